This design comes from an exercise in tuning for small area and a short achievable clock period on the open sky130 flow, not from production work.
The RTL was checked by simulation tests, not by an equivalence proof against the original design.
Runs are listed by start time; runs that overlapped did not see each other's results, and the first one shown may already differ from the original design.
Some runs may be left out. An edit can pass the tests and still lose a function that they never use.
The flow treats the clock pin as an ideal source, which a real chip does not have.

[flow/run.sh]
#!/bin/bash
# synth_recipe.tcl (not shown) runs the flow's synth.tcl, then flattens the netlist and writes it again
# the make line also repeats each setting of config.mk as NAME=value (left out here)
make -C /OpenROAD-flow-scripts/flow DESIGN_CONFIG=/design/flow/config.mk WORK_HOME=/design/flow/orfs CLKGATE_MAP_FILE= SYNTH_SCRIPT=/design/flow/synth_recipe.tcl finish
[flow/config.mk]
export PLATFORM = sky130hd
export DESIGN_NAME = alu_top
export DESIGN_NICKNAME = alu_top
export VERILOG_FILES = /design/flow/design.v
export SDC_FILE = /design/flow/constraint.sdc
export NUM_CORES = 4
export LEC_CHECK = 0
export CAP_MARGIN = 20
export CORE_MARGIN = 2
export CORE_UTILIZATION = 45
export SLEW_MARGIN = 20
[flow/constraint.sdc]
create_clock -name core_clock -period 28.0 [get_ports {clk}]
set_input_delay 5.6000 -clock core_clock [delete_from_list [all_inputs] [get_ports {clk}]]
set_output_delay 5.6000 -clock core_clock [all_outputs]
set_load 0.01 [all_outputs]
[flow/design.v]
module alu_top(clk, A, B, opcode, OUT);
input clk;
input [31:0] A, B;
input [4:0] opcode;
output [63:0] OUT;
reg [31:0] a_r, b_r;
reg [4:0] op_r;
reg [63:0] out_r;
wire [63:0] alu_out;
ALU u_alu(.A(a_r), .B(b_r), .opcode(op_r), .OUT(alu_out));
always @(posedge clk) begin
  a_r <= A;
  b_r <= B;
  op_r <= opcode;
  out_r <= alu_out;
end
assign OUT = out_r;
endmodule

module white_dot(gl,gr,al,ar,gout,aout);
input gl,al,gr,ar;
output gout,aout;
assign gout=gl | al&gr ;
assign aout= al&ar ;
endmodule
module black_dot(gl,gr,al,gout);
input gl,al,gr;
output gout;
assign gout=gl | al&gr ;
endmodule
module prefix_adder(x,y,cin,cout,sum);
input [31:0]x,y;
input cin;
output [31:0]sum;
output cout;
wire [31:0]c,g,p,a;
wire [100:0]G;
wire [100:0]A;
assign p= x^y;
assign g= x&y;
assign a= x|y;
black_dot l11(g[0],cin,a[0],G[0]);
white_dot l12(g[2],g[1],a[2],a[1],G[1],A[1]);
white_dot l13(g[4],g[3],a[4],a[3],G[2],A[2]);
white_dot l14(g[6],g[5],a[6],a[5],G[3],A[3]);
white_dot l15(g[8],g[7],a[8],a[7],G[4],A[4]);
white_dot l16(g[10],g[9],a[10],a[9],G[5],A[5]);
white_dot l17(g[12],g[11],a[12],a[11],G[6],A[6]);
white_dot l18(g[14],g[13],a[14],a[13],G[7],A[7]);
white_dot l19(g[16],g[15],a[16],a[15],G[8],A[8]);
white_dot l110(g[18],g[17],a[18],a[17],G[9],A[9]);
white_dot l111(g[20],g[19],a[20],a[19],G[10],A[10]);
white_dot l112(g[22],g[21],a[22],a[21],G[11],A[11]);
white_dot l113(g[24],g[23],a[24],a[23],G[12],A[12]);
white_dot l114(g[26],g[25],a[26],a[25],G[13],A[13]);
white_dot l115(g[28],g[27],a[28],a[27],G[14],A[14]);
white_dot l116(g[30],g[29],a[30],a[29],G[15],A[15]);
black_dot l21(g[1],G[0],a[1],G[16]);
black_dot l22(G[1],G[0],A[1],G[17]);
white_dot l23(g[5],G[2],a[5],A[2],G[18],A[18]);
white_dot l24(G[3],G[2],A[3],A[2],G[19],A[19]);
white_dot l25(g[9],G[4],a[9],A[4],G[20],A[20]);
white_dot l26(G[5],G[4],A[5],A[4],G[21],A[21]);
white_dot l27(g[13],G[6],a[13],A[6],G[22],A[22]);
white_dot l28(G[7],G[6],A[7],A[6],G[23],A[23]);
white_dot l29(g[17],G[8],a[17],A[8],G[24],A[24]);
white_dot l210(G[9],G[8],A[9],A[8],G[25],A[25]);
white_dot l211(g[21],G[10],a[21],A[10],G[26],A[26]);
white_dot l212(G[11],G[10],A[11],A[10],G[27],A[27]);
white_dot l213(g[25],G[12],a[25],A[12],G[28],A[28]);
white_dot l214(G[13],G[12],A[13],A[12],G[29],A[29]);
white_dot l215(g[29],G[14],a[29],A[14],G[30],A[30]);
white_dot l216(G[15],G[14],A[15],A[14],G[31],A[31]);
black_dot l31(g[3],G[17],a[3],G[32]);
black_dot l32(G[2],G[17],A[2],G[33]);
black_dot l33(G[18],G[17],A[18],G[34]);
black_dot l34(G[19],G[17],A[19],G[35]);
white_dot l35(g[11],G[21],a[11],A[21],G[36],A[36]);
white_dot l36(G[6],G[21],A[6],A[21],G[37],A[37]);
white_dot l37(G[22],G[21],A[22],A[21],G[38],A[38]);
white_dot l38(G[23],G[21],A[23],A[21],G[39],A[39]);
white_dot l39(g[19],G[25],a[19],A[25],G[40],A[40]);
white_dot l310(G[10],G[25],A[10],A[25],G[41],A[41]);
white_dot l311(G[26],G[25],A[26],A[25],G[42],A[42]);
white_dot l312(G[27],G[25],A[27],A[25],G[43],A[43]);
white_dot l313(g[27],G[29],a[27],A[29],G[44],A[44]);
white_dot l314(G[14],G[29],A[14],A[29],G[45],A[45]);
white_dot l315(G[30],G[29],A[30],A[29],G[46],A[46]);
white_dot l316(G[31],G[29],A[31],A[29],G[47],A[47]);
black_dot l41(g[7],G[35],a[7],G[48]);  
black_dot l42(G[4],G[35],A[4],G[49]);
black_dot l43(G[20],G[35],A[20],G[50]);
black_dot l44(G[21],G[35],A[21],G[51]);
black_dot l45(G[36],G[35],A[36],G[52]);
black_dot l46(G[37],G[35],A[37],G[53]);
black_dot l47(G[38],G[35],A[38],G[54]);
black_dot l48(G[39],G[35],A[39],G[55]);
white_dot l49(g[23],G[43],a[23],A[43],G[56],A[56]);
white_dot l410(G[12],G[43],A[12],A[43],G[57],A[57]);
white_dot l411(G[28],G[43],A[28],A[43],G[58],A[58]);
white_dot l412(G[29],G[43],A[29],A[43],G[59],A[59]);
white_dot l413(G[44],G[43],A[44],A[43],G[60],A[60]);
white_dot l414(G[45],G[43],A[45],A[43],G[61],A[61]);
white_dot l415(G[46],G[43],A[46],A[43],G[62],A[62]);
white_dot l416(G[47],G[43],A[47],A[43],G[63],A[63]);
black_dot l51(g[15],G[55],a[15],G[64]);
black_dot l52(G[8],G[55],A[8],G[65]);
black_dot l53(G[24],G[55],A[24],G[66]);
black_dot l54(G[25],G[55],A[25],G[67]);
black_dot l55(G[40],G[55],A[40],G[68]);
black_dot l56(G[41],G[55],A[41],G[69]);
black_dot l57(G[42],G[55],A[42],G[70]);
black_dot l58(G[43],G[55],A[43],G[71]);
black_dot l59(G[56],G[55],A[56],G[72]);
black_dot l510(G[57],G[55],A[57],G[73]);
black_dot l511(G[58],G[55],A[58],G[74]);
black_dot l512(G[59],G[55],A[59],G[75]);
black_dot l513(G[60],G[55],A[60],G[76]);
black_dot l514(G[61],G[55],A[61],G[77]);
black_dot l515(G[62],G[55],A[62],G[78]);
black_dot l516(G[63],G[55],A[63],G[79]);
black_dot l61(g[31],G[79],a[31],G[80]);
assign sum[0]= p[0]^cin;
assign sum[1]= p[1]^G[0];
assign sum[2]= p[2]^G[16];
assign sum[3]= p[3]^G[17];
assign sum[4]= p[4]^G[32];
assign sum[5]= p[5]^G[33];
assign sum[6]= p[6]^G[34];
assign sum[7]= p[7]^G[35];
assign sum[8]= p[8]^G[48];
assign sum[9]= p[9]^G[49];
assign sum[10]= p[10]^G[50];
assign sum[11]= p[11]^G[51];
assign sum[12]= p[12]^G[52];
assign sum[13]= p[13]^G[53];
assign sum[14]= p[14]^G[54];
assign sum[15]= p[15]^G[55];
assign sum[16]= p[16]^G[64];
assign sum[17]= p[17]^G[65];
assign sum[18]= p[18]^G[66];
assign sum[19]= p[19]^G[67];
assign sum[20]= p[20]^G[68];
assign sum[21]= p[21]^G[69];
assign sum[22]= p[22]^G[70];
assign sum[23]= p[23]^G[71];
assign sum[24]= p[24]^G[72];
assign sum[25]= p[25]^G[73];
assign sum[26]= p[26]^G[74];
assign sum[27]= p[27]^G[75];
assign sum[28]= p[28]^G[76];
assign sum[29]= p[29]^G[77];
assign sum[30]= p[30]^G[78];
assign sum[31]= p[31]^G[79];
assign cout= G[80];
endmodule 
module csa(a,b,c,sum,carry);
input [62:0]a,b,c;
output [63:0]sum,carry;
assign sum[62:0]=a^b^c;
assign carry[63:1]= a&b | b&c | c&a;
assign carry[0]=0;
assign sum[63]=0;
endmodule                  
module multiplier(a,b,out);
input [31:0]a,b;
output [63:0]out;
wire [62:0]p[0:31];
wire [31:0]x[31:0];
AND a1(a,b[0],x[0]);
AND a2(a,b[1],x[1]);
AND a3(a,b[2],x[2]);
AND a4(a,b[3],x[3]);
AND a5(a,b[4],x[4]);
AND a6(a,b[5],x[5]);
AND a7(a,b[6],x[6]);
AND a8(a,b[7],x[7]);
AND a9(a,b[8],x[8]);
AND a10(a,b[9],x[9]);
AND a11(a,b[10],x[10]);
AND a12(a,b[11],x[11]);
AND a13(a,b[12],x[12]);
AND a14(a,b[13],x[13]);
AND a15(a,b[14],x[14]);
AND a16(a,b[15],x[15]);
AND a17(a,b[16],x[16]);
AND a18(a,b[17],x[17]);
AND a19(a,b[18],x[18]);
AND a20(a,b[19],x[19]);
AND a21(a,b[20],x[20]);
AND a22(a,b[21],x[21]);
AND a23(a,b[22],x[22]);
AND a24(a,b[23],x[23]);
AND a25(a,b[24],x[24]);
AND a26(a,b[25],x[25]);
AND a27(a,b[26],x[26]);
AND a28(a,b[27],x[27]);
AND a29(a,b[28],x[28]);
AND a30(a,b[29],x[29]);
AND a31(a,b[30],x[30]);
AND a32(a,b[31],x[31]);
assign p[0][31:0]=x[0];
assign p[1][32:1]=x[1];
assign p[2][33:2]=x[2];
assign p[3][34:3]=x[3];
assign p[4][35:4]=x[4];
assign p[5][36:5]=x[5];
assign p[6][37:6]=x[6]; 	
assign p[7][38:7]=x[7];
assign p[8][39:8]=x[8];
assign p[9][40:9]=x[9];
assign p[10][41:10]=x[10];
assign p[11][42:11]=x[11];
assign p[12][43:12]=x[12];
assign p[13][44:13]=x[13];
assign p[14][45:14]=x[14]; 	
assign p[15][46:15]=x[15];
assign p[16][47:16]=x[16];
assign p[17][48:17]=x[17];
assign p[18][49:18]=x[18];
assign p[19][50:19]=x[19];
assign p[20][51:20]=x[20];
assign p[21][52:21]=x[21];
assign p[22][53:22]=x[22]; 	
assign p[23][54:23]=x[23];
assign p[24][55:24]=x[24];
assign p[25][56:25]=x[25];
assign p[26][57:26]=x[26];
assign p[27][58:27]=x[27];
assign p[28][59:28]=x[28];
assign p[29][60:29]=x[29];
assign p[30][61:30]=x[30]; 	
assign p[31][62:31]=x[31];
assign p[0][62:32]=0;
assign p[1][62:33]=0;
assign p[2][62:34]=0;
assign p[3][62:35]=0;
assign p[4][62:36]=0;
assign p[5][62:37]=0;
assign p[6][62:38]=0;
assign p[7][62:39]=0;
assign p[8][62:40]=0;
assign p[9][62:41]=0;
assign p[10][62:42]=0;
assign p[11][62:43]=0;
assign p[12][62:44]=0;
assign p[13][62:45]=0;
assign p[14][62:46]=0;
assign p[15][62:47]=0;
assign p[16][62:48]=0;
assign p[17][62:49]=0;
assign p[18][62:50]=0;
assign p[19][62:51]=0;
assign p[20][62:52]=0;
assign p[21][62:53]=0;
assign p[22][62:54]=0;
assign p[23][62:55]=0;
assign p[24][62:56]=0;
assign p[25][62:57]=0;
assign p[26][62:58]=0;
assign p[27][62:59]=0;
assign p[28][62:60]=0;
assign p[29][62:61]=0;
assign p[30][62:62]=0;
assign p[1][0:0]=0;
assign p[2][1:0]=0;
assign p[3][2:0]=0;
assign p[4][3:0]=0;
assign p[5][4:0]=0;
assign p[6][5:0]=0;
assign p[7][6:0]=0;
assign p[8][7:0]=0;
assign p[9][8:0]=0;
assign p[10][9:0]=0;
assign p[11][10:0]=0;
assign p[12][11:0]=0;
assign p[13][12:0]=0;
assign p[14][13:0]=0;
assign p[15][14:0]=0;
assign p[16][15:0]=0;
assign p[17][16:0]=0;
assign p[18][17:0]=0;
assign p[19][18:0]=0;
assign p[20][19:0]=0;
assign p[21][20:0]=0;
assign p[22][21:0]=0;
assign p[23][22:0]=0;
assign p[24][23:0]=0;
assign p[25][24:0]=0;
assign p[26][25:0]=0;
assign p[27][26:0]=0;
assign p[28][27:0]=0;
assign p[29][28:0]=0;
assign p[30][29:0]=0;
assign p[31][30:0]=0;
wire [63:0]p1,p2,p3,p4,p5,p6,p7,p8,p9,p10,p11,p12,p13,p14,p15,p16,p17,p18,p19,p20,p21,p22;
csa l11(p[0],p[1],p[2],p1,p2);
csa l12(p[3],p[4],p[5],p3,p4);
csa l13(p[6],p[7],p[8],p5,p6);
csa l14(p[9],p[10],p[11],p7,p8);
csa l15(p[12],p[13],p[14],p9,p10);
csa l16(p[15],p[16],p[17],p11,p12);
csa l17(p[18],p[19],p[20],p13,p14);
csa l18(p[21],p[22],p[23],p15,p16);
csa l19(p[24],p[25],p[26],p17,p18);
csa l110(p[27],p[28],p[29],p19,p20);
assign p21[63]=0;
assign p22[63]=0;
assign p21[62:0]=p[30];
assign p22[62:0]=p[31];
wire [63:0]q1,q2,q3,q4,q5,q6,q7,q8,q9,q10,q11,q12,q13,q14,q15;
csa  l21(p1[62:0],p2[62:0],p3[62:0],q1,q2);
csa  l22(p4[62:0],p5[62:0],p6[62:0],q3,q4);
csa  l23(p7[62:0],p8[62:0],p9[62:0],q5,q6);
csa  l24(p10[62:0],p11[62:0],p12[62:0],q7,q8);
csa  l25(p13[62:0],p14[62:0],p15[62:0],q9,q10);
csa  l26(p16[62:0],p17[62:0],p18[62:0],q11,q12);
csa  l27(p19[62:0],p20[62:0],p21[62:0],q13,q14);
assign q15=p22;
wire [63:0]r1,r2,r3,r4,r5,r6,r7,r8,r9,r10;
csa  l31(q1[62:0],q2[62:0],q3[62:0],r1,r2);
csa  l32(q4[62:0],q5[62:0],q6[62:0],r3,r4);
csa  l33(q7[62:0],q8[62:0],q9[62:0],r5,r6);
csa  l34(q10[62:0],q11[62:0],q12[62:0],r7,r8);
csa  l35(q13[62:0],q14[62:0],q15[62:0],r9,r10);
wire [63:0]s1,s2,s3,s4,s5,s6,s7;
csa  l41(r1[62:0],r2[62:0],r3[62:0],s1,s2);
csa  l42(r4[62:0],r5[62:0],r6[62:0],s3,s4);
csa  l43(r7[62:0],r8[62:0],r9[62:0],s5,s6);
assign s7=r10;
wire [63:0]t1,t2,t3,t4,t5;
csa  l51(s1[62:0],s2[62:0],s3[62:0],t1,t2);
csa  l52(s4[62:0],s5[62:0],s6[62:0],t3,t4);
assign t5=s7;
wire [63:0]u1,u2,u3,u4;
csa  l61(t1[62:0],t2[62:0],t3[62:0],u1,u2);
assign u3=t4;
assign u4=t5;
wire [63:0]v1,v2,v3;
csa  l71(u1[62:0],u2[62:0],u3[62:0],v1,v2);
assign v3=u4;
wire [63:0]w1,w2;
csa  l81(v1[62:0],v2[62:0],v3[62:0],w1,w2);
wire [63:0]mult;
prefix_adder pre(w1[31:0],w2[31:0],0,cout,mult[31:0]);
prefix_adder pre1(w1[63:32],w2[63:32],cout,Cout,mult[63:32]);
assign out=mult;
endmodule  
module AND(a,b,c);
input [31:0]a;
input b;
output [31:0]c;
assign c[0]=a[0]&b;
assign c[1]=a[1]&b;
assign c[2]=a[2]&b;
assign c[3]=a[3]&b;
assign c[4]=a[4]&b;
assign c[5]=a[5]&b;
assign c[6]=a[6]&b;
assign c[7]=a[7]&b;
assign c[8]=a[8]&b;
assign c[9]=a[9]&b;
assign c[10]=a[10]&b;
assign c[11]=a[11]&b;
assign c[12]=a[12]&b;
assign c[13]=a[13]&b;
assign c[14]=a[14]&b;
assign c[15]=a[15]&b;
assign c[16]=a[16]&b;
assign c[17]=a[17]&b;
assign c[18]=a[18]&b;
assign c[19]=a[19]&b;
assign c[20]=a[20]&b;
assign c[21]=a[21]&b;
assign c[22]=a[22]&b;
assign c[23]=a[23]&b;
assign c[24]=a[24]&b;
assign c[25]=a[25]&b;
assign c[26]=a[26]&b;
assign c[27]=a[27]&b;
assign c[28]=a[28]&b;
assign c[29]=a[29]&b;
assign c[30]=a[30]&b;
assign c[31]=a[31]&b;
endmodule
module acompare_shift(Sa,Sb,SaOut,SbOut,Ma,Mb,Ea,Eb,Ec,MaOut,MbOut);
input Sa,Sb;
output SaOut,SbOut;
input [23:0]Ma,Mb;
output reg [23:0]MaOut,MbOut;
input [7:0]Ea,Eb;
output reg [7:0]Ec;
reg diff;
assign SaOut = Sa;
assign SbOut = Sb;
always@ (*)
begin
	if(Ea==Eb)
	begin
		diff=1'b0;
		 Ec=Ea;
		 MbOut=Mb;
		 MaOut=Ma;
	end
	else if(Ea>Eb)
	begin
		diff=Ea-Eb;
		MbOut=Mb>>diff;
		MaOut=Ma;
		Ec=Ea;
	end
	else
	begin
		 diff=Eb-Ea;
		 MaOut=Ma>>diff;
		 Ec=Eb;
		 MbOut=Mb;
	end
end
endmodule        
module acarry_calculation(a,b,p,cin,c);
input [23:0]a,b;
input cin;
output [23:0]p;
wire [23:0]g;
output [24:0]c;  
assign g=a&b;
assign p=a^b;
assign c[0]=g[0]|(p[0]&cin);
assign c[1]=g[1]|(p[1]&(g[0]|(p[0]&cin)));
assign c[2]=g[2]|(p[2]&(g[1]|(p[1]&(g[0]|(p[0]&cin)))));
assign c[3]=g[3]|(p[3]&(g[2]|(p[2]&(g[1]|(p[1]&(g[0]|(p[0]&cin)))))));
assign c[4]=g[4]|(p[4]&(g[3]|(p[3]&(g[2]|(p[2]&(g[1]|(p[1]&(g[0]|(p[0]&cin)))))))));
assign c[5]=g[5]|(p[5]&(g[4]|(p[4]&(g[3]|(p[3]&(g[2]|(p[2]&(g[1]|(p[1]&(g[0]|(p[0]&cin)))))))))));
assign c[6]=g[6]|(p[6]&(g[5]|(p[5]&(g[4]|(p[4]&(g[3]|(p[3]&(g[2]|(p[2]&(g[1]|(p[1]&(g[0]|(p[0]&cin)))))))))))));
assign c[7]=g[7]|(p[7]&(g[6]|(p[6]&(g[5]|(p[5]&(g[4]|(p[4]&(g[3]|(p[3]&(g[2]|(p[2]&(g[1]|(p[1]&(g[0]|(p[0]&cin)))))))))))))));
assign c[8]=g[8]|(p[8]&(g[7]|(p[7]&(g[6]|(p[6]&(g[5]|(p[5]&(g[4]|(p[4]&(g[3]|(p[3]&(g[2]|(p[2]&(g[1]|(p[1]&(g[0]|(p[0]&cin)))))))))))))))));
assign c[9]=g[9]|(p[9]&(g[8]|(p[8]&(g[7]|(p[7]&(g[6]|(p[6]&(g[5]|(p[5]&(g[4]|(p[4]&(g[3]|(p[3]&(g[2]|(p[2]&(g[1]|(p[1]&(g[0]|(p[0]&cin)))))))))))))))))));
assign c[10]=g[10]|(p[10]&(g[9]|(p[9]&(g[8]|(p[8]&(g[7]|(p[7]&(g[6]|(p[6]&(g[5]|(p[5]&(g[4]|(p[4]&(g[3]|(p[3]&(g[2]|(p[2]&(g[1]|(p[1]&(g[0]|(p[0]&cin)))))))))))))))))))));
assign c[11]=g[11]|(p[11]&(g[10]|(p[10]&(g[9]|(p[9]&(g[8]|(p[8]&(g[7]|(p[7]&(g[6]|(p[6]&(g[5]|(p[5]&(g[4]|(p[4]&(g[3]|(p[3]&(g[2]|(p[2]&(g[1]|(p[1]&(g[0]|(p[0]&cin)))))))))))))))))))))));
assign c[12]=g[12]|(p[12]&(g[11]|(p[11]&(g[10]|(p[10]&(g[9]|(p[9]&(g[8]|(p[8]&(g[7]|(p[7]&(g[6]|(p[6]&(g[5]|(p[5]&(g[4]|(p[4]&(g[3]|(p[3]&(g[2]|(p[2]&(g[1]|(p[1]&(g[0]|(p[0]&cin)))))))))))))))))))))))));
assign c[13]=g[13]|(p[13]&(g[12]|(p[12]&(g[11]|(p[11]&(g[10]|(p[10]&(g[9]|(p[9]&(g[8]|(p[8]&(g[7]|(p[7]&(g[6]|(p[6]&(g[5]|(p[5]&(g[4]|(p[4]&(g[3]|(p[3]&(g[2]|(p[2]&(g[1]|(p[1]&(g[0]|(p[0]&cin)))))))))))))))))))))))))));
assign c[14]=g[14]|(p[14]&(g[13]|(p[13]&(g[12]|(p[12]&(g[11]|(p[11]&(g[10]|(p[10]&(g[9]|(p[9]&(g[8]|(p[8]&(g[7]|(p[7]&(g[6]|(p[6]&(g[5]|(p[5]&(g[4]|(p[4]&(g[3]|(p[3]&(g[2]|(p[2]&(g[1]|(p[1]&(g[0]|(p[0]&cin)))))))))))))))))))))))))))));
assign c[15]=g[15]|(p[15]&(g[14]|(p[14]&(g[13]|(p[13]&(g[12]|(p[12]&(g[11]|(p[11]&(g[10]|(p[10]&(g[9]|(p[9]&(g[8]|(p[8]&(g[7]|(p[7]&(g[6]|(p[6]&(g[5]|(p[5]&(g[4]|(p[4]&(g[3]|(p[3]&(g[2]|(p[2]&(g[1]|(p[1]&(g[0]|(p[0]&cin)))))))))))))))))))))))))))))));
assign c[16]=g[16]|(p[16]&(g[15]|(p[15]&(g[14]|(p[14]&(g[13]|(p[13]&(g[12]|(p[12]&(g[11]|(p[11]&(g[10]|(p[10]&(g[9]|(p[9]&(g[8]|(p[8]&(g[7]|(p[7]&(g[6]|(p[6]&(g[5]|(p[5]&(g[4]|(p[4]&(g[3]|(p[3]&(g[2]|(p[2]&(g[1]|(p[1]&(g[0]|(p[0]&cin)))))))))))))))))))))))))))))))));
assign c[17]=g[17]|(p[17]&(g[16]|(p[16]&(g[15]|(p[15]&(g[14]|(p[14]&(g[13]|(p[13]&(g[12]|(p[12]&(g[11]|(p[11]&(g[10]|(p[10]&(g[9]|(p[9]&(g[8]|(p[8]&(g[7]|(p[7]&(g[6]|(p[6]&(g[5]|(p[5]&(g[4]|(p[4]&(g[3]|(p[3]&(g[2]|(p[2]&(g[1]|(p[1]&(g[0]|(p[0]&cin)))))))))))))))))))))))))))))))))));
assign c[18]=g[18]|(p[18]&(g[17]|(p[17]&(g[16]|(p[16]&(g[15]|(p[15]&(g[14]|(p[14]&(g[13]|(p[13]&(g[12]|(p[12]&(g[11]|(p[11]&(g[10]|(p[10]&(g[9]|(p[9]&(g[8]|(p[8]&(g[7]|(p[7]&(g[6]|(p[6]&(g[5]|(p[5]&(g[4]|(p[4]&(g[3]|(p[3]&(g[2]|(p[2]&(g[1]|(p[1]&(g[0]|(p[0]&cin)))))))))))))))))))))))))))))))))))));
assign c[19]=g[19]|(p[19]&(g[18]|(p[18]&(g[17]|(p[17]&(g[16]|(p[16]&(g[15]|(p[15]&(g[14]|(p[14]&(g[13]|(p[13]&(g[12]|(p[12]&(g[11]|(p[11]&(g[10]|(p[10]&(g[9]|(p[9]&(g[8]|(p[8]&(g[7]|(p[7]&(g[6]|(p[6]&(g[5]|(p[5]&(g[4]|(p[4]&(g[3]|(p[3]&(g[2]|(p[2]&(g[1]|(p[1]&(g[0]|(p[0]&cin)))))))))))))))))))))))))))))))))))))));
assign c[20]=g[20]|(p[20]&(g[19]|(p[19]&(g[18]|(p[18]&(g[17]|(p[17]&(g[16]|(p[16]&(g[15]|(p[15]&(g[14]|(p[14]&(g[13]|(p[13]&(g[12]|(p[12]&(g[11]|(p[11]&(g[10]|(p[10]&(g[9]|(p[9]&(g[8]|(p[8]&(g[7]|(p[7]&(g[6]|(p[6]&(g[5]|(p[5]&(g[4]|(p[4]&(g[3]|(p[3]&(g[2]|(p[2]&(g[1]|(p[1]&(g[0]|(p[0]&cin)))))))))))))))))))))))))))))))))))))))));
assign c[21]=g[21]|(p[21]&(g[20]|(p[20]&(g[19]|(p[19]&(g[18]|(p[18]&(g[17]|(p[17]&(g[16]|(p[16]&(g[15]|(p[15]&(g[14]|(p[14]&(g[13]|(p[13]&(g[12]|(p[12]&(g[11]|(p[11]&(g[10]|(p[10]&(g[9]|(p[9]&(g[8]|(p[8]&(g[7]|(p[7]&(g[6]|(p[6]&(g[5]|(p[5]&(g[4]|(p[4]&(g[3]|(p[3]&(g[2]|(p[2]&(g[1]|(p[1]&(g[0]|(p[0]&cin)))))))))))))))))))))))))))))))))))))))))));
assign c[22]=g[22]|(p[22]&(g[21]|(p[21]&(g[20]|(p[20]&(g[19]|(p[19]&(g[18]|(p[18]&(g[17]|(p[17]&(g[16]|(p[16]&(g[15]|(p[15]&(g[14]|(p[14]&(g[13]|(p[13]&(g[12]|(p[12]&(g[11]|(p[11]&(g[10]|(p[10]&(g[9]|(p[9]&(g[8]|(p[8]&(g[7]|(p[7]&(g[6]|(p[6]&(g[5]|(p[5]&(g[4]|(p[4]&(g[3]|(p[3]&(g[2]|(p[2]&(g[1]|(p[1]&(g[0]|(p[0]&cin)))))))))))))))))))))))))))))))))))))))))))));
assign c[23]=g[23]|(p[23]&(g[22]|(p[22]&(g[21]|(p[21]&(g[20]|(p[20]&(g[19]|(p[19]&(g[18]|(p[18]&(g[17]|(p[17]&(g[16]|(p[16]&(g[15]|(p[15]&(g[14]|(p[14]&(g[13]|(p[13]&(g[12]|(p[12]&(g[11]|(p[11]&(g[10]|(p[10]&(g[9]|(p[9]&(g[8]|(p[8]&(g[7]|(p[7]&(g[6]|(p[6]&(g[5]|(p[5]&(g[4]|(p[4]&(g[3]|(p[3]&(g[2]|(p[2]&(g[1]|(p[1]&(g[0]|(p[0]&cin)))))))))))))))))))))))))))))))))))))))))))))));
assign c[24]=cin;
endmodule   
  module asum_calculation(p,c,sum);
  output [24:0]sum;
  input [23:0]p;
  input [24:0]c;
   assign sum[0]=p[0]^c[24];
  assign sum[1]=p[1]^c[0];
  assign sum[2]=p[2]^c[1];
  assign sum[3]=p[3]^c[2];
  assign sum[4]=p[4]^c[3];
  assign sum[5]=p[5]^c[4];
  assign sum[6]=p[6]^c[5];
  assign sum[7]=p[7]^c[6];
  assign sum[8]=p[8]^c[7];
  assign sum[9]=p[9]^c[8];
  assign sum[10]=p[10]^c[9];
  assign sum[11]=p[11]^c[10];
  assign sum[12]=p[12]^c[11];
  assign sum[13]=p[13]^c[12];
  assign sum[14]=p[14]^c[13];
  assign sum[15]=p[15]^c[14];
  assign sum[16]=p[16]^c[15];
  assign sum[17]=p[17]^c[16];
  assign sum[18]=p[18]^c[17];
  assign sum[19]=p[19]^c[18];
  assign sum[20]=p[20]^c[19];
  assign sum[21]=p[21]^c[20];
  assign sum[22]=p[22]^c[21];
  assign sum[23]=p[23]^c[22];
  assign sum[24]=c[23];
endmodule
module acla(a,b,cin,s1);
  input [23:0]a,b;
  input cin;
  wire [23:0]g,p;
  wire [24:0]c;
  wire [24:0]s;
  output [24:0]s1;
  acarry_calculation acc(a,b,p,cin,c);  
  asum_calculation asc(p,c,s);
  assign s1=s;
endmodule
module aadd(Sa,Sb,Sc,MaOut,MbOut,Mc);
input Sa,Sb;
output reg Sc;
input [23:0]MaOut,MbOut;
reg [23:0]M1,M2;
wire [24:0]M;
output reg [24:0]Mc;
wire sin;
assign sin = Sa^Sb;
always@ (*)
begin
	if(sin)
	begin
		if(MaOut>MbOut)
		begin
		     M1=MaOut;
		     M2=~MbOut+1; 
			 Mc=M;
			 Sc=Sa;
		end
		else
		begin
		     M1=MbOut;
		     M2=~MaOut+1; 
			 Mc=M;
			 Sc=Sb;
		end
	end
	else
	begin
	   M1=MaOut;
	   M2=MbOut;
	   Mc=M;
	   Sc=Sa;
	end
end
acla cl(M1,M2,0,M); 
endmodule
module aresult_normalize(Mc,Sc,Ec,McOut,ScOut,EcOut);
input [24:0]Mc;
input [7:0]Ec;
input Sc;
output reg [24:0]McOut;
output reg [7:0]EcOut;
output reg ScOut;
always@(*)
begin
     McOut= Mc;
     ScOut=Sc;
     EcOut=Ec; 
	if(McOut[24]==1'b1)
	begin
		McOut=McOut>>1'b1;
		EcOut=EcOut+8'b00000001;
	end
	else
	begin
		repeat(24)
		begin
			if(McOut[23]==1'b0)
			begin
				McOut= McOut<<1'b1;
				EcOut=EcOut-8'b00000001;
			end
		end	
	end
end
endmodule
module fpa(a,b,c);
input [31:0]a,b;
output [31:0]c;
reg [31:0]cReg;
wire Sa,Sb,Sc,SaOut,SbOut;
reg SaOutReg,SbOutReg,ScOutReg,ScReg;
reg [7:0]EcReg,EcReg1;
wire [7:0]Ea,Eb,Ec;
wire [23:0]Ma,Mb,MaOut,MbOut;
wire [24:0]Mc;
reg [24:0]McReg;
reg [23:0]MaOutReg,MbOutReg;
wire [24:0]McOut;
wire [7:0]EcOut;
wire ScOut;
wire [31:0]cwire;
reg [24:0]McOutReg;
reg [7:0]EcOutReg;
assign Ma[23]=1'b1;
assign Mb[23]=1'b1;
assign Sa=a[31];
assign Sb=b[31];
assign Ma[22:0]=a[22:0];
assign Mb[22:0]=b[22:0];
assign Ea=a[30:23];
assign Eb=b[30:23];
acompare_shift acs(Sa,Sb,SaOut,SbOut,Ma,Mb,Ea,Eb,Ec,MaOut,MbOut);
aadd aad(SaOutReg,SbOutReg,Sc,MaOutReg,MbOutReg,Mc);
aresult_normalize arn(McReg,ScReg,EcReg1,McOut,ScOut,EcOut);
assign c={ScOutReg,EcOutReg,McOutReg[22:0]};
always @(*)
begin
	EcReg<=Ec;
	MaOutReg<=MaOut;
	MbOutReg<=MbOut;
	SaOutReg<=SaOut;
	SbOutReg<=SbOut;
	ScReg<=Sc;
	McReg<=Mc;
	EcReg1<=EcReg;
	McOutReg<=McOut;
	ScOutReg<=ScOut;
	EcOutReg<=EcOut;
end
endmodule       
module scompare_shift(Sa,Sb,SaOut,SbOut,Ma,Mb,Ea,Eb,Ec,MaOut,MbOut);
input [23:0]Ma,Mb;
output reg [23:0]MaOut,MbOut;
input [7:0]Ea,Eb;
output reg [7:0]Ec;
reg diff;
input Sa,Sb;
output SaOut,SbOut;
assign SaOut = Sa;
assign SbOut = Sb;
always@ (*)
begin
	if(Ea==Eb)
	begin
		diff=1'b0;
		 Ec=Ea;
		 MbOut=Mb;
		 MaOut=Ma;
	end
	else if(Ea>Eb)
	begin
		diff=Ea-Eb;
		MbOut=Mb>>diff;
		MaOut=Ma;
		Ec=Ea;
	end
	else
	begin
		 diff=Eb-Ea;
		 MaOut=Ma>>diff;
		 Ec=Eb;
		 MbOut=Mb;
	end
end
endmodule        
module scarry_calculation(a,b,p,cin,c);
input [23:0]a,b;
input cin;
output [23:0]p;
wire [23:0]g;
output [24:0]c;  
assign g=a&b;
assign p=a^b;
assign c[0]=g[0]|(p[0]&cin);
assign c[1]=g[1]|(p[1]&(g[0]|(p[0]&cin)));
assign c[2]=g[2]|(p[2]&(g[1]|(p[1]&(g[0]|(p[0]&cin)))));
assign c[3]=g[3]|(p[3]&(g[2]|(p[2]&(g[1]|(p[1]&(g[0]|(p[0]&cin)))))));
assign c[4]=g[4]|(p[4]&(g[3]|(p[3]&(g[2]|(p[2]&(g[1]|(p[1]&(g[0]|(p[0]&cin)))))))));
assign c[5]=g[5]|(p[5]&(g[4]|(p[4]&(g[3]|(p[3]&(g[2]|(p[2]&(g[1]|(p[1]&(g[0]|(p[0]&cin)))))))))));
assign c[6]=g[6]|(p[6]&(g[5]|(p[5]&(g[4]|(p[4]&(g[3]|(p[3]&(g[2]|(p[2]&(g[1]|(p[1]&(g[0]|(p[0]&cin)))))))))))));
assign c[7]=g[7]|(p[7]&(g[6]|(p[6]&(g[5]|(p[5]&(g[4]|(p[4]&(g[3]|(p[3]&(g[2]|(p[2]&(g[1]|(p[1]&(g[0]|(p[0]&cin)))))))))))))));
assign c[8]=g[8]|(p[8]&(g[7]|(p[7]&(g[6]|(p[6]&(g[5]|(p[5]&(g[4]|(p[4]&(g[3]|(p[3]&(g[2]|(p[2]&(g[1]|(p[1]&(g[0]|(p[0]&cin)))))))))))))))));
assign c[9]=g[9]|(p[9]&(g[8]|(p[8]&(g[7]|(p[7]&(g[6]|(p[6]&(g[5]|(p[5]&(g[4]|(p[4]&(g[3]|(p[3]&(g[2]|(p[2]&(g[1]|(p[1]&(g[0]|(p[0]&cin)))))))))))))))))));
assign c[10]=g[10]|(p[10]&(g[9]|(p[9]&(g[8]|(p[8]&(g[7]|(p[7]&(g[6]|(p[6]&(g[5]|(p[5]&(g[4]|(p[4]&(g[3]|(p[3]&(g[2]|(p[2]&(g[1]|(p[1]&(g[0]|(p[0]&cin)))))))))))))))))))));
assign c[11]=g[11]|(p[11]&(g[10]|(p[10]&(g[9]|(p[9]&(g[8]|(p[8]&(g[7]|(p[7]&(g[6]|(p[6]&(g[5]|(p[5]&(g[4]|(p[4]&(g[3]|(p[3]&(g[2]|(p[2]&(g[1]|(p[1]&(g[0]|(p[0]&cin)))))))))))))))))))))));
assign c[12]=g[12]|(p[12]&(g[11]|(p[11]&(g[10]|(p[10]&(g[9]|(p[9]&(g[8]|(p[8]&(g[7]|(p[7]&(g[6]|(p[6]&(g[5]|(p[5]&(g[4]|(p[4]&(g[3]|(p[3]&(g[2]|(p[2]&(g[1]|(p[1]&(g[0]|(p[0]&cin)))))))))))))))))))))))));
assign c[13]=g[13]|(p[13]&(g[12]|(p[12]&(g[11]|(p[11]&(g[10]|(p[10]&(g[9]|(p[9]&(g[8]|(p[8]&(g[7]|(p[7]&(g[6]|(p[6]&(g[5]|(p[5]&(g[4]|(p[4]&(g[3]|(p[3]&(g[2]|(p[2]&(g[1]|(p[1]&(g[0]|(p[0]&cin)))))))))))))))))))))))))));
assign c[14]=g[14]|(p[14]&(g[13]|(p[13]&(g[12]|(p[12]&(g[11]|(p[11]&(g[10]|(p[10]&(g[9]|(p[9]&(g[8]|(p[8]&(g[7]|(p[7]&(g[6]|(p[6]&(g[5]|(p[5]&(g[4]|(p[4]&(g[3]|(p[3]&(g[2]|(p[2]&(g[1]|(p[1]&(g[0]|(p[0]&cin)))))))))))))))))))))))))))));
assign c[15]=g[15]|(p[15]&(g[14]|(p[14]&(g[13]|(p[13]&(g[12]|(p[12]&(g[11]|(p[11]&(g[10]|(p[10]&(g[9]|(p[9]&(g[8]|(p[8]&(g[7]|(p[7]&(g[6]|(p[6]&(g[5]|(p[5]&(g[4]|(p[4]&(g[3]|(p[3]&(g[2]|(p[2]&(g[1]|(p[1]&(g[0]|(p[0]&cin)))))))))))))))))))))))))))))));
assign c[16]=g[16]|(p[16]&(g[15]|(p[15]&(g[14]|(p[14]&(g[13]|(p[13]&(g[12]|(p[12]&(g[11]|(p[11]&(g[10]|(p[10]&(g[9]|(p[9]&(g[8]|(p[8]&(g[7]|(p[7]&(g[6]|(p[6]&(g[5]|(p[5]&(g[4]|(p[4]&(g[3]|(p[3]&(g[2]|(p[2]&(g[1]|(p[1]&(g[0]|(p[0]&cin)))))))))))))))))))))))))))))))));
assign c[17]=g[17]|(p[17]&(g[16]|(p[16]&(g[15]|(p[15]&(g[14]|(p[14]&(g[13]|(p[13]&(g[12]|(p[12]&(g[11]|(p[11]&(g[10]|(p[10]&(g[9]|(p[9]&(g[8]|(p[8]&(g[7]|(p[7]&(g[6]|(p[6]&(g[5]|(p[5]&(g[4]|(p[4]&(g[3]|(p[3]&(g[2]|(p[2]&(g[1]|(p[1]&(g[0]|(p[0]&cin)))))))))))))))))))))))))))))))))));
assign c[18]=g[18]|(p[18]&(g[17]|(p[17]&(g[16]|(p[16]&(g[15]|(p[15]&(g[14]|(p[14]&(g[13]|(p[13]&(g[12]|(p[12]&(g[11]|(p[11]&(g[10]|(p[10]&(g[9]|(p[9]&(g[8]|(p[8]&(g[7]|(p[7]&(g[6]|(p[6]&(g[5]|(p[5]&(g[4]|(p[4]&(g[3]|(p[3]&(g[2]|(p[2]&(g[1]|(p[1]&(g[0]|(p[0]&cin)))))))))))))))))))))))))))))))))))));
assign c[19]=g[19]|(p[19]&(g[18]|(p[18]&(g[17]|(p[17]&(g[16]|(p[16]&(g[15]|(p[15]&(g[14]|(p[14]&(g[13]|(p[13]&(g[12]|(p[12]&(g[11]|(p[11]&(g[10]|(p[10]&(g[9]|(p[9]&(g[8]|(p[8]&(g[7]|(p[7]&(g[6]|(p[6]&(g[5]|(p[5]&(g[4]|(p[4]&(g[3]|(p[3]&(g[2]|(p[2]&(g[1]|(p[1]&(g[0]|(p[0]&cin)))))))))))))))))))))))))))))))))))))));
assign c[20]=g[20]|(p[20]&(g[19]|(p[19]&(g[18]|(p[18]&(g[17]|(p[17]&(g[16]|(p[16]&(g[15]|(p[15]&(g[14]|(p[14]&(g[13]|(p[13]&(g[12]|(p[12]&(g[11]|(p[11]&(g[10]|(p[10]&(g[9]|(p[9]&(g[8]|(p[8]&(g[7]|(p[7]&(g[6]|(p[6]&(g[5]|(p[5]&(g[4]|(p[4]&(g[3]|(p[3]&(g[2]|(p[2]&(g[1]|(p[1]&(g[0]|(p[0]&cin)))))))))))))))))))))))))))))))))))))))));
assign c[21]=g[21]|(p[21]&(g[20]|(p[20]&(g[19]|(p[19]&(g[18]|(p[18]&(g[17]|(p[17]&(g[16]|(p[16]&(g[15]|(p[15]&(g[14]|(p[14]&(g[13]|(p[13]&(g[12]|(p[12]&(g[11]|(p[11]&(g[10]|(p[10]&(g[9]|(p[9]&(g[8]|(p[8]&(g[7]|(p[7]&(g[6]|(p[6]&(g[5]|(p[5]&(g[4]|(p[4]&(g[3]|(p[3]&(g[2]|(p[2]&(g[1]|(p[1]&(g[0]|(p[0]&cin)))))))))))))))))))))))))))))))))))))))))));
assign c[22]=g[22]|(p[22]&(g[21]|(p[21]&(g[20]|(p[20]&(g[19]|(p[19]&(g[18]|(p[18]&(g[17]|(p[17]&(g[16]|(p[16]&(g[15]|(p[15]&(g[14]|(p[14]&(g[13]|(p[13]&(g[12]|(p[12]&(g[11]|(p[11]&(g[10]|(p[10]&(g[9]|(p[9]&(g[8]|(p[8]&(g[7]|(p[7]&(g[6]|(p[6]&(g[5]|(p[5]&(g[4]|(p[4]&(g[3]|(p[3]&(g[2]|(p[2]&(g[1]|(p[1]&(g[0]|(p[0]&cin)))))))))))))))))))))))))))))))))))))))))))));
assign c[23]=g[23]|(p[23]&(g[22]|(p[22]&(g[21]|(p[21]&(g[20]|(p[20]&(g[19]|(p[19]&(g[18]|(p[18]&(g[17]|(p[17]&(g[16]|(p[16]&(g[15]|(p[15]&(g[14]|(p[14]&(g[13]|(p[13]&(g[12]|(p[12]&(g[11]|(p[11]&(g[10]|(p[10]&(g[9]|(p[9]&(g[8]|(p[8]&(g[7]|(p[7]&(g[6]|(p[6]&(g[5]|(p[5]&(g[4]|(p[4]&(g[3]|(p[3]&(g[2]|(p[2]&(g[1]|(p[1]&(g[0]|(p[0]&cin)))))))))))))))))))))))))))))))))))))))))))))));
assign c[24]=cin;
endmodule   
module ssum_calculation(p,c,sum);
  output [24:0]sum;
  input [23:0]p;
  input [24:0]c;
  assign sum[0]=p[0]^c[24];
  assign sum[1]=p[1]^c[0];
  assign sum[2]=p[2]^c[1];
  assign sum[3]=p[3]^c[2];
  assign sum[4]=p[4]^c[3];
  assign sum[5]=p[5]^c[4];
  assign sum[6]=p[6]^c[5];
  assign sum[7]=p[7]^c[6];
  assign sum[8]=p[8]^c[7];
  assign sum[9]=p[9]^c[8];
  assign sum[10]=p[10]^c[9];
  assign sum[11]=p[11]^c[10];
  assign sum[12]=p[12]^c[11];
  assign sum[13]=p[13]^c[12];
  assign sum[14]=p[14]^c[13];
  assign sum[15]=p[15]^c[14];
  assign sum[16]=p[16]^c[15];
  assign sum[17]=p[17]^c[16];
  assign sum[18]=p[18]^c[17];
  assign sum[19]=p[19]^c[18];
  assign sum[20]=p[20]^c[19];
  assign sum[21]=p[21]^c[20];
  assign sum[22]=p[22]^c[21];
  assign sum[23]=p[23]^c[22];
  assign sum[24]=c[23];
endmodule
module scla(a,b,cin,s1);
  input [23:0]a,b;
  input cin;
  wire [23:0]g,p;
  wire [24:0]c;
  wire [24:0]s;
  output [24:0]s1;
  scarry_calculation cc(a,b,p,cin,c);  
  ssum_calculation sc(p,c,s);
  assign s1=s;
endmodule
module sadd(Sa,Sb,Sc,MaOut,MbOut,Mc);
input Sa,Sb;
output reg Sc;
input [23:0]MaOut,MbOut;
reg [23:0]M1,M2;
wire [24:0]M;
output reg [24:0]Mc;
wire sin;
assign sin = Sa^Sb;
always@ (*)
begin
	if(sin)
	begin
		M1=MaOut;
	   	M2=MbOut;
	    Mc=M;
	    if(Sa==1'b0 && Sb==1'b1)
	    	Sc=1'b0;
	    else
	    	Sc=1'b1;		
	end
	else
	begin
	    if(MaOut>MbOut)
		begin
		     M1=MaOut;
		     M2=~MbOut+1; 
			 Mc=M;
			 Sc=Sa;
		end
		else
		begin
		     M1=MbOut;
		     M2=~MaOut+1; 
			 Mc=M;
			 Sc=Sb;
		end
	end
end
	scla cl(M1,M2,0,M); 
endmodule
module sresult_normalize(Mc,Sc,Ec,McOut,ScOut,EcOut);
input [24:0]Mc;
input [7:0]Ec;
input Sc;
output reg [24:0]McOut;
output reg [7:0]EcOut;
output reg ScOut;
always@ (*)
begin
     McOut= Mc;
     ScOut=Sc;
     EcOut=Ec; 
	if(McOut[24]==1'b1)
	begin
		McOut=McOut>>1'b1;
		EcOut=EcOut+8'b00000001;
	end
	else
	begin
		repeat(24)
		begin
			if(McOut[23]==1'b0)
			begin
				McOut= McOut<<1'b1;
				EcOut=EcOut-8'b00000001;
			end
		end	
	end
end
endmodule
module fps(a,b,c);
input [31:0]a,b;
output [31:0]c;
reg [31:0]cReg;
wire Sa,Sb,Sc,SaOut,SbOut;
reg SaOutReg,SbOutReg,ScOutReg,ScReg;
reg [7:0]EcReg,EcReg1;
wire [7:0]Ea,Eb,Ec;
wire [23:0]Ma,Mb,MaOut,MbOut;
wire [24:0]Mc;
reg [24:0]McReg;
reg [23:0]MaOutReg,MbOutReg;
wire [24:0]McOut;
wire [7:0]EcOut;
wire ScOut;wire [31:0]fpa_out;
fpa fla(a,b,fpa_out);
wire [31:0]cwire;
reg [24:0]McOutReg;
reg [7:0]EcOutReg;
assign Ma[23]=1'b1;
assign Mb[23]=1'b1;
assign Sa=a[31];
assign Sb=b[31];
assign Ma[22:0]=a[22:0];
assign Mb[22:0]=b[22:0];
assign Ea=a[30:23];
assign Eb=b[30:23];
scompare_shift cs(Sa,Sb,SaOut,SbOut,Ma,Mb,Ea,Eb,Ec,MaOut,MbOut);
sadd ad(SaOutReg,SbOutReg,Sc,MaOutReg,MbOutReg,Mc);
sresult_normalize rn(McReg,ScReg,EcReg1,McOut,ScOut,EcOut);
assign c={ScOutReg,EcOutReg,McOutReg[22:0]};
always @(*)
begin
	EcReg<=Ec;
	MaOutReg<=MaOut;
	MbOutReg<=MbOut;
	SaOutReg<=SaOut;
	SbOutReg<=SbOut;
	ScReg<=Sc;
	McReg<=Mc;
	EcReg1<=EcReg;
	McOutReg<=McOut;
	ScOutReg<=ScOut;
	EcOutReg<=EcOut;
end
endmodule       
module mresult_normalize(Mc,Sc,Ec,ScOut,EcOut,Mc1);
input [48:0]Mc;
input [7:0]Ec;
input Sc;
reg [48:0]McOut;
output reg [24:0]Mc1;
output reg [7:0]EcOut;
output reg ScOut;
always@ (*)
 begin
     McOut= Mc;
     ScOut=Sc;
     EcOut=Ec; 
     Mc1[24:0]=McOut[48:24];
	if(Mc1[24]==1'b1)
	begin
		Mc1=Mc1>>1'b1;
		EcOut=EcOut+8'b00000001;
	end
	else
	begin
		repeat(24)
		begin
			if(Mc1[23]==1'b0)
			begin
				Mc1= Mc1<<1'b1;
				EcOut=EcOut-8'b00000001;
			end
		end	
	end
end
endmodule
module mcarry_calculation(a,b,p,cin,c);
  input [47:0]a,b;
  input cin;
  output [47:0]p;
  wire [47:0]g;
  output [48:0]c;  
assign g=a&b;
assign p=a^b;
assign c[0]=g[0]|(p[0]&cin);
assign c[1]=g[1]|(p[1]&(g[0]|(p[0]&cin)));
assign c[2]=g[2]|(p[2]&(g[1]|(p[1]&(g[0]|(p[0]&cin)))));
assign c[3]=g[3]|(p[3]&(g[2]|(p[2]&(g[1]|(p[1]&(g[0]|(p[0]&cin)))))));
assign c[4]=g[4]|(p[4]&(g[3]|(p[3]&(g[2]|(p[2]&(g[1]|(p[1]&(g[0]|(p[0]&cin)))))))));
assign c[5]=g[5]|(p[5]&(g[4]|(p[4]&(g[3]|(p[3]&(g[2]|(p[2]&(g[1]|(p[1]&(g[0]|(p[0]&cin)))))))))));
assign c[6]=g[6]|(p[6]&(g[5]|(p[5]&(g[4]|(p[4]&(g[3]|(p[3]&(g[2]|(p[2]&(g[1]|(p[1]&(g[0]|(p[0]&cin)))))))))))));
assign c[7]=g[7]|(p[7]&(g[6]|(p[6]&(g[5]|(p[5]&(g[4]|(p[4]&(g[3]|(p[3]&(g[2]|(p[2]&(g[1]|(p[1]&(g[0]|(p[0]&cin)))))))))))))));
assign c[8]=g[8]|(p[8]&(g[7]|(p[7]&(g[6]|(p[6]&(g[5]|(p[5]&(g[4]|(p[4]&(g[3]|(p[3]&(g[2]|(p[2]&(g[1]|(p[1]&(g[0]|(p[0]&cin)))))))))))))))));
assign c[9]=g[9]|(p[9]&(g[8]|(p[8]&(g[7]|(p[7]&(g[6]|(p[6]&(g[5]|(p[5]&(g[4]|(p[4]&(g[3]|(p[3]&(g[2]|(p[2]&(g[1]|(p[1]&(g[0]|(p[0]&cin)))))))))))))))))));
assign c[10]=g[10]|(p[10]&(g[9]|(p[9]&(g[8]|(p[8]&(g[7]|(p[7]&(g[6]|(p[6]&(g[5]|(p[5]&(g[4]|(p[4]&(g[3]|(p[3]&(g[2]|(p[2]&(g[1]|(p[1]&(g[0]|(p[0]&cin)))))))))))))))))))));
assign c[11]=g[11]|(p[11]&(g[10]|(p[10]&(g[9]|(p[9]&(g[8]|(p[8]&(g[7]|(p[7]&(g[6]|(p[6]&(g[5]|(p[5]&(g[4]|(p[4]&(g[3]|(p[3]&(g[2]|(p[2]&(g[1]|(p[1]&(g[0]|(p[0]&cin)))))))))))))))))))))));
assign c[12]=g[12]|(p[12]&(g[11]|(p[11]&(g[10]|(p[10]&(g[9]|(p[9]&(g[8]|(p[8]&(g[7]|(p[7]&(g[6]|(p[6]&(g[5]|(p[5]&(g[4]|(p[4]&(g[3]|(p[3]&(g[2]|(p[2]&(g[1]|(p[1]&(g[0]|(p[0]&cin)))))))))))))))))))))))));
assign c[13]=g[13]|(p[13]&(g[12]|(p[12]&(g[11]|(p[11]&(g[10]|(p[10]&(g[9]|(p[9]&(g[8]|(p[8]&(g[7]|(p[7]&(g[6]|(p[6]&(g[5]|(p[5]&(g[4]|(p[4]&(g[3]|(p[3]&(g[2]|(p[2]&(g[1]|(p[1]&(g[0]|(p[0]&cin)))))))))))))))))))))))))));
assign c[14]=g[14]|(p[14]&(g[13]|(p[13]&(g[12]|(p[12]&(g[11]|(p[11]&(g[10]|(p[10]&(g[9]|(p[9]&(g[8]|(p[8]&(g[7]|(p[7]&(g[6]|(p[6]&(g[5]|(p[5]&(g[4]|(p[4]&(g[3]|(p[3]&(g[2]|(p[2]&(g[1]|(p[1]&(g[0]|(p[0]&cin)))))))))))))))))))))))))))));
assign c[15]=g[15]|(p[15]&(g[14]|(p[14]&(g[13]|(p[13]&(g[12]|(p[12]&(g[11]|(p[11]&(g[10]|(p[10]&(g[9]|(p[9]&(g[8]|(p[8]&(g[7]|(p[7]&(g[6]|(p[6]&(g[5]|(p[5]&(g[4]|(p[4]&(g[3]|(p[3]&(g[2]|(p[2]&(g[1]|(p[1]&(g[0]|(p[0]&cin)))))))))))))))))))))))))))))));
assign c[16]=g[16]|(p[16]&(g[15]|(p[15]&(g[14]|(p[14]&(g[13]|(p[13]&(g[12]|(p[12]&(g[11]|(p[11]&(g[10]|(p[10]&(g[9]|(p[9]&(g[8]|(p[8]&(g[7]|(p[7]&(g[6]|(p[6]&(g[5]|(p[5]&(g[4]|(p[4]&(g[3]|(p[3]&(g[2]|(p[2]&(g[1]|(p[1]&(g[0]|(p[0]&cin)))))))))))))))))))))))))))))))));
assign c[17]=g[17]|(p[17]&(g[16]|(p[16]&(g[15]|(p[15]&(g[14]|(p[14]&(g[13]|(p[13]&(g[12]|(p[12]&(g[11]|(p[11]&(g[10]|(p[10]&(g[9]|(p[9]&(g[8]|(p[8]&(g[7]|(p[7]&(g[6]|(p[6]&(g[5]|(p[5]&(g[4]|(p[4]&(g[3]|(p[3]&(g[2]|(p[2]&(g[1]|(p[1]&(g[0]|(p[0]&cin)))))))))))))))))))))))))))))))))));
assign c[18]=g[18]|(p[18]&(g[17]|(p[17]&(g[16]|(p[16]&(g[15]|(p[15]&(g[14]|(p[14]&(g[13]|(p[13]&(g[12]|(p[12]&(g[11]|(p[11]&(g[10]|(p[10]&(g[9]|(p[9]&(g[8]|(p[8]&(g[7]|(p[7]&(g[6]|(p[6]&(g[5]|(p[5]&(g[4]|(p[4]&(g[3]|(p[3]&(g[2]|(p[2]&(g[1]|(p[1]&(g[0]|(p[0]&cin)))))))))))))))))))))))))))))))))))));
assign c[19]=g[19]|(p[19]&(g[18]|(p[18]&(g[17]|(p[17]&(g[16]|(p[16]&(g[15]|(p[15]&(g[14]|(p[14]&(g[13]|(p[13]&(g[12]|(p[12]&(g[11]|(p[11]&(g[10]|(p[10]&(g[9]|(p[9]&(g[8]|(p[8]&(g[7]|(p[7]&(g[6]|(p[6]&(g[5]|(p[5]&(g[4]|(p[4]&(g[3]|(p[3]&(g[2]|(p[2]&(g[1]|(p[1]&(g[0]|(p[0]&cin)))))))))))))))))))))))))))))))))))))));
assign c[20]=g[20]|(p[20]&(g[19]|(p[19]&(g[18]|(p[18]&(g[17]|(p[17]&(g[16]|(p[16]&(g[15]|(p[15]&(g[14]|(p[14]&(g[13]|(p[13]&(g[12]|(p[12]&(g[11]|(p[11]&(g[10]|(p[10]&(g[9]|(p[9]&(g[8]|(p[8]&(g[7]|(p[7]&(g[6]|(p[6]&(g[5]|(p[5]&(g[4]|(p[4]&(g[3]|(p[3]&(g[2]|(p[2]&(g[1]|(p[1]&(g[0]|(p[0]&cin)))))))))))))))))))))))))))))))))))))))));
assign c[21]=g[21]|(p[21]&(g[20]|(p[20]&(g[19]|(p[19]&(g[18]|(p[18]&(g[17]|(p[17]&(g[16]|(p[16]&(g[15]|(p[15]&(g[14]|(p[14]&(g[13]|(p[13]&(g[12]|(p[12]&(g[11]|(p[11]&(g[10]|(p[10]&(g[9]|(p[9]&(g[8]|(p[8]&(g[7]|(p[7]&(g[6]|(p[6]&(g[5]|(p[5]&(g[4]|(p[4]&(g[3]|(p[3]&(g[2]|(p[2]&(g[1]|(p[1]&(g[0]|(p[0]&cin)))))))))))))))))))))))))))))))))))))))))));
assign c[22]=g[22]|(p[22]&(g[21]|(p[21]&(g[20]|(p[20]&(g[19]|(p[19]&(g[18]|(p[18]&(g[17]|(p[17]&(g[16]|(p[16]&(g[15]|(p[15]&(g[14]|(p[14]&(g[13]|(p[13]&(g[12]|(p[12]&(g[11]|(p[11]&(g[10]|(p[10]&(g[9]|(p[9]&(g[8]|(p[8]&(g[7]|(p[7]&(g[6]|(p[6]&(g[5]|(p[5]&(g[4]|(p[4]&(g[3]|(p[3]&(g[2]|(p[2]&(g[1]|(p[1]&(g[0]|(p[0]&cin)))))))))))))))))))))))))))))))))))))))))))));
assign c[23]=g[23]|(p[23]&(g[22]|(p[22]&(g[21]|(p[21]&(g[20]|(p[20]&(g[19]|(p[19]&(g[18]|(p[18]&(g[17]|(p[17]&(g[16]|(p[16]&(g[15]|(p[15]&(g[14]|(p[14]&(g[13]|(p[13]&(g[12]|(p[12]&(g[11]|(p[11]&(g[10]|(p[10]&(g[9]|(p[9]&(g[8]|(p[8]&(g[7]|(p[7]&(g[6]|(p[6]&(g[5]|(p[5]&(g[4]|(p[4]&(g[3]|(p[3]&(g[2]|(p[2]&(g[1]|(p[1]&(g[0]|(p[0]&cin)))))))))))))))))))))))))))))))))))))))))))))));
assign c[24]=g[24]|(p[24]&(g[23]|(p[23]&(g[22]|(p[22]&(g[21]|(p[21]&(g[20]|(p[20]&(g[19]|(p[19]&(g[18]|(p[18]&(g[17]|(p[17]&(g[16]|(p[16]&(g[15]|(p[15]&(g[14]|(p[14]&(g[13]|(p[13]&(g[12]|(p[12]&(g[11]|(p[11]&(g[10]|(p[10]&(g[9]|(p[9]&(g[8]|(p[8]&(g[7]|(p[7]&(g[6]|(p[6]&(g[5]|(p[5]&(g[4]|(p[4]&(g[3]|(p[3]&(g[2]|(p[2]&(g[1]|(p[1]&(g[0]|(p[0]&cin)))))))))))))))))))))))))))))))))))))))))))))))));
assign c[25]=g[25]|(p[25]&(g[24]|(p[24]&(g[23]|(p[23]&(g[22]|(p[22]&(g[21]|(p[21]&(g[20]|(p[20]&(g[19]|(p[19]&(g[18]|(p[18]&(g[17]|(p[17]&(g[16]|(p[16]&(g[15]|(p[15]&(g[14]|(p[14]&(g[13]|(p[13]&(g[12]|(p[12]&(g[11]|(p[11]&(g[10]|(p[10]&(g[9]|(p[9]&(g[8]|(p[8]&(g[7]|(p[7]&(g[6]|(p[6]&(g[5]|(p[5]&(g[4]|(p[4]&(g[3]|(p[3]&(g[2]|(p[2]&(g[1]|(p[1]&(g[0]|(p[0]&cin)))))))))))))))))))))))))))))))))))))))))))))))))));
assign c[26]=g[26]|(p[26]&(g[25]|(p[25]&(g[24]|(p[24]&(g[23]|(p[23]&(g[22]|(p[22]&(g[21]|(p[21]&(g[20]|(p[20]&(g[19]|(p[19]&(g[18]|(p[18]&(g[17]|(p[17]&(g[16]|(p[16]&(g[15]|(p[15]&(g[14]|(p[14]&(g[13]|(p[13]&(g[12]|(p[12]&(g[11]|(p[11]&(g[10]|(p[10]&(g[9]|(p[9]&(g[8]|(p[8]&(g[7]|(p[7]&(g[6]|(p[6]&(g[5]|(p[5]&(g[4]|(p[4]&(g[3]|(p[3]&(g[2]|(p[2]&(g[1]|(p[1]&(g[0]|(p[0]&cin)))))))))))))))))))))))))))))))))))))))))))))))))))));
assign c[27]=g[27]|(p[27]&(g[26]|(p[26]&(g[25]|(p[25]&(g[24]|(p[24]&(g[23]|(p[23]&(g[22]|(p[22]&(g[21]|(p[21]&(g[20]|(p[20]&(g[19]|(p[19]&(g[18]|(p[18]&(g[17]|(p[17]&(g[16]|(p[16]&(g[15]|(p[15]&(g[14]|(p[14]&(g[13]|(p[13]&(g[12]|(p[12]&(g[11]|(p[11]&(g[10]|(p[10]&(g[9]|(p[9]&(g[8]|(p[8]&(g[7]|(p[7]&(g[6]|(p[6]&(g[5]|(p[5]&(g[4]|(p[4]&(g[3]|(p[3]&(g[2]|(p[2]&(g[1]|(p[1]&(g[0]|(p[0]&cin)))))))))))))))))))))))))))))))))))))))))))))))))))))));
assign c[28]=g[28]|(p[28]&(g[27]|(p[27]&(g[26]|(p[26]&(g[25]|(p[25]&(g[24]|(p[24]&(g[23]|(p[23]&(g[22]|(p[22]&(g[21]|(p[21]&(g[20]|(p[20]&(g[19]|(p[19]&(g[18]|(p[18]&(g[17]|(p[17]&(g[16]|(p[16]&(g[15]|(p[15]&(g[14]|(p[14]&(g[13]|(p[13]&(g[12]|(p[12]&(g[11]|(p[11]&(g[10]|(p[10]&(g[9]|(p[9]&(g[8]|(p[8]&(g[7]|(p[7]&(g[6]|(p[6]&(g[5]|(p[5]&(g[4]|(p[4]&(g[3]|(p[3]&(g[2]|(p[2]&(g[1]|(p[1]&(g[0]|(p[0]&cin)))))))))))))))))))))))))))))))))))))))))))))))))))))))));
assign c[29]=g[29]|(p[29]&(g[28]|(p[28]&(g[27]|(p[27]&(g[26]|(p[26]&(g[25]|(p[25]&(g[24]|(p[24]&(g[23]|(p[23]&(g[22]|(p[22]&(g[21]|(p[21]&(g[20]|(p[20]&(g[19]|(p[19]&(g[18]|(p[18]&(g[17]|(p[17]&(g[16]|(p[16]&(g[15]|(p[15]&(g[14]|(p[14]&(g[13]|(p[13]&(g[12]|(p[12]&(g[11]|(p[11]&(g[10]|(p[10]&(g[9]|(p[9]&(g[8]|(p[8]&(g[7]|(p[7]&(g[6]|(p[6]&(g[5]|(p[5]&(g[4]|(p[4]&(g[3]|(p[3]&(g[2]|(p[2]&(g[1]|(p[1]&(g[0]|(p[0]&cin)))))))))))))))))))))))))))))))))))))))))))))))))))))))))));
assign c[30]=g[30]|(p[30]&(g[29]|(p[29]&(g[28]|(p[28]&(g[27]|(p[27]&(g[26]|(p[26]&(g[25]|(p[25]&(g[24]|(p[24]&(g[23]|(p[23]&(g[22]|(p[22]&(g[21]|(p[21]&(g[20]|(p[20]&(g[19]|(p[19]&(g[18]|(p[18]&(g[17]|(p[17]&(g[16]|(p[16]&(g[15]|(p[15]&(g[14]|(p[14]&(g[13]|(p[13]&(g[12]|(p[12]&(g[11]|(p[11]&(g[10]|(p[10]&(g[9]|(p[9]&(g[8]|(p[8]&(g[7]|(p[7]&(g[6]|(p[6]&(g[5]|(p[5]&(g[4]|(p[4]&(g[3]|(p[3]&(g[2]|(p[2]&(g[1]|(p[1]&(g[0]|(p[0]&cin)))))))))))))))))))))))))))))))))))))))))))))))))))))))))))));
assign c[31]=g[31]|(p[31]&(g[30]|(p[30]&(g[29]|(p[29]&(g[28]|(p[28]&(g[27]|(p[27]&(g[26]|(p[26]&(g[25]|(p[25]&(g[24]|(p[24]&(g[23]|(p[23]&(g[22]|(p[22]&(g[21]|(p[21]&(g[20]|(p[20]&(g[19]|(p[19]&(g[18]|(p[18]&(g[17]|(p[17]&(g[16]|(p[16]&(g[15]|(p[15]&(g[14]|(p[14]&(g[13]|(p[13]&(g[12]|(p[12]&(g[11]|(p[11]&(g[10]|(p[10]&(g[9]|(p[9]&(g[8]|(p[8]&(g[7]|(p[7]&(g[6]|(p[6]&(g[5]|(p[5]&(g[4]|(p[4]&(g[3]|(p[3]&(g[2]|(p[2]&(g[1]|(p[1]&(g[0]|(p[0]&cin)))))))))))))))))))))))))))))))))))))))))))))))))))))))))))))));
assign c[32]=g[32]|(p[32]&(g[31]|(p[31]&(g[30]|(p[30]&(g[29]|(p[29]&(g[28]|(p[28]&(g[27]|(p[27]&(g[26]|(p[26]&(g[25]|(p[25]&(g[24]|(p[24]&(g[23]|(p[23]&(g[22]|(p[22]&(g[21]|(p[21]&(g[20]|(p[20]&(g[19]|(p[19]&(g[18]|(p[18]&(g[17]|(p[17]&(g[16]|(p[16]&(g[15]|(p[15]&(g[14]|(p[14]&(g[13]|(p[13]&(g[12]|(p[12]&(g[11]|(p[11]&(g[10]|(p[10]&(g[9]|(p[9]&(g[8]|(p[8]&(g[7]|(p[7]&(g[6]|(p[6]&(g[5]|(p[5]&(g[4]|(p[4]&(g[3]|(p[3]&(g[2]|(p[2]&(g[1]|(p[1]&(g[0]|(p[0]&cin))))))))))))))))))))))))))))))))))))))))))))))))))))))))))))))))); 
assign c[33]=g[33]|(p[33]&(g[32]|(p[32]&(g[31]|(p[31]&(g[30]|(p[30]&(g[29]|(p[29]&(g[28]|(p[28]&(g[27]|(p[27]&(g[26]|(p[26]&(g[25]|(p[25]&(g[24]|(p[24]&(g[23]|(p[23]&(g[22]|(p[22]&(g[21]|(p[21]&(g[20]|(p[20]&(g[19]|(p[19]&(g[18]|(p[18]&(g[17]|(p[17]&(g[16]|(p[16]&(g[15]|(p[15]&(g[14]|(p[14]&(g[13]|(p[13]&(g[12]|(p[12]&(g[11]|(p[11]&(g[10]|(p[10]&(g[9]|(p[9]&(g[8]|(p[8]&(g[7]|(p[7]&(g[6]|(p[6]&(g[5]|(p[5]&(g[4]|(p[4]&(g[3]|(p[3]&(g[2]|(p[2]&(g[1]|(p[1]&(g[0]|(p[0]&cin)))))))))))))))))))))))))))))))))))))))))))))))))))))))))))))))))));
assign c[34]=g[34]|(p[34]&(g[33]|(p[33]&(g[32]|(p[32]&(g[31]|(p[31]&(g[30]|(p[30]&(g[29]|(p[29]&(g[28]|(p[28]&(g[27]|(p[27]&(g[26]|(p[26]&(g[25]|(p[25]&(g[24]|(p[24]&(g[23]|(p[23]&(g[22]|(p[22]&(g[21]|(p[21]&(g[20]|(p[20]&(g[19]|(p[19]&(g[18]|(p[18]&(g[17]|(p[17]&(g[16]|(p[16]&(g[15]|(p[15]&(g[14]|(p[14]&(g[13]|(p[13]&(g[12]|(p[12]&(g[11]|(p[11]&(g[10]|(p[10]&(g[9]|(p[9]&(g[8]|(p[8]&(g[7]|(p[7]&(g[6]|(p[6]&(g[5]|(p[5]&(g[4]|(p[4]&(g[3]|(p[3]&(g[2]|(p[2]&(g[1]|(p[1]&(g[0]|(p[0]&cin)))))))))))))))))))))))))))))))))))))))))))))))))))))))))))))))))))));
assign c[35]=g[35]|(p[35]&(g[34]|(p[34]&(g[33]|(p[33]&(g[32]|(p[32]&(g[31]|(p[31]&(g[30]|(p[30]&(g[29]|(p[29]&(g[28]|(p[28]&(g[27]|(p[27]&(g[26]|(p[26]&(g[25]|(p[25]&(g[24]|(p[24]&(g[23]|(p[23]&(g[22]|(p[22]&(g[21]|(p[21]&(g[20]|(p[20]&(g[19]|(p[19]&(g[18]|(p[18]&(g[17]|(p[17]&(g[16]|(p[16]&(g[15]|(p[15]&(g[14]|(p[14]&(g[13]|(p[13]&(g[12]|(p[12]&(g[11]|(p[11]&(g[10]|(p[10]&(g[9]|(p[9]&(g[8]|(p[8]&(g[7]|(p[7]&(g[6]|(p[6]&(g[5]|(p[5]&(g[4]|(p[4]&(g[3]|(p[3]&(g[2]|(p[2]&(g[1]|(p[1]&(g[0]|(p[0]&cin)))))))))))))))))))))))))))))))))))))))))))))))))))))))))))))))))))))));
assign c[36]=g[36]|(p[36]&(g[35]|(p[35]&(g[34]|(p[34]&(g[33]|(p[33]&(g[32]|(p[32]&(g[31]|(p[31]&(g[30]|(p[30]&(g[29]|(p[29]&(g[28]|(p[28]&(g[27]|(p[27]&(g[26]|(p[26]&(g[25]|(p[25]&(g[24]|(p[24]&(g[23]|(p[23]&(g[22]|(p[22]&(g[21]|(p[21]&(g[20]|(p[20]&(g[19]|(p[19]&(g[18]|(p[18]&(g[17]|(p[17]&(g[16]|(p[16]&(g[15]|(p[15]&(g[14]|(p[14]&(g[13]|(p[13]&(g[12]|(p[12]&(g[11]|(p[11]&(g[10]|(p[10]&(g[9]|(p[9]&(g[8]|(p[8]&(g[7]|(p[7]&(g[6]|(p[6]&(g[5]|(p[5]&(g[4]|(p[4]&(g[3]|(p[3]&(g[2]|(p[2]&(g[1]|(p[1]&(g[0]|(p[0]&cin)))))))))))))))))))))))))))))))))))))))))))))))))))))))))))))))))))))))));
assign c[37]=g[37]|(p[37]&(g[36]|(p[36]&(g[35]|(p[35]&(g[34]|(p[34]&(g[33]|(p[33]&(g[32]|(p[32]&(g[31]|(p[31]&(g[30]|(p[30]&(g[29]|(p[29]&(g[28]|(p[28]&(g[27]|(p[27]&(g[26]|(p[26]&(g[25]|(p[25]&(g[24]|(p[24]&(g[23]|(p[23]&(g[22]|(p[22]&(g[21]|(p[21]&(g[20]|(p[20]&(g[19]|(p[19]&(g[18]|(p[18]&(g[17]|(p[17]&(g[16]|(p[16]&(g[15]|(p[15]&(g[14]|(p[14]&(g[13]|(p[13]&(g[12]|(p[12]&(g[11]|(p[11]&(g[10]|(p[10]&(g[9]|(p[9]&(g[8]|(p[8]&(g[7]|(p[7]&(g[6]|(p[6]&(g[5]|(p[5]&(g[4]|(p[4]&(g[3]|(p[3]&(g[2]|(p[2]&(g[1]|(p[1]&(g[0]|(p[0]&cin)))))))))))))))))))))))))))))))))))))))))))))))))))))))))))))))))))))))))));
assign c[38]=g[38]|(p[38]&(g[37]|(p[37]&(g[36]|(p[36]&(g[35]|(p[35]&(g[34]|(p[34]&(g[33]|(p[33]&(g[32]|(p[32]&(g[31]|(p[31]&(g[30]|(p[30]&(g[29]|(p[29]&(g[28]|(p[28]&(g[27]|(p[27]&(g[26]|(p[26]&(g[25]|(p[25]&(g[24]|(p[24]&(g[23]|(p[23]&(g[22]|(p[22]&(g[21]|(p[21]&(g[20]|(p[20]&(g[19]|(p[19]&(g[18]|(p[18]&(g[17]|(p[17]&(g[16]|(p[16]&(g[15]|(p[15]&(g[14]|(p[14]&(g[13]|(p[13]&(g[12]|(p[12]&(g[11]|(p[11]&(g[10]|(p[10]&(g[9]|(p[9]&(g[8]|(p[8]&(g[7]|(p[7]&(g[6]|(p[6]&(g[5]|(p[5]&(g[4]|(p[4]&(g[3]|(p[3]&(g[2]|(p[2]&(g[1]|(p[1]&(g[0]|(p[0]&cin)))))))))))))))))))))))))))))))))))))))))))))))))))))))))))))))))))))))))))));
assign c[39]=g[39]|(p[39]&(g[38]|(p[38]&(g[37]|(p[37]&(g[36]|(p[36]&(g[35]|(p[35]&(g[34]|(p[34]&(g[33]|(p[33]&(g[32]|(p[32]&(g[31]|(p[31]&(g[30]|(p[30]&(g[29]|(p[29]&(g[28]|(p[28]&(g[27]|(p[27]&(g[26]|(p[26]&(g[25]|(p[25]&(g[24]|(p[24]&(g[23]|(p[23]&(g[22]|(p[22]&(g[21]|(p[21]&(g[20]|(p[20]&(g[19]|(p[19]&(g[18]|(p[18]&(g[17]|(p[17]&(g[16]|(p[16]&(g[15]|(p[15]&(g[14]|(p[14]&(g[13]|(p[13]&(g[12]|(p[12]&(g[11]|(p[11]&(g[10]|(p[10]&(g[9]|(p[9]&(g[8]|(p[8]&(g[7]|(p[7]&(g[6]|(p[6]&(g[5]|(p[5]&(g[4]|(p[4]&(g[3]|(p[3]&(g[2]|(p[2]&(g[1]|(p[1]&(g[0]|(p[0]&cin)))))))))))))))))))))))))))))))))))))))))))))))))))))))))))))))))))))))))))))));
assign c[40]=g[40]|(p[40]&(g[39]|(p[39]&(g[38]|(p[38]&(g[37]|(p[37]&(g[36]|(p[36]&(g[35]|(p[35]&(g[34]|(p[34]&(g[33]|(p[33]&(g[32]|(p[32]&(g[31]|(p[31]&(g[30]|(p[30]&(g[29]|(p[29]&(g[28]|(p[28]&(g[27]|(p[27]&(g[26]|(p[26]&(g[25]|(p[25]&(g[24]|(p[24]&(g[23]|(p[23]&(g[22]|(p[22]&(g[21]|(p[21]&(g[20]|(p[20]&(g[19]|(p[19]&(g[18]|(p[18]&(g[17]|(p[17]&(g[16]|(p[16]&(g[15]|(p[15]&(g[14]|(p[14]&(g[13]|(p[13]&(g[12]|(p[12]&(g[11]|(p[11]&(g[10]|(p[10]&(g[9]|(p[9]&(g[8]|(p[8]&(g[7]|(p[7]&(g[6]|(p[6]&(g[5]|(p[5]&(g[4]|(p[4]&(g[3]|(p[3]&(g[2]|(p[2]&(g[1]|(p[1]&(g[0]|(p[0]&cin)))))))))))))))))))))))))))))))))))))))))))))))))))))))))))))))))))))))))))))))));
assign c[41]=g[41]|(p[41]&(g[40]|(p[40]&(g[39]|(p[39]&(g[38]|(p[38]&(g[37]|(p[37]&(g[36]|(p[36]&(g[35]|(p[35]&(g[34]|(p[34]&(g[33]|(p[33]&(g[32]|(p[32]&(g[31]|(p[31]&(g[30]|(p[30]&(g[29]|(p[29]&(g[28]|(p[28]&(g[27]|(p[27]&(g[26]|(p[26]&(g[25]|(p[25]&(g[24]|(p[24]&(g[23]|(p[23]&(g[22]|(p[22]&(g[21]|(p[21]&(g[20]|(p[20]&(g[19]|(p[19]&(g[18]|(p[18]&(g[17]|(p[17]&(g[16]|(p[16]&(g[15]|(p[15]&(g[14]|(p[14]&(g[13]|(p[13]&(g[12]|(p[12]&(g[11]|(p[11]&(g[10]|(p[10]&(g[9]|(p[9]&(g[8]|(p[8]&(g[7]|(p[7]&(g[6]|(p[6]&(g[5]|(p[5]&(g[4]|(p[4]&(g[3]|(p[3]&(g[2]|(p[2]&(g[1]|(p[1]&(g[0]|(p[0]&cin)))))))))))))))))))))))))))))))))))))))))))))))))))))))))))))))))))))))))))))))))));
assign c[42]=g[42]|(p[42]&(g[41]|(p[41]&(g[40]|(p[40]&(g[39]|(p[39]&(g[38]|(p[38]&(g[37]|(p[37]&(g[36]|(p[36]&(g[35]|(p[35]&(g[34]|(p[34]&(g[33]|(p[33]&(g[32]|(p[32]&(g[31]|(p[31]&(g[30]|(p[30]&(g[29]|(p[29]&(g[28]|(p[28]&(g[27]|(p[27]&(g[26]|(p[26]&(g[25]|(p[25]&(g[24]|(p[24]&(g[23]|(p[23]&(g[22]|(p[22]&(g[21]|(p[21]&(g[20]|(p[20]&(g[19]|(p[19]&(g[18]|(p[18]&(g[17]|(p[17]&(g[16]|(p[16]&(g[15]|(p[15]&(g[14]|(p[14]&(g[13]|(p[13]&(g[12]|(p[12]&(g[11]|(p[11]&(g[10]|(p[10]&(g[9]|(p[9]&(g[8]|(p[8]&(g[7]|(p[7]&(g[6]|(p[6]&(g[5]|(p[5]&(g[4]|(p[4]&(g[3]|(p[3]&(g[2]|(p[2]&(g[1]|(p[1]&(g[0]|(p[0]&cin)))))))))))))))))))))))))))))))))))))))))))))))))))))))))))))))))))))))))))))))))))));
assign c[43]=g[43]|(p[43]&(g[42]|(p[42]&(g[41]|(p[41]&(g[40]|(p[40]&(g[39]|(p[39]&(g[38]|(p[38]&(g[37]|(p[37]&(g[36]|(p[36]&(g[35]|(p[35]&(g[34]|(p[34]&(g[33]|(p[33]&(g[32]|(p[32]&(g[31]|(p[31]&(g[30]|(p[30]&(g[29]|(p[29]&(g[28]|(p[28]&(g[27]|(p[27]&(g[26]|(p[26]&(g[25]|(p[25]&(g[24]|(p[24]&(g[23]|(p[23]&(g[22]|(p[22]&(g[21]|(p[21]&(g[20]|(p[20]&(g[19]|(p[19]&(g[18]|(p[18]&(g[17]|(p[17]&(g[16]|(p[16]&(g[15]|(p[15]&(g[14]|(p[14]&(g[13]|(p[13]&(g[12]|(p[12]&(g[11]|(p[11]&(g[10]|(p[10]&(g[9]|(p[9]&(g[8]|(p[8]&(g[7]|(p[7]&(g[6]|(p[6]&(g[5]|(p[5]&(g[4]|(p[4]&(g[3]|(p[3]&(g[2]|(p[2]&(g[1]|(p[1]&(g[0]|(p[0]&cin)))))))))))))))))))))))))))))))))))))))))))))))))))))))))))))))))))))))))))))))))))))));
assign c[44]=g[44]|(p[44]&(g[43]|(p[43]&(g[42]|(p[42]&(g[41]|(p[41]&(g[40]|(p[40]&(g[39]|(p[39]&(g[38]|(p[38]&(g[37]|(p[37]&(g[36]|(p[36]&(g[35]|(p[35]&(g[34]|(p[34]&(g[33]|(p[33]&(g[32]|(p[32]&(g[31]|(p[31]&(g[30]|(p[30]&(g[29]|(p[29]&(g[28]|(p[28]&(g[27]|(p[27]&(g[26]|(p[26]&(g[25]|(p[25]&(g[24]|(p[24]&(g[23]|(p[23]&(g[22]|(p[22]&(g[21]|(p[21]&(g[20]|(p[20]&(g[19]|(p[19]&(g[18]|(p[18]&(g[17]|(p[17]&(g[16]|(p[16]&(g[15]|(p[15]&(g[14]|(p[14]&(g[13]|(p[13]&(g[12]|(p[12]&(g[11]|(p[11]&(g[10]|(p[10]&(g[9]|(p[9]&(g[8]|(p[8]&(g[7]|(p[7]&(g[6]|(p[6]&(g[5]|(p[5]&(g[4]|(p[4]&(g[3]|(p[3]&(g[2]|(p[2]&(g[1]|(p[1]&(g[0]|(p[0]&cin)))))))))))))))))))))))))))))))))))))))))))))))))))))))))))))))))))))))))))))))))))))))));
assign c[45]=g[45]|(p[45]&(g[44]|(p[44]&(g[43]|(p[43]&(g[42]|(p[42]&(g[41]|(p[41]&(g[40]|(p[40]&(g[39]|(p[39]&(g[38]|(p[38]&(g[37]|(p[37]&(g[36]|(p[36]&(g[35]|(p[35]&(g[34]|(p[34]&(g[33]|(p[33]&(g[32]|(p[32]&(g[31]|(p[31]&(g[30]|(p[30]&(g[29]|(p[29]&(g[28]|(p[28]&(g[27]|(p[27]&(g[26]|(p[26]&(g[25]|(p[25]&(g[24]|(p[24]&(g[23]|(p[23]&(g[22]|(p[22]&(g[21]|(p[21]&(g[20]|(p[20]&(g[19]|(p[19]&(g[18]|(p[18]&(g[17]|(p[17]&(g[16]|(p[16]&(g[15]|(p[15]&(g[14]|(p[14]&(g[13]|(p[13]&(g[12]|(p[12]&(g[11]|(p[11]&(g[10]|(p[10]&(g[9]|(p[9]&(g[8]|(p[8]&(g[7]|(p[7]&(g[6]|(p[6]&(g[5]|(p[5]&(g[4]|(p[4]&(g[3]|(p[3]&(g[2]|(p[2]&(g[1]|(p[1]&(g[0]|(p[0]&cin)))))))))))))))))))))))))))))))))))))))))))))))))))))))))))))))))))))))))))))))))))))))))));
assign c[46]=g[46]|(p[46]&(g[45]|(p[45]&(g[44]|(p[44]&(g[43]|(p[43]&(g[42]|(p[42]&(g[41]|(p[41]&(g[40]|(p[40]&(g[39]|(p[39]&(g[38]|(p[38]&(g[37]|(p[37]&(g[36]|(p[36]&(g[35]|(p[35]&(g[34]|(p[34]&(g[33]|(p[33]&(g[32]|(p[32]&(g[31]|(p[31]&(g[30]|(p[30]&(g[29]|(p[29]&(g[28]|(p[28]&(g[27]|(p[27]&(g[26]|(p[26]&(g[25]|(p[25]&(g[24]|(p[24]&(g[23]|(p[23]&(g[22]|(p[22]&(g[21]|(p[21]&(g[20]|(p[20]&(g[19]|(p[19]&(g[18]|(p[18]&(g[17]|(p[17]&(g[16]|(p[16]&(g[15]|(p[15]&(g[14]|(p[14]&(g[13]|(p[13]&(g[12]|(p[12]&(g[11]|(p[11]&(g[10]|(p[10]&(g[9]|(p[9]&(g[8]|(p[8]&(g[7]|(p[7]&(g[6]|(p[6]&(g[5]|(p[5]&(g[4]|(p[4]&(g[3]|(p[3]&(g[2]|(p[2]&(g[1]|(p[1]&(g[0]|(p[0]&cin)))))))))))))))))))))))))))))))))))))))))))))))))))))))))))))))))))))))))))))))))))))))))))));
assign c[47]=g[47]|(p[47]&(g[46]|(p[46]&(g[45]|(p[45]&(g[44]|(p[44]&(g[43]|(p[43]&(g[42]|(p[42]&(g[41]|(p[41]&(g[40]|(p[40]&(g[39]|(p[39]&(g[38]|(p[38]&(g[37]|(p[37]&(g[36]|(p[36]&(g[35]|(p[35]&(g[34]|(p[34]&(g[33]|(p[33]&(g[32]|(p[32]&(g[31]|(p[31]&(g[30]|(p[30]&(g[29]|(p[29]&(g[28]|(p[28]&(g[27]|(p[27]&(g[26]|(p[26]&(g[25]|(p[25]&(g[24]|(p[24]&(g[23]|(p[23]&(g[22]|(p[22]&(g[21]|(p[21]&(g[20]|(p[20]&(g[19]|(p[19]&(g[18]|(p[18]&(g[17]|(p[17]&(g[16]|(p[16]&(g[15]|(p[15]&(g[14]|(p[14]&(g[13]|(p[13]&(g[12]|(p[12]&(g[11]|(p[11]&(g[10]|(p[10]&(g[9]|(p[9]&(g[8]|(p[8]&(g[7]|(p[7]&(g[6]|(p[6]&(g[5]|(p[5]&(g[4]|(p[4]&(g[3]|(p[3]&(g[2]|(p[2]&(g[1]|(p[1]&(g[0]|(p[0]&cin)))))))))))))))))))))))))))))))))))))))))))))))))))))))))))))))))))))))))))))))))))))))))))))));
assign c[48]=cin;
endmodule  
module msum_calculation(p,c,sum);
  output [48:0]sum;
  input [47:0]p;
  input [48:0]c;
  assign sum[0]=p[0]^c[48];
  assign sum[1]=p[1]^c[0];
  assign sum[2]=p[2]^c[1];
  assign sum[3]=p[3]^c[2];
  assign sum[4]=p[4]^c[3];
  assign sum[5]=p[5]^c[4];
  assign sum[6]=p[6]^c[5];
  assign sum[7]=p[7]^c[6];
  assign sum[8]=p[8]^c[7];
  assign sum[9]=p[9]^c[8];
  assign sum[10]=p[10]^c[9];
  assign sum[11]=p[11]^c[10];
  assign sum[12]=p[12]^c[11];
  assign sum[13]=p[13]^c[12];
  assign sum[14]=p[14]^c[13];
  assign sum[15]=p[15]^c[14];
  assign sum[16]=p[16]^c[15];
  assign sum[17]=p[17]^c[16];
  assign sum[18]=p[18]^c[17];
  assign sum[19]=p[19]^c[18];
  assign sum[20]=p[20]^c[19];
  assign sum[21]=p[21]^c[20];
  assign sum[22]=p[22]^c[21];
  assign sum[23]=p[23]^c[22];
  assign sum[24]=p[24]^c[23];
  assign sum[25]=p[25]^c[24];
  assign sum[26]=p[26]^c[25];
  assign sum[27]=p[27]^c[26];
  assign sum[28]=p[28]^c[27];
  assign sum[29]=p[29]^c[28];
  assign sum[30]=p[30]^c[29];
  assign sum[31]=p[31]^c[30];
  assign sum[32]=p[32]^c[31];
  assign sum[33]=p[33]^c[32];
  assign sum[34]=p[34]^c[33];
  assign sum[35]=p[35]^c[34];
  assign sum[36]=p[36]^c[35];
  assign sum[37]=p[37]^c[36];
  assign sum[38]=p[38]^c[37];
  assign sum[39]=p[39]^c[38];
  assign sum[40]=p[40]^c[39];
  assign sum[41]=p[41]^c[40];
  assign sum[42]=p[42]^c[41];
  assign sum[43]=p[43]^c[42];
  assign sum[44]=p[44]^c[43];
  assign sum[45]=p[45]^c[44];
  assign sum[46]=p[46]^c[45];
  assign sum[47]=p[47]^c[46];
  assign sum[48]=c[47];
endmodule
module mcla64(a,b,cin,sum);
  input [47:0]a,b;
  input cin;
  output [48:0]sum;
  wire [47:0]p;
  wire [48:0]c;
mcarry_calculation cc(a,b,p,cin,c);  
msum_calculation sc(p,c,sum);  
endmodule
module mfulladder(a,b,cin,s,cout);
input a,b,cin;
output s,cout;
assign s=a^b^cin;
assign cout=(a&b)|(b&cin)|(cin&a);
endmodule
module mcsaveadder(X,Y,Z,U,V);
input [47:0]X;
input [47:0]Y;
input [47:0]Z;
output [47:0]U;
output [47:0]V;
wire m;
assign V[0] = 0;
mfulladder fa0(X[0],Y[0],Z[0],U[0],V[1]);
mfulladder fa1(X[1],Y[1],Z[1],U[1],V[2]);
mfulladder fa2(X[2],Y[2],Z[2],U[2],V[3]);
mfulladder fa3(X[3],Y[3],Z[3],U[3],V[4]);
mfulladder fa4(X[4],Y[4],Z[4],U[4],V[5]);
mfulladder fa5(X[5],Y[5],Z[5],U[5],V[6]);
mfulladder fa6(X[6],Y[6],Z[6],U[6],V[7]);
mfulladder fa7(X[7],Y[7],Z[7],U[7],V[8]);
mfulladder fa8(X[8],Y[8],Z[8],U[8],V[9]);
mfulladder fa9(X[9],Y[9],Z[9],U[9],V[10]);
mfulladder fa10(X[10],Y[10],Z[10],U[10],V[11]);
mfulladder fa11(X[11],Y[11],Z[11],U[11],V[12]);
mfulladder fa12(X[12],Y[12],Z[12],U[12],V[13]);
mfulladder fa13(X[13],Y[13],Z[13],U[13],V[14]);
mfulladder fa14(X[14],Y[14],Z[14],U[14],V[15]);
mfulladder fa15(X[15],Y[15],Z[15],U[15],V[16]);
mfulladder fa16(X[16],Y[16],Z[16],U[16],V[17]);
mfulladder fa17(X[17],Y[17],Z[17],U[17],V[18]);
mfulladder fa18(X[18],Y[18],Z[18],U[18],V[19]);
mfulladder fa19(X[19],Y[19],Z[19],U[19],V[20]);
mfulladder fa20(X[20],Y[20],Z[20],U[20],V[21]);
mfulladder fa21(X[21],Y[21],Z[21],U[21],V[22]);
mfulladder fa22(X[22],Y[22],Z[22],U[22],V[23]);
mfulladder fa23(X[23],Y[23],Z[23],U[23],V[24]);
mfulladder fa24(X[24],Y[24],Z[24],U[24],V[25]);
mfulladder fa25(X[25],Y[25],Z[25],U[25],V[26]);
mfulladder fa26(X[26],Y[26],Z[26],U[26],V[27]);
mfulladder fa27(X[27],Y[27],Z[27],U[27],V[28]);
mfulladder fa28(X[28],Y[28],Z[28],U[28],V[29]);
mfulladder fa29(X[29],Y[29],Z[29],U[29],V[30]);
mfulladder fa30(X[30],Y[30],Z[30],U[30],V[31]);
mfulladder fa31(X[31],Y[31],Z[31],U[31],V[32]);
mfulladder fa32(X[32],Y[32],Z[32],U[32],V[33]);
mfulladder fa33(X[33],Y[33],Z[33],U[33],V[34]);
mfulladder fa34(X[34],Y[34],Z[34],U[34],V[35]);
mfulladder fa35(X[35],Y[35],Z[35],U[35],V[36]);
mfulladder fa36(X[36],Y[36],Z[36],U[36],V[37]);
mfulladder fa37(X[37],Y[37],Z[37],U[37],V[38]);
mfulladder fa38(X[38],Y[38],Z[38],U[38],V[39]);
mfulladder fa39(X[39],Y[39],Z[39],U[39],V[40]);
mfulladder fa40(X[40],Y[40],Z[40],U[40],V[41]);
mfulladder fa41(X[41],Y[41],Z[41],U[41],V[42]);
mfulladder fa42(X[42],Y[42],Z[42],U[42],V[43]);
mfulladder fa43(X[43],Y[43],Z[43],U[43],V[44]);
mfulladder fa44(X[44],Y[44],Z[44],U[44],V[45]);
mfulladder fa45(X[45],Y[45],Z[45],U[45],V[46]);
mfulladder fa46(X[46],Y[46],Z[46],U[46],V[47]);
mfulladder fa47(X[47],Y[47],Z[47],U[47],m);
endmodule
module mpartial_product_add(P0,P1,P2,P3,P4,P5,P6,P7,P8,P9,P10,P11,P12,P13,P14,P15,P16,P17,P18,P19,P20,P21,P22,P23,U0,U1,U2,U3,U4,U5,U6,U7,U8,U9,U10,U11,U12,U13,U14,U15,U16,U17,U18,U19,U20,U29,V0,V1,V2,V3,V4,V5,V6,V7,V8,V9,V10,V11,V12,V13,V14,V15,V16,V17,V18,V19,V20,V29);
input [47:0]P0,P1,P2,P3,P4,P5,P6,P7,P8,P9,P10,P11,P12,P13,P14,P15,P16,P17,P18,P19,P20,P21,P22,P23;
output [47:0]U0,U1,U2,U3,U4,U5,U6,U7,U8,U9,U10,U11,U12,U13,U14,U15,U16,U17,U18,U19,U20,U29;
output [47:0]V0,V1,V2,V3,V4,V5,V6,V7,V8,V9,V10,V11,V12,V13,V14,V15,V16,V17,V18,V19,V20,V29;
mcsaveadder c1(P0,P1,P2,U0,V0);
mcsaveadder c2(P3,P4,P5,U1,V1);
mcsaveadder c3(P6,P7,P8,U2,V2);
mcsaveadder c4(P9,P10,P11,U3,V3);
mcsaveadder c5(P12,P13,P14,U4,V4);
mcsaveadder c6(P15,P16,P17,U5,V5);
mcsaveadder c7(P18,P19,P20,U6,V6);
mcsaveadder c8(P21,P22,P23,U7,V7);
mcsaveadder c9(U0,V0,U1,U8,V8);
mcsaveadder c10(V1,U2,V2,U9,V9);
mcsaveadder c11(U3,V3,U4,U10,V10);
mcsaveadder c12(V4,U5,V5,U11,V11);
mcsaveadder c13(U6,V6,U7,U12,V12);
mcsaveadder c14(U8,V8,U9,U13,V13);
mcsaveadder c15(V9,U10,V10,U14,V14);
mcsaveadder c16(U11,V11,U12,U15,V15);
mcsaveadder c17(U13,V13,U14,U16,V16);
mcsaveadder c18(V14,U15,V15,U17,V17);
mcsaveadder c19(U16,V16,U17,U18,V18);
mcsaveadder c20(V17,V12,V7,U19,V19);
mcsaveadder c21(U18,V18,U19,U20,V20);
mcsaveadder c22(U20,V20,V19,U29,V29);
endmodule
module mpartial_product_gen(A,B,P0,P1,P2,P3,P4,P5,P6,P7,P8,P9,P10,P11,P12,P13,P14,P15,P16,P17,P18,P19,P20,P21,P22,P23);
output [47:0]P0,P1,P2,P3,P4,P5,P6,P7,P8,P9,P10,P11,P12,P13,P14,P15,P16,P17,P18,P19,P20,P21,P22,P23;
input [23:0]A,B;
assign P0=B[0]?A:48'd0;
assign P1=B[1]?A<<1:48'd0;
assign P2=B[2]?A<<2:48'd0;
assign P3=B[3]?A<<3:48'd0;
assign P4=B[4]?A<<4:48'd0;
assign P5=B[5]?A<<5:48'd0;
assign P6=B[6]?A<<6:48'd0;
assign P7=B[7]?A<<7:48'd0;
assign P8=B[8]?A<<8:48'd0;
assign P9=B[9]?A<<9:48'd0;
assign P10=B[10]?A<<10:48'd0;
assign P11=B[11]?A<<11:48'd0;
assign P12=B[12]?A<<12:48'd0;
assign P13=B[13]?A<<13:48'd0;
assign P14=B[14]?A<<14:48'd0;
assign P15=B[15]?A<<15:48'd0;
assign P16=B[16]?A<<16:48'd0;
assign P17=B[17]?A<<17:48'd0;
assign P18=B[18]?A<<18:48'd0;
assign P19=B[19]?A<<19:48'd0;
assign P20=B[20]?A<<20:48'd0;
assign P21=B[21]?A<<21:48'd0;
assign P22=B[22]?A<<22:48'd0;
assign P23=B[23]?A<<23:48'd0;
endmodule
module mwallace_tree_mult32(A,B,product);
input [23:0]A,B;
wire [47:0]U0,U1,U2,U3,U4,U5,U6,U7,U8,U9,U10,U11,U12,U13,U14,U15,U16,U17,U18,U19,U20,U29;
wire [47:0]V0,V1,V2,V3,V4,V5,V6,V7,V8,V9,V10,V11,V12,V13,V14,V15,V16,V17,V18,V19,V20,V29;
wire carry_wire;
wire [48:0]product_wire;
reg [47:0]product_reg;
reg carry_reg;
output [48:0]product;
wire carry;
wire [47:0]P0,P1,P2,P3,P4,P5,P6,P7,P8,P9,P10,P11,P12,P13,P14,P15,P16,P17,P18,P19,P20,P21,P22,P23;
reg [47:0]regU29,regV29;
mpartial_product_gen ppgen(A,B,P0,P1,P2,P3,P4,P5,P6,P7,P8,P9,P10,P11,P12,P13,P14,P15,P16,P17,P18,P19,P20,P21,P22,P23);
mpartial_product_add ppadd(P0,P1,P2,P3,P4,P5,P6,P7,P8,P9,P10,P11,P12,P13,P14,P15,P16,P17,P18,P19,P20,P21,P22,P23,U0,U1,U2,U3,U4,U5,U6,U7,U8,U9,U10,U11,U12,U13,U14,U15,U16,U17,U18,U19,U20,U29,V0,V1,V2,V3,V4,V5,V6,V7,V8,V9,V10,V11,V12,V13,V14,V15,V16,V17,V18,V19,V20,V29);
mcla64 cla(U29,V29,0,product_wire);
assign product=product_wire;
endmodule
module madd(Sa,Sb,Sc,MaOut,MbOut,Mc);
input Sa,Sb;
output reg Sc;   
input [23:0]MaOut,MbOut;
reg [23:0]M1,M2;
wire [48:0]M;
output reg [48:0]Mc;
wire sin;
assign sin = Sa^Sb;
always@ (*)
begin
	if(sin)
	begin
		M1=MaOut;
	   	M2=MbOut;
	    Mc=M;
	    Sc=1'b1;	
	end
	else
	begin
	   	M1=MaOut;
		M2=MbOut; 
		Mc=M;
		Sc=1'b0;
	end
end
mwallace_tree_mult32 wc(M1,M2,M);	
endmodule
module exponent_add(Sa,Sb,SaOut,SbOut,Ma,Mb,Ea,Eb,Ec,MaOut,MbOut);
input Sa,Sb;
output SaOut,SbOut;
input [23:0]Ma,Mb;
output [23:0]MaOut,MbOut;
input [7:0]Ea,Eb;
wire [7:0]EaOut,EbOut;
output [7:0]Ec;
assign EaOut = Ea-8'b11111111;
assign EbOut = Eb-8'b11111111;
assign Ec = EaOut+EbOut+8'b11111111;
assign MaOut = Ma;
assign MbOut = Mb;
assign SaOut = Sa;
assign SbOut = Sb;
endmodule        
module fpm(a,b,c);
input [31:0]a,b;
output [31:0]c;
wire [31:0]cwire;
reg [31:0]cReg;
wire Sa,Sb,Sc;
wire [7:0]Ea,Eb,Ec;
wire [23:0]Ma,Mb,MaOut,MbOut;
wire [48:0]Mc;
wire [24:0]Mc1;
reg [24:0]Mc1Reg;
reg [48:0]McReg;
reg ScReg;
wire [48:0]McOut;
wire [7:0]EcOut;
wire ScOut,SaOut,SbOut;
reg SaOutReg,SbOutReg,ScOutReg;
reg [7:0]EcReg,EcReg1,EcOutReg;
reg [23:0]MaOutReg,MbOutReg;
assign Ma[23]=1'b1;
assign Mb[23]=1'b1;
assign Sa=a[31];
assign Sb=b[31];
assign Ma[22:0]=a[22:0];
assign Mb[22:0]=b[22:0];
assign Ea=a[30:23];
assign Eb=b[30:23];
exponent_add cs(Sa,Sb,SaOut,SbOut,Ma,Mb,Ea,Eb,Ec,MaOut,MbOut);
madd ad(SaOutReg,SbOutReg,Sc,MaOutReg,MbOutReg,Mc);
mresult_normalize rn(McReg,ScReg,EcReg1,ScOut,EcOut,Mc1);
assign c={ScOutReg,EcOutReg,Mc1Reg[22:0]};
always @(*)
  begin
	 SaOutReg<=SaOut;
	 SbOutReg<=SbOut;
	 MaOutReg<=MaOut;
	 MbOutReg<=MbOut;
	 EcReg<=Ec;
	 ScReg<=Sc;
	 McReg<=Mc;
	 EcReg1<=EcReg;
	 ScOutReg<=ScOut;
	 EcOutReg<=EcOut;
	 Mc1Reg<=Mc1;
  end
endmodule       
`timescale 1ns / 1ps
module ALU(A,B,opcode,OUT);
input [31:0] A,B;
input [4:0] opcode;
output [63:0] OUT;          
wire [31:0] A,B;                 
wire [4:0] opcode;
wire [31:0] mem [31:0];
reg [63:0] OUT;                  
wire [63:0]mult;
multiplier mul(A,B,mult);                      
wire [31:0]s_car;
wire c_car;
prefix_adder addc(A,B,1,c_car,s_car);         
wire [31:0]subt;
wire cou;
prefix_adder sub(A,~B,1,cou,subt);            
wire [31:0]s;
wire cout;
prefix_adder add(A,B,0,cout,s);                
wire [31:0]sub_bor;
wire c_bor;
prefix_adder subb(A,~B,0,c_bor,sub_bor);      
wire [31:0]fpa_out;
fpa fla(A,B,fpa_out);
wire [31:0]fps_out;
fps fls(A,B,fps_out);
wire [31:0]fpm_out;
fpm flm(A,B,fpm_out);
        parameter   ADD = 5'b0000;
        parameter   ADD_CARRY = 5'b0001;
        parameter   SUB = 5'b0010;
        parameter   SUB_BORROW = 5'b0011;
        parameter   MUL = 5'b0100;
        parameter   FPA = 5'b0101;
        parameter   FPS = 5'b0110;
        parameter   FPM = 5'b0111;
        parameter   AND = 5'b1000;
        parameter   OR  = 5'b1001;
        parameter   XOR = 5'b1010;
        parameter   NAND = 5'b1011;
        parameter   NOR = 5'b1100;
        parameter   XNOR = 5'b1101;
        parameter   NOT = 5'b1110;
        parameter   NEG = 5'b1111;
        parameter   LOAD = 5'b10000;
        parameter   STORE = 5'b10001;
always @(*)
begin
    case(opcode)
        ADD: OUT <= {cout,s};           
        ADD_CARRY: OUT <= {c_car,s_car};
        SUB: OUT <= {cou,subt};
        SUB_BORROW: OUT <= {c_bor,sub_bor};
        MUL: OUT <= mult;
        FPA: OUT <= fpa_out;
        FPS: OUT <= fps_out;
        FPM: OUT <= fpm_out;
        AND: OUT <= A & B;
        OR:  OUT <= A | B;
        XOR: OUT <= A ^ B;
        XNOR: OUT <= A ~^ B;
        NOR: OUT <= ~(A|B);
        NAND: OUT <= ~(A&B);
        NOT: OUT <= ~A;
        NEG: OUT <= !A;
        default: OUT <= 16'b0000000000000000;
    endcase
end
endmodule
==> run notes, run 1 <==
Status
The run finished with no timing, DRC or antenna violations.

Setup path
The top cell family by delay on the critical path is adder cells. The cell with the biggest individual delay on the critical path is sky130_fd_sc_hd__fa_1. The count of buffer and inverter cells on the critical path is 10. The type of destination of the critical path is a flop. The critical path required time is between 20,000 and 30,000 ps.

The most repeated library cell on the critical path is sky130_fd_sc_hd__fa_1. The kind of launch point of the worst setup path is a flop. The largest single stage delay on the critical path is 540 ps.

At the worst endpoint, the arrival time is around 27,000 ps. The critical setup path kind is reg2reg. The worst-path maximum fanout is 21.

Run
The tool flagged a number of max-cap violations equal to 0.

Yosys
The synthesized area is 74,300 µm². The share of synthesized registers carrying an async set or reset is 0. The Yosys step of the flow raised 26 warnings.

The dominant combinational cell family by area after synthesis is adder cells. The post-synthesis sequential area ratio is 0.0358. Among all flip-flop cells after synthesis, the most frequent one is sky130_fd_sc_hd__dfxtp_1. Counting distinct cell types in the post-synthesis netlist gives around 120. The compound-gate portion of the synthesized area is 0.156. The flip-flop and latch count after synthesis is ~130. In this run the mean area of a mapped cell was 7.82 µm².

After technology mapping, the gate count stands at roughly 9,500. The XOR/XNOR share of the synthesized area is 0.0607. The fraction of the mapped netlist area in adder cells is 0.406.

Measured against the total synthesized area, the mux share comes to 0.0494. The simple-gate area share of the yosys netlist is 0.188. In this run, synthesis inferred 0 flip-flops with an integrated enable.

Drt
In the routed design, unresolved DRC markers number 0. The total wirelength of the detailed-routed design is between 300,000 and 400,000 µm. The detailed-route wire length per cell is 27.2 µm. After the first detailed-routing iteration, the DRC count stood at ~7,400. The post-detailed-route via-to-cell ratio is 6.04. The routed layout has 71,284 vias. The detailed-routing iteration count for the pre-antenna-repair pass is 6. In this run the remaining antenna-violating nets after routing total 0.

Floorplan
In this run the standard cell core region covers 164,000 µm². The overall die width is 410 µm. The number of top-level pins is 134. The effective utilization at floorplan is 0.452. The die footprint is 168,000 µm². In this run the vertical extent of the chip is 410 µm. The floorplan has 149 rows.

STA
Dividing the final minimum period by the clock period gives 0.965. In the final timing run, aggregate negative setup slack is 0 ps. The hold violation total from the final report is 0. Setup violations remaining at the end of the flow were counted as 0. The achievable frequency is 37.0 MHz. The final-report max-slew violation count is 0. The slew at the pin closest to its max-slew limit is around 1300 ps.

Across all setup checks in the final design, the least slack found is 973 ps. Headroom to the max-slew limit came out at 0.159. The worst path needs 27,030 ps of the cycle, external delays included.

The maximum clock skew at final layout is approximately 40 ps.

GRT
The remaining global-route overflow is 0. In the global route stage, overall resource usage came out at 0.381. The initial antenna violation count is 17. Entering global routing, the biggest net connects 76 pins. The via count of the first global-routing pass is 71,850. The global-route wire length before repair is 475,000 µm.

Placement
In this run the cell area measured after placement is 79,800 µm². The placer congestion estimate is 1.00. Detailed placement finished with a half-perimeter wire length of 259,000 µm. The number of port buffers is 133. The pre-CTS setup slack is -510 ps.

Clocking
Counting along the longest clock path gives a buffer depth of 2. The TritonCTS clock tree is done. For this design, the CTS-stage hold fixing added 0 buffers. The H-tree depth is 4.

TritonCTS created 17 clock buffers. The root buffer selected by CTS is sky130_fd_sc_hd__clkbuf_16. The source-to-sink clock delay at the later pin of the worst-skew pair is 610 ps.

CTS saw 133 sinks. The register clock-pin slew on the reported worst setup and hold paths is roughly 90 ps.

Cells and area
The share of final-layout standard cells stronger than drive strength 1 is 0.102. The relative area change from synthesis to final layout is 9.85%. The most frequent standard cell in the layout excluding fill and tap cells is sky130_fd_sc_hd__inv_1. Counting the fill cells in the layout gives 16,233. After routing the design area is 81,600 µm².

The total number of nets in the final design is 11,361. In the layout the commonest cells are sky130_fd_sc_hd__inv_1 (1,477), sky130_fd_sc_hd__nor2_1 (1,279), sky130_fd_sc_hd__fa_1 (1,125), sky130_fd_sc_hd__nand2_1 (879), sky130_fd_sc_hd__ha_1 (504).

Hold path
The type of the tightest min-delay check is reg2reg.
[layout make-up]
type                            count  area (µm²)  share of cell area
Clock buffer                       17         425             0.00521
Tap cell                         2189        2740              0.0336
Multi-Input combinational cell   7344       65100               0.797
Timing Repair Buffer              583        4840              0.0593
Inverter                         1508        5690              0.0697
Sequential cell                   133        2700              0.0330
Antenna cell                       11        27.5            0.000337
Clock inverter                     15         158             0.00193
[stage by stage]
step                      cells  hold slack (ps)  utilization
after floorplan            9501              622            -
after global placement    11702              932        0.486
after detailed placement  11702              974        0.486
after CTS                 11744              974        0.490
after global routing      11793             1020        0.496
final                     11800              982        0.496
[worst register-to-register path, delay by kind of cell (launching register included)]
kind            cells  cell delay [ps]
xor+xnor            5             1180
buf+inv            10             1270
simple gates       16             1880
mux                11             2840
compound gates     18             2680
fa+ha+maj          46            16670
flops               1              400
[cell usage after synthesis, types with 34 or more instances]
master	instances	share of area
sky130_fd_sc_hd__inv_1	1486	0.075
sky130_fd_sc_hd__nor2_1	1289	0.065
sky130_fd_sc_hd__fa_1	1176	0.32
sky130_fd_sc_hd__nand2_1	886	0.045
sky130_fd_sc_hd__ha_1	528	0.089
sky130_fd_sc_hd__clkbuf_1	414	0.021
sky130_fd_sc_hd__a21oi_1	408	0.027
sky130_fd_sc_hd__o21ai_0	356	0.024
sky130_fd_sc_hd__xnor2_1	284	0.033
sky130_fd_sc_hd__nand3_1	179	0.012
sky130_fd_sc_hd__nor3_1	167	0.011
sky130_fd_sc_hd__mux2i_1	153	0.021
sky130_fd_sc_hd__dfxtp_1	133	0.036
sky130_fd_sc_hd__xor2_1	131	0.015
sky130_fd_sc_hd__mux2_2	124	0.019
sky130_fd_sc_hd__o211ai_1	115	0.012
sky130_fd_sc_hd__a211oi_1	101	0.010
sky130_fd_sc_hd__nand4_1	80	0.0067
sky130_fd_sc_hd__a31oi_1	78	0.0066
sky130_fd_sc_hd__buf_1	73	0.0037
sky130_fd_sc_hd__o22ai_1	73	0.0061
sky130_fd_sc_hd__nand2b_1	69	0.0058
sky130_fd_sc_hd__nor2b_1	61	0.0051
sky130_fd_sc_hd__a21o_1	58	0.0059
sky130_fd_sc_hd__and2_1	56	0.0047
sky130_fd_sc_hd__or3_1	50	0.0042
sky130_fd_sc_hd__and3_1	48	0.0040
sky130_fd_sc_hd__nor4_1	48	0.0040
sky130_fd_sc_hd__o21a_1	48	0.0048
sky130_fd_sc_hd__a221oi_1	47	0.0055
sky130_fd_sc_hd__o31ai_1	47	0.0047
sky130_fd_sc_hd__o21bai_1	46	0.0046
sky130_fd_sc_hd__or2_2	37	0.0031
sky130_fd_sc_hd__nor3b_1	36	0.0036
sky130_fd_sc_hd__a22oi_1	34	0.0034
[path summary, 6_finish.rpt]
| check | startpoint | to | slack (ps) | cells past startpoint |
|---|---|---|---|---|
| setup reg to reg | b_r[2] | out_r[30] | 970 | 106 |
| hold reg to reg | b_r[24] | out_r[24] | 980 | 6 |
| setup / recovery | b_r[2] | out_r[30] | 970 | 106 |
| hold / removal | b_r[24] | out_r[24] | 980 | 6 |
[kinds of logic (layout without fill, tap and decap cells)]
kind of cell	Yosys count	in the layout
other cells	0	11
buf+inv	2025	2123
simple gates	3123	3124
mux	310	310
fa+ha+maj	1709	1709
flops	133	133
xor+xnor	456	456
compound gates	1745	1745
[timing repair]
action                     CTS  global route
setup endpoints to repair    5             7
hold endpoints to repair     0             0
gates cloned                 0             2
buffers inserted            10            43
resized for setup           27           163
pin swaps                    9            55
[layer usage]
layer	wire length (µm)	track usage
met1	127000	0.489
met2	143000	0.600
met3	29900	0.0827
met4	20500	0.197
met5	77	0
[registers in the layout (all words and copies together) (netlist names)]
| register | cells |
|---|---|
| op_r | 5 |
| a_r | 32 |
| b_r | 32 |
| out_r | 64 |
Power of run 1 is not shown: default switching activity piles up to over one toggle a cycle in this logic, so the estimate is an artifact.
==> run 2: too many edits to list; what changed since run 1 <==
flow/design.v: 1283 -> 1974 lines; modules unchanged: 1
  fa: new, 6 lines
  ALU: edited, 69 -> 1949 lines, shown in part
  removed: white_dot, black_dot, prefix_adder, csa, multiplier, AND, acompare_shift, acarry_calculation, asum_calculation, acla, aadd, aresult_normalize, fpa, scompare_shift, scarry_calculation, ssum_calculation, scla, sadd, sresult_normalize, fps, mresult_normalize, mcarry_calculation, msum_calculation, mcla64, mfulladder, mcsaveadder, mpartial_product_add, mpartial_product_gen, mwallace_tree_mult32, madd and 2 more
  code outside the modules changed too, not shown
==> module fa as of run 2 <==
module fa(a, b, c, s, co);
input a, b, c;
output s, co;
assign s = a ^ b ^ c;
assign co = (a & b) | (a & c) | (b & c);
endmodule
==> module ALU as of run 2, first 44 of 1949 lines <==
module ALU(A, B, opcode, OUT);
input [31:0] A, B;
input [4:0] opcode;
output [63:0] OUT;
wire is_add = (opcode[4:2] == 3'b000);             
wire is_mul = (opcode == 5'd4);
wire is_fas = (opcode == 5'd5) | (opcode == 5'd6);  
wire is_fpm = (opcode == 5'd7);
wire is_fps = (opcode == 5'd6);
wire sel_p  = (opcode[4:3] == 2'b00) & ~(opcode[2] & (opcode[1] | opcode[0]));  
wire sel_fp = is_fas | is_fpm;
wire ones_hi = (opcode == 5'd11) | (opcode == 5'd12) | (opcode == 5'd13) | (opcode == 5'd14);
wire is_neg = (opcode == 5'd15);
wire sa = A[31], sb = B[31];
wire [7:0] ea = A[30:23], eb = B[30:23];
wire [23:0] ma = {1'b1, A[22:0]}, mb = {1'b1, B[22:0]};
wire a_gt = ea > eb;
wire dsh = ea[0] ^ eb[0];             
wire sh_a = dsh & ~a_gt;
wire sh_b = dsh & a_gt;
wire [23:0] ma_al = sh_a ? {1'b0, ma[23:1]} : ma;
wire [23:0] mb_al = sh_b ? {1'b0, mb[23:1]} : mb;
wire [7:0] ec = a_gt ? ea : eb;
wire [7:0] ec1 = ec + 8'd1;
wire eff_sub = sa ^ sb ^ is_fps;
wire [7:0] em = ea + eb;
wire [7:0] em1 = em + 8'd1;
wire [31:0] x = {A[31:24] & {8{~is_fpm}}, A[23] | is_fpm, A[22:0]};
wire [31:0] y = {B[31:24] & {8{is_mul}}, (B[23] & is_mul) | is_fpm,
                 B[22:1] & {22{is_mul | is_fpm}}, B[0] | is_add};
wire [31:0] z = is_add ? (B ^ {32{opcode[1]}}) :
                is_fas ? {8'b0, mb_al ^ {24{eff_sub}}} : 32'b0;
wire cin = is_add & (opcode[0] ^ opcode[1]);
wire [31:0] pp0 = is_fas ? {8'b0, ma_al} : (x & {32{y[0]}});
wire [31:0] pp1 = x & {32{y[1]}};
wire [31:0] pp2 = x & {32{y[2]}};
wire [31:0] pp3 = x & {32{y[3]}};
wire [31:0] pp4 = x & {32{y[4]}};
wire [31:0] pp5 = x & {32{y[5]}};
wire [31:0] pp6 = x & {32{y[6]}};
wire [31:0] pp7 = x & {32{y[7]}};
wire [31:0] pp8 = x & {32{y[8]}};
wire [31:0] pp9 = x & {32{y[9]}};
wire [31:0] pp10 = x & {32{y[10]}};
--- a/flow/config.mk
+++ b/flow/config.mk
@@ -9,3 +9,5 @@
 export CORE_MARGIN = 2
 export CORE_UTILIZATION = 45
 export SLEW_MARGIN = 20
+export SYNTH_HIERARCHICAL = 1
+export SYNTH_MINIMUM_KEEP_SIZE = 0
==> run 2 against run 1 <==
Against the previous run: sequential share of layout area up 3.3 points; hold slack worse by 110 ps; register-to-register slack better by 15000 ps; cell area down 51%; via count down 56%; area after synthesis down 49%; still clean; non-clock buffer count down 362; clock skew down 6.4 ps; global-route usage down 3.6 points.
==> run notes, run 2 <==
Status
The flow ran to the end and the layout has no timing, DRC or antenna violations.

Drt
The number of DRC markers after the initial detailed-route iteration is 3,919 (-47%). The post-detailed-route DRC marker count is 0 (unchanged). The total wirelength of the detailed-routed design is 148,000 µm (-54%). The post-detailed-route via-to-cell ratio is 6.61 (+9.5%).

The detailed-routing iteration count for the pre-antenna-repair pass is 9 (+3). The detailed-route wire length per cell is 30.8 µm (+13%). The post-route antenna net violation count was 0 (unchanged). The total number of vias was 31,712 (-56%).

Yosys
Sorting the synthesized cells by how often they occur yields sky130_fd_sc_hd__fa_1 (933), sky130_fd_sc_hd__and3_1 (711), sky130_fd_sc_hd__nor2_1 (391). The flip-flop and latch count after synthesis came to 133 (unchanged). The number of flops mapped to enable cells by yosys was 0 (unchanged). In the synthesized netlist the dominant register cell turns out to be sky130_fd_sc_hd__dfxtp_1. The proportion of netlist area held by the largest area contributor was 0.493 (+0.176). The synthesized area came to 37,900 µm² (-49%). The number of cells produced by synthesis is 3,835 (-60%). The total number of yosys warnings is 8 (-69%).

Yosys attributes the largest share of cell area to sky130_fd_sc_hd__fa_1 (49%), sky130_fd_sc_hd__and3_1 (12%), sky130_fd_sc_hd__dfxtp_1 (7.0%), sky130_fd_sc_hd__ha_1 (4.6%), sky130_fd_sc_hd__nor2_1 (3.9%). The unique cell type count in the Yosys netlist was 67 (-42%). The most common cell in the synthesized netlist is sky130_fd_sc_hd__fa_1. The share of synthesized registers carrying an async set or reset is 0 (unchanged).

The most area-hungry cell type in the Yosys netlist is sky130_fd_sc_hd__fa_1. The average footprint of a synthesized cell came to 9.88 µm² (+26%). The post-synthesis sequential area ratio is 0.0703 (+0.0345).

STA
The setup violation total in the final timing report is 0 (unchanged). The worst max-slew margin expressed relative to the limit was 0.226 (+0.0660). The maximum clock skew at final layout is 33.4 ps (-6.39 ps). Setup repair after global routing left no endpoint under its margin. The final-report max-slew violation count is 0 (unchanged). The total negative slack is 0 ps (unchanged). The slew at the pin closest to its max-slew limit is 1160 ps (-101 ps). The share of the cycle needed by the critical path after routing is 0.412 (-0.553). The final setup slack of the worst path is 16,450 ps (+15,480 ps).

The hold violation total from the final report came to 0 (unchanged). The achievable frequency is 86.6 MHz (+130%). The shortest period the worst path allows was 11,550 ps (-15,480 ps).

Cells and area
The share of final-layout standard cells stronger than drive strength 1 is 0.0456 (-0.0568). The relative area change from synthesis to final layout is 6.65%. The library cells used most frequently in the layout, excluding fill and tap cells, are sky130_fd_sc_hd__fa_1 (933), sky130_fd_sc_hd__and3_1 (710), sky130_fd_sc_hd__nor2_1 (389), sky130_fd_sc_hd__nand2_1 (213), sky130_fd_sc_hd__a21oi_1 (149). The number of cells in the finished layout apart from fillers is 4,796 (-59%). The library cell used most frequently in the layout, excluding fill and tap cells, is sky130_fd_sc_hd__fa_1. The area of all placed cells without fillers is 40,400 µm² (-51%).

The largest registers in the layout are out_r (64), a_r (32), b_r (32). The flip-flop count of the largest register after layout is 64 (unchanged). The filler cell count came to 7,791 (-52%).

The total number of nets in the final design is 4,837 (-57%). The combined area of the multi-input logic cells was 33,600 µm² (-48%). The largest register by flop count is out_r.

The register area is 2670 µm² (-1.0%).

Floorplan
The overall die height is 294 µm (-28%). The number of top-level pins is 134 (unchanged). The effective utilization at floorplan was 0.453 (+0.00140). The die footprint is 86,500 µm² (-49%). The core region area is 83,600 µm² (-49%). The overall die width is 294 µm (-28%). The placement row count came to 106 (-29%).

Clocking
The quantity of gates resized following cts came to 0 (-100%). The total clock buffers created by CTS is 17 (unchanged). The number of clock sinks is 133 (unchanged).

The buffer depth of the longest clock path is 2 (unchanged). The count of hold buffers inserted by post-cts repair is 0 (unchanged). The H-tree depth is 4 (unchanged). The TritonCTS clock tree is done. The cell sitting at the root of the clock tree is a sky130_fd_sc_hd__clkbuf_16. The source-to-sink clock delay at the later pin of the worst-skew pair is 530 ps (-80 ps).

The post-CTS setup buffer count came to 0 (-10). The register clock-pin slew on the reported worst setup and hold paths came to 100 ps (about the same).

GRT
The remaining global-route overflow is 0 (unchanged). The pin count of the biggest net entering global routing is 155 (+100%). The via count of the first global-routing pass is 32,843 (-54%). The global-route usage over all layers is 0.345 (-0.0360). The initial antenna violation count is 12 (-5). The global-route wire length before repair is 219,000 µm (-54%).

Placement
The placer congestion estimate is 0.937 (-6.7%). The instance count after placement with tap cells included was 4,757 (-59%). The detailed placer's ending HPWL is 97,000 µm (-63%). The number of port buffers is 133 (unchanged). The pre-CTS setup slack came to 16,260 ps (+16,770 ps). The placed cell area is 39,800 µm² (-50%).

Setup path
The worst setup path is launched from a flop. The critical path required time is 28,310 ps (-150 ps). The critical path in this run is classified as reg2reg. The arrival time reported for the critical path endpoint is 11,860 ps (-15,630 ps). The worst-path maximum fanout was 154 (+630%).

The type of destination of the critical path is a flop.

Hold path
The type of the tightest min-delay check is reg2reg.

Run
The number of maximum-capacitance violations is 0 (unchanged).
## run 2: changes by cell type after synthesis, sizes merged, moves of 243 or more
cell   before  now
nand2     886  213
o21ai     373  121
fa       1176  933
a21oi     409  151
and3       48  711
ha        528  138
nor2     1289  391
inv      1491   40
## run 2: layer usage
metal	vias to the layer above	GRT usage	routed length [µm]
li1	12728	-	-
met1	16331	0.450	54800
met2	2221	0.551	69200
met3	432	0.0754	16400
met4	0	0.155	7170
met5	-	0	0
## run 2: worst max-delay path: stages (launching register included)
cell and delay (ps):
sky130_fd_sc_hd__dfxtp_2 410, sky130_fd_sc_hd__ha_1 320, sky130_fd_sc_hd__and3_1 750, sky130_fd_sc_hd__or2_4 860, sky130_fd_sc_hd__buf_6 770, sky130_fd_sc_hd__buf_4 860
sky130_fd_sc_hd__and3_1 290, sky130_fd_sc_hd__fa_1 460, sky130_fd_sc_hd__fa_1 590, sky130_fd_sc_hd__fa_1 450, sky130_fd_sc_hd__fa_1 410, sky130_fd_sc_hd__fa_1 540
sky130_fd_sc_hd__fa_1 430, sky130_fd_sc_hd__ha_1 190, sky130_fd_sc_hd__ha_1 320, sky130_fd_sc_hd__ha_1 450, sky130_fd_sc_hd__nand2_1 160, sky130_fd_sc_hd__nor2_1 230
sky130_fd_sc_hd__o2111ai_1 260, sky130_fd_sc_hd__a31o_2 330, sky130_fd_sc_hd__a21o_1 200, sky130_fd_sc_hd__nand3_1 90, sky130_fd_sc_hd__buf_4 450, sky130_fd_sc_hd__o2bb2ai_1 180
sky130_fd_sc_hd__a211oi_1 70, sky130_fd_sc_hd__a2111oi_0 840, sky130_fd_sc_hd__o21ai_0 300
## run 2: cell families (layout without fill, tap and decap cells)
family | count (synthesis) | in the layout | share of synthesized area
xor+xnor | 150 | 150 | 0.0352
fa+ha+maj | 1071 | 1071 | 0.539
simple gates | 1494 | 1494 | 0.205
mux | 64 | 64 | 0.0237
flops | 133 | 133 | 0.0703
other cells | 0 | 8 | 0
compound gates | 503 | 503 | 0.0845
buf+inv | 420 | 293 | 0.0425
## run 2: worst paths after layout
kind,end,cells past startpoint,slack (ps),start
hold reg to reg,out_r[30],5,870,a_r[30]
setup reg to reg,out_r[19],26,16450,op_r[1]
hold / removal,out_r[30],5,870,a_r[30]
setup / recovery,out_r[19],26,16450,op_r[1]
## run 2: final cells by class
type | count | share of cell area
clock inverters | 13 | 0.00310
repair buffers | 221 | 0.0495
flip-flops and latches | 133 | 0.0660
well taps | 1080 | 0.0335
clock buffers | 18 | 0.0106
multi-input cells | 3282 | 0.833
diodes | 8 | 0.000496
inverters | 41 | 0.00381
## run 2: modules after synthesis (local to each module, per instance)
| module | copies in the design | cells inside | flip-flops and latches | area [µm²] |
|---|---|---|---|---|
| ALU | 1 | 2771 | 0 | 16600 |
| fa | 931 | 1 | 0 | 20.0 |
| alu_top | 1 | 133 | 133 | 2660 |
## run 2: through the flow
stage / hold WS (ps) / utilization
5_1_grt: 931 / 0.483
3_5_place_dp: 868 / 0.476
3_3_place_gp: 856 / 0.476
4_1_cts: 859 / 0.483
6_report: 872 / 0.483
2_1_floorplan: 511 / -
Power of run 2 is not shown: the default activity estimate is doubtful for this run.
## Run 3: large edit since run 2, in outline
flow/design.v: 1974 -> 1947 lines; modules unchanged: 2
  benc: new, 7 lines
  brow: new, 11 lines
  bcell: new, 5 lines
  fadd: new, 1184 lines, not shown
  ALU: edited, 1949 -> 715 lines, shown in part
==> module benc as of run 3 <==
module benc(b, one, two, neg);
input [2:0] b;
output one, two, neg;
assign one = b[1] ^ b[0];
assign two = (b[2] & ~b[1] & ~b[0]) | (~b[2] & b[1] & b[0]);
assign neg = b[2];
endmodule
==> module brow as of run 3 <==
module brow(x, one, two, neg, p);
input [31:0] x;
input one, two, neg;
output [33:0] p;
wire [33:0] xa = {2'b0, x};
wire [33:0] xb = {1'b0, x, 1'b0};
genvar i;
generate for (i = 0; i < 34; i = i + 1) begin : bits
  bcell uc(.a(xa[i]), .b(xb[i]), .one(one), .two(two), .neg(neg), .p(p[i]));
end endgenerate
endmodule
==> module bcell as of run 3 <==
module bcell(a, b, one, two, neg, p);
input a, b, one, two, neg;
output p;
assign p = ((one & a) | (two & b)) ^ neg;
endmodule
==> module ALU as of run 3, first 44 of 715 lines <==
module ALU(A, B, opcode, OUT);
input [31:0] A, B;
input [4:0] opcode;
output [63:0] OUT;
wire is_add = (opcode[4:2] == 3'b000);             
wire is_mul = (opcode == 5'd4);
wire is_fas = (opcode == 5'd5) | (opcode == 5'd6);  
wire is_fpm = (opcode == 5'd7);
wire is_fps = (opcode == 5'd6);
wire sel_p  = (opcode[4:3] == 2'b00) & ~(opcode[2] & (opcode[1] | opcode[0]));  
wire sel_fp = is_fas | is_fpm;
wire ones_hi = (opcode == 5'd11) | (opcode == 5'd12) | (opcode == 5'd13) | (opcode == 5'd14);
wire is_neg = (opcode == 5'd15);
wire sa = A[31], sb = B[31];
wire [7:0] ea = A[30:23], eb = B[30:23];
wire [23:0] ma = {1'b1, A[22:0]}, mb = {1'b1, B[22:0]};
wire a_gt = ea > eb;
wire dsh = ea[0] ^ eb[0];             
wire sh_a = dsh & ~a_gt;
wire sh_b = dsh & a_gt;
wire [23:0] ma_al = sh_a ? {1'b0, ma[23:1]} : ma;
wire [23:0] mb_al = sh_b ? {1'b0, mb[23:1]} : mb;
wire [7:0] ec = a_gt ? ea : eb;
wire [7:0] ec1 = ec + 8'd1;
wire eff_sub = sa ^ sb ^ is_fps;
wire [7:0] em = ea + eb;
wire [7:0] em1 = em + 8'd1;
wire [31:0] x = {A[31:24] & {8{~is_fpm}}, A[23] | is_fpm, A[22:0]};
wire [31:0] y = {B[31:24] & {8{is_mul}}, (B[23] & is_mul) | is_fpm,
                 B[22:1] & {22{is_mul | is_fpm}}, B[0] | is_add};
wire [31:0] z = is_add ? (B ^ {32{opcode[1]}}) :
                is_fas ? {8'b0, mb_al ^ {24{eff_sub}}} : 32'b0;
wire cin = is_add & (opcode[0] ^ opcode[1]);
wire [31:0] pp0 = is_fas ? {8'b0, ma_al} : (x & {32{y[0]}});
wire [34:0] ye = {2'b0, y, 1'b0};
wire [15:0] one, two, neg;
genvar k;
generate for (k = 0; k < 16; k = k + 1) begin : benc
  benc ue(.b(ye[2*k+2:2*k]), .one(one[k]), .two(two[k]), .neg(neg[k]));
end endgenerate
wire [33:0] bp0;
wire [33:0] bs0;
brow ur0(.x(x), .one(one[0]), .two(two[0]), .neg(neg[0]), .p(bs0));
assign bp0 = is_fas ? {10'b0, ma_al} : bs0;
==> run 3 against run 2 <==
Against the previous run: setup slack got worse by 180 ps; utilization up 2.2 points; register-to-register slack lost 180 ps; clock skew shrank 9.1 ps; critical endpoint is now out_r[29]; largest cell class unchanged; critical path depth up 7; first-iteration DRC count fell by 26%; still clean; clock-buffer cell count stayed put; highest routed layer unchanged.
==> run notes, run 3 <==
Status
The flow ran to the end and the layout has no timing, DRC or antenna violations.

Setup path
The arrival time reported for the critical path endpoint came to 12,060 ps (+200 ps). Among the stages of the critical path, the cell type that occurs most often is sky130_fd_sc_hd__fa_1. The worst setup path is captured at a flop.

The worst-path maximum fanout is 35 (-77%). The critical path required time is 28,340 ps (+30 ps). The kind of launch point of the worst setup path is a flop. The worst setup path is of the reg2reg kind. The largest stage delay on the critical path is 760 ps (-100 ps). The slowest stage of the critical path belongs to the cell sky130_fd_sc_hd__nand2_2.

Cells and area
The number of cells in the finished layout apart from fillers is 4,731 (-1.4%). The largest register by flop count is out_r. From synthesis to final layout, the design area changed by 11.9%. The combined area of the multi-input logic cells is 33,600 µm² (-0.25%). The most frequent standard cell in the layout excluding fill and tap cells is sky130_fd_sc_hd__xnor2_1. The post-route core utilization is 0.505 (+0.0220). The register area is 2700 µm² (+1.0%).

The total number of nets in the final design came to 4,394 (-9.2%). The area of all placed cells without fillers is 40,500 µm² (+0.29%). The filler cell count is 7,546 (-3.1%). The flip-flop count of the largest register after layout is 64 (unchanged).

In the layout the commonest cells are sky130_fd_sc_hd__xnor2_1 (662), sky130_fd_sc_hd__a22oi_2 (544), sky130_fd_sc_hd__fa_1 (514), sky130_fd_sc_hd__nand2_1 (228), sky130_fd_sc_hd__ha_1 (153). The largest registers in the layout are out_r (64), a_r (32), b_r (32). The share of final-layout standard cells stronger than drive strength 1 is 0.227 (+0.182).

Clocking
The quantity of gates resized following cts was 0 (unchanged). The root buffer selected by CTS is sky130_fd_sc_hd__clkbuf_16. The source-to-sink clock delay at the later pin of the worst-skew pair is 490 ps (-40 ps).

The H-tree depth is 4 (unchanged). The total clock buffers created by CTS came to 17 (unchanged). The buffer depth of the longest clock path is 2 (unchanged). The register clock-pin slew on the reported worst setup and hold paths is 80 ps (-20 ps).

The number of clock sinks is 133 (unchanged). The post-CTS setup buffer count is 0 (unchanged). The TritonCTS clock tree is done. The count of hold buffers inserted by post-cts repair is 0 (unchanged).

Yosys
The flip-flop and latch count after synthesis is 133 (unchanged). The post-synthesis sequential area ratio came to 0.0735 (+0.00322). The unique cell type count in the Yosys netlist came to 88 (+31%). The share of synthesized registers carrying an async set or reset is 0 (unchanged). By area the synthesized netlist is led by sky130_fd_sc_hd__fa_1 (28%), sky130_fd_sc_hd__a22oi_2 (19%), sky130_fd_sc_hd__xnor2_1 (16%), sky130_fd_sc_hd__dfxtp_1 (7.4%), sky130_fd_sc_hd__ha_1 (5.3%). The top flip-flop cell by instance count after synthesis is sky130_fd_sc_hd__dfxtp_1. The number of flops mapped to enable cells by yosys came to 0 (unchanged). The total number of yosys warnings is 8 (unchanged). The synthesized area is 36,200 µm² (-4.4%).

The average footprint of a synthesized cell is 10.5 µm² (+6.0%). The proportion of netlist area held by the largest area contributor is 0.284 (-0.209). The number of cells produced by synthesis is 3,461 (-9.8%). Counting instances in the post-synthesis netlist gives the leading cell types as sky130_fd_sc_hd__xnor2_1 (662), sky130_fd_sc_hd__a22oi_2 (544), sky130_fd_sc_hd__fa_1 (514).

The most common cell in the synthesized netlist is sky130_fd_sc_hd__xnor2_1. The most area-hungry cell type in the Yosys netlist is sky130_fd_sc_hd__fa_1.

GRT
The remaining global-route overflow is 0 (unchanged). The pin count of the biggest net entering global routing is 70 (-55%). The via count of the first global-routing pass is 30,779 (-6.3%). The global-route wire length before repair came to 209,000 µm (-4.6%).

The initial antenna violation count is 1 (-11). The global-route usage over all layers is 0.342 (-0.00255).

Placement
The instance count after placement with tap cells included is 4,697 (-1.3%). The number of port buffers is 133 (unchanged). The detailed placer's ending HPWL is 101,000 µm (+4.0%). The placer congestion estimate is 0.948 (+1.1%). The placed cell area is 39,900 µm² (+0.34%).

Drt
The post-detailed-route DRC marker count is 0 (unchanged). The detailed-route wire length per cell is 29.7 µm (-3.6%). The post-route antenna net violation count is 0 (unchanged).

The number of DRC markers after the initial detailed-route iteration is 2,898 (-26%). The detailed-routing iteration count for the pre-antenna-repair pass is 8 (-1). The total number of vias is 30,207 (-4.7%).

The post-detailed-route via-to-cell ratio is 6.38 (-3.4%). The total wirelength of the detailed-routed design is 140,000 µm (-4.9%).

Floorplan
The placement row count came to 104 (-1.9%). The die footprint came to 82,800 µm² (-4.3%). The number of top-level pins is 134 (unchanged). The core region area is 80,200 µm² (-4.1%).

The overall die width is 288 µm (-2.2%). The effective utilization at floorplan is 0.452 (-0.00145). The overall die height is 288 µm (-2.2%).

STA
The maximum clock skew at final layout came to 24.3 ps (-9.11 ps). Setup repair after global routing left no endpoint under its margin. The hold violation total from the final report was 0 (unchanged). The final-report max-slew violation count is 0 (unchanged). The shortest period the worst path allows is 11,720 ps (+176 ps). The slew at the pin closest to its max-slew limit is 1200 ps (+48.6 ps). The setup violation total in the final timing report was 0 (unchanged). The achievable frequency is 85.3 MHz (-1.5%). The share of the cycle needed by the critical path after routing came to 0.419 (+0.00629). The worst max-slew margin expressed relative to the limit is 0.192 (-0.0340). The total negative slack is 0 ps (unchanged).

Hold path
The min-delay analysis places its worst path in the category reg2reg.

Run
The number of maximum-capacitance violations is 0 (unchanged).
-- run 3: changes by cell type in the layout (fill, tap and decap cells not counted), sizes merged, moves of 24 or more --
cell | previous run | this run
and3 | 711 | 45
xnor2 | 104 | 662
a22oi | 4 | 546
fa | 933 | 514
nor2 | 391 | 117
conb | 0 | 83
mux2i | 39 | 74
a222oi | 8 | 32
-- run 3: final cells by class --
cell class                 instances  share of cell area
multi-input combinational       3205               0.828
sequential                       133              0.0665
timing repair buffer             241              0.0529
tap                             1060              0.0327
clock buffer                      18              0.0106
inverter                          58             0.00537
clock inverter                    14             0.00330
antenna                            2            0.000124
-- run 3: worst max-delay path, delay by kind of cell, from the launching register on --
kind                     cells  cell delay [ps]
AO/OA/AOI/OAI                9             1790
adder cells (fa/ha/maj)      9             3880
buffers and inverters        4             2200
AND/OR/NAND/NOR              8             2660
XOR/XNOR                     3              580
flip-flops                   1              320
-- run 3: kinds of logic (layout without fill, tap and decap cells) --
group           Yosys count  count (layout)  synth area share
flops                   133             133            0.0735
other cells              18              85           0.00187
simple gates            582             582            0.0769
xor+xnor                717             717             0.174
fa+ha+maj               668             668             0.337
mux                      99              99            0.0285
buf+inv                 188             331            0.0244
compound gates         1056            1056             0.284
-- run 3: Yosys stat by module, one instance, submodules excluded --
module	area (µm²)	flip-flops and latches
ALU	6650	0
bcell	21.3	0
fa	20.0	0
benc	38.8	0
fadd	4400	0
alu_top	2660	133
brow	3.75	0
-- run 3: worst paths after layout --
path / startpoint / to / slack, ps / depth (start not counted)
worst max-delay path: op_r[1] / out_r[29] / 16280 / 33
worst min-delay path: b_r[20] / out_r[20] / 620 / 2
worst min register to register: b_r[20] / out_r[20] / 620 / 2
worst max register to register: op_r[1] / out_r[29] / 16280 / 33
-- run 3: metal layers --
layer	share of wire	track usage	wire [µm]
met1	0.40	0.434	55700
met2	0.45	0.528	63200
met4	0.079	0.236	11000
met5	0	0	0
met3	0.075	0.0621	10500
-- run 3: stage by stage --
stage	hold slack [ps]	worst slack, ps
finish	615	16280
global route	638	15860
CTS	622	16510
detailed placement	617	16590
global placement	614	16520
floorplan	520	16940
Power of run 3 is not shown: the default activity estimate is doubtful for this run.
==> inputs of run 4 (changes only) <==
--- a/flow/design.v
+++ b/flow/design.v
@@ -34,17 +34,7 @@
 input [31:0] x;
 input one, two, neg;
 output [33:0] p;
-wire [33:0] xa = {2'b0, x};
-wire [33:0] xb = {1'b0, x, 1'b0};
-genvar i;
-generate for (i = 0; i < 34; i = i + 1) begin : bits
-  bcell uc(.a(xa[i]), .b(xb[i]), .one(one), .two(two), .neg(neg), .p(p[i]));
-end endgenerate
-endmodule
-module bcell(a, b, one, two, neg, p);
-input a, b, one, two, neg;
-output p;
-assign p = ((one & a) | (two & b)) ^ neg;
+assign p = (({2'b0, x} & {34{one}}) | ({1'b0, x, 1'b0} & {34{two}})) ^ {34{neg}};
 endmodule
 module fadd(a, b, s, s1);
 input [63:0] a, b;
--- a/flow/config.mk
+++ b/flow/config.mk
@@ -7,7 +7,7 @@
 export LEC_CHECK = 0
 export CAP_MARGIN = 20
 export CORE_MARGIN = 2
-export CORE_UTILIZATION = 45
+export CORE_UTILIZATION = 60
 export SLEW_MARGIN = 20
 export SYNTH_HIERARCHICAL = 1
 export SYNTH_MINIMUM_KEEP_SIZE = 0
==> run 4 against run 3 <==
Against the previous run: first-iteration DRC count is 53% higher; critical path depth grew 2; cell count is 8.4% lower; via count rose by 4.6%; sequential cell count unchanged; clock-buffer cell count unchanged; utilization grew 14 points; hold slack worse by 21 ps; cell area fell by 9.8%; synthesized cell count rose by 3.9%; clock skew grew 2.2 ps; fmax up 0.96%.
==> run notes, run 4 <==
Status
The run finished with no timing, DRC or antenna violations.

Floorplan
The overall die height is 244 µm (-15%). The placement row count is 87 (-16%). The overall die width was 244 µm (-15%). The core region area was 56,600 µm² (-29%).

The die footprint is 59,400 µm² (-28%). The number of top-level pins was 134 (unchanged). The effective utilization at floorplan is 0.609 (+0.157).

Drt
The post-route antenna net violation count was 0 (unchanged). The total number of vias was 31,594 (+4.6%). The detailed-route wire length per cell is 31.2 µm (+5.1%).

The post-detailed-route DRC marker count was 0 (unchanged). The detailed-routing iteration count for the pre-antenna-repair pass is 13 (+5). The total wirelength of the detailed-routed design is 135,000 µm (-3.7%). The post-detailed-route via-to-cell ratio is 7.29 (+14%).

The number of DRC markers after the initial detailed-route iteration is 4,435 (+53%).

GRT
The remaining global-route overflow is 0 (unchanged). The initial antenna violation count is 4 (+3). The pin count of the biggest net entering global routing is 76 (+8.6%). The global-route usage over all layers is 0.450 (+0.108).

The via count of the first global-routing pass was 33,085 (+7.5%). The global-route wire length before repair came to 201,000 µm (-3.8%).

Clocking
The count of hold buffers inserted by post-cts repair is 0 (unchanged). The register clock-pin slew on the reported worst setup and hold paths is 70 ps (about the same). The quantity of gates resized following cts is 0 (unchanged). The buffer depth of the longest clock path came to 2 (unchanged). The number of clock sinks is 133 (unchanged). The tree is rooted in a sky130_fd_sc_hd__clkbuf_16. The post-CTS setup buffer count is 0 (unchanged).

The H-tree depth is 4 (unchanged). The source-to-sink clock delay at the later pin of the worst-skew pair is 470 ps (-20 ps). TritonCTS built the clock tree. The total clock buffers created by CTS is 17 (unchanged).

Cells and area
The largest registers in the layout are out_r (64), a_r (32), b_r (32). The filler cell count was 4,726 (-37%). More flip-flops sit in one register than any other, and that register is out_r. Compared with the post-synthesis result, the final layout area differs by 6.10%. The top cell types in the final layout, fill and taps aside, are sky130_fd_sc_hd__xnor2_1 (653), sky130_fd_sc_hd__fa_1 (514), sky130_fd_sc_hd__a22oi_1 (501), sky130_fd_sc_hd__nand2_1 (254), sky130_fd_sc_hd__ha_1 (153).

The flip-flop count of the largest register after layout was 64 (unchanged). The share of final-layout standard cells stronger than drive strength 1 is 0.0752 (-0.152). The most frequent standard cell in the layout excluding fill and tap cells is sky130_fd_sc_hd__xnor2_1. The total number of nets in the final design is 4,301 (-2.1%).

Setup path
The arrival time reported for the critical path endpoint is 11,940 ps (-120 ps). The endpoint identified for the worst register-to-register timing path is out_r[30]. The setup path with the least slack is of type reg2reg. The setup slack on the worst flop-to-flop path came to 16,390 ps (+110 ps). The largest stage delay on the critical path came to 930 ps (+170 ps). The kind of launch point of the worst setup path is a flop. The critical path required time is 28,330 ps (about the same). The worst-path maximum fanout is 38 (+8.6%). The worst register-to-register path begins at op_r[1]. The number of cell instances on the worst register-to-register path is 35 (+6.1%).

By instance count, the cell type seen most on the critical path is sky130_fd_sc_hd__fa_1. STA classifies the critical path endpoint as a flop. The cell with the biggest individual delay on the critical path is sky130_fd_sc_hd__o22ai_4.

Yosys
The average footprint of a synthesized cell is 9.58 µm² (-8.4%). The unique cell type count in the Yosys netlist is 89 (+1.1%). The fraction of the mapped netlist area in adder cells is 0.355 (+0.0173).

The number of cells produced by synthesis was 3,595 (+3.9%). The multiplexer share of the synthesized area is 0.0293 (+0.000807). For this run, the leading register cell type out of synthesis is sky130_fd_sc_hd__dfxtp_1. The XOR/XNOR share of the synthesized area is 0.179 (+0.00570). By count the netlist is led by sky130_fd_sc_hd__xnor2_1 (653), sky130_fd_sc_hd__fa_1 (514), sky130_fd_sc_hd__a22oi_1 (501). The synthesized design spends more area on one cell type than any other, namely sky130_fd_sc_hd__fa_1. By area, the combinational part of the netlist is dominated by adder cells. The share of synthesized registers carrying an async set or reset was 0 (unchanged).

The total number of yosys warnings was 8 (unchanged). The synthesized area is 34,500 µm² (-4.9%). Sorting the synthesized cells by area gives the leading types as sky130_fd_sc_hd__fa_1 (30%), sky130_fd_sc_hd__xnor2_1 (17%), sky130_fd_sc_hd__a22oi_1 (11%), sky130_fd_sc_hd__dfxtp_1 (7.7%), sky130_fd_sc_hd__ha_1 (5.6%). The compound-gate portion of the synthesized area is 0.211 (-0.0727). The proportion of netlist area held by the largest area contributor came to 0.299 (+0.0145). Among all cell types in the netlist, the one instantiated most often is sky130_fd_sc_hd__xnor2_1. The flip-flop and latch count after synthesis was 133 (unchanged).

The post-synthesis sequential area ratio came to 0.0773 (+0.00376). The simple-gate area share of the yosys netlist is 0.0834 (+0.00648). The number of flops mapped to enable cells by yosys is 0 (unchanged).

Placement
The placer congestion estimate came to 0.987 (+4.2%). The number of port buffers is 133 (unchanged). The detailed placer's ending HPWL came to 91,500 µm (-9.3%).

STA
The final-report max-slew violation count is 0 (unchanged). The slew at the pin closest to its max-slew limit is 1210 ps (+7.97 ps). Setup repair after global routing left no endpoint under its margin. The setup violation total in the final timing report was 0 (unchanged).

The achievable frequency is 86.1 MHz (+0.96%). The hold violation total from the final report was 0 (unchanged). The worst max-slew margin expressed relative to the limit came to 0.192 (+0.000454).

The maximum clock skew at final layout is 26.4 ps (+2.18 ps). The share of the cycle needed by the critical path after routing is 0.415 (-0.00399). The shortest period the worst path allows came to 11,610 ps (-112 ps). The total negative slack is 0 ps (unchanged).

Hold path
The startpoint identified for the worst hold timing path is b_r[13]. The type of the tightest min-delay check is reg2reg. The capture endpoint of the worst hold path is out_r[13].

The number of instances on the worst hold path came to 2 (unchanged).

Run
The number of maximum-capacitance violations came to 0 (unchanged).
## run 4: how the worst max path moves through the flow
stage               startpoint        end  slack, ps  depth (start not counted)
detailed placement     op_r[1]  out_r[30]      16660                         34
floorplan              op_r[1]  out_r[30]      18920                         37
CTS                    op_r[1]  out_r[30]      16620                         34
finish                 op_r[1]  out_r[30]      16390                         35
global placement       op_r[1]  out_r[30]      16880                         35
global route           op_r[1]  out_r[30]      16110                         35
## run 4: final cells by class
cell class                      count  area (µm²)  share of cell area
Multi-Input combinational cell   3116       30000               0.819
Timing Repair Buffer              236        2120              0.0581
Clock inverter                     13         196             0.00537
Tap cell                          756         946              0.0259
Sequential cell                   133        2670              0.0731
Antenna cell                        4        10.0            0.000274
Clock buffer                       18         429              0.0117
Inverter                           59         221             0.00606
## run 4: worst max-delay path: cells and delay by family (launching register included)
| family | cells | cell delay, ps |
|---|---|---|
| compound gates | 10 | 2780 |
| xor+xnor | 4 | 690 |
| fa+ha+maj | 9 | 3650 |
| buf+inv | 4 | 1460 |
| flops | 1 | 310 |
| simple gates | 8 | 2450 |
## run 4: per-module statistics from Yosys, one instance, submodules excluded
module,times used,flip-flops and latches,cells
ALU,1,0,998
alu_top,1,133,133
benc,16,0,5
brow,16,0,77
fa,512,0,1
fadd,1,0,640
## run 4: metrics by stage
step                instance area [µm²]  utilization  worst slack (ps)  hold WS, ps  std cells
CTS                               36500        0.645             16620          595       4330
finish                            36600        0.646             16390          594       4335
global placement                  35900        0.634             16880          574       4299
detailed placement                35900        0.634             16660          578       4299
global route                      36500        0.646             16110          629       4331
floorplan                         34500            -             18920          520       3612
## run 4: metal layers
metal	GRT usage	up-vias	part of all wire
li1	-	12608	-
met1	0.532	15426	0.34
met2	0.710	2705	0.45
met3	0.105	851	0.11
met4	0.351	4	0.092
met5	0	-	0.00020
## run 4: cells by family (layout without fill, tap and decap cells)
logic type                 count (synthesis)  in the layout
AOI/OAI and AO/OA                       1019           1019
xor gates and xnor gates                 706            706
adders and majority gates                668            668
buffers and inverters                    363            326
DFF                                      133            133
muxes                                     97             97
other                                      2             23
and+or+nand+nor                          607            607
Power of run 4 is not shown: the default activity estimate is doubtful for this run.
==> inputs of run 5 (changes only) <==
--- a/flow/design.v
+++ b/flow/design.v
@@ -1247,15 +1247,17 @@
 wire eff_sub = sa ^ sb ^ is_fps;
 wire [7:0] em = ea + eb;
 wire [7:0] em1 = em + 8'd1;
-wire [31:0] x = {A[31:24] & {8{~is_fpm}}, A[23] | is_fpm, A[22:0]};
-wire [31:0] y = {B[31:24] & {8{is_mul}}, (B[23] & is_mul) | is_fpm,
-                 B[22:1] & {22{is_mul | is_fpm}}, B[0] | is_add};
+wire en_x = is_mul | is_fpm;
+wire [31:0] x = {A[31:24] & {8{is_mul}}, (A[23] & is_mul) | is_fpm, A[22:0] & {23{en_x}}};
+wire [31:0] y = {B[31:24] & {8{~is_fpm}}, B[23] | is_fpm, B[22:0]};
+wire ovr = is_add | is_fas;
+wire [33:0] ov0 = is_fas ? {10'b0, ma_al} : {2'b0, A};
 wire [31:0] z = is_add ? (B ^ {32{opcode[1]}}) :
                 is_fas ? {8'b0, mb_al ^ {24{eff_sub}}} : 32'b0;
 wire cin = is_add & (opcode[0] ^ opcode[1]);
-wire [31:0] pp0 = is_fas ? {8'b0, ma_al} : (x & {32{y[0]}});
 wire [34:0] ye = {2'b0, y, 1'b0};
 wire [15:0] one, two, neg;
+wire neg0e = neg[0] & ~ovr;
 genvar k;
 generate for (k = 0; k < 16; k = k + 1) begin : benc
   benc ue(.b(ye[2*k+2:2*k]), .one(one[k]), .two(two[k]), .neg(neg[k]));
@@ -1263,7 +1265,7 @@
 wire [33:0] bp0;
 wire [33:0] bs0;
 brow ur0(.x(x), .one(one[0]), .two(two[0]), .neg(neg[0]), .p(bs0));
-assign bp0 = is_fas ? {10'b0, ma_al} : bs0;
+assign bp0 = ovr ? ov0 : bs0;
 wire [33:0] bp1;
 brow ur1(.x(x), .one(one[1]), .two(two[1]), .neg(neg[1]), .p(bp1));
 wire [33:0] bp2;
@@ -1296,7 +1298,7 @@
 brow ur15(.x(x), .one(one[15]), .two(two[15]), .neg(neg[15]), .p(bp15));
 wire [31:0] bq = x & {32{y[31]}};
 wire fs1, fc2, hs3, hc4, fs5, fc6, hs7, hc8, fs9, fc10, hs11, hc12, fs13, fc14, fs15, fc16, hs17, hc18, fs19, fc20, fs21, fc22, hs23, hc24, fs25, fc26, fs27, fc28, fs29, fc30, hs31, hc32, fs33, fc34, fs35, fc36, fs37, fc38, hs39, hc40, fs41, fc42, fs43, fc44, fs45, fc46, fs47, fc48, hs49, hc50, fs51, fc52, fs53, fc54, fs55, fc56, fs57, fc58, hs59, hc60, fs61, fc62, fs63, fc64, fs65, fc66, fs67, fc68, fs69, fc70, hs71, hc72, fs73, fc74, fs75, fc76, fs77, fc78, fs79, fc80, fs81, fc82, hs83, hc84, fs85, fc86, fs87, fc88, fs89, fc90, fs91, fc92, fs93, fc94, fs95, fc96, hs97, hc98, fs99, fc100, fs101, fc102, fs103, fc104, fs105, fc106, fs107, fc108, fs109, fc110, hs111, hc112, fs113, fc114, fs115, fc116, fs117, fc118, fs119, fc120, fs121, fc122, fs123, fc124, fs125, fc126, hs127, hc128, fs129, fc130, fs131, fc132, fs133, fc134, fs135, fc136, fs137, fc138, fs139, fc140, fs141, fc142, hs143, hc144, fs145, fc146, fs147, fc148, fs149, fc150, fs151, fc152, fs153, fc154, fs155, fc156, fs157, fc158, fs159, fc160, hs161, hc162, fs163, fc164, fs165, fc166, fs167, fc168, fs169, fc170, fs171, fc172, fs173, fc174, fs175, fc176, fs177, fc178, hs179, hc180, fs181, fc182, fs183, fc184, fs185, fc186, fs187, fc188, fs189, fc190, fs191, fc192, fs193, fc194, fs195, fc196, fs197, fc198, hs199, hc200, fs201, fc202, fs203, fc204, fs205, fc206, fs207, fc208, fs209, fc210, fs211, fc212, fs213, fc214, fs215, fc216, fs217, fc218, hs219, hc220, fs221, fc222, fs223, fc224, fs225, fc226, fs227, fc228, fs229, fc230, fs231, fc232, fs233, fc234, fs235, fc236, fs237, fc238, fs239, fc240, hs241, hc242, fs243, fc244, fs245, fc246, fs247, fc248, fs249, fc250, fs251, fc252, fs253, fc254, fs255, fc256, fs257, fc258, fs259, fc260, fs261, fc262, hs263, hc264, fs265, fc266, fs267, fc268, fs269, fc270, fs271, fc272, fs273, fc274, fs275, fc276, fs277, fc278, fs279, fc280, fs281, fc282, fs283, fc284, fs285, fc286, hs287, hc288, fs289, fc290, fs291, fc292, fs293, fc294, fs295, fc296, fs297, fc298, fs299, fc300, fs301, fc302, fs303, fc304, fs305, fc306, fs307, fc308, fs309, fc310, hs311, hc312, fs313, fc314, fs315, fc316, fs317, fc318, fs319, fc320, fs321, fc322, fs323, fc324, fs325, fc326, fs327, fc328, fs329, fc330, fs331, fc332, fs333, fc334, fs335, fc336, hs337, hc338, fs339, fc340, fs341, fc342, fs343, fc344, fs345, fc346, fs347, fc348, fs349, fc350, fs351, fc352, fs353, fc354, fs355, fc356, fs357, fc358, fs359, fc360, fs361, fc362, hs363, hc364, fs365, fc366, fs367, fc368, fs369, fc370, fs371, fc372, fs373, fc374, fs375, fc376, fs377, fc378, fs379, fc380, fs381, fc382, fs383, fc384, fs385, fc386, fs387, fc388, fs389, fc390, hs391, hc392, fs393, fc394, fs395, fc396, fs397, fc398, fs399, fc400, fs401, fc402, fs403, fc404, fs405, fc406, fs407, fc408, fs409, fc410, fs411, fc412, fs413, fc414, fs415, fc416, fs417, fc418, hs419, hc420, fs421, fc422, fs423, fc424, fs425, fc426, fs427, fc428, fs429, fc430, fs431, fc432, fs433, fc434, fs435, fc436, fs437, fc438, fs439, fc440, fs441, fc442, fs443, fc444, fs445, fc446, fs447, fc448, hs449, hc450, fs451, fc452, fs453, fc454, fs455, fc456, fs457, fc458, fs459, fc460, fs461, fc462, fs463, fc464, fs465, fc466, fs467, fc468, fs469, fc470, fs471, fc472, fs473, fc474, fs475, fc476, fs477, fc478, hs479, hc480, fs481, fc482, fs483, fc484, fs485, fc486, fs487, fc488, fs489, fc490, fs491, fc492, fs493, fc494, fs495, fc496, fs497, fc498, fs499, fc500, fs501, fc502, fs503, fc504, fs505, fc506, fs507, fc508, fs509, fc510, hs511, hc512, fs513, fc514, fs515, fc516, fs517, fc518, fs519, fc520, fs521, fc522, fs523, fc524, fs525, fc526, fs527, fc528, fs529, fc530, fs531, fc532, fs533, fc534, fs535, fc536, fs537, fc538, fs539, fc540, fs541, fc542, hs543, hc544, fs545, fc546, fs547, fc548, fs549, fc550, fs551, fc552, fs553, fc554, fs555, fc556, fs557, fc558, fs559, fc560, fs561, fc562, fs563, fc564, fs565, fc566, fs567, fc568, fs569, fc570, fs571, fc572, fs573, fc574, hs575, hc576, fs577, fc578, fs579, fc580, fs581, fc582, fs583, fc584, fs585, fc586, fs587, fc588, fs589, fc590, fs591, fc592, fs593, fc594, fs595, fc596, fs597, fc598, fs599, fc600, fs601, fc602, fs603, fc604, fs605, fc606, fs607, fc608, fs609, fc610, fs611, fc612, fs613, fc614, fs615, fc616, fs617, fc618, fs619, fc620, fs621, fc622, fs623, fc624, fs625, fc626, fs627, fc628, fs629, fc630, fs631, fc632, fs633, fc634, fs635, fc636, fs637, fc638, hs639, hc640, fs641, fc642, fs643, fc644, fs645, fc646, fs647, fc648, fs649, fc650, fs651, fc652, fs653, fc654, fs655, fc656, fs657, fc658, fs659, fc660, fs661, fc662, fs663, fc664, fs665, fc666, fs667, fc668, fs669, fc670, fs671, fc672, fs673, fc674, fs675, fc676, fs677, fc678, fs679, fc680, fs681, fc682, fs683, fc684, fs685, fc686, fs687, fc688, fs689, fc690, fs691, fc692, fs693, fc694, fs695, fc696, fs697, fc698, hs699, hc700, fs701, fc702, fs703, fc704, fs705, fc706, fs707, fc708, fs709, fc710, fs711, fc712, fs713, fc714, fs715, fc716, fs717, fc718, fs719, fc720, fs721, fc722, fs723, fc724, fs725, fc726, fs727, fc728, fs729, fc730, fs731, fc732, fs733, fc734, fs735, fc736, fs737, fc738, fs739, fc740, fs741, fc742, fs743, fc744, fs745, fc746, fs747, fc748, fs749, fc750, fs751, fc752, fs753, fc754, hs755, hc756, fs757, fc758, fs759, fc760, fs761, fc762, fs763, fc764, fs765, fc766, fs767, fc768, fs769, fc770, fs771, fc772, fs773, fc774, fs775, fc776, fs777, fc778, fs779, fc780, fs781, fc782, fs783, fc784, fs785, fc786, fs787, fc788, fs789, fc790, fs791, fc792, fs793, fc794, fs795, fc796, fs797, fc798, fs799, fc800, fs801, fc802, fs803, fc804, fs805, fc806, hs807, hc808, fs809, fc810, fs811, fc812, fs813, fc814, fs815, fc816, fs817, fc818, fs819, fc820, fs821, fc822, fs823, fc824, fs825, fc826, fs827, fc828, fs829, fc830, fs831, fc832, fs833, fc834, fs835, fc836, fs837, fc838, fs839, fc840, fs841, fc842, fs843, fc844, fs845, fc846, fs847, fc848, fs849, fc850, fs851, fc852, fs853, fc854, hs855, hc856, fs857, fc858, fs859, fc860, fs861, fc862, fs863, fc864, fs865, fc866, fs867, fc868, fs869, fc870, fs871, fc872, fs873, fc874, fs875, fc876, fs877, fc878, fs879, fc880, fs881, fc882, fs883, fc884, fs885, fc886, fs887, fc888, fs889, fc890, fs891, fc892, fs893, fc894, fs895, fc896, fs897, fc898, hs899, hc900, fs901, fc902, fs903, fc904, fs905, fc906, fs907, fc908, fs909, fc910, fs911, fc912, fs913, fc914, fs915, fc916, fs917, fc918, fs919, fc920, fs921, fc922, fs923, fc924, fs925, fc926, fs927, fc928, fs929, fc930, fs931, fc932, fs933, fc934, fs935, fc936, fs937, fc938, hs939, hc940, fs941, fc942, fs943, fc944, fs945, fc946, fs947, fc948, fs949, fc950, fs951, fc952, fs953, fc954, fs955, fc956, fs957, fc958, fs959, fc960, fs961, fc962, fs963, fc964, fs965, fc966, fs967, fc968, fs969, fc970, fs971, fc972, fs973, fc974, hs975, hc976, fs977, fc978, fs979, fc980, fs981, fc982, fs983, fc984, fs985, fc986, fs987, fc988, fs989, fc990, fs991, fc992, fs993, fc994, fs995, fc996, fs997, fc998, fs999, fc1000, fs1001, fc1002, fs1003, fc1004, fs1005, fc1006, hs1007, hc1008, fs1009, fc1010, fs1011, fc1012, fs1013, fc1014, fs1015, fc1016, fs1017, fc1018, fs1019, fc1020, fs1021, fc1022, fs1023, fc1024, fs1025, fc1026, fs1027, fc1028, fs1029, fc1030, fs1031, fc1032, fs1033, fc1034, hs1035, hc1036, fs1037, fc1038, fs1039, fc1040, fs1041, fc1042, fs1043, fc1044, fs1045, fc1046, fs1047, fc1048, fs1049, fc1050, fs1051, fc1052, fs1053, fc1054, fs1055, fc1056, fs1057, fc1058, hs1059, hc1060, fs1061, fc1062, fs1063, fc1064, fs1065, fc1066, fs1067, fc1068, fs1069, fc1070, fs1071, fc1072, fs1073, fc1074, fs1075, fc1076, fs1077, fc1078, hs1079, hc1080, fs1081, fc1082, fs1083, fc1084, fs1085, fc1086, fs1087, fc1088, fs1089, fc1090, fs1091, fc1092, fs1093, fc1094, hs1095, hc1096, fs1097, fc1098, fs1099, fc1100, fs1101, fc1102, fs1103, fc1104, fs1105, fc1106, hs1107, hc1108, fs1109, fc1110, fs1111, fc1112, fs1113, fc1114, hs1115, hc1116, fs1117, fc1118;
-fa ufs1(.a(neg[0]), .b(bp0[0]), .c(z[0]), .s(fs1), .co(fc2));
+fa ufs1(.a(neg0e), .b(bp0[0]), .c(z[0]), .s(fs1), .co(fc2));
 assign hs3 = bp0[1] ^ z[1];
 assign hc4 = bp0[1] & z[1];
 fa ufs5(.a(bp1[0]), .b(neg[1]), .c(bp0[2]), .s(fs5), .co(fc6));
@@ -1906,16 +1908,16 @@
 wire [23:1] prod1;
 fadd uadd(.a({hc1116, fc1112, hc1108, fc1102, hc1096, fc1088, hc1080, fc1070, hc1060, fc1048, hc1036, fc1022, hc1008, fc992, hc976, fc958, hc940, fc920, hc900, fc878, hc856, fc832, hc808, fc782, hc756, fc728, hc700, fc670, hc640, fc608, hc576, hc544, hc512, hc480, hc450, hc420, hc392, hc364, hc338, fs335, hc288, hc264, hc242, hc220, hc200, hc180, hc162, hc144, fs141, hc112, hc98, hc84, hc72, hc60, fs57, hc40, hc32, hc24, fs21, hc12, fs9, fs5, fc2, cin}), .b({fs1117, hs1115, fs1111, hs1107, fs1101, hs1095, fs1087, hs1079, fs1069, hs1059, fs1047, hs1035, fs1021, hs1007, fs991, hs975, fs957, hs939, fs919, hs899, fs877, hs855, fs831, hs807, fs781, hs755, fs727, hs699, fs669, hs639, fs607, hs575, hs543, hs511, hs479, hs449, hs419, hs391, hs363, hs337, hs311, hs287, hs263, hs241, hs219, hs199, hs179, hs161, hs143, hs127, hs111, hs97, hs83, hs71, hs59, hs49, hs39, hs31, hs23, hs17, hs11, hs7, hs3, fs1}), .s(prod), .s1(prod1));
 wire r24 = prod[24];
-wire [22:0] m_add = r24 ? prod[23:1] : prod[22:0];
-wire [22:0] m_sub = r24 ? prod1[23:1] : ~prod[23:1];
-wire [22:0] m_as = eff_sub ? m_sub : m_add;
 wire [7:0] e_as = (eff_sub | r24) ? ec1 : ec;
 wire s_as = (eff_sub & ~is_fps) ? (r24 ? sa : sb) : sa;
 wire p47 = prod[47];
-wire [22:0] m_m = p47 ? prod[46:24] : {prod[45:24], 1'b0};
 wire [7:0] e_m = p47 ? em1 : em;
 wire s_m = sa ^ sb;
-wire [31:0] fpres = is_fpm ? {s_m, e_m, m_m} : {s_as, e_as, m_as};
+wire late = is_fpm ? p47 : r24;
+wire [22:0] m_hi = is_fpm ? prod[46:24] : (eff_sub ? prod1[23:1] : prod[23:1]);
+wire [22:0] m_lo = is_fpm ? {prod[45:24], 1'b0} : (eff_sub ? ~prod[23:1] : prod[22:0]);
+wire [22:0] m_fp = late ? m_hi : m_lo;
+wire [31:0] fpres = is_fpm ? {s_m, e_m, m_fp} : {s_as, e_as, m_fp};
 reg [3:0] tt;
 always @(*) begin
   case (opcode)
--- a/flow/config.mk
+++ b/flow/config.mk
@@ -5,9 +5,9 @@
 export SDC_FILE = /design/flow/constraint.sdc
 export NUM_CORES = 4
 export LEC_CHECK = 0
-export CAP_MARGIN = 20
+export CAP_MARGIN = 50
 export CORE_MARGIN = 2
 export CORE_UTILIZATION = 60
-export SLEW_MARGIN = 20
+export SLEW_MARGIN = 70
 export SYNTH_HIERARCHICAL = 1
 export SYNTH_MINIMUM_KEEP_SIZE = 0
==> run 5 against run 4 <==
Against the previous run: still clean; die area increased by 0.39%; via count increased by 3.0%; setup slack improved by 1900 ps; register-to-register slack improved by 1900 ps; global-route usage increased by 2.9 points; hold slack improved by 65 ps; area after synthesis increased by 0.39%; fmax increased by 20%; cell count increased by 3.0%; critical path type unchanged.
==> run notes, run 5 <==
Yosys
The most used flip-flop cell after synthesis is sky130_fd_sc_hd__dfxtp_1. The total number of yosys warnings is 8 (unchanged). The number of flops mapped to enable cells by yosys came to 0 (unchanged). Summed over all instances, the cell type with the most area after synthesis is sky130_fd_sc_hd__fa_1. Counting instances in the post-synthesis netlist gives the leading cell types as sky130_fd_sc_hd__xnor2_1 (649), sky130_fd_sc_hd__fa_1 (514), sky130_fd_sc_hd__a22oi_1 (505). The unique cell type count in the Yosys netlist is 93 (+4.5%). The post-synthesis sequential area ratio is 0.0770 (-0.000302). The average footprint of a synthesized cell is 9.41 µm² (-1.8%). After synthesis, the cell types taking the most area are sky130_fd_sc_hd__fa_1 (30%), sky130_fd_sc_hd__xnor2_1 (16%), sky130_fd_sc_hd__a22oi_1 (11%), sky130_fd_sc_hd__dfxtp_1 (7.7%), sky130_fd_sc_hd__ha_1 (5.6%). Among all cell types in the netlist, the one instantiated most often is sky130_fd_sc_hd__xnor2_1. The proportion of netlist area held by the largest area contributor came to 0.297 (-0.00117). The flip-flop and latch count after synthesis is 133 (unchanged).

The number of cells produced by synthesis is 3,676 (+2.3%). The share of synthesized registers carrying an async set or reset is 0 (unchanged). The synthesized area is 34,600 µm² (+0.39%).

Clocking
The post-CTS setup buffer count is 0 (unchanged). The number of clock sinks is 133 (unchanged). The H-tree depth is 4 (unchanged). The quantity of gates resized following cts is 0 (unchanged). The count of hold buffers inserted by post-cts repair is 0 (unchanged). The source-to-sink clock delay at the later pin of the worst-skew pair is 440 ps (-30 ps). The buffer depth of the longest clock path is 2 (unchanged).

The register clock-pin slew on the reported worst setup and hold paths is 70 ps (about the same). The total clock buffers created by CTS is 17 (unchanged). TritonCTS built the clock tree. Clock tree synthesis selected as its root buffer the cell sky130_fd_sc_hd__clkbuf_16.

Cells and area
The most frequent standard cell in the layout excluding fill and tap cells is sky130_fd_sc_hd__xnor2_1. The flip-flop count of the largest register after layout was 64 (unchanged). The filler cell count is 4,674 (-1.1%). The relative area change from synthesis to final layout is 10.3%. The library cells used most frequently in the layout, excluding fill and tap cells, are sky130_fd_sc_hd__xnor2_1 (632), sky130_fd_sc_hd__fa_1 (514), sky130_fd_sc_hd__a22oi_1 (505), sky130_fd_sc_hd__nand2_1 (251), sky130_fd_sc_hd__a21oi_1 (165). The share of final-layout standard cells stronger than drive strength 1 is 0.108 (+0.0329). In the final layout, the registers with the most flip-flops are out_r (64), a_r (32), b_r (32). The total number of nets in the final design is 4,423 (+2.8%).

The largest register by flop count is out_r.

STA
Setup repair after global routing left no endpoint under its margin. The share of the cycle needed by the critical path after routing was 0.346 (-0.0690). The worst max-slew margin expressed relative to the limit is 0.666 (+0.474). The total negative slack is 0 ps (unchanged). The hold violation total from the final report is 0 (unchanged). The maximum clock skew at final layout is 20.3 ps (-6.15 ps). The achievable frequency is 103 MHz (+20%). The setup violation total in the final timing report is 0 (unchanged). The shortest period the worst path allows is 9680 ps (-1930 ps). The final-report max-slew violation count was 0 (unchanged). The slew at the pin closest to its max-slew limit was 497 ps (-715 ps).

Setup path
The critical path required time came to 28,300 ps (-30 ps). The arrival time reported for the critical path endpoint was 9980 ps (-1960 ps). The most repeated library cell on the critical path is sky130_fd_sc_hd__fa_1. STA classifies the critical path startpoint as a flop. By startpoint and endpoint, the worst setup path is classified as reg2reg. On the critical path, the stage with the largest delay is an instance of sky130_fd_sc_hd__dfxtp_1. The worst setup path is captured at a flop. The largest stage delay on the critical path is 480 ps (-450 ps). The worst-path maximum fanout is 40 (+5.3%).

Drt
The detailed-route wire length per cell is 32.4 µm (+3.9%). The detailed-routing iteration count for the pre-antenna-repair pass is 10 (-3). The post-detailed-route via-to-cell ratio is 7.28 (about the same).

The total wirelength of the detailed-routed design is 145,000 µm (+7.1%). The total number of vias came to 32,528 (+3.0%). The post-route antenna net violation count is 0 (unchanged).

The post-detailed-route DRC marker count is 0 (unchanged). The number of DRC markers after the initial detailed-route iteration came to 4,127 (-6.9%).

Floorplan
The core region area is 57,400 µm² (+1.3%). The die footprint is 59,600 µm² (+0.39%). The overall die width is 244 µm (+0.19%). The number of top-level pins is 134 (unchanged). The effective utilization at floorplan is 0.603 (-0.00572). The placement row count is 88 (+1.1%).

The overall die height is 244 µm (+0.19%).

Placement
The detailed placer's ending HPWL came to 102,000 µm (+11%). The number of port buffers is 133 (unchanged). The placer congestion estimate is 1.04 (+5.7%).

GRT
The global-route wire length before repair is 212,000 µm (+5.2%). The global-route usage over all layers is 0.479 (+0.0290). The initial antenna violation count came to 6 (+2). The remaining global-route overflow is 0 (unchanged). The pin count of the biggest net entering global routing is 65 (-14%).

The via count of the first global-routing pass was 33,292 (+0.63%).

Hold path
The min-delay analysis places its worst path in the category reg2reg.

Status
The flow ran to the end and the layout has no timing, DRC or antenna violations.

Run
The number of maximum-capacitance violations is 0 (unchanged).
[run 5: area by class of cell]
class                   instances  area (µm²)  share of cell area
diodes                          3        7.51            0.000197
repair buffers                298        3230              0.0848
multi-input cells            3174       30400               0.797
flip-flops and latches        133        2710              0.0710
clock inverters                15         181             0.00475
clock buffers                  17         425              0.0111
well taps                     765         957              0.0251
inverters                      61         229             0.00600
[run 5: per-module statistics from Yosys, one instance, submodules excluded]
module | cells | flip-flops and latches | cell area [µm²] | times used
alu_top | 133 | 133 | 2660 | 1
fadd | 640 | 0 | 4400 | 1
fa | 1 | 0 | 20.0 | 512
benc | 5 | 0 | 38.8 | 16
ALU | 1079 | 0 | 6820 | 1
brow | 77 | 0 | 614 | 16
[run 5: cells by family after synthesis]
| logic type | synth area share |
|---|---|
| muxes | 0.0167 |
| adders and majority gates | 0.353 |
| buffers and inverters | 0.0689 |
| other | 0.000217 |
| AOI/OAI and AO/OA | 0.217 |
| xor gates and xnor gates | 0.179 |
| and+or+nand+nor | 0.0888 |
| DFF | 0.0770 |
[run 5: routing by layer]
layer,routed length [µm],global-route usage,part of all wire,up-vias
met5,87,0.000817,0.00060,-
met4,14100,0.389,0.098,12
met3,18900,0.168,0.13,901
met2,63500,0.723,0.44,2902
met1,48000,0.550,0.33,15868
li1,-,-,-,12845
[run 5: worst max-delay path: cells and delay by family (launching register included)]
kind            cells  cell delay [ps]
simple gates        9             1540
xor+xnor            4             1060
fa+ha+maj           8             3490
flops               1              480
buf+inv             6             1630
compound gates      7             1310
[run 5: stage by stage]
step,area [µm²],utilization,cells,worst slack [ps],hold slack [ps]
final,38200,0.665,4466,18320,658
after global routing,38200,0.665,4465,17910,682
after CTS,37900,0.660,4457,18420,653
after detailed placement,37300,0.650,4425,18460,625
after global placement,36000,0.627,4384,17880,718
after floorplan,34700,-,3693,18810,569
[run 5: worst paths after layout]
kind / start / slack, ps / cells past startpoint / endpoint
setup / recovery: op_r[2] / 18320 / 34 / out_r[29]
hold / removal: b_r[17] / 660 / 3 / out_r[17]
setup reg to reg: op_r[2] / 18320 / 34 / out_r[29]
hold reg to reg: b_r[17] / 660 / 3 / out_r[17]
Power of run 5 is not shown: default switching activity piles up to over one toggle a cycle in this logic, so the estimate is an artifact.
==> run 6: too many edits to list; what changed since run 5 <==
flow/design.v: 1939 -> 1570 lines; modules unchanged: 3
  benc: edited, 7 -> 8 lines
  fadd: edited, 1184 -> 797 lines, not shown
  omux: new, 6 lines
  fa1: new, 6 lines
  ALU: edited, 717 -> 722 lines, shown in part
==> module benc as of run 6 <==
module benc(b, en, one, two, neg);
input [2:0] b;
input en;
output one, two, neg;
assign one = (b[1] ^ b[0]) & en;
assign two = ((b[2] & ~b[1] & ~b[0]) | (~b[2] & b[1] & b[0])) & en;
assign neg = b[2] & en;
endmodule
==> module omux as of run 6 <==
module omux(s, a, b, y);
input s;
input [31:0] a, b;
output [31:0] y;
assign y = s ? a : b;
endmodule
==> module fa1 as of run 6 <==
module fa1(b, c, s, co);
input b, c;
output s, co;
assign s = ~(b ^ c);
assign co = b | c;
endmodule
==> module ALU, changes in run 6, first 30 of 956 lines <==
@@ -26,8 +26,8 @@
 wire [7:0] em = ea + eb;
 wire [7:0] em1 = em + 8'd1;
 wire en_x = is_mul | is_fpm;
-wire [31:0] x = {A[31:24] & {8{is_mul}}, (A[23] & is_mul) | is_fpm, A[22:0] & {23{en_x}}};
-wire [31:0] y = {B[31:24] & {8{~is_fpm}}, B[23] | is_fpm, B[22:0]};
+wire [31:0] x = {A[31:24] & {8{~is_fpm}}, A[23] | is_fpm, A[22:0]};
+wire [31:0] y = {B[31:26], B[25:24] & {2{~is_fpm}}, B[23] | is_fpm, B[22:0]};
 wire ovr = is_add | is_fas;
 wire [33:0] ov0 = is_fas ? {10'b0, ma_al} : {2'b0, A};
 wire [31:0] z = is_add ? (B ^ {32{opcode[1]}}) :
@@ -35,10 +35,10 @@
 wire cin = is_add & (opcode[0] ^ opcode[1]);
 wire [34:0] ye = {2'b0, y, 1'b0};
 wire [15:0] one, two, neg;
-wire neg0e = neg[0] & ~ovr;
+wire neg0e = neg[0];
 genvar k;
 generate for (k = 0; k < 16; k = k + 1) begin : benc
-  benc ue(.b(ye[2*k+2:2*k]), .one(one[k]), .two(two[k]), .neg(neg[k]));
+  benc ue(.b(ye[2*k+2:2*k]), .en(k < 13 ? en_x : is_mul), .one(one[k]), .two(two[k]), .neg(neg[k]));
 end endgenerate
 wire [33:0] bp0;
 wire [33:0] bs0;
@@ -74,7 +74,7 @@
 brow ur14(.x(x), .one(one[14]), .two(two[14]), .neg(neg[14]), .p(bp14));
 wire [33:0] bp15;
 brow ur15(.x(x), .one(one[15]), .two(two[15]), .neg(neg[15]), .p(bp15));
-wire [31:0] bq = x & {32{y[31]}};
+wire [31:0] bq = x & {32{y[31] & is_mul}};
removed: flow/run.sh
==> flow/flow/run.sh (new file) <==
#!/bin/bash
# Own flow: the standard layout (standard.sh, unchanged synthesis), with
# plain buf_1 port buffers instead of the delay-cell buffers buffer_ports picks.
# The SDC is not changed.
set -euo pipefail
bash standard.sh "BUFFER_PORTS_ARGS=-buffer_cell sky130_fd_sc_hd__buf_1" finish > flow_standard.log 2>&1
==> flow/standard.sh (new file) <==
#!/bin/bash
# synth_recipe.tcl (not shown) runs the flow's synth.tcl, then flattens the netlist and writes it again
# the make line also repeats each setting of config.mk as NAME=value (left out here)
make -C /OpenROAD-flow-scripts/flow DESIGN_CONFIG=/design/flow/config.mk WORK_HOME=/design/flow/orfs CLKGATE_MAP_FILE= SYNTH_SCRIPT=/design/flow/synth_recipe.tcl "${@:-finish}"
==> flow/config.mk (replaced) <==
export PLATFORM = sky130hd
export DESIGN_NAME = alu_top
export DESIGN_NICKNAME = alu_top
export VERILOG_FILES = /design/flow/design.v
export SDC_FILE = /design/flow/constraint.sdc
export NUM_CORES = 4
export LEC_CHECK = 0
export CAP_MARGIN = 20
export CORE_MARGIN = 2
export CORE_UTILIZATION = 70
export PLACE_DENSITY = 0.8
export SLEW_MARGIN = 20
export SYNTH_HIERARCHICAL = 1
export SYNTH_MINIMUM_KEEP_SIZE = 0
==> run 6 against run 5 <==
Against the previous run: clock skew fell by 5.3 ps; synthesized cell count fell by 4.7%; sequential cell count did not move; area after synthesis fell by 0.97%; fmax fell by 15%; clock-buffer cell count did not move; setup slack got worse by 1700 ps; critical path depth fell by 4; sequential share of layout area rose by 0.43 points; critical path type unchanged.
==> run notes, run 6 <==
STA
Setup repair after global routing left no endpoint under its margin. The achievable frequency is 87.9 MHz (-15%). The hold violation total from the final report is 0 (unchanged).

The total negative slack is 0 ps (unchanged). The worst max-slew margin expressed relative to the limit was 0.252 (-0.415). The final-report max-slew violation count is 0 (unchanged). The setup violation total in the final timing report is 0 (unchanged).

The slew at the pin closest to its max-slew limit came to 1110 ps (+614 ps). The shortest period the worst path allows is 11,380 ps (+1700 ps). The maximum clock skew at final layout is 15.0 ps (-5.29 ps). The share of the cycle needed by the critical path after routing is 0.406 (+0.0608).

Clocking
The post-CTS setup buffer count is 0 (unchanged). The count of hold buffers inserted by post-cts repair is 0 (unchanged). The register clock-pin slew on the reported worst setup and hold paths is 70 ps (about the same). The total clock buffers created by CTS is 17 (unchanged). TritonCTS built the clock tree. The H-tree depth is 4 (unchanged). The number of clock sinks was 133 (unchanged). CTS placed an instance of sky130_fd_sc_hd__clkbuf_16 at the clock tree root. The buffer depth of the longest clock path is 2 (unchanged). The quantity of gates resized following cts was 0 (unchanged).

The source-to-sink clock delay at the later pin of the worst-skew pair is 460 ps (+20 ps).

Yosys
The most common cell in the synthesized netlist is sky130_fd_sc_hd__xnor2_1. The proportion of netlist area held by the largest area contributor came to 0.319 (+0.0210). The post-synthesis sequential area ratio was 0.0777 (+0.000756). In the synthesized netlist, the cells that appear most often are sky130_fd_sc_hd__xnor2_1 (612), sky130_fd_sc_hd__fa_1 (545), sky130_fd_sc_hd__a22oi_1 (515). The synthesized area is 34,300 µm² (-0.97%).

In the post-synthesis netlist, the biggest area contributors are sky130_fd_sc_hd__fa_1 (32%), sky130_fd_sc_hd__xnor2_1 (16%), sky130_fd_sc_hd__a22oi_1 (11%), sky130_fd_sc_hd__dfxtp_1 (7.8%), sky130_fd_sc_hd__ha_1 (5.6%). The total number of yosys warnings is 8 (unchanged). In the synthesized netlist the dominant register cell turns out to be sky130_fd_sc_hd__dfxtp_1. The share of synthesized registers carrying an async set or reset is 0 (unchanged). The most area-hungry cell type in the Yosys netlist is sky130_fd_sc_hd__fa_1. The number of cells produced by synthesis is 3,502 (-4.7%). The flip-flop and latch count after synthesis is 133 (unchanged). The average footprint of a synthesized cell is 9.78 µm² (+3.9%). The unique cell type count in the Yosys netlist was 89 (-4.3%). The number of flops mapped to enable cells by yosys is 0 (unchanged).

Cells and area
The largest registers in the layout are out_r (64), a_r (32), b_r (32). The combined area of the multi-input logic cells was 29,800 µm² (-2.2%). The flip-flop count of the largest register after layout came to 64 (unchanged). The total number of nets in the final design is 4,263 (-3.6%).

The filler cell count was 3,594 (-23%). The share of final-layout standard cells stronger than drive strength 1 is 0.0715 (-0.0366). The register area is 2660 µm² (-1.7%). The relative area change from synthesis to final layout is 3.32%. Ranked by flip-flop count, first place goes to out_r. The top cell types in the final layout, fill and taps aside, are sky130_fd_sc_hd__xnor2_1 (612), sky130_fd_sc_hd__fa_1 (545), sky130_fd_sc_hd__a22oi_1 (515), sky130_fd_sc_hd__nand2_1 (244), sky130_fd_sc_hd__ha_1 (152). The most frequent standard cell in the layout excluding fill and tap cells is sky130_fd_sc_hd__xnor2_1.

Setup path
The launching instance or port of the critical path is op_r[1]. The critical path is of the reg2reg type. The top cell family by delay on the critical path is adder cells. The largest stage delay on the critical path was 710 ps (+230 ps). The number of cell instances on the worst register-to-register path is 30 (-12%).

The setup slack on the worst flop-to-flop path is 16,620 ps (-1700 ps). The type of destination of the critical path is a flop. The largest individual stage delay along the critical path comes from the cell sky130_fd_sc_hd__or2_2. The most repeated library cell on the critical path is sky130_fd_sc_hd__fa_1. In this run the critical register-to-register path is launched from op_r[1].

The critical path required time is 28,340 ps (+40 ps). The arrival time reported for the critical path endpoint is 11,720 ps (+1740 ps). The worst setup path is launched from a flop.

The count of buffer and inverter cells on the critical path is 5 (-1). The worst-path maximum fanout is 46 (+15%). In this run the critical register-to-register path is captured at out_r[31].

GRT
The pin count of the biggest net entering global routing is 77 (+18%). The remaining global-route overflow is 0 (unchanged). The global-route wire length before repair is 203,000 µm (-3.9%). The initial antenna violation count is 2 (-4).

The global-route usage over all layers came to 0.545 (+0.0654). The via count of the first global-routing pass was 33,393 (+0.30%).

Placement
The placer congestion estimate is 1.08 (+3.5%). The number of port buffers was 133 (unchanged). The detailed placer's ending HPWL is 88,700 µm (-13%).

Floorplan
The core region area is 48,600 µm² (-15%). The die footprint was 50,700 µm² (-15%). The effective utilization at floorplan is 0.704 (+0.101). The placement row count is 81 (-8.0%).

The number of top-level pins is 134 (unchanged). The overall die height is 225 µm (-7.7%). The overall die width was 225 µm (-7.7%).

Drt
The detailed-route wire length per cell is 33.4 µm (+3.0%). The post-detailed-route via-to-cell ratio came to 7.82 (+7.4%). The detailed-routing iteration count for the pre-antenna-repair pass is 9 (-1). The total wirelength of the detailed-routed design is 138,000 µm (-4.6%). The total number of vias is 32,344 (-0.57%). The post-route antenna net violation count was 0 (unchanged). The number of DRC markers after the initial detailed-route iteration is 5,670 (+37%). The post-detailed-route DRC marker count is 0 (unchanged).

Hold path
The launch instance of the worst min-delay path is b_r[14]. For hold timing, the worst endpoint is out_r[14]. The worst hold path belongs to the class reg2reg. The number of instances on the worst hold path came to 4 (+1).

Run
The number of maximum-capacitance violations is 0 (unchanged).

Status
The run finished with no timing, DRC or antenna violations.
## run 6: cell count changes in the layout (fill, tap and decap cells not counted), moves of 45 or more
cell | previous run | this run
sky130_fd_sc_hd__o211ai_1 | 11 | 59
sky130_fd_sc_hd__clkdlybuf4s50_1 | 133 | 0
sky130_fd_sc_hd__and3_1 | 15 | 60
sky130_fd_sc_hd__buf_1 | 1 | 133
sky130_fd_sc_hd__a21oi_1 | 165 | 63
sky130_fd_sc_hd__buf_6 | 50 | 0
## run 6: per-module statistics from Yosys, one instance, submodules excluded, excerpt
module	cell area, µm²	cells	flops+latches	copies in the design
ALU	7060	1088	0	1
alu_top	2660	133	133	1
benc	38.8	6	0	16
brow	614	77	0	16
fa	20.0	1	0	512
omux	544	36	0	1
## run 6: area by class of cell
cell class	instances	area share
flip-flops and latches	133	0.0753
well taps	622	0.0220
clock inverters	15	0.00442
diodes	4	0.000283
repair buffers	234	0.0355
inverters	91	0.00972
clock buffers	17	0.0120
multi-input cells	3019	0.841
## run 6: layer usage
layer / GRT usage / vias up / routed length, µm / part of all wire
met2: 0.791 / 3438 / 57600 / 0.42
met3: 0.210 / 1206 / 20900 / 0.15
met5: 0.0166 / - / 92 / 0.00067
met4: 0.453 / 4 / 15100 / 0.11
li1: - / 12303 / - / -
met1: 0.636 / 15393 / 44300 / 0.32
## run 6: how the worst max path moves through the flow
stage / to / slack [ps] / depth (start not counted)
floorplan: out_r[0] / 18900 / 35
global placement: out_r[31] / 17430 / 29
detailed placement: out_r[31] / 17140 / 29
CTS: out_r[31] / 17070 / 30
global route: out_r[31] / 16320 / 30
finish: out_r[31] / 16620 / 30
## run 6: metrics by stage
step / instance area, µm² / util / hold WS (ps) / std cells / worst slack [ps]
final: 35400 / 0.727 / 1010 / 4135 / 16620
after global placement: 34800 / 0.715 / 968 / 4099 / 17430
after detailed placement: 34800 / 0.715 / 976 / 4099 / 17140
after CTS: 35400 / 0.727 / 1010 / 4131 / 17070
after global routing: 35400 / 0.727 / 1040 / 4131 / 16320
after floorplan: 34300 / - / 772 / 3519 / 18900
## run 6: worst min-delay path, cell delays in order (launching register included)
cell and delay [ps]:
sky130_fd_sc_hd__dfxtp_1 460, sky130_fd_sc_hd__o21ai_0 220, sky130_fd_sc_hd__a221oi_1 100, sky130_fd_sc_hd__nand3_1 70, sky130_fd_sc_hd__mux2_4 130
## run 6: cell families after synthesis
| family | count (synthesis) | share of synthesized area |
|---|---|---|
| muxes | 83 | 0.0291 |
| AOI/OAI and AO/OA | 970 | 0.202 |
| buffers and inverters | 367 | 0.0647 |
| DFF | 133 | 0.0777 |
| other | 2 | 0.000219 |
| and+or+nand+nor | 579 | 0.0798 |
| adders and majority gates | 697 | 0.374 |
| xor gates and xnor gates | 671 | 0.172 |
Power of run 6 is not shown: the default activity estimate is doubtful for this run.
## Run 7: large edit since run 6, in outline
flow/design.v: 1570 -> 1572 lines; modules unchanged: 6
  fadd: edited, 797 -> 797 lines, not shown
  ALU: edited, 722 -> 724 lines, shown in part
==> module ALU as of run 7, first 45 of 724 lines <==
module ALU(A, B, opcode, OUT);
input [31:0] A, B;
input [4:0] opcode;
output [63:0] OUT;
wire is_add = (opcode[4:2] == 3'b000);             
wire is_mul = (opcode == 5'd4);
wire is_fas = (opcode == 5'd5) | (opcode == 5'd6);  
wire is_fpm = (opcode == 5'd7);
wire is_fps = (opcode == 5'd6);
wire sel_p  = (opcode[4:3] == 2'b00) & ~(opcode[2] & (opcode[1] | opcode[0]));  
wire sel_fp = is_fas | is_fpm;
wire ones_hi = (opcode == 5'd11) | (opcode == 5'd12) | (opcode == 5'd13) | (opcode == 5'd14);
wire is_neg = (opcode == 5'd15);
wire sa = A[31], sb = B[31];
wire [7:0] ea = A[30:23], eb = B[30:23];
wire [23:0] ma = {1'b1, A[22:0]}, mb = {1'b1, B[22:0]};
wire a_gt = ea > eb;
wire dsh = ea[0] ^ eb[0];             
wire sh_a = dsh & ~a_gt;
wire sh_b = dsh & a_gt;
wire [23:0] ma_al = sh_a ? {1'b0, ma[23:1]} : ma;
wire [23:0] mb_al = sh_b ? {1'b0, mb[23:1]} : mb;
wire [7:0] ec = a_gt ? ea : eb;
wire [7:0] ec1 = ec + 8'd1;
wire eff_sub = sa ^ sb ^ is_fps;
wire [7:0] em = ea + eb;
wire [7:0] em1 = em + 8'd1;
wire en_x = is_mul | is_fpm;
wire [31:0] x = {A[31:24] & {8{~is_fpm}}, A[23] | is_fpm, A[22:0]};
wire [31:0] y = {B[31:26], B[25:24] & {2{~is_fpm}}, B[23] | is_fpm, B[22:0]};
wire ovr = is_add | is_fas;
wire [33:0] ov0 = is_fas ? {10'b0, ma_al} : {2'b0, A};
wire [31:0] z = is_add ? (B ^ {32{opcode[1]}}) :
                is_fas ? {8'b0, mb_al ^ {24{eff_sub}}} : 32'b0;
wire cin = is_add & (opcode[0] ^ opcode[1]);
wire [34:0] ye = {2'b0, y, 1'b0};
wire [15:0] one, two, neg;
wire neg0e = neg[0];
genvar k;
generate for (k = 0; k < 16; k = k + 1) begin : benc
  benc ue(.b(ye[2*k+2:2*k]), .en(k < 13 ? en_x : is_mul), .one(one[k]), .two(two[k]), .neg(neg[k]));
end endgenerate
wire [33:0] bp0;
wire [33:0] bs0;
brow ur0(.x(x), .one(one[0]), .two(two[0]), .neg(neg[0]), .p(bs0));
==> flow/flow/run.sh (replaced) <==
#!/bin/bash
# Own flow: the standard layout (standard.sh, unchanged synthesis), with
# repair_timing kept to a setup margin so it shortens the critical path, and
# plain buf_1 port buffers instead of the delay-cell buffers buffer_ports picks.
# The SDC is not changed.
set -euo pipefail
bash standard.sh SETUP_SLACK_MARGIN=19 "BUFFER_PORTS_ARGS=-buffer_cell sky130_fd_sc_hd__buf_1" finish > flow_standard.log 2>&1
==> run 7 against run 6 <==
Against the previous run: global-route usage is 2.0 points lower; cell count down 1.3%; via count decreased by 0.75%; synthesized cell count shrank 2.0%; critical path type unchanged; sequential cell count is the same; utilization is 1.8 points higher; hold slack worse by 120 ps; critical endpoint is now out_r[29]; sequential share of layout area is essentially flat; critical path depth decreased by 2; highest routed layer unchanged; register-to-register slack better by 2500 ps; clock skew increased by 8.2 ps.
==> run notes, run 7 <==
Setup path
The setup slack on the worst flop-to-flop path came to 19,080 ps (+2470 ps). The worst-path maximum fanout is 22 (-52%). The arrival time reported for the critical path endpoint is 9360 ps (-2360 ps). The largest stage delay on the critical path is 610 ps (-100 ps). The critical setup path kind is reg2reg. The number of cell instances on the worst register-to-register path is 28 (-6.7%).

The most repeated library cell on the critical path is sky130_fd_sc_hd__fa_1. The critical path required time came to 28,450 ps (+110 ps). The worst flop-to-flop path endpoint is out_r[29]. The cell with the biggest individual delay on the critical path is sky130_fd_sc_hd__or4_4. The worst setup path is launched from a flop. In this run the critical register-to-register path is launched from a_r[28]. The worst setup path is captured at a flop.

Yosys
The top flip-flop cell by instance count after synthesis is sky130_fd_sc_hd__dfxtp_1. The most area-hungry cell type in the Yosys netlist is sky130_fd_sc_hd__fa_1. The post-synthesis sequential area ratio is 0.0787 (+0.000998). The share of synthesized registers carrying an async set or reset is 0 (unchanged). The average footprint of a synthesized cell is 9.85 µm² (+0.75%). Ranked by total cell area, the synthesized netlist is headed by sky130_fd_sc_hd__fa_1 (32%), sky130_fd_sc_hd__xnor2_1 (15%), sky130_fd_sc_hd__a22oi_1 (12%), sky130_fd_sc_hd__dfxtp_1 (7.9%), sky130_fd_sc_hd__ha_1 (5.5%).

The flip-flop and latch count after synthesis is 133 (unchanged). The unique cell type count in the Yosys netlist is 77 (-13%). sky130_fd_sc_hd__xnor2_1 is the most common cell in the netlist. The number of cells produced by synthesis came to 3,432 (-2.0%). In the synthesized netlist, the cells that appear most often are sky130_fd_sc_hd__xnor2_1 (597), sky130_fd_sc_hd__fa_1 (545), sky130_fd_sc_hd__a22oi_1 (537).

The synthesized area is 33,800 µm² (-1.3%). The number of flops mapped to enable cells by yosys is 0 (unchanged). The proportion of netlist area held by the largest area contributor came to 0.323 (+0.00409). The total number of yosys warnings is 8 (unchanged).

STA
The hold violation total from the final report is 0 (unchanged). The achievable frequency is 112 MHz (+28%). The total negative slack came to 0 ps (unchanged). The slew at the pin closest to its max-slew limit is 1070 ps (-38.1 ps).

The shortest period the worst path allows is 8920 ps (-2470 ps). The worst max-slew margin expressed relative to the limit was 0.285 (+0.0332). The setup violation total in the final timing report was 0 (unchanged).

The final-report max-slew violation count is 0 (unchanged). The share of the cycle needed by the critical path after routing is 0.318 (-0.0881). The maximum clock skew at final layout was 23.2 ps (+8.22 ps). Setup repair after global routing left no endpoint under its margin.

Drt
The post-detailed-route via-to-cell ratio is 7.86 (+0.51%). The post-detailed-route DRC marker count was 0 (unchanged). The post-route antenna net violation count is 0 (unchanged). The detailed-routing iteration count for the pre-antenna-repair pass is 11 (+2).

The detailed-route wire length per cell came to 32.7 µm (-2.0%). The total number of vias was 32,100 (-0.75%). The total wirelength of the detailed-routed design came to 134,000 µm (-3.2%).

The number of DRC markers after the initial detailed-route iteration was 5,529 (-2.5%).

Clocking
The source-to-sink clock delay at the later pin of the worst-skew pair came to 510 ps (+50 ps). The H-tree depth is 4 (unchanged). The register clock-pin slew on the reported worst setup and hold paths is 70 ps (about the same).

The total clock buffers created by CTS is 17 (unchanged). The number of clock sinks came to 133 (unchanged). The buffer depth of the longest clock path came to 2 (unchanged). The tree is rooted in a sky130_fd_sc_hd__clkbuf_16. TritonCTS built the clock tree.

Hold path
The min-delay analysis places its worst path in the category reg2reg. The number of instances on the worst hold path came to 3 (-1). The launch instance of the worst min-delay path is b_r[29]. The capture endpoint of the worst hold path is out_r[29].

Floorplan
The placement row count is 80 (-1.2%). The core region area was 47,700 µm² (-1.9%). The overall die width came to 224 µm (-0.62%). The die footprint was 50,100 µm² (-1.2%). The overall die height came to 224 µm (-0.62%).

The effective utilization at floorplan was 0.708 (+0.00419). The number of top-level pins is 134 (unchanged).

Cells and area
The post-route core utilization is 0.745 (+0.0178). Leaving out fill and tap cells, the most frequent cell in the layout is sky130_fd_sc_hd__xnor2_1. In the layout the commonest cells are sky130_fd_sc_hd__xnor2_1 (597), sky130_fd_sc_hd__fa_1 (543), sky130_fd_sc_hd__a22oi_1 (536), sky130_fd_sc_hd__nand2_1 (196), sky130_fd_sc_hd__ha_1 (148). The largest register by flop count is out_r. The total number of nets in the final design is 4,213 (-1.2%).

The flip-flop count of the largest register after layout was 64 (unchanged). The share of final-layout standard cells stronger than drive strength 1 is 0.0869 (+0.0154). The largest registers in the layout are out_r (64), a_r (32), b_r (32). The area of all placed cells without fillers came to 35,600 µm² (+0.55%). The relative area change from synthesis to final layout is 5.22%.

The filler cell count came to 3,480 (-3.2%).

Placement
The placer congestion estimate came to 1.05 (-3.3%). The placed cell area came to 34,300 µm² (-1.3%). The number of port buffers is 133 (unchanged). The detailed placer's ending HPWL is 84,300 µm (-5.0%).

GRT
The remaining global-route overflow is 0 (unchanged). The via count of the first global-routing pass was 32,610 (-2.3%). The global-route wire length before repair is 195,000 µm (-4.0%). The pin count of the biggest net entering global routing is 49 (-36%). The global-route usage over all layers is 0.525 (-0.0195). The initial antenna violation count is 6 (+4).

Status
The flow ran to the end and the layout has no timing, DRC or antenna violations.

Run
The number of maximum-capacitance violations is 0 (unchanged).
[run 7: changes by cell type in the layout (fill, tap and decap cells not counted), moves of 28 or more]
cell and delta:
sky130_fd_sc_hd__nor2_1 +49, sky130_fd_sc_hd__nand2_1 -48, sky130_fd_sc_hd__and3_1 -43, sky130_fd_sc_hd__mux2i_1 +43, sky130_fd_sc_hd__o21ai_0 -35, sky130_fd_sc_hd__o211ai_1 -28
[run 7: cell type report]
class,count,area [µm²],share of cell area
inverters,96,370,0.0104
clock inverters,13,134,0.00376
flip-flops and latches,133,2690,0.0756
multi-input cells,2945,29500,0.830
diodes,6,15.0,0.000422
repair buffers,256,1610,0.0451
clock buffers,19,453,0.0127
well taps,615,769,0.0216
[run 7: what timing repair did]
item | CTS | global route
gates resized for setup | 46 | 51
hold buffers | 0 | 0
buffers inserted | 4 | 17
gates cloned | 4 | 6
pin swaps | 3 | 12
setup endpoints to repair | 64 | 48
[run 7: worst max-delay path: cells and delay by family (launching register included)]
kind | cells | cell delay [ps]
buf+inv | 3 | 580
fa+ha+maj | 7 | 3130
compound gates | 9 | 1720
mux | 3 | 750
flops | 1 | 440
xor+xnor | 1 | 600
simple gates | 5 | 1600
[run 7: cells by family (layout without fill, tap and decap cells)]
family                     Yosys count  in the layout  share of synthesized area
AOI/OAI and AO/OA                  901            901                      0.191
xor gates and xnor gates           651            651                      0.169
adders and majority gates          694            694                      0.378
buffers and inverters              375            384                     0.0651
DFF                                133            133                     0.0787
muxes                              125            125                     0.0415
other                                2             20                   0.000222
and+or+nand+nor                    551            560                     0.0772
[run 7: per-layer routing]
layer | vias to the layer above | GRT usage | share of wire
li1 | 12043 | - | -
met1 | 15270 | 0.615 | 0.32
met2 | 3555 | 0.775 | 0.42
met3 | 1230 | 0.221 | 0.16
met4 | 2 | 0.382 | 0.098
met5 | - | 0.000978 | 0.000052
[run 7: how the worst max path moves through the flow]
stage,to,depth (start not counted),slack (ps),startpoint
floorplan,out_r[22],31,19170,op_r[1]
CTS,out_r[31],28,19010,op_r[1]
finish,out_r[29],28,19080,a_r[28]
detailed placement,out_r[29],27,16580,op_r[1]
global placement,out_r[31],27,16910,op_r[1]
global route,out_r[22],27,18980,a_r[29]
[run 7: per-module statistics from Yosys, one instance, submodules excluded, excerpt]
module,copies in the design,cells
ALU,1,1018
alu_top,1,133
benc,16,6
brow,16,77
fa,512,1
omux,1,36
[run 7: stage by stage]
step                instances  setup WS [ps]  hold slack (ps)
floorplan                3444          19170              727
global placement         4014          16910              840
detailed placement       4014          16580              869
CTS                      4054          19010              908
global route             4077          18980              899
finish                   4083          19080              893
Power of run 7 is not shown: the default activity estimate is doubtful for this run.
==> inputs of run 8 (changes only) <==
--- a/flow/design.v
+++ b/flow/design.v
@@ -23,13 +23,23 @@
 assign s = a ^ b ^ c;
 assign co = (a & b) | (a & c) | (b & c);
 endmodule
-module benc(b, en, one, two, neg);
+module benc_mf(b, op, one, two, neg);
 input [2:0] b;
-input en;
+input [4:0] op;
 output one, two, neg;
+wire en = (op[4:2] == 3'b001) & (op[1] ~^ op[0]);    
 assign one = (b[1] ^ b[0]) & en;
 assign two = ((b[2] & ~b[1] & ~b[0]) | (~b[2] & b[1] & b[0])) & en;
-assign neg = b[2] & en;
+assign neg = b[2];
+endmodule
+module benc_m(b, op, one, two, neg);
+input [2:0] b;
+input [4:0] op;
+output one, two, neg;
+wire en = (op == 5'd4);
+assign one = (b[1] ^ b[0]) & en;
+assign two = ((b[2] & ~b[1] & ~b[0]) | (~b[2] & b[1] & b[0])) & en;
+assign neg = b[2];
 endmodule
 module brow(x, one, two, neg, p);
 input [31:0] x;
@@ -834,10 +844,11 @@
 assign s1[22] = fp[22] ^ (pg1367 | pp1368);
 assign s1[23] = fp[23] ^ (pg1463 | pp1464);
 endmodule
-module omux(s, a, b, y);
-input s;
-input [31:0] a, b;
-output [31:0] y;
+module omux(f, p47, r24, a, b, y);
+input f, p47, r24;
+input [7:0] a, b;
+output [7:0] y;
+wire s = f ? p47 : r24;
 assign y = s ? a : b;
 endmodule
 module fa1(b, c, s, co);
@@ -883,10 +894,14 @@
 wire cin = is_add & (opcode[0] ^ opcode[1]);
 wire [34:0] ye = {2'b0, y, 1'b0};
 wire [15:0] one, two, neg;
-wire neg0e = neg[0];
+wire neg0e = neg[0] & en_x;
 genvar k;
 generate for (k = 0; k < 16; k = k + 1) begin : benc
-  benc ue(.b(ye[2*k+2:2*k]), .en(k < 13 ? en_x : is_mul), .one(one[k]), .two(two[k]), .neg(neg[k]));
+  if (k < 13) begin : lo
+    benc_mf ue(.b(ye[2*k+2:2*k]), .op(opcode), .one(one[k]), .two(two[k]), .neg(neg[k]));
+  end else begin : hi
+    benc_m ue(.b(ye[2*k+2:2*k]), .op(opcode), .one(one[k]), .two(two[k]), .neg(neg[k]));
+  end
 end endgenerate
 wire [33:0] bp0;
 wire [33:0] bs0;
@@ -1538,7 +1553,6 @@
 wire r24 = prod[24];
 wire p47 = prod[47];
 wire s_m = sa ^ sb;
-wire late = is_fpm ? p47 : r24;
 wire c_add = is_fas & ~eff_sub;
 wire c_sub = is_fas & eff_sub;
 wire s_lo = (eff_sub & ~is_fps) ? sb : sa;
@@ -1552,7 +1566,10 @@
 assign lo[30:23] = pl[30:23] | ((eff_sub ? ec1 : ec) & {8{is_fas}}) | (em & {8{is_fpm}});
 assign hi[31] = pl[31] | (is_fas & sa) | (is_fpm & s_m);
 assign lo[31] = pl[31] | (is_fas & s_lo) | (is_fpm & s_m);
-omux uo(.s(late), .a(hi), .b(lo), .y(OUT[31:0]));
+omux uo0(.f(is_fpm), .p47(p47), .r24(r24), .a(hi[7:0]), .b(lo[7:0]), .y(OUT[7:0]));
+omux uo1(.f(is_fpm), .p47(p47), .r24(r24), .a(hi[15:8]), .b(lo[15:8]), .y(OUT[15:8]));
+omux uo2(.f(is_fpm), .p47(p47), .r24(r24), .a(hi[23:16]), .b(lo[23:16]), .y(OUT[23:16]));
+omux uo3(.f(is_fpm), .p47(p47), .r24(r24), .a(hi[31:24]), .b(lo[31:24]), .y(OUT[31:24]));
 reg [3:0] tt;
 always @(*) begin
   case (opcode)
==> flow/flow/run.sh (replaced) <==
#!/bin/bash
# Own flow: the standard layout (standard.sh, unchanged synthesis), with
# repair_timing kept to a setup margin so it shortens the critical path, and
# plain buf_1 port buffers instead of the delay-cell buffers buffer_ports picks.
# The SDC is not changed.
set -euo pipefail
bash standard.sh SETUP_SLACK_MARGIN=19.5 "BUFFER_PORTS_ARGS=-buffer_cell sky130_fd_sc_hd__buf_1" finish > flow_standard.log 2>&1
==> run 8 against run 7 <==
Against the previous run: first-iteration DRC count grew 11%; sequential cell count is the same; area after synthesis grew 2.0%; via count grew 3.5%; cell count grew 1.6%; hold slack gained 1.7 ps.
==> run notes, run 8 <==
Run
The number of maximum-capacitance violations came to 0 (unchanged).

STA
The total negative slack is 0 ps (unchanged). The slew at the pin closest to its max-slew limit is 1070 ps (-4.13 ps). The setup violation total in the final timing report came to 0 (unchanged). The worst max-slew margin expressed relative to the limit is 0.284 (-0.00113).

The maximum clock skew at final layout is 16.5 ps (-6.73 ps). The final-report max-slew violation count is 0 (unchanged). The hold violation total from the final report is 0 (unchanged). The share of the cycle needed by the critical path after routing is 0.306 (-0.0128). Setup repair after global routing could not meet its margin everywhere.

The shortest period the worst path allows is 8560 ps (-359 ps). The achievable frequency came to 117 MHz (+4.2%).

Floorplan
The core region area came to 48,700 µm² (+2.1%). The overall die height is 226 µm (+0.99%). The number of top-level pins is 134 (unchanged). The overall die width is 226 µm (+0.99%). The effective utilization at floorplan is 0.708 (about the same).

The die footprint came to 51,100 µm² (+2.0%). The placement row count came to 81 (+1.3%).

GRT
The remaining global-route overflow is 0 (unchanged). The initial antenna violation count is 3 (-3). The global-route wire length before repair is 206,000 µm (+5.5%).

The via count of the first global-routing pass is 33,675 (+3.3%). The pin count of the biggest net entering global routing came to 50 (+2.0%). The global-route usage over all layers is 0.552 (+0.0268).

Drt
The post-route antenna net violation count is 0 (unchanged). The number of DRC markers after the initial detailed-route iteration is 6,142 (+11%). The post-detailed-route DRC marker count came to 0 (unchanged).

The detailed-route wire length per cell is 34.6 µm (+5.7%). The post-detailed-route via-to-cell ratio is 8.01 (+1.8%). The total number of vias is 33,223 (+3.5%). The detailed-routing iteration count for the pre-antenna-repair pass is 11 (unchanged). The total wirelength of the detailed-routed design is 144,000 µm (+7.5%).

Hold path
The min-delay analysis places its worst path in the category reg2reg.

Setup path
The arrival time reported for the critical path endpoint came to 8950 ps (-410 ps). The worst setup path is captured at a flop. The number of cell instances on the worst register-to-register path was 25 (-11%). The largest stage delay on the critical path is 780 ps (+170 ps).

The endpoint of the worst setup timing path is out_r[22]. The kind of launch point of the worst setup path is a flop. The critical path required time came to 28,400 ps (-50 ps). The setup slack on the worst flop-to-flop path is 19,440 ps (+360 ps). The worst register-to-register path ends at out_r[22]. The worst-path maximum fanout came to 47 (+110%). The worst setup path is of the reg2reg kind.

The launching instance or port of the critical path is b_r[7]. The start of the worst register-to-register path is b_r[7]. The cell with the biggest individual delay on the critical path is sky130_fd_sc_hd__fa_1. The most repeated library cell on the critical path is sky130_fd_sc_hd__fa_1.

Clocking
The H-tree depth is 4 (unchanged). The number of clock sinks is 133 (unchanged). The count of hold buffers inserted by post-cts repair is 0 (unchanged). The root buffer selected by CTS is sky130_fd_sc_hd__clkbuf_16. The TritonCTS clock tree is done. The source-to-sink clock delay at the later pin of the worst-skew pair is 510 ps (about the same). The total clock buffers created by CTS is 17 (unchanged). The buffer depth of the longest clock path came to 2 (unchanged). The register clock-pin slew on the reported worst setup and hold paths is 80 ps (about the same).

Cells and area
The flip-flop count of the largest register after layout is 64 (unchanged). The total number of nets in the final design is 4,236 (+0.55%). The largest register by flop count is out_r.

Leaving out fill and tap cells, the most frequent cell in the layout is sky130_fd_sc_hd__xnor2_1. Compared with the post-synthesis result, the final layout area differs by 7.59%. The share of final-layout standard cells stronger than drive strength 1 is 0.123 (+0.0365). The largest registers in the layout are out_r (64), a_r (32), b_r (32). In the layout the commonest cells are sky130_fd_sc_hd__xnor2_1 (598), sky130_fd_sc_hd__fa_1 (535), sky130_fd_sc_hd__a22oi_1 (531), sky130_fd_sc_hd__nand2_1 (183), sky130_fd_sc_hd__buf_1 (133).

Yosys
The compound-gate portion of the synthesized area came to 0.209 (+0.0177). The number of flops mapped to enable cells by yosys is 0 (unchanged). The number of cells produced by synthesis is 3,434 (+0.058%). The flip-flop and latch count after synthesis is 133 (unchanged). The most area-hungry cell type in the Yosys netlist is sky130_fd_sc_hd__fa_1. The post-synthesis sequential area ratio is 0.0772 (-0.00156).

After synthesis, the largest family of logic cells by area is adder cells. The simple-gate area share of the yosys netlist was 0.0787 (+0.00148). In the synthesized netlist, the cells that appear most often are sky130_fd_sc_hd__xnor2_1 (598), sky130_fd_sc_hd__fa_1 (545), sky130_fd_sc_hd__a22oi_1 (536). By instance count, the leading cell after synthesis is sky130_fd_sc_hd__xnor2_1. The fraction of the mapped netlist area in adder cells is 0.370 (-0.00751).

The total number of yosys warnings came to 8 (unchanged). The synthesized area is 34,500 µm² (+2.0%). The proportion of netlist area held by the largest area contributor is 0.316 (-0.00641). Sorting the synthesized cells by area gives the leading types as sky130_fd_sc_hd__fa_1 (32%), sky130_fd_sc_hd__xnor2_1 (15%), sky130_fd_sc_hd__a22oi_1 (12%), sky130_fd_sc_hd__dfxtp_1 (7.7%), sky130_fd_sc_hd__ha_1 (5.4%).

The average footprint of a synthesized cell is 10.0 µm² (+2.0%). The multiplexer share of the synthesized area is 0.0278 (-0.0137). The XOR/XNOR share of the synthesized area is 0.170 (+0.00173). The top flip-flop cell by instance count after synthesis is sky130_fd_sc_hd__dfxtp_1. The share of synthesized registers carrying an async set or reset came to 0 (unchanged). The unique cell type count in the Yosys netlist came to 93 (+21%).

Placement
The placer congestion estimate is 1.09 (+4.2%). The detailed placer's ending HPWL is 88,000 µm (+4.4%). The number of port buffers is 133 (unchanged).

Status
The flow ran to the end and the layout has no timing, DRC or antenna violations.
[run 8: cell count changes after synthesis, moves of 26 or more]
cell	previous run	this run
sky130_fd_sc_hd__nor2_1	151	74
sky130_fd_sc_hd__o21ai_0	81	55
sky130_fd_sc_hd__mux2i_1	93	51
sky130_fd_sc_hd__mux2_2	2	32
sky130_fd_sc_hd__mux2_4	30	0
sky130_fd_sc_hd__or3b_1	0	29
[run 8: per-module statistics from Yosys, one instance, submodules excluded]
module | flip-flops and latches | times used
ALU | 0 | 1
fadd | 0 | 1
alu_top | 133 | 1
brow | 0 | 16
omux | 0 | 4
benc_m | 0 | 3
benc_mf | 0 | 13
fa | 0 | 512
[run 8: area by class of cell]
| type | instances | area (µm²) |
|---|---|---|
| multi-input combinational | 2937 | 30300 |
| fill | 3291 | 11600 |
| sequential | 133 | 2720 |
| timing repair buffer | 301 | 2360 |
| tap | 664 | 831 |
| clock buffer | 19 | 443 |
| inverter | 82 | 314 |
| clock inverter | 12 | 166 |
| antenna | 2 | 5.00 |
[run 8: cell families after synthesis]
logic type,count (synthesis)
AO/OA/AOI/OAI,952
adder cells (fa/ha/maj),694
flip-flops,133
XOR/XNOR,671
other,2
buffers and inverters,378
AND/OR/NAND/NOR,517
multiplexers,87
[run 8: worst min path at each step]
stage               slack [ps]  depth (start not counted)  startpoint        end
global route               960                          4     a_r[29]  out_r[29]
detailed placement         860                          5     b_r[21]  out_r[21]
finish                     890                          5     b_r[21]  out_r[21]
global placement           820                          5     b_r[21]  out_r[21]
floorplan                  780                          4     b_r[23]  out_r[23]
CTS                        890                          5     b_r[21]  out_r[21]
[run 8: metrics by stage]
stage	cell area [µm²]	hold slack [ps]	std cells	util	setup WS, ps
4_1_cts	36400	885	4121	0.746	19480
6_report	37100	894	4150	0.762	19440
3_3_place_gp	35000	819	4055	0.718	18160
3_5_place_dp	35000	861	4055	0.718	17920
5_1_grt	37100	964	4148	0.761	19280
2_1_floorplan	34600	783	3446	-	19590
[run 8: routing by layer]
metal	global-route usage	vias to the layer above	wire, µm
li1	-	12230	-
met1	0.642	15826	45100
met2	0.780	3805	59400
met3	0.241	1355	23400
met4	0.464	7	15600
met5	0.0127	-	107
[run 8: critical path: cells and delay by family, from the launching register on]
| kind | cells | cell delay (ps) |
|---|---|---|
| and+or+nand+nor | 3 | 870 |
| DFF | 1 | 320 |
| buffers and inverters | 3 | 950 |
| xor gates and xnor gates | 2 | 510 |
| adders and majority gates | 8 | 4020 |
| muxes | 1 | 280 |
| AOI/OAI and AO/OA | 8 | 1480 |
[run 8: repair_timing]
action | CTS | global route
buffers inserted | 29 | 20
cloned | 6 | 6
endpoints found under the setup margin | 64 | 46
gates resized for setup | 82 | 101
pin swaps | 12 | 36
Power of run 8 is left out: the tool's default activity adds up to more than one toggle a clock period on the data nets, which glitch-free logic cannot reach.
==> inputs of run 9 (changes only) <==
--- a/flow/design.v
+++ b/flow/design.v
@@ -844,12 +844,17 @@
 assign s1[22] = fp[22] ^ (pg1367 | pp1368);
 assign s1[23] = fp[23] ^ (pg1463 | pp1464);
 endmodule
-module omux(f, p47, r24, a, b, y);
+module omux(f, p47, r24, a, b, c, y);
 input f, p47, r24;
-input [7:0] a, b;
+input [7:0] a, b, c;
 output [7:0] y;
 wire s = f ? p47 : r24;
-assign y = s ? a : b;
+assign y = ~(s ? a : b) | c;
+endmodule
+module ao3n(a1, b1, a2, b2, a3, b3, y);
+input a1, b1, a2, b2, a3, b3;
+output y;
+assign y = ~((a1 & b1) | (a2 & b2) | (a3 & b3));
 endmodule
 module fa1(b, c, s, co);
 input b, c;
@@ -1557,19 +1562,21 @@
 wire c_sub = is_fas & eff_sub;
 wire s_lo = (eff_sub & ~is_fps) ? sb : sa;
 wire [31:0] pl = (prod[31:0] & {32{sel_p}}) | lg | {31'b0, is_neg & (A == 32'b0)};
-wire [31:0] hi, lo;
-assign hi[22:0] = pl[22:0] | (prod[23:1] & {23{c_add}}) | (prod1[23:1] & {23{c_sub}}) |
-                  (prod[46:24] & {23{is_fpm}});
-assign lo[22:0] = pl[22:0] | (prod[22:0] & {23{c_add}}) | (~prod[23:1] & {23{c_sub}}) |
-                  ({prod[45:24], 1'b0} & {23{is_fpm}});
-assign hi[30:23] = pl[30:23] | (ec1 & {8{is_fas}}) | (em1 & {8{is_fpm}});
-assign lo[30:23] = pl[30:23] | ((eff_sub ? ec1 : ec) & {8{is_fas}}) | (em & {8{is_fpm}});
-assign hi[31] = pl[31] | (is_fas & sa) | (is_fpm & s_m);
-assign lo[31] = pl[31] | (is_fas & s_lo) | (is_fpm & s_m);
-omux uo0(.f(is_fpm), .p47(p47), .r24(r24), .a(hi[7:0]), .b(lo[7:0]), .y(OUT[7:0]));
-omux uo1(.f(is_fpm), .p47(p47), .r24(r24), .a(hi[15:8]), .b(lo[15:8]), .y(OUT[15:8]));
-omux uo2(.f(is_fpm), .p47(p47), .r24(r24), .a(hi[23:16]), .b(lo[23:16]), .y(OUT[23:16]));
-omux uo3(.f(is_fpm), .p47(p47), .r24(r24), .a(hi[31:24]), .b(lo[31:24]), .y(OUT[31:24]));
+wire [31:0] hn, ln;    
+wire [23:1] nprod = ~prod[23:1];
+genvar m;
+generate for (m = 0; m < 23; m = m + 1) begin : fsig
+  ao3n uh(.a1(prod[m+1]), .b1(c_add), .a2(prod1[m+1]), .b2(c_sub), .a3(prod[m+24]), .b3(is_fpm), .y(hn[m]));
+  ao3n ul(.a1(prod[m]), .b1(c_add), .a2(nprod[m+1]), .b2(c_sub), .a3(m == 0 ? 1'b0 : prod[m+23]), .b3(is_fpm), .y(ln[m]));
+end endgenerate
+assign hn[30:23] = ~((ec1 & {8{is_fas}}) | (em1 & {8{is_fpm}}));
+assign ln[30:23] = ~(((eff_sub ? ec1 : ec) & {8{is_fas}}) | (em & {8{is_fpm}}));
+assign hn[31] = ~((is_fas & sa) | (is_fpm & s_m));
+assign ln[31] = ~((is_fas & s_lo) | (is_fpm & s_m));
+omux uo0(.f(is_fpm), .p47(p47), .r24(r24), .a(hn[7:0]), .b(ln[7:0]), .c(pl[7:0]), .y(OUT[7:0]));
+omux uo1(.f(is_fpm), .p47(p47), .r24(r24), .a(hn[15:8]), .b(ln[15:8]), .c(pl[15:8]), .y(OUT[15:8]));
+omux uo2(.f(is_fpm), .p47(p47), .r24(r24), .a(hn[23:16]), .b(ln[23:16]), .c(pl[23:16]), .y(OUT[23:16]));
+omux uo3(.f(is_fpm), .p47(p47), .r24(r24), .a(hn[31:24]), .b(ln[31:24]), .c(pl[31:24]), .y(OUT[31:24]));
 reg [3:0] tt;
 always @(*) begin
   case (opcode)
==> run 9 against run 8 <==
Against the previous run: critical path depth fell by 1; fmax rose by 1.0%; utilization fell by 0.90 points; largest cell class unchanged.
==> run notes, run 9 <==
Status
The flow ran to the end and the layout has no timing, DRC or antenna violations.

Setup path
The worst-path maximum fanout is 47 (unchanged). The cell with the biggest individual delay on the critical path is sky130_fd_sc_hd__fa_1. The largest stage delay on the critical path was 740 ps (-40 ps). The critical path required time came to 28,390 ps (about the same). The count of buffer and inverter cells on the critical path is 2 (-1). The critical path in this run is classified as reg2reg. The arrival time reported for the critical path endpoint was 8860 ps (-90 ps). STA classifies the critical path endpoint as a flop. The most repeated library cell on the critical path is sky130_fd_sc_hd__fa_1. The kind of launch point of the worst setup path is a flop. The critical path goes through buf_12 -> or3b_1 -> a211oi_4 -> buf_4 -> a22oi_1 -> xnor2_1 -> fa_1 -> fa_1 -> fa_1 -> fa_1 -> fa_1 -> fa_1 -> ha_2 -> a21o_1 -> a21oi_1 -> o211ai_1 -> a211oi_2 -> a21o_1 -> o21ai_0 -> fa_1 -> xor2_1 -> a222oi_1 -> nor2b_1 -> mux2i_1. In this design, the largest share of critical-path delay is due to adder cells.

Floorplan
The core region area came to 48,700 µm² (unchanged). The number of top-level pins was 134 (unchanged). The overall die width came to 226 µm (-0.16%). The placement row count is 81 (unchanged).

The die footprint is 50,900 µm² (-0.31%). The effective utilization at floorplan is 0.706 (-0.00228). The overall die height is 226 µm (-0.16%).

GRT
The via count of the first global-routing pass came to 33,387 (-0.86%). The global routing's busiest layer is met2. The met2 track demand over resource is 0.776 (-0.00436). The initial antenna violation count was 6 (+3). The remaining global-route overflow is 0 (unchanged). The met1 layer usage reported by global route is 0.635 (-0.00753). The global-route wire length before repair came to 203,000 µm (-1.4%). The global-route usage over all layers is 0.543 (-0.00916). The met3 demand-to-capacity share in global routing is 0.240 (-0.00104). The pin count of the biggest net entering global routing is 77 (+54%).

STA
The shortest period the worst path allows came to 8470 ps (-85.5 ps). Setup repair after global routing left no endpoint under its margin. The total negative slack is 0 ps (unchanged). The maximum clock skew at final layout is 13.8 ps (-2.66 ps).

The achievable frequency is 118 MHz (+1.0%). The share of the cycle needed by the critical path after routing is 0.303 (-0.00305). The hold violation total from the final report is 0 (unchanged). The slew at the pin closest to its max-slew limit is 1040 ps (-29.0 ps). The setup violation total in the final timing report came to 0 (unchanged).

The tightest hold margin was 941 ps (+46.7 ps). The worst max-slew margin expressed relative to the limit came to 0.307 (+0.0232). The final-report max-slew violation count is 0 (unchanged).

Yosys
The proportion of netlist area held by the largest area contributor is 0.317 (+0.00102). The average footprint of a synthesized cell is 9.85 µm² (-2.0%). After synthesis, the cell types taking the most area are sky130_fd_sc_hd__fa_1 (32%), sky130_fd_sc_hd__xnor2_1 (16%), sky130_fd_sc_hd__a22oi_1 (12%), sky130_fd_sc_hd__dfxtp_1 (7.7%), sky130_fd_sc_hd__ha_1 (5.3%). The total number of yosys warnings is 8 (unchanged).

The synthesized area is 34,400 µm² (-0.32%). The unique cell type count in the Yosys netlist is 81 (-13%). The share of synthesized registers carrying an async set or reset came to 0 (unchanged). The number of flops mapped to enable cells by yosys is 0 (unchanged). The flip-flop and latch count after synthesis was 133 (unchanged).

The largest total area in the synthesized netlist belongs to sky130_fd_sc_hd__fa_1. The most common cell in the synthesized netlist is sky130_fd_sc_hd__xnor2_1. The commonest cells after synthesis are sky130_fd_sc_hd__xnor2_1 (624), sky130_fd_sc_hd__fa_1 (545), sky130_fd_sc_hd__a22oi_1 (530). The top flip-flop cell by instance count after synthesis is sky130_fd_sc_hd__dfxtp_1.

The number of cells produced by synthesis is 3,493 (+1.7%). The post-synthesis sequential area ratio is 0.0774 (+0.000250).

Cells and area
The area growth from synthesis to layout is 6.67%. The share of final-layout standard cells stronger than drive strength 1 is 0.0907 (-0.0327). The flip-flop count of the largest register after layout came to 64 (unchanged).

The register with the most flip-flops in the final layout is out_r. The largest registers in the layout are out_r (64), a_r (32), b_r (32). The top cell types in the final layout, fill and taps aside, are sky130_fd_sc_hd__xnor2_1 (624), sky130_fd_sc_hd__fa_1 (537), sky130_fd_sc_hd__a22oi_1 (530), sky130_fd_sc_hd__nand2_1 (195), sky130_fd_sc_hd__ha_1 (139).

The most frequent standard cell in the layout excluding fill and tap cells is sky130_fd_sc_hd__xnor2_1. The post-route core utilization is 0.753 (-0.00898). The total number of nets in the final design is 4,298 (+1.5%).

The area of all placed cells without fillers is 36,700 µm² (-1.2%).

Clocking
The number of clock sinks is 133 (unchanged). The register clock-pin slew on the reported worst setup and hold paths is 70 ps (about the same). The buffer depth of the longest clock path is 2 (unchanged). The count of hold buffers inserted by post-cts repair is 0 (unchanged). The tree is rooted in a sky130_fd_sc_hd__clkbuf_16.

The source-to-sink clock delay at the later pin of the worst-skew pair is 460 ps (-50 ps). TritonCTS built the clock tree. The H-tree depth came to 4 (unchanged). The total clock buffers created by CTS is 17 (unchanged).

Placement
The placed cell area is 35,000 µm² (about the same). The detailed placer's ending HPWL was 88,400 µm (+0.41%). The number of port buffers is 133 (unchanged). The placer congestion estimate was 1.10 (+1.2%).

Drt
The post-detailed-route via-to-cell ratio is 7.89 (-1.5%). The number of DRC markers after the initial detailed-route iteration is 6,196 (+0.88%). The post-route antenna net violation count is 0 (unchanged). The detailed-routing iteration count for the pre-antenna-repair pass is 13 (+2). The post-detailed-route DRC marker count is 0 (unchanged). The detailed-route wire length per cell is 33.4 µm (-3.4%). The total number of vias is 33,261 (+0.11%). The total wirelength of the detailed-routed design is 141,000 µm (-1.8%).

Run
The number of maximum-capacitance violations is 0 (unchanged).

Hold path
The type of the tightest min-delay check is reg2reg.
run 9: changes by cell type after synthesis, sizes merged, moves of 27 or more:
| cell | previous run | this run |
|---|---|---|
| a221oi | 48 | 3 |
| a222oi | 1 | 56 |
| clkbuf | 96 | 69 |
| mux2 | 32 | 0 |
| nor2b | 9 | 71 |
| o211ai | 38 | 6 |
| o21ai | 87 | 154 |
run 9: worst min-delay path: stages (launching register included):
cell	delay, ps
sky130_fd_sc_hd__dfxtp_4	500
sky130_fd_sc_hd__nor3_4	180
sky130_fd_sc_hd__a21o_1	200
run 9: path summary, 6_finish.rpt:
| path | depth (start not counted) | startpoint | endpoint | slack [ps] |
|---|---|---|---|---|
| worst max-delay path | 24 | b_r[7] | out_r[19] | 19530 |
| worst min-delay path | 2 | op_r[4] | out_r[43] | 940 |
| worst max register to register | 24 | b_r[7] | out_r[19] | 19530 |
| worst min register to register | 2 | op_r[4] | out_r[43] | 940 |
run 9: logic make-up after synthesis:
group / Yosys count / share of synthesized area
other cells: 2 / 0.000218
buf+inv: 372 / 0.0646
xor+xnor: 672 / 0.171
fa+ha+maj: 692 / 0.371
compound gates: 969 / 0.206
flops: 133 / 0.0774
mux: 60 / 0.0189
simple gates: 593 / 0.0907
run 9: repair_timing:
item                       in CTS  in global routing
pin swaps                       3                 31
buffers inserted               14                 18
cloned                          1                  6
setup endpoints to repair      64                 52
gates resized for setup        43                 99
run 9: metrics by stage:
step                      setup slack [ps]  cells
final                                19530   4218
after global routing                 19460   4213
after CTS                            19520   4188
after detailed placement             18040   4141
after global placement               18330   4141
after floorplan                      19580   3506
run 9: Yosys stat by module (local to each module, per instance):
module   copies in the design  cell area [µm²]
benc_mf                    13             67.6
brow                       16              614
ALU                         1             5960
alu_top                     1             2660
fadd                        1             3330
ao3n                       46             10.0
benc_m                      3             68.8
omux                        4              203
fa                        512             20.0
run 9: layout make-up:
class / count / area [µm²]
Multi-Input combinational cell: 3002 / 30200
Timing Repair inverter: 1 / 5.00
Clock buffer: 17 / 425
Tap cell: 664 / 831
Antenna cell: 5 / 12.5
Timing Repair Buffer: 276 / 1940
Inverter: 105 / 400
Clock inverter: 15 / 191
Sequential cell: 133 / 2720
Fill cell: 3470 / 12100
run 9: per-layer routing:
layer | vias to the layer above | share of wire
met2 | 3637 | 0.41
met1 | 15914 | 0.31
met4 | 8 | 0.11
li1 | 12450 | -
met3 | 1252 | 0.17
met5 | - | 0.00079
Power of run 9 is left out for the same reason.
==> inputs of run 10 (changes only) <==
==> flow/flow/run.sh (replaced) <==
#!/bin/bash
# Own flow: the standard layout (standard.sh, unchanged synthesis) with
#  - repair_timing kept to a setup margin so it shortens the critical path,
#  - plain buf_1 port buffers instead of the delay-cell buffers buffer_ports picks,
#  - after CTS, one clock delay stage in front of the result registers (out_r),
#    so the register-to-register paths through the ALU get more of the cycle
#    (the output paths lose the same amount; input paths are unchanged).
# The SDC is not changed. Each step's output goes to its own log here.
set -euo pipefail
KNOBS=(SETUP_SLACK_MARGIN=20.2 "BUFFER_PORTS_ARGS=-buffer_cell sky130_fd_sc_hd__buf_1")
bash standard.sh "${KNOBS[@]}" cts > flow_standard_cts.log 2>&1
R=orfs/results/sky130hd/alu_top/base
cp $R/4_cts.odb $R/4_cts_noskew.odb
SKEW_IN=$R/4_cts_noskew.odb SKEW_OUT=$R/4_cts.odb SKEW_NDLY=1 \
  PLATFORM_DIR=$FLOW_HOME/platforms/sky130hd \
  LIB=$FLOW_HOME/platforms/sky130hd/lib/sky130_fd_sc_hd__tt_025C_1v80.lib \
  SDC=$R/4_cts.sdc openroad -no_init -exit flow/skew.tcl > flow_skew.log 2>&1
bash standard.sh "${KNOBS[@]}" finish > flow_standard_finish.log 2>&1
==> flow/flow/skew.tcl (new file) <==
# Delay the clock of the result registers (out_r*) so the register-to-register
# paths through the ALU get more of the cycle. Input and output paths lose
# slack by this, they never gain. Usage: env SKEW_IN SKEW_OUT SKEW_NDLY PLATFORM_DIR LIB SDC
read_db $::env(SKEW_IN)
read_liberty $::env(LIB)
read_sdc $::env(SDC)
source $::env(PLATFORM_DIR)/setRC.tcl
set_propagated_clock [all_clocks]
estimate_parasitics -placement
puts "SKEW before: ws [worst_slack -max] hold [worst_slack -min]"
set block [ord::get_db_block]
set db [ord::get_db]
set dlym [$db findMaster sky130_fd_sc_hd__clkdlybuf4s50_1]
set bufm [$db findMaster sky130_fd_sc_hd__clkbuf_4]
# group out_r flops by their clock net
array set groups {}
foreach inst [$block getInsts] {
  if {![string match {out_r*} [$inst getName]]} { continue }
  set it [$inst findITerm CLK]
  set n [$it getNet]
  lappend groups([$n getName]) $it
}
set k 0
foreach nname [array names groups] {
  set net [$block findNet $nname]
  set its $groups($nname)
  # centroid of the group
  set sx 0; set sy 0
  foreach it $its { set b [[$it getInst] getBBox]; set sx [expr {$sx + [$b xMin]}]; set sy [expr {$sy + [$b yMin]}] }
  set cx [expr {$sx / [llength $its]}]; set cy [expr {$sy / [llength $its]}]
  set prev $net
  for {set d 0} {$d < $::env(SKEW_NDLY)} {incr d} {
    set inst [odb::dbInst_create $block $dlym "skew_dly_${k}_$d"]
    set nn [odb::dbNet_create $block "skew_net_${k}_$d"]
    $nn setSigType CLOCK
    [$inst findITerm A] connect $prev
    [$inst findITerm X] connect $nn
    $inst setLocation $cx $cy
    $inst setPlacementStatus PLACED
    set prev $nn
  }
  set inst [odb::dbInst_create $block $bufm "skew_buf_$k"]
  set nn [odb::dbNet_create $block "skew_clk_$k"]
  $nn setSigType CLOCK
  [$inst findITerm A] connect $prev
  [$inst findITerm X] connect $nn
  $inst setLocation $cx $cy
  $inst setPlacementStatus PLACED
  foreach it $its { $it disconnect; $it connect $nn }
  incr k
}
puts "SKEW groups: $k"
detailed_placement
estimate_parasitics -placement
puts "SKEW after: ws [worst_slack -max] hold [worst_slack -min]"
report_checks -path_delay max -group_path_count 1 -format end
report_checks -path_delay max -to [all_outputs] -format end
detailed_placement
estimate_parasitics -placement
puts "SKEW final: ws [worst_slack -max] hold [worst_slack -min]"
check_placement
write_db $::env(SKEW_OUT)
==> run 10 against run 9 <==
Against the previous run: clock-buffer cell count is the same; sequential cell count stayed put; critical path type unchanged; die area stayed put; cell area grew 2.7%; clock skew grew 660 ps; hold slack got worse by 660 ps; still clean; fmax increased by 9.1%.
==> run notes, run 10 <==
Setup path
The critical path required time came to 29,030 ps (+640 ps). The start of the worst register-to-register path is b_r[15]. The arrival time reported for the critical path endpoint is 8790 ps (-70 ps). The endpoint identified for the worst register-to-register timing path is out_r[20]. The type of destination of the critical path is a flop.

The largest stage delay on the critical path came to 770 ps (+30 ps). The number of cell instances on the worst register-to-register path was 25 (+4.2%). The critical path ends at out_r[20].

The launching instance or port of the critical path is b_r[15]. The count of buffer and inverter cells on the critical path was 3 (+1). The worst setup path is launched from a flop. The slowest stage of the critical path is the sky130_fd_sc_hd__fa_1 cell. The setup slack on the worst flop-to-flop path is 20,240 ps (+710 ps). The worst-path maximum fanout is 47 (unchanged). The most repeated library cell on the critical path is sky130_fd_sc_hd__fa_1. The critical path is of the reg2reg type. The cell depth of the worst setup path is 25 (+4.2%).

On the critical path the largest part of the delay comes from adder cells.

Cells and area
Leaving out fill and tap cells, the most frequent cells in the layout are sky130_fd_sc_hd__xnor2_1 (623), sky130_fd_sc_hd__a22oi_1 (528), sky130_fd_sc_hd__fa_1 (528), sky130_fd_sc_hd__nand2_1 (194), sky130_fd_sc_hd__ha_1 (139). The share of final-layout standard cells stronger than drive strength 1 is 0.106 (+0.0158). The total number of nets in the final design is 4,355 (+1.3%). The flip-flop count of the largest register after layout is 64 (unchanged). The largest registers in the layout are out_r (64), a_r (32), b_r (32). The largest register by flop count is out_r. The relative area change from synthesis to final layout is 9.49%.

The most frequent standard cell in the layout excluding fill and tap cells is sky130_fd_sc_hd__xnor2_1.

Clocking
The total clock buffers created by CTS was 17 (unchanged). The buffer depth of the longest clock path is 2 (unchanged). The source-to-sink clock delay at the later pin of the worst-skew pair is 1130 ps (+670 ps). The number of clock sinks is 133 (unchanged).

TritonCTS built the clock tree. The root buffer selected by CTS is sky130_fd_sc_hd__clkbuf_16. The H-tree depth came to 4 (unchanged). The register clock-pin slew on the reported worst setup and hold paths is 100 ps (+30 ps).

The count of hold buffers inserted by post-cts repair was 0 (unchanged).

Yosys
Among all flip-flop cells after synthesis, the most frequent one is sky130_fd_sc_hd__dfxtp_1. sky130_fd_sc_hd__fa_1 takes more of the synthesized area than any other cell. The unique cell type count in the Yosys netlist is 81 (unchanged).

The proportion of netlist area held by the largest area contributor is 0.317 (unchanged). The commonest cells after synthesis are sky130_fd_sc_hd__xnor2_1 (624), sky130_fd_sc_hd__fa_1 (545), sky130_fd_sc_hd__a22oi_1 (530). The number of cells produced by synthesis came to 3,493 (unchanged).

The number of flops mapped to enable cells by yosys is 0 (unchanged). The share of synthesized registers carrying an async set or reset came to 0 (unchanged). Ranked by total cell area, the synthesized netlist is headed by sky130_fd_sc_hd__fa_1 (32%), sky130_fd_sc_hd__xnor2_1 (16%), sky130_fd_sc_hd__a22oi_1 (12%), sky130_fd_sc_hd__dfxtp_1 (7.7%), sky130_fd_sc_hd__ha_1 (5.3%).

The average footprint of a synthesized cell is 9.85 µm² (unchanged). The post-synthesis sequential area ratio is 0.0774 (unchanged). The synthesized area is 34,400 µm² (unchanged).

The total number of yosys warnings is 8 (unchanged). sky130_fd_sc_hd__xnor2_1 is the most common cell in the netlist. The flip-flop and latch count after synthesis is 133 (unchanged).

Drt
The post-detailed-route DRC marker count is 0 (unchanged). The detailed-routing iteration count for the pre-antenna-repair pass was 12 (-1). The number of DRC markers after the initial detailed-route iteration was 6,659 (+7.5%). The post-route antenna net violation count was 0 (unchanged).

The total number of vias is 34,529 (+3.8%). The post-detailed-route via-to-cell ratio is 8.07 (+2.4%). The total wirelength of the detailed-routed design is 149,000 µm (+5.3%).

The detailed-route wire length per cell is 34.7 µm (+3.9%).

Floorplan
The overall die height is 226 µm (unchanged). The effective utilization at floorplan is 0.706 (unchanged). The overall die width is 226 µm (unchanged). The number of top-level pins is 134 (unchanged). The placement row count is 81 (unchanged). The die footprint is 50,900 µm² (unchanged).

The core region area came to 48,700 µm² (unchanged).

STA
The worst max-slew margin expressed relative to the limit came to 0.253 (-0.0542). The final-report max-slew violation count came to 0 (unchanged). The maximum clock skew at final layout is 676 ps (+662 ps). The hold violation total from the final report is 0 (unchanged).

The total negative slack is 0 ps (unchanged). The achievable frequency is 129 MHz (+9.1%). The setup violation total in the final timing report came to 0 (unchanged).

The shortest period the worst path allows came to 7760 ps (-709 ps). Setup repair after global routing left no endpoint under its margin. The slew at the pin closest to its max-slew limit is 1120 ps (+81.3 ps). The share of the cycle needed by the critical path after routing is 0.277 (-0.0253).

Placement
The placer congestion estimate is 1.08 (-1.9%). The number of port buffers was 133 (unchanged). The detailed placer's ending HPWL is 88,800 µm (+0.53%).

GRT
The via count of the first global-routing pass is 35,098 (+5.1%). The remaining global-route overflow came to 0 (unchanged). The initial antenna violation count was 9 (+3). The global-route wire length before repair is 216,000 µm (+6.6%). The pin count of the biggest net entering global routing is 55 (-29%). The global-route usage over all layers is 0.582 (+0.0396).

Hold path
The min-delay analysis places its worst path in the category reg2reg.

Run
The number of maximum-capacitance violations was 0 (unchanged).

Status
The run finished with no timing, DRC or antenna violations.
-- run 10: cell counts after synthesis --
No cell type changed its count.
-- run 10: kinds of logic (layout without fill, tap and decap cells) --
family / Yosys count / count (layout) / share of synthesized area
and+or+nand+nor: 593 / 594 / 0.0907
AOI/OAI and AO/OA: 969 / 969 / 0.206
other: 2 / 23 / 0.000218
DFF: 133 / 133 / 0.0774
xor gates and xnor gates: 672 / 672 / 0.171
adders and majority gates: 692 / 692 / 0.371
muxes: 60 / 60 / 0.0189
buffers and inverters: 372 / 471 / 0.0646
-- run 10: stage by stage --
stage / instance area (µm²) / hold WS, ps / util / cells / setup WS (ps)
after floorplan: 34500 / 745 / - / 3506 / 20210
after global placement: 35100 / 776 / 0.720 / 4138 / 18460
after detailed placement: 35100 / 802 / 0.720 / 4138 / 18210
after CTS: 37400 / 909 / 0.766 / 4240 / 20060
after global routing: 37600 / 305 / 0.772 / 4271 / 20200
final: 37700 / 282 / 0.773 / 4278 / 20240
-- run 10: worst min-delay path by stage --
stage / from / end / slack, ps / depth (start not counted)
detailed placement: b_r[5] / out_r[5] / 800 / 6
global placement: b_r[5] / out_r[5] / 780 / 6
finish: b_r[22] / out_r[22] / 280 / 4
global route: a_r[23] / out_r[23] / 300 / 4
floorplan: a_r[31] / out_r[31] / 740 / 3
CTS: a_r[23] / out_r[23] / 910 / 4
-- run 10: area by class of cell --
cell class,count,area [µm²]
multi-input cells,3002,30200
repair inverters,1,7.51
plain buffers,30,263
repair buffers,303,2570
clock buffers,17,425
clock inverters,15,159
well taps,664,831
inverters,105,409
fillers,3288,11100
flip-flops and latches,133,2730
diodes,8,20.0
-- run 10: tightest hold or removal path, delay by kind of cell (launching register included) --
| family | cells | cell delay (ps) |
|---|---|---|
| and+or+nand+nor | 1 | 120 |
| DFF | 1 | 420 |
| AOI/OAI and AO/OA | 2 | 290 |
| muxes | 1 | 70 |
-- run 10: repair_timing --
action / 4_1_cts / 5_1_grt
endpoints found under the setup margin: 64 / 19
pin swaps: 58 / 1
cloned: 15 / 0
resized for setup: 187 / 6
buffers inserted: 55 / 0
-- run 10: modules after synthesis, one instance, submodules excluded --
module | times used | flops+latches
alu_top | 1 | 133
ALU | 1 | 0
ao3n | 46 | 0
brow | 16 | 0
fadd | 1 | 0
fa | 512 | 0
benc_mf | 13 | 0
omux | 4 | 0
benc_m | 3 | 0
-- run 10: metal layers --
| metal | vias up | global-route usage | part of all wire |
|---|---|---|---|
| li1 | 12578 | - | - |
| met1 | 16375 | 0.661 | 0.30 |
| met5 | - | 0.00391 | 0.00042 |
| met3 | 1494 | 0.277 | 0.18 |
| met2 | 4076 | 0.811 | 0.40 |
| met4 | 6 | 0.523 | 0.12 |
Power of run 10 is left out for the same reason.
==> inputs of run 11 (changes only) <==
==> flow/flow/run.sh (replaced) <==
#!/bin/bash
# Own flow: the standard layout (standard.sh, unchanged synthesis) with
#  - repair_timing kept to a setup margin so it shortens the critical path
#    (a smaller margin up to CTS, the full one after the clock skew below),
#  - plain buf_1 port buffers instead of the delay-cell buffers buffer_ports picks,
#  - after CTS, one clock delay stage in front of the result registers (out_r),
#    so the register-to-register paths through the ALU get more of the cycle
#    (the output paths lose the same amount; input paths are unchanged).
# The SDC is not changed. Each step's output goes to its own log here.
set -euo pipefail
PORTS="BUFFER_PORTS_ARGS=-buffer_cell sky130_fd_sc_hd__buf_1"
bash standard.sh SETUP_SLACK_MARGIN=19 "$PORTS" cts > flow_standard_cts.log 2>&1
R=orfs/results/sky130hd/alu_top/base
cp $R/4_cts.odb $R/4_cts_noskew.odb
SKEW_IN=$R/4_cts_noskew.odb SKEW_OUT=$R/4_cts.odb SKEW_NDLY=1 \
  PLATFORM_DIR=$FLOW_HOME/platforms/sky130hd \
  LIB=$FLOW_HOME/platforms/sky130hd/lib/sky130_fd_sc_hd__tt_025C_1v80.lib \
  SDC=$R/4_cts.sdc openroad -no_init -exit flow/skew.tcl > flow_skew.log 2>&1
bash standard.sh SETUP_SLACK_MARGIN=20.2 "$PORTS" finish > flow_standard_finish.log 2>&1
==> run 11 against run 10 <==
Against the previous run: clock skew is 8.3 ps higher; register-to-register slack got worse by 40 ps; sequential cell count is the same; critical endpoint is now out_r[3].
==> run notes, run 11 <==
Clocking
The count of hold buffers inserted by post-cts repair is 0 (unchanged). The number of clock sinks is 133 (unchanged). The total clock buffers created by CTS is 17 (unchanged). The H-tree depth was 4 (unchanged). The cell sitting at the root of the clock tree is a sky130_fd_sc_hd__clkbuf_16.

The register clock-pin slew on the reported worst setup and hold paths is 80 ps (-20 ps). TritonCTS built the clock tree. The source-to-sink clock delay at the later pin of the worst-skew pair is 1130 ps (about the same). The buffer depth of the longest clock path is 2 (unchanged).

Floorplan
The placement row count came to 81 (unchanged). The overall die width is 226 µm (unchanged). The number of top-level pins is 134 (unchanged). The overall die height is 226 µm (unchanged).

The core region area is 48,700 µm² (unchanged). The effective utilization at floorplan was 0.706 (unchanged). The die footprint was 50,900 µm² (unchanged).

Drt
The total wirelength of the detailed-routed design is 144,000 µm (-2.9%). The post-detailed-route DRC marker count is 0 (unchanged). The post-detailed-route via-to-cell ratio is 7.97 (-1.3%). The post-route antenna net violation count is 0 (unchanged). The number of DRC markers after the initial detailed-route iteration is 6,470 (-2.8%). The detailed-routing iteration count for the pre-antenna-repair pass was 22 (+10).

The detailed-route wire length per cell came to 34.0 µm (-2.2%). The total number of vias is 33,834 (-2.0%).

Yosys
The average footprint of a synthesized cell is 9.85 µm² (unchanged). The synthesized area is 34,400 µm² (unchanged). The number of cells produced by synthesis is 3,493 (unchanged). The flip-flop and latch count after synthesis is 133 (unchanged). The total number of yosys warnings is 8 (unchanged). The post-synthesis sequential area ratio is 0.0774 (unchanged).

The unique cell type count in the Yosys netlist is 81 (unchanged). The number of flops mapped to enable cells by yosys came to 0 (unchanged). The most area-hungry cell type in the Yosys netlist is sky130_fd_sc_hd__fa_1.

sky130_fd_sc_hd__xnor2_1 is the most common cell in the netlist. The proportion of netlist area held by the largest area contributor was 0.317 (unchanged). Among all flip-flop cells after synthesis, the most frequent one is sky130_fd_sc_hd__dfxtp_1. In the post-synthesis netlist, the biggest area contributors are sky130_fd_sc_hd__fa_1 (32%), sky130_fd_sc_hd__xnor2_1 (16%), sky130_fd_sc_hd__a22oi_1 (12%), sky130_fd_sc_hd__dfxtp_1 (7.7%), sky130_fd_sc_hd__ha_1 (5.3%). The share of synthesized registers carrying an async set or reset is 0 (unchanged). The commonest cells after synthesis are sky130_fd_sc_hd__xnor2_1 (624), sky130_fd_sc_hd__fa_1 (545), sky130_fd_sc_hd__a22oi_1 (530).

Cells and area
The flip-flop count of the largest register after layout is 64 (unchanged). The share of final-layout standard cells stronger than drive strength 1 came to 0.0894 (-0.0171). The total number of nets in the final design is 4,328 (-0.62%).

Ranked by flip-flop count, first place goes to out_r. The combined area of the multi-input logic cells came to 30,100 µm² (-0.49%). The library cells used most frequently in the layout, excluding fill and tap cells, are sky130_fd_sc_hd__xnor2_1 (624), sky130_fd_sc_hd__fa_1 (545), sky130_fd_sc_hd__a22oi_1 (530), sky130_fd_sc_hd__nand2_1 (196), sky130_fd_sc_hd__ha_1 (140). The area of all placed cells without fillers was 36,800 µm² (-2.2%). The number of cells in the finished layout apart from fillers is 4,247 (-0.72%).

From synthesis to final layout, the design area changed by 7.08%. Leaving out fill and tap cells, the most frequent cell in the layout is sky130_fd_sc_hd__xnor2_1. The register area came to 2710 µm² (-0.78%).

The largest registers in the layout are out_r (64), a_r (32), b_r (32). The filler cell count is 3,413 (+3.8%).

GRT
The remaining global-route overflow came to 0 (unchanged). The via count of the first global-routing pass is 34,360 (-2.1%). The pin count of the biggest net entering global routing was 77 (+40%). The global-route wire length before repair is 208,000 µm (-4.0%). The initial antenna violation count was 3 (-6). The global-route usage over all layers came to 0.555 (-0.0274).

Hold path
The path class of the tightest hold or removal check is reg2reg.

Setup path
The critical path required time is 28,940 ps (-90 ps). The type of destination of the critical path is a flop. The arrival time reported for the critical path endpoint was 8740 ps (-50 ps).

STA classifies the critical path startpoint as a flop. The worst-path maximum fanout is 32 (-32%). The worst setup path is of the reg2reg kind.

Placement
The detailed placer's ending HPWL was 88,500 µm (-0.32%). The placed cell area is 35,000 µm² (-0.14%). The number of port buffers is 133 (unchanged). The placer congestion estimate is 1.06 (-1.8%). The instance count after placement with tap cells included is 4,140 (+0.048%).

Status
The flow ran to the end and the layout has no timing, DRC or antenna violations.

Run
The number of maximum-capacitance violations is 0 (unchanged).

STA
The total negative slack was 0 ps (unchanged). The maximum clock skew at final layout is 684 ps (+8.29 ps). The shortest period the worst path allows came to 7800 ps (+39.1 ps). The worst max-slew margin expressed relative to the limit is 0.177 (-0.0761). The final-report max-slew violation count came to 0 (unchanged). The share of the cycle needed by the critical path after routing is 0.279 (+0.00140). Setup repair after global routing could not meet its margin everywhere. The hold violation total from the final report is 0 (unchanged). The setup violation total in the final timing report is 0 (unchanged). The achievable frequency is 128 MHz (-0.50%). The slew at the pin closest to its max-slew limit is 1230 ps (+114 ps).
run 11: cell counts after synthesis:
Identical to the previous run, type by type.
run 11: worst paths after layout:
kind | depth (start not counted) | from | slack [ps] | to
min | 4 | b_r[0] | 290 | out_r[0]
max reg2reg | 25 | b_r[13] | 20200 | out_r[3]
max | 25 | b_r[13] | 20200 | out_r[3]
min reg2reg | 4 | b_r[0] | 290 | out_r[0]
run 11: logic make-up (layout without fill, tap and decap cells):
logic type,after synthesis,count (layout),share of synthesized area
compound gates,969,970,0.206
fa+ha+maj,692,692,0.371
xor+xnor,672,672,0.171
simple gates,593,594,0.0907
buf+inv,372,443,0.0646
flops,133,133,0.0774
mux,60,60,0.0189
other cells,2,19,0.000218
run 11: per-layer routing:
metal,vias to the layer above,track usage,share of wire
li1,12526,-,-
met1,16022,0.644,0.31
met2,3920,0.793,0.41
met3,1356,0.243,0.17
met4,10,0.457,0.11
met5,-,0.00293,0.0018
run 11: stage by stage:
step	hold WS, ps	util	setup slack, ps
floorplan	745	-	19000
global route	330	0.755	20120
CTS	955	0.734	19000
global placement	907	0.718	18400
finish	290	0.755	20200
detailed placement	937	0.719	18170
run 11: cell type report:
cell class	instances	area share
diodes	4	0.000272
plain buffers	30	0.00713
clock buffers	17	0.0116
clock inverters	15	0.00452
inverters	105	0.0110
multi-input cells	3003	0.817
flip-flops and latches	133	0.0736
well taps	664	0.0226
repair buffers	275	0.0522
repair inverters	1	0.000136
run 11: per-module statistics from Yosys (local to each module, per instance):
module | copies in the design | flip-flops and latches | cells | cell area (µm²)
ALU | 1 | 0 | 941 | 5960
alu_top | 1 | 133 | 133 | 2660
omux | 4 | 0 | 25 | 203
benc_m | 3 | 0 | 7 | 68.8
ao3n | 46 | 0 | 1 | 10.0
benc_mf | 13 | 0 | 8 | 67.6
brow | 16 | 0 | 77 | 614
fa | 512 | 0 | 1 | 20.0
fadd | 1 | 0 | 404 | 3330
run 11: worst max-delay path, stage by stage, from the launching register on:
cell,delay [ps]
sky130_fd_sc_hd__dfxtp_4,700
sky130_fd_sc_hd__or3b_1,460
sky130_fd_sc_hd__a211oi_4,240
sky130_fd_sc_hd__buf_4,530
sky130_fd_sc_hd__a22oi_1,200
sky130_fd_sc_hd__xnor2_1,270
sky130_fd_sc_hd__fa_1,490
sky130_fd_sc_hd__fa_1,530
sky130_fd_sc_hd__fa_1,480
sky130_fd_sc_hd__fa_1,550
sky130_fd_sc_hd__fa_1,440
sky130_fd_sc_hd__fa_1,510
sky130_fd_sc_hd__ha_2,310
sky130_fd_sc_hd__a21oi_2,180
sky130_fd_sc_hd__o21ai_0,110
sky130_fd_sc_hd__a211o_1,350
sky130_fd_sc_hd__o211ai_1,230
sky130_fd_sc_hd__a21o_1,140
sky130_fd_sc_hd__o31a_1,160
sky130_fd_sc_hd__inv_1,60
sky130_fd_sc_hd__fa_1,370
sky130_fd_sc_hd__xor2_1,210
sky130_fd_sc_hd__buf_6,230
sky130_fd_sc_hd__mux2i_4,100
sky130_fd_sc_hd__buf_12,200
sky130_fd_sc_hd__mux2i_2,150
run 11: timing repair:
| action | CTS | global route |
|---|---|---|
| gates resized for setup | 14 | 101 |
| cloned | 1 | 9 |
| endpoints found under the setup margin | 60 | 64 |
| pin swaps | 0 | 21 |
| setup buffers | 8 | 22 |
Power of run 11 is left out for the same reason.
==> inputs of run 12 (changes only) <==
--- a/flow/flow/run.sh
+++ b/flow/flow/run.sh
@@ -16,4 +16,4 @@
   PLATFORM_DIR=$FLOW_HOME/platforms/sky130hd \
   LIB=$FLOW_HOME/platforms/sky130hd/lib/sky130_fd_sc_hd__tt_025C_1v80.lib \
   SDC=$R/4_cts.sdc openroad -no_init -exit flow/skew.tcl > flow_skew.log 2>&1
-bash standard.sh SETUP_SLACK_MARGIN=20.2 "$PORTS" finish > flow_standard_finish.log 2>&1
+bash standard.sh SETUP_SLACK_MARGIN=20.6 "$PORTS" finish > flow_standard_finish.log 2>&1
==> run 12 against run 11 <==
Against the previous run: utilization rose by 1.7 points; area after synthesis did not move; cell count rose by 0.75%; first-iteration DRC count rose by 3.2%; non-clock buffer count rose by 32; clock skew rose by 7.1 ps; setup slack improved by 140 ps; sequential share of layout area fell by 0.11 points; critical path type unchanged; largest cell class unchanged.
==> run notes, run 12 <==
Drt
The detailed-route wire length per cell is 34.2 µm (+0.67%). The post-detailed-route DRC marker count was 0 (unchanged). The number of DRC markers after the initial detailed-route iteration came to 6,678 (+3.2%). The total wirelength of the detailed-routed design is 146,000 µm (+1.4%). The post-route antenna net violation count is 0 (unchanged). The detailed-routing iteration count for the pre-antenna-repair pass is 22 (unchanged). The post-detailed-route via-to-cell ratio came to 8.00 (+0.38%).

The total number of vias is 34,219 (+1.1%).

Floorplan
The number of top-level pins was 134 (unchanged). The die footprint was 50,900 µm² (unchanged). The overall die width was 226 µm (unchanged). The effective utilization at floorplan was 0.706 (unchanged). The placement row count came to 81 (unchanged). The core region area is 48,700 µm² (unchanged). The overall die height is 226 µm (unchanged).

Clocking
The buffer depth of the longest clock path is 2 (unchanged). The count of hold buffers inserted by post-cts repair was 0 (unchanged). Clock tree synthesis selected as its root buffer the cell sky130_fd_sc_hd__clkbuf_16. The source-to-sink clock delay at the later pin of the worst-skew pair is 1150 ps (+20 ps). The H-tree depth came to 4 (unchanged).

The total clock buffers created by CTS is 17 (unchanged). TritonCTS built the clock tree. The register clock-pin slew on the reported worst setup and hold paths is 80 ps (about the same). The number of clock sinks is 133 (unchanged).

GRT
The global-route usage over all layers is 0.555 (unchanged). The pin count of the biggest net entering global routing is 77 (unchanged). The via count of the first global-routing pass is 34,360 (unchanged). The initial antenna violation count came to 6 (+3). The global-route wire length before repair is 208,000 µm (unchanged).

The remaining global-route overflow came to 0 (unchanged).

Placement
The number of port buffers is 133 (unchanged). The placer congestion estimate came to 1.06 (unchanged). The detailed placer's ending HPWL was 88,500 µm (unchanged).

STA
The shortest period the worst path allows is 7660 ps (-145 ps). The slew at the pin closest to its max-slew limit is 1140 ps (-90.0 ps). Setup repair after global routing could not meet its margin everywhere. The hold violation total from the final report was 0 (unchanged). The share of the cycle needed by the critical path after routing was 0.273 (-0.00516). The total negative slack is 0 ps (unchanged).

The worst max-slew margin expressed relative to the limit is 0.237 (+0.0600). The maximum clock skew at final layout came to 692 ps (+7.09 ps). The final-report max-slew violation count was 0 (unchanged). The setup violation total in the final timing report is 0 (unchanged). The achievable frequency is 131 MHz (+1.9%).

Cells and area
Leaving out fill and tap cells, the most frequent cells in the layout are sky130_fd_sc_hd__xnor2_1 (624), sky130_fd_sc_hd__a22oi_1 (529), sky130_fd_sc_hd__fa_1 (526), sky130_fd_sc_hd__nand2_1 (195), sky130_fd_sc_hd__ha_1 (134). The filler cell count is 3,264 (-4.4%). The total number of nets in the final design is 4,360 (+0.74%). The most frequent standard cell in the layout excluding fill and tap cells is sky130_fd_sc_hd__xnor2_1.

The flip-flop count of the largest register after layout is 64 (unchanged). The area growth from synthesis to layout is 9.49%. The largest register by flop count is out_r. The share of final-layout standard cells stronger than drive strength 1 is 0.112 (+0.0230). In the final layout, the registers with the most flip-flops are out_r (64), a_r (32), b_r (32).

Yosys
Of all cell types, the one taking the most synthesized area is sky130_fd_sc_hd__fa_1. The proportion of netlist area held by the largest area contributor is 0.317 (unchanged). The synthesized area is 34,400 µm² (unchanged).

In the synthesized netlist the dominant register cell turns out to be sky130_fd_sc_hd__dfxtp_1. The total number of yosys warnings is 8 (unchanged). The number of flops mapped to enable cells by yosys came to 0 (unchanged). The number of cells produced by synthesis was 3,493 (unchanged). By area the synthesized netlist is led by sky130_fd_sc_hd__fa_1 (32%), sky130_fd_sc_hd__xnor2_1 (16%), sky130_fd_sc_hd__a22oi_1 (12%), sky130_fd_sc_hd__dfxtp_1 (7.7%), sky130_fd_sc_hd__ha_1 (5.3%). The unique cell type count in the Yosys netlist is 81 (unchanged). The average footprint of a synthesized cell is 9.85 µm² (unchanged). The flip-flop and latch count after synthesis came to 133 (unchanged).

The post-synthesis sequential area ratio is 0.0774 (unchanged). The most common cell in the synthesized netlist is sky130_fd_sc_hd__xnor2_1. The commonest cells after synthesis are sky130_fd_sc_hd__xnor2_1 (624), sky130_fd_sc_hd__fa_1 (545), sky130_fd_sc_hd__a22oi_1 (530). The share of synthesized registers carrying an async set or reset was 0 (unchanged).

Setup path
The number of cell instances on the worst register-to-register path is 26 (+4.0%). The critical path required time is 29,000 ps (+60 ps). The setup slack on the worst flop-to-flop path is 20,340 ps (+140 ps).

The critical path is of the reg2reg type. The arrival time reported for the critical path endpoint is 8650 ps (-90 ps). The worst-path maximum fanout came to 12 (-63%). The kind of launch point of the worst setup path is a flop. The type of destination of the critical path is a flop.

Run
The number of maximum-capacitance violations came to 0 (unchanged).

Hold path
The type of the tightest min-delay check is reg2reg. The number of instances on the worst hold path came to 4 (unchanged).

Status
The flow ran to the end and the layout has no timing, DRC or antenna violations.
[run 12: cell type report]
class	instances	area, µm²	area share
multi-input cells	3003	30400	0.807
flip-flops and latches	133	2730	0.0725
repair buffers	307	2440	0.0649
well taps	664	831	0.0221
clock buffers	17	425	0.0113
inverters	105	409	0.0109
plain buffers	30	263	0.00698
clock inverters	15	166	0.00442
diodes	4	10.0	0.000266
repair inverters	1	5.00	0.000133
[run 12: logic make-up after synthesis]
logic type	after synthesis	share of synthesized area
buffers and inverters	372	0.0646
adder cells (fa/ha/maj)	692	0.371
AO/OA/AOI/OAI	969	0.206
XOR/XNOR	672	0.171
other	2	0.000218
AND/OR/NAND/NOR	593	0.0907
flip-flops	133	0.0774
multiplexers	60	0.0189
[run 12: worst max-delay path, stage by stage (launching register included)]
cell                       delay (ps)
sky130_fd_sc_hd__dfxtp_4          360
sky130_fd_sc_hd__buf_12           140
sky130_fd_sc_hd__nor3b_4          300
sky130_fd_sc_hd__nand2_4          140
sky130_fd_sc_hd__inv_8             80
sky130_fd_sc_hd__nor2_4            40
sky130_fd_sc_hd__buf_12           140
sky130_fd_sc_hd__or3b_4           400
sky130_fd_sc_hd__a211oi_4         310
sky130_fd_sc_hd__buf_12           210
sky130_fd_sc_hd__buf_12           110
sky130_fd_sc_hd__a22oi_1           70
sky130_fd_sc_hd__xnor2_1          200
sky130_fd_sc_hd__fa_1             410
sky130_fd_sc_hd__fa_1             480
sky130_fd_sc_hd__fa_1             530
sky130_fd_sc_hd__fa_1             500
sky130_fd_sc_hd__fa_1             520
sky130_fd_sc_hd__fa_1             470
sky130_fd_sc_hd__ha_1             390
sky130_fd_sc_hd__nand4_1          270
sky130_fd_sc_hd__or4_1            660
sky130_fd_sc_hd__o21ai_4          220
sky130_fd_sc_hd__fa_2             560
sky130_fd_sc_hd__a222oi_1         360
sky130_fd_sc_hd__nor2b_1          220
sky130_fd_sc_hd__mux2i_1           90
[run 12: path summary, 6_finish.rpt]
path         startpoint         to
min reg2reg     a_r[23]  out_r[23]
min             a_r[23]  out_r[23]
max reg2reg     op_r[3]  out_r[20]
max             op_r[3]  out_r[20]
[run 12: repair_timing]
action | CTS | global route
pin swaps | 0 | 47
setup endpoints to repair | 60 | 64
setup buffers | 8 | 51
gates cloned | 1 | 12
gates resized for setup | 14 | 223
[run 12: modules after synthesis (local to each module, per instance)]
module	copies in the design	cell area, µm²
brow	16	614
benc_m	3	68.8
ALU	1	5960
alu_top	1	2660
omux	4	203
benc_mf	13	67.6
ao3n	46	10.0
fadd	1	3330
fa	512	20.0
[run 12: through the flow]
step	instance area [µm²]	worst slack [ps]	cells	utilization	hold slack, ps
6_report	37700	20340	4279	0.772	289
5_1_grt	37600	20270	4275	0.772	305
4_1_cts	35800	19000	4181	0.734	955
3_5_place_dp	35000	18170	4140	0.719	937
3_3_place_gp	35000	18400	4140	0.718	907
2_1_floorplan	34500	19000	3506	-	745
[run 12: layer usage]
layer / routed length [µm] / track usage / part of all wire / vias to the layer above
li1: - / - / - / 12593
met1: 45700 / 0.644 / 0.31 / 16242
met2: 59900 / 0.793 / 0.41 / 3950
met3: 24300 / 0.243 / 0.17 / 1430
met4: 16300 / 0.457 / 0.11 / 4
met5: 42 / 0.00293 / 0.00029 / -
Power of run 12 is left out for the same reason.
==> inputs of run 13 (changes only) <==
--- a/flow/flow/run.sh
+++ b/flow/flow/run.sh
@@ -16,4 +16,4 @@
   PLATFORM_DIR=$FLOW_HOME/platforms/sky130hd \
   LIB=$FLOW_HOME/platforms/sky130hd/lib/sky130_fd_sc_hd__tt_025C_1v80.lib \
   SDC=$R/4_cts.sdc openroad -no_init -exit flow/skew.tcl > flow_skew.log 2>&1
-bash standard.sh SETUP_SLACK_MARGIN=20.6 "$PORTS" finish > flow_standard_finish.log 2>&1
+bash standard.sh SETUP_SLACK_MARGIN=21 "$PORTS" finish > flow_standard_finish.log 2>&1
==> run 13 against run 12 <==
Against the previous run: still clean; register-to-register slack lost 100 ps; fmax fell by 1.3%; global-route usage did not move; clock-buffer cell count is the same; critical path type unchanged; highest routed layer unchanged.
==> run notes, run 13 <==
Cells and area
The largest registers in the layout are out_r (64), a_r (32), b_r (32). The post-route core utilization is 0.797 (+0.0245). The library cells used most frequently in the layout, excluding fill and tap cells, are sky130_fd_sc_hd__xnor2_1 (624), sky130_fd_sc_hd__a22oi_1 (527), sky130_fd_sc_hd__fa_1 (519), sky130_fd_sc_hd__nand2_1 (195), sky130_fd_sc_hd__buf_4 (130).

The most frequent standard cell in the layout excluding fill and tap cells is sky130_fd_sc_hd__xnor2_1. The flip-flop count of the largest register after layout is 64 (unchanged). The total number of nets in the final design is 4,393 (+0.76%). The relative area change from synthesis to final layout is 13.0%. The share of final-layout standard cells stronger than drive strength 1 was 0.160 (+0.0473). Ranked by flip-flop count, first place goes to out_r.

Yosys
Among all flip-flop cells after synthesis, the most frequent one is sky130_fd_sc_hd__dfxtp_1. The proportion of netlist area held by the largest area contributor came to 0.317 (unchanged). The post-synthesis sequential area ratio is 0.0774 (unchanged). The most area-hungry cell type in the Yosys netlist is sky130_fd_sc_hd__fa_1. The number of cells produced by synthesis is 3,493 (unchanged). The synthesized area is 34,400 µm² (unchanged). The share of synthesized registers carrying an async set or reset was 0 (unchanged). The unique cell type count in the Yosys netlist is 81 (unchanged).

Yosys instantiated no cell more often than sky130_fd_sc_hd__xnor2_1. Ranked by total cell area, the synthesized netlist is headed by sky130_fd_sc_hd__fa_1 (32%), sky130_fd_sc_hd__xnor2_1 (16%), sky130_fd_sc_hd__a22oi_1 (12%), sky130_fd_sc_hd__dfxtp_1 (7.7%), sky130_fd_sc_hd__ha_1 (5.3%). The total number of yosys warnings is 8 (unchanged). The flip-flop and latch count after synthesis is 133 (unchanged). The average footprint of a synthesized cell is 9.85 µm² (unchanged). The number of flops mapped to enable cells by yosys is 0 (unchanged). The commonest cells after synthesis are sky130_fd_sc_hd__xnor2_1 (624), sky130_fd_sc_hd__fa_1 (545), sky130_fd_sc_hd__a22oi_1 (530).

Clocking
The H-tree depth was 4 (unchanged). The number of clock sinks is 133 (unchanged). The source-to-sink clock delay at the later pin of the worst-skew pair is 1130 ps (-20 ps). The buffer depth of the longest clock path was 2 (unchanged). The total clock buffers created by CTS is 17 (unchanged). The register clock-pin slew on the reported worst setup and hold paths was 90 ps (about the same). Clock tree synthesis selected as its root buffer the cell sky130_fd_sc_hd__clkbuf_16. The TritonCTS clock tree is done.

Floorplan
The overall die height is 226 µm (unchanged). The number of top-level pins is 134 (unchanged). The effective utilization at floorplan is 0.706 (unchanged).

The overall die width is 226 µm (unchanged). The die footprint is 50,900 µm² (unchanged). The core region area is 48,700 µm² (unchanged). The placement row count is 81 (unchanged).

Drt
The detailed-routing iteration count for the pre-antenna-repair pass was 22 (unchanged). The post-detailed-route DRC marker count is 0 (unchanged). The number of DRC markers after the initial detailed-route iteration is 7,188 (+7.6%).

The post-route antenna net violation count came to 0 (unchanged). The total number of vias is 34,909 (+2.0%). The detailed-route wire length per cell was 35.7 µm (+4.3%). The post-detailed-route via-to-cell ratio was 8.10 (+1.2%). The total wirelength of the detailed-routed design is 154,000 µm (+5.1%).

Setup path
The worst-path maximum fanout is 32 (+20). The kind of launch point of the worst setup path is a flop. The arrival time reported for the critical path endpoint was 8740 ps (+90 ps).

The critical path required time is 28,980 ps (-20 ps). The type of destination of the critical path is a flop. The critical setup path kind is reg2reg.

Run
The number of maximum-capacitance violations came to 0 (unchanged).

STA
The share of the cycle needed by the critical path after routing is 0.277 (+0.00364). The achievable frequency came to 129 MHz (-1.3%). The maximum clock skew at final layout is 685 ps (-6.91 ps). The setup violation total in the final timing report is 0 (unchanged). Setup repair after global routing could not meet its margin everywhere.

The total negative slack is 0 ps (unchanged). The worst max-slew margin expressed relative to the limit is 0.299 (+0.0619). The tightest hold margin is 271 ps (-17.9 ps).

The shortest period the worst path allows is 7760 ps (+102 ps). The slew at the pin closest to its max-slew limit is 1050 ps (-92.9 ps). The hold violation total from the final report came to 0 (unchanged).

The final-report max-slew violation count is 0 (unchanged). The final setup slack of the worst path is 20,240 ps (-102 ps).

Status
The run finished with no timing, DRC or antenna violations.

GRT
The via count of the first global-routing pass is 34,360 (unchanged). The remaining global-route overflow was 0 (unchanged). The global-route wire length before repair came to 208,000 µm (unchanged).

The global-route usage over all layers is 0.555 (unchanged). The pin count of the biggest net entering global routing was 77 (unchanged). The initial antenna violation count is 9 (+3).

Placement
The placer congestion estimate is 1.06 (unchanged). The detailed placer's ending HPWL came to 88,500 µm (unchanged). The number of port buffers is 133 (unchanged). The pre-CTS setup slack is 18,170 ps (unchanged).

Hold path
The worst hold path belongs to the class reg2reg.
==> run 13: cell counts after synthesis <==
Identical to the previous run, type by type.
==> run 13: layout make-up <==
cell class / count / area [µm²]
flip-flops and latches: 133 / 2810
repair buffers: 340 / 3280
plain buffers: 30 / 263
diodes: 4 / 10.0
well taps: 664 / 831
clock inverters: 15 / 166
inverters: 105 / 413
multi-input cells: 3003 / 30600
repair inverters: 1 / 5.00
fillers: 3045 / 9900
clock buffers: 17 / 425
==> run 13: metrics by stage <==
step	area, µm²	cells
after global routing	38800	4308
after CTS	35800	4181
after global placement	35000	4140
final	38800	4312
after floorplan	34500	3506
after detailed placement	35000	4140
==> run 13: worst paths after layout <==
check        cells after the start   endpoint  startpoint  slack [ps]
max                             21  out_r[20]     op_r[3]       20240
min                              4   out_r[0]      b_r[0]         270
max reg2reg                     21  out_r[20]     op_r[3]       20240
min reg2reg                      4   out_r[0]      b_r[0]         270
==> run 13: cells by family after synthesis <==
group / Yosys count / synth area share
AO/OA/AOI/OAI: 969 / 0.206
adder cells (fa/ha/maj): 692 / 0.371
other: 2 / 0.000218
AND/OR/NAND/NOR: 593 / 0.0907
XOR/XNOR: 672 / 0.171
flip-flops: 133 / 0.0774
buffers and inverters: 372 / 0.0646
multiplexers: 60 / 0.0189
==> run 13: worst max-delay path, stage by stage (launching register included) <==
cell                       delay (ps)
sky130_fd_sc_hd__dfxtp_4          370
sky130_fd_sc_hd__buf_12           140
sky130_fd_sc_hd__buf_4            130
sky130_fd_sc_hd__or3b_1           410
sky130_fd_sc_hd__nor3_2           200
sky130_fd_sc_hd__buf_4            550
sky130_fd_sc_hd__a22oi_1          220
sky130_fd_sc_hd__xnor2_1          190
sky130_fd_sc_hd__fa_1             470
sky130_fd_sc_hd__fa_1             850
sky130_fd_sc_hd__fa_1             540
sky130_fd_sc_hd__fa_1             450
sky130_fd_sc_hd__fa_1             530
sky130_fd_sc_hd__fa_1             460
sky130_fd_sc_hd__ha_4             370
sky130_fd_sc_hd__nand4_1          250
sky130_fd_sc_hd__or4_1            620
sky130_fd_sc_hd__o21ai_4          210
sky130_fd_sc_hd__fa_2             550
sky130_fd_sc_hd__a222oi_1         380
sky130_fd_sc_hd__nor2b_1          220
sky130_fd_sc_hd__mux2i_1           90
==> run 13: routing by layer <==
layer / vias to the layer above / part of all wire / GRT usage
li1: 12661 / - / -
met4: 14 / 0.12 / 0.457
met2: 4107 / 0.40 / 0.793
met1: 16510 / 0.30 / 0.644
met5: - / 0.0012 / 0.00293
met3: 1617 / 0.18 / 0.243
==> run 13: per-module statistics from Yosys (local to each module, per instance) <==
| module | times used | cell area (µm²) |
|---|---|---|
| benc_mf | 13 | 67.6 |
| alu_top | 1 | 2660 |
| fa | 512 | 20.0 |
| omux | 4 | 203 |
| ao3n | 46 | 10.0 |
| fadd | 1 | 3330 |
| brow | 16 | 614 |
| ALU | 1 | 5960 |
| benc_m | 3 | 68.8 |
==> run 13: what timing repair did <==
action	CTS	global route
resized for setup	14	525
endpoints found under the setup margin	60	128
hold buffers	0	0
pin swaps	0	60
setup buffers	8	77
gates cloned	1	19
Power of run 13 is left out for the same reason.

## separate check: timing with driven ports
The results above use ideal ports. As a check the final layouts listed here were re-extracted and re-timed, cells and wires unchanged. Step 1, drivers: a clkbuf_16 drives clk and a buf_2 each remaining input, both assumed. Step 2, shift: input delay + t, output delay - t, t = (earliest + latest rising clock arrival at the registers) / 2. This alone moves slack from input paths to output paths. Three values: no drivers, after step 1, after step 2; two values: the first two.
run	t (ns)	slack for setup (ns)	hold slack, ns	clock arrival spread, ns	cell pins on the clock port's net
run 1	0.670	0.973 / 0.973 / 0.973	0.982 / 0.982 / 0.982	0.040 / 0.040	1
run 2	0.589	16.453 / 16.453 / 16.453	0.872 / 0.872 / 0.872	0.033 / 0.033	1
run 3	0.545	16.277 / 16.277 / 16.277	0.615 / 0.615 / 0.615	0.025 / 0.024	1
run 4	0.510	16.388 / 16.388 / 16.388	0.594 / 0.594 / 0.594	0.027 / 0.026	1
run 5	0.489	18.321 / 18.321 / 18.321	0.658 / 0.658 / 0.658	0.020 / 0.021	1
run 6	0.510	16.619 / 16.619 / 16.619	1.014 / 1.014 / 1.014	0.015 / 0.015	1
run 7	0.562	19.085 / 19.085 / 19.085	0.893 / 0.893 / 0.893	0.023 / 0.023	1
run 8	0.567	19.444 / 19.444 / 19.444	0.894 / 0.894 / 0.894	0.018 / 0.018	1
run 9	0.515	19.529 / 19.529 / 19.529	0.941 / 0.941 / 0.941	0.014 / 0.014	1
run 10	0.845	20.239 / 20.239 / 20.239	0.282 / 0.282 / 0.282	0.676 / 0.676	1
run 11	0.841	20.200 / 20.200 / 20.200	0.290 / 0.290 / 0.290	0.684 / 0.685	1
run 12	0.857	20.344 / 20.344 / 20.344	0.289 / 0.289 / 0.289	0.692 / 0.691	1
run 13	0.843	20.242 / 20.242 / 20.242	0.271 / 0.271 / 0.271	0.685 / 0.685	1
Clock arrivals are far apart in run 10, run 11, run 12 and run 13, so t is only a midpoint there and step 2 fits no single register.
